This is an optimization exercise on Yosys and OpenROAD, whose aim is small area, not a production implementation. Where RTL was checked, it was by simulation tests only, not by an equivalence proof against the original. Runs are listed by start time; runs that overlapped did not see each other's results, and the first one shown may already differ from the original design. Some runs may be left out. An edit can pass the tests and still lose a function that they never use. No functional check of the RTL was part of runs 3 to 6. In runs 10 to 15 the design's own scripts or RTL, not TritonCTS, make the clock network. The clock input has no modelled driver; a real chip could not lean on it and would need a root buffer or a full tree. Power is estimated from default activity; no workload was simulated.

===== flow/run.sh =====
#!/bin/bash
# synth_recipe.tcl (not shown) runs the flow's synth.tcl, then flattens the netlist and writes it again
# the make line also repeats each setting of config.mk as NAME=value (left out here)
make -C /OpenROAD-flow-scripts/flow DESIGN_CONFIG=/design/flow/config.mk WORK_HOME=/design/flow/orfs CLKGATE_MAP_FILE= SYNTH_SCRIPT=/design/flow/synth_recipe.tcl finish

===== flow/config.mk =====
export PLATFORM = sky130hd
export DESIGN_NAME = Game
export DESIGN_NICKNAME = Game
export VERILOG_FILES = /design/flow/design.v
export SDC_FILE = /design/flow/constraint.sdc
export NUM_CORES = 4
export LEC_CHECK = 0
export CAP_MARGIN = 20
export CORE_MARGIN = 2
export CORE_UTILIZATION = 40
export SLEW_MARGIN = 20

===== flow/constraint.sdc =====
create_clock -name core_clock -period 10.0 [get_ports {Clk100M}]
set_input_delay 2.0000 -clock core_clock [delete_from_list [all_inputs] [get_ports {Clk100M}]]
set_output_delay 2.0000 -clock core_clock [all_outputs]
set_load 0.01 [all_outputs]

===== flow/design.v =====
`timescale 1ns / 1ps
module Clock #(
    parameter integer DIV_1HZ  = 2000,
    parameter integer DIV_DISP = 10,
    parameter integer DIV_BTN  = 3
  )(
    input Clk100M,
    input rst,
    output reg ClkDisp,
    output reg Clk1Hz,
    output reg ClkBtn,
    output reg [31:0] counterBtn
    );
integer counter1Hz;
integer counterDisp;
always @(posedge Clk100M) begin
  if (rst) begin
    counter1Hz <= 0;
    counterDisp <= 0;
    counterBtn <= 0;
    Clk1Hz <= 0;
    ClkDisp <= 0;
    ClkBtn <= 0;
  end
  else begin
  if (counter1Hz == DIV_1HZ - 1) begin
    counter1Hz <= 0;
    Clk1Hz <= 1;
  end
  else begin
    Clk1Hz <= 0;
    counter1Hz <= counter1Hz + 1;
  end
  if (counterDisp == DIV_DISP - 1) begin
    counterDisp <= 0;
    ClkDisp <= 1;
  end
  else begin
    ClkDisp <= 0;
    counterDisp <= counterDisp + 1;
  end
  if (counterBtn == DIV_BTN - 1) begin
    counterBtn <= 0;
    ClkBtn <= 1;
  end
  else begin
    counterBtn <= counterBtn + 1;
    ClkBtn <= 0;
  end
  end
end
endmodule
`timescale 1ns / 1ps
module BtnInput(
   input clk,
   input rst,
   input en,    
   input btnU,  
   input btnD,  
   input btnS,  
   output reg up,
   output reg down,
   output reg start
    );
	always @(posedge clk) begin
		if (rst)
			up <= 0;
		else if (en) begin
			if (btnU)
				up <= 1;
			else
				up <= 0;
		end
	end
	always @(posedge clk) begin
		if (rst)
			down <= 0;
		else if (en) begin
			if (btnD)
				down <= 1;
			else
				down <= 0;
		end
	end
  always @(posedge clk) begin
    if (rst)
      start <= 0;
    else if (en) begin
      if (btnS)
        start <= 1;
      else
        start <= 0;
    end
  end
endmodule
`timescale 1ns / 1ps
module BtnBlip(
        input Clk100M,
        input rst,
        input D,
        output reg blip
);
reg prevVal;
always @(posedge Clk100M) begin
  if (rst) begin
    blip <= 0;
    prevVal <= 0;
  end
  else if (D == 1) begin
    if (prevVal == 1) begin
      blip <= 0;
    end
    else begin
      blip <= 1;
      prevVal <= 1;
    end
  end
  else begin  
    blip <= 0;
    prevVal <= 0;
  end
end
endmodule
`timescale 1ns / 1ps
module RandomNum(
  input clk,
  input rst,
  input [31:0] counter,
  output [12:0] randomNum
 );
wire feedback =random[12] ^ random[3] ^ random[2] ^ random[0];
reg[12:0] random;
 always @(posedge clk) begin
  if(rst) begin
    random<=13'hf;
  end
  else begin
    random<={random[11:0], feedback};
  end
 end
 assign randomNum = random;
endmodule
`timescale 1ns / 1ps
module SymGen(
        input Clk100M,
        input rst,
        input [31:0] symGenMax,  
        input [31:0] counter,
        input genSym,  
        output reg generated,  
        output reg special,  
        output reg [7:0] generatedSym
);
wire [12:0] randomNum;
RandomNum rn(
  .clk(Clk100M),
  .rst(rst),
  .counter(counter),
  .randomNum(randomNum)
);
function [7:0] newSym;
input [12:0] number;
  case(number %16)
    0: newSym=8'b11101010;
    1: newSym=8'b11110001;
    2: newSym=8'b11010110;
    3: newSym=8'b10001001;
    4: newSym=8'b10011110;
    5: newSym=8'b11100101;
    6: newSym=8'b10110110;
    7: newSym=8'b10111111;
    8: newSym=8'b11011010;
    9: newSym=8'b11010101;
    10: newSym=8'b11100110;
    11: newSym=8'b10011101;
    12: newSym=8'b11111000;
    13: newSym=8'b10110011;
    14: newSym=8'b11110100;
    15: newSym=8'b11101101;
    default: newSym=8'b11111101;
  endcase
endfunction
integer symGenCount;
always @(posedge Clk100M) begin
  if (rst) begin
    special <= 0;
    generated <= 0;
    symGenCount <= 0;
    generatedSym <= 8'b11111111;
  end
  else if (genSym && (symGenCount >= symGenMax - 1)) begin
    generated <= 1;
    symGenCount <= 0;
    generatedSym <= newSym(randomNum);
    if((~generatedSym) & (8'b00000001))
      special<=1;
    else
      special<=0;
  end
  else begin
    generated <= 0;
    special <= 0;
    symGenCount <= symGenCount + 1;
  end
end
endmodule
`timescale 1ns / 1ps
module Starter(
          input Clk100M,
          input rst,
          input Clk1Hz,
          input newLevel,
          input start,
          output reg prelimSig
);
reg started;
always @(posedge Clk100M) begin
  if (rst) begin
    started <= 0;
    prelimSig <= 0;
  end
  else if (start) begin
    started <= 1;
    prelimSig <= 1;
  end
  else if (newLevel) begin
    prelimSig <= 1;
  end
  else begin
    prelimSig <= 0;
  end
end
endmodule
`timescale 1ns / 1ps
module CountDownTimer(
              input Clk100M,
              input rst,
              input Clk1Hz,
              input start,
              input [3:0] curLevel,
              output reg doneCounting,
              output reg [7:0] seg0,
              output reg [7:0] seg1
);
function [7:0] intToSeg;
input [3:0] number;
  case(number)
    0: intToSeg=8'b11000000;
    1: intToSeg=8'b11111001;
    2: intToSeg=8'b10100100;
    3: intToSeg=8'b10110000;
    4: intToSeg=8'b10011001;
    5: intToSeg=8'b10010010;
    6: intToSeg=8'b10000010;
    7: intToSeg=8'b11011000;
    8: intToSeg=8'b10000000;
    9: intToSeg=8'b10010000;
    default: intToSeg=8'b11111111;
  endcase
endfunction
integer curCount;
reg counting;
reg finished;
always @(posedge Clk100M) begin
  if (rst) begin
    counting <= 0;
    doneCounting <= 0;
  end
  else if (start && counting == 0) begin
    counting <= 1;
  end
  else if (finished && counting == 1) begin
    counting <= 0;
    doneCounting <= 1;
  end
  else begin
    doneCounting <= 0;
  end
end
always @(posedge Clk100M) begin
  if (rst) begin
    seg0 <= 8'b11111111;
    seg1 <= 8'b11111111;
    curCount <= 6;
    finished <= 0;
  end
  else if (Clk1Hz) begin
  if (counting && curCount == 6) begin  
    seg0 <= 8'b11000111;  
    seg1 <= intToSeg(curLevel);  
    curCount <= curCount - 1;
  end
  else if (counting && curCount > 0) begin  
    seg0 <= intToSeg(curCount);
    seg1 <= 8'b11111111;
    curCount <= curCount - 1;
    finished <= 0;
  end
  else if (counting && curCount == 0) begin
    finished <= 1;
    curCount <= 6;
    seg0 <= 8'b11111111;
    seg1 <= 8'b11111111;
  end
  else begin
    finished <= 0;
  end
  end
end
endmodule
`timescale 1ns / 1ps
module PrelimPeriod(
          input Clk100M,
          input rst,
          input Clk1Hz,
          input prelimSig,
          input [3:0] curLevel,
          output reg gameSig,
          output [7:0] prelimSeg0,
          output [7:0] prelimSeg1,
          output reg [7:0] prelimSeg2,
          output reg [7:0] prelimSeg3
);
wire doneCounting;
reg startCountDown;
CountDownTimer t(.Clk100M(Clk100M),
                 .rst(rst),
                 .Clk1Hz(Clk1Hz),
                 .curLevel(curLevel),
                 .start(startCountDown),
                 .doneCounting(doneCounting),
                 .seg0(prelimSeg0),
                 .seg1(prelimSeg1));
always @(posedge Clk100M) begin
  if (rst) begin
    startCountDown <= 0;
    gameSig <= 0;
    prelimSeg2 <= 8'b11111111;
    prelimSeg3 <= 8'b11111111;
  end
  else begin
  if (prelimSig) begin
    startCountDown <= 1;
    prelimSeg2 <= 8'b11111111;
    prelimSeg3 <= 8'b11111111;
  end
  else begin
    startCountDown <= 0;
  end
  if (doneCounting) begin
    gameSig <= 1;
  end
  else begin
    gameSig <= 0;
  end
  end
end
endmodule
`timescale 1ns / 1ps
module GamePeriod(
          input Clk100M,
          input rst,
          input Clk1Hz,
          input gameSig,
          input [31:0] symGenMax,
          input [31:0] counter,
          output reg [0:0] startGen,
          output reg [0:0] stopGen,
          output reg [0:0] answerSig,
          output reg [7:0] numSpecial,
          output reg [7:0] gameSeg0,
          output reg [7:0] gameSeg1,
          output reg [7:0] gameSeg2,
          output reg [7:0] gameSeg3
);
integer gameTime;
reg runTiming;
reg periodFinished;
wire generated, special;
reg generateSymbols;
wire [7:0] generatedSym;
SymGen sg(
      .Clk100M(Clk100M),
      .rst(rst),
      .symGenMax(symGenMax),
      .counter(counter),
      .genSym(generateSymbols),
      .generated(generated),
      .special(special),
      .generatedSym(generatedSym)
);
always @(posedge Clk100M) begin
  if (rst) begin
    answerSig <= 0;
    startGen <= 0;
    stopGen <= 0;
    runTiming <= 0;
    numSpecial <= 0;
    gameSeg0 <= 8'b11111111;
    gameSeg1 <= 8'b11111111;
    gameSeg2 <= 8'b11111111;
    gameSeg3 <= 8'b11111111;
  end
  else begin
  if (gameSig) begin
    gameSeg0 <= 8'b11111111;
    gameSeg1 <= 8'b11111111;
    gameSeg2 <= 8'b11111111;
    gameSeg3 <= 8'b11111111;
    numSpecial <= 0;
    runTiming <= 1;
    startGen <= 1;
  end
  else begin
    startGen <= 0;
  end
  if (periodFinished && runTiming == 1) begin
    runTiming <= 0;
    stopGen <= 1;
    answerSig <= 1;
  end
  else begin
    stopGen <= 0;
    answerSig <= 0;
  end
  if (generated) begin
    if (special) begin
      numSpecial <= numSpecial + 1;
    end
    gameSeg3 <= gameSeg2;
    gameSeg2 <= gameSeg1;
    gameSeg1 <= gameSeg0;
    gameSeg0 <= generatedSym;
  end
  end
end
always @(posedge Clk100M) begin
  if (rst) begin
    gameTime <= 0;
    periodFinished <= 0;
    generateSymbols <= 0;
  end
  else if (Clk1Hz) begin
  if (runTiming && !periodFinished && gameTime < 14) begin
    generateSymbols <= 1;
    gameTime <= gameTime + 1;
    periodFinished <= 0;
  end
  else if (runTiming && gameTime == 14) begin
    generateSymbols <= 0;  
    gameTime <= gameTime +1;
  end
  else if (runTiming && gameTime == 15) begin
    generateSymbols <= 0;
    periodFinished <= 1;
    gameTime <= 0;
  end
  else begin
    generateSymbols <= 0;
    periodFinished <= 0;
  end
  end
end
endmodule
`timescale 1ns / 1ps
module AnswerPeriod(
          input Clk100M,
          input rst,
          input Clk1Hz,
          input answerSig,
          input [7:0] userCount,
          output reg postSig,
          output reg stopCount,
          output reg [7:0] answerSeg0,
          output reg [7:0] answerSeg1,
          output reg [7:0] answerSeg2,
          output reg [7:0] answerSeg3
);
function [7:0] intToSeg;
input [3:0] number;
  case(number)
    0: intToSeg=8'b11000000;
    1: intToSeg=8'b11111001;
    2: intToSeg=8'b10100100;
    3: intToSeg=8'b10110000;
    4: intToSeg=8'b10011001;
    5: intToSeg=8'b10010010;
    6: intToSeg=8'b10000010;
    7: intToSeg=8'b11011000;
    8: intToSeg=8'b10000000;
    9: intToSeg=8'b10010000;
    default: intToSeg=8'b11111111;
  endcase
endfunction
integer answerTime;
reg periodFinished;
reg runTiming;
always @(posedge Clk100M) begin
  if (rst) begin
    runTiming <= 0;
    postSig <= 0;
    stopCount <= 0;
    answerSeg0 <= 8'b11111111;
    answerSeg1 <= 8'b11111111;
    answerSeg2 <= 8'b11111111;
    answerSeg3 <= 8'b11111111;
  end
  else if (answerSig && runTiming == 0) begin
    answerSeg0 <= 8'b11111111;
    answerSeg1 <= 8'b11111111;
    answerSeg2 <= 8'b11111111;
    answerSeg3 <= 8'b11111111;
    runTiming <= 1;
  end
  else if (periodFinished && runTiming == 1) begin
    runTiming <= 0;
    stopCount <= 1;
    postSig <= 1;
  end
  else begin
    stopCount <= 0;
    postSig <= 0;
    answerSeg0 <= intToSeg(userCount / 10);
    answerSeg1 <= intToSeg(userCount % 10);
    answerSeg3 <= 8'b11000001;
  end
end
always @(posedge Clk100M) begin
  if (rst) begin
    answerTime <= 0;
    periodFinished <= 0;
  end
  else if (Clk1Hz) begin
  if (runTiming && !periodFinished && answerTime < 5) begin
    answerTime <= answerTime + 1;
    periodFinished <= 0;
  end
  else if (runTiming && answerTime == 5) begin
    periodFinished <= 1;
    answerTime <= 0;
  end
  else begin
    periodFinished <= 0;
  end
  end
end
endmodule
`timescale 1ns / 1ps
module PostPeriod(
          input Clk100M,
          input rst,
          input Clk1Hz,
          input postSig,
          input [7:0] magicSymbolCount,
          output reg levelComplete,
          output reg [7:0] postSeg0,
          output reg [7:0] postSeg1,
          output reg [7:0] postSeg2,
          output reg [7:0] postSeg3
);
function [7:0] intToSeg;
input [3:0] number;
  case(number)
    0: intToSeg=8'b11000000;
    1: intToSeg=8'b11111001;
    2: intToSeg=8'b10100100;
    3: intToSeg=8'b10110000;
    4: intToSeg=8'b10011001;
    5: intToSeg=8'b10010010;
    6: intToSeg=8'b10000010;
    7: intToSeg=8'b11011000;
    8: intToSeg=8'b10000000;
    9: intToSeg=8'b10010000;
    default: intToSeg=8'b11111111;
  endcase
endfunction
integer postTime;
reg periodFinished;
reg runTiming;
always @(posedge Clk100M) begin
  if (rst) begin
    runTiming <= 0;
    levelComplete <= 0;
    postSeg0 <= 8'b11111111;
    postSeg1 <= 8'b11111111;
    postSeg2 <= 8'b11111111;
    postSeg3 <= 8'b11111111;
  end
  else begin
  if (postSig && runTiming == 0) begin
    postSeg0 <= 8'b11111111;
    postSeg1 <= 8'b11111111;
    postSeg2 <= 8'b11111111;
    postSeg3 <= 8'b11111111;
    runTiming <= 1;
  end
  else if (periodFinished && runTiming == 1) begin
    runTiming <= 0;
    levelComplete <= 1;
  end
  else begin
    levelComplete <= 0;
  end
  postSeg0 <= intToSeg(magicSymbolCount / 10);
  postSeg1 <= intToSeg(magicSymbolCount % 10);
  postSeg3 <= 8'b10001000;
  end
end
always @(posedge Clk100M) begin
  if (rst) begin
    postTime <= 0;
    periodFinished <= 0;
  end
  else if (Clk1Hz) begin
  if (runTiming && !periodFinished && postTime < 5) begin
    postTime <= postTime + 1;
    periodFinished <= 0;
  end
  else if (runTiming && postTime == 5) begin
    periodFinished <= 1;
    postTime <= 0;
  end
  else begin
    periodFinished <= 0;
  end
  end
end
endmodule
`timescale 1ns / 1ps
module UserCount(
                  input Clk100M,
                  input rst,
                  input start,
                  input stop,
                  input up,
                  input down,
                  output reg [7:0] count
);
reg counting;
always @(posedge Clk100M) begin
  if (rst) begin
    count <= 0;
    counting <= 0;
  end
  else if (stop) begin
    counting <= 0;
  end
  else if (start) begin
    count <= 0;
    counting <= 1;
  end
  else if (up && counting) begin
    count <= count + 1;
  end
  else if (down && counting) begin
    count <= count - 1;
  end
  else begin
  end
end
endmodule
`timescale 1ns / 1ps
module Score(
          input Clk100M,
          input rst,
          input start,
          input stop,
          input [7:0] userCount,
          input [7:0] magicSymbolCount,
          output reg [7:0] difference
);
reg counting;
always @(posedge Clk100M) begin
  if (rst) begin
    difference <= 0;
    counting <= 0;
  end
  else begin
  if (stop) begin
    counting <= 0;
  end
  if (start) begin
    difference <= 0;
    counting <= 1;
  end
  if (counting) begin
    if(magicSymbolCount == userCount)
      difference <=0;
    else
      difference <=1;
  end
  end
end
endmodule
`timescale 1ns / 1ps
module Judge(
          input Clk100M,
          input rst,
          input levelComplete,
          input [4:0] difference,
          output reg incLevel,
          output reg lose
);
always @(posedge Clk100M) begin
  if (rst) begin
    incLevel <= 0;
    lose <= 0;
  end
  else if (levelComplete) begin
    if (difference) begin
      lose <= 1;
      incLevel <= 0;
    end
    else begin  
      incLevel <= 1;
      lose <= 0;
    end
  end
  else begin
    incLevel <= 0;
  end
end
endmodule
`timescale 1ns / 1ps
module LevelControl #(
          parameter [31:0] SYM_GEN_START = 2000,  
          parameter [31:0] SYM_GEN_STEP  = 500,   
          parameter [3:0]  MAX_LEVEL     = 3
        )(
          input Clk100M,
          input rst,
          input incLevel,
          output reg newLevel,
          output reg victory,
          output reg [3:0] curLevel,
          output reg [31:0] symGenMax  
);
always @(posedge Clk100M) begin
  if (rst) begin
    victory <= 0;
    curLevel <= 1;
    symGenMax <= SYM_GEN_START;
    newLevel <= 0;
  end
  else if (incLevel) begin
    if (curLevel == MAX_LEVEL) begin  
      victory <= 1;
    end
    else begin
      curLevel <= curLevel + 1;
      symGenMax <= symGenMax - SYM_GEN_STEP*curLevel;  
      newLevel <= 1;
    end
  end
  else begin
    newLevel <= 0;
  end
end
endmodule
`timescale 1ns / 1ps
module CurPeriod(
          input Clk100M,
          input rst,
          input prelimSig,
          input gameSig,
          input answerSig,
          input postSig,
          output reg pre,
          output reg game,
          output reg answer,
          output reg post
);
always @(posedge Clk100M) begin
  if (rst) begin
    pre <= 0;
    game <= 0;
    answer <= 0;
    post <= 0;
  end
  else if (prelimSig) begin
    pre <= 1;
    game <= 0;
    answer <= 0;
    post <= 0;
  end
  else if (gameSig) begin
    pre <= 0;
    game <= 1;
    answer <= 0;
    post <= 0;
  end
  else if (answerSig) begin
    pre <= 0;
    game <= 0;
    answer <= 1;
    post <= 0;
  end
  else if (postSig) begin
    pre <= 0;
    game <= 0;
    answer <= 0;
    post <= 1;
  end
  else begin
  end
end
endmodule
`timescale 1ns / 1ps
module DisplayCntrl(
                input Clk100M,
                input rst,
                input lose,
                input victory,
                input pre,
                input game,
                input answer,
                input post,
                input [7:0] prelimSeg0,
                input [7:0] prelimSeg1,
                input [7:0] prelimSeg2,
                input [7:0] prelimSeg3,
                input [7:0] gameSeg0,
                input [7:0] gameSeg1,
                input [7:0] gameSeg2,
                input [7:0] gameSeg3,
                input [7:0] answerSeg0,
                input [7:0] answerSeg1,
                input [7:0] answerSeg2,
                input [7:0] answerSeg3,
                input [7:0] postSeg0,
                input [7:0] postSeg1,
                input [7:0] postSeg2,
                input [7:0] postSeg3,
                output reg [7:0] segOut0,
                output reg [7:0] segOut1,
                output reg [7:0] segOut2,
                output reg [7:0] segOut3
);
function [7:0] intToSeg;
input [3:0] number;
  case(number)
    0: intToSeg=8'b11000000;
    1: intToSeg=8'b11111001;
    2: intToSeg=8'b10100100;
    3: intToSeg=8'b10110000;
    4: intToSeg=8'b10011001;
    5: intToSeg=8'b10010010;
    6: intToSeg=8'b10000010;
    7: intToSeg=8'b11011000;
    8: intToSeg=8'b10000000;
    9: intToSeg=8'b10010000;
    default: intToSeg=8'b11111111;
  endcase
endfunction
always @(posedge Clk100M) begin
  if (rst) begin
    segOut0 <= 8'b11111111;
    segOut1 <= 8'b11111111;
    segOut2 <= 8'b11111111;
    segOut3 <= 8'b11111111;
  end
  else if (lose) begin
    segOut0 <= 8'b11000111;  
    segOut1 <= 8'b11000000;  
    segOut2 <= 8'b10010010;  
    segOut3 <= 8'b10000110;  
  end
  else if (victory) begin
    segOut0 <= 8'b10010001;  
    segOut1 <= 8'b10001000;  
    segOut2 <= 8'b10010001;  
    segOut3 <= 8'b11111111; 
  end
  else if (pre) begin
    segOut0 <= prelimSeg0;
    segOut1 <= prelimSeg1;
    segOut2 <= prelimSeg2;
    segOut3 <= prelimSeg3;
  end
  else if (game) begin
    segOut0 <= gameSeg0;
    segOut1 <= gameSeg1;
    segOut2 <= gameSeg2;
    segOut3 <= gameSeg3;  
  end 
  else if (answer) begin
    segOut0 <= answerSeg0;
    segOut1 <= answerSeg1;
    segOut2 <= answerSeg2;
    segOut3 <= answerSeg3;
  end 
  else if (post) begin
    segOut0 <= postSeg0;
    segOut1 <= postSeg1;
    segOut2 <= postSeg2;
    segOut3 <= postSeg3;
  end
  else begin
    segOut0 <= 8'b10001001;
    segOut1 <= 8'b11111001;
    segOut2 <= 8'b11111111;
    segOut3 <= 8'b11111111;
  end
end
endmodule
`timescale 1ns / 1ps
module GamePlay(
                input Clk100M,
                input rst,
                input Clk1Hz,
                input ClkDisp,
                input userUp,
                input userDown,
                input start,
                input [31:0] counter,
                output [7:0] seg0,
                output [7:0] seg1,
                output [7:0] seg2,
                output [7:0] seg3
);
wire prelimSig;  
wire newLevel;
Starter st(
          .Clk100M(Clk100M),
          .rst(rst),
          .Clk1Hz(Clk1Hz),
          .start(start),
          .newLevel(newLevel),
          .prelimSig(prelimSig));
wire [7:0] prelimSeg0;
wire [7:0] prelimSeg1;
wire [7:0] prelimSeg2;
wire [7:0] prelimSeg3;
wire gameSig;
wire [3:0] curLevel;
PrelimPeriod prelim(
          .Clk100M(Clk100M),
          .rst(rst),
          .Clk1Hz(Clk1Hz),
          .prelimSig(prelimSig),
          .curLevel(curLevel),
          .gameSig(gameSig),
          .prelimSeg0(prelimSeg0),
          .prelimSeg1(prelimSeg1),
          .prelimSeg2(prelimSeg2),
          .prelimSeg3(prelimSeg3));
wire [7:0] gameSeg0;
wire [7:0] gameSeg1;
wire [7:0] gameSeg2;
wire [7:0] gameSeg3;
wire [7:0] numSpecial;
wire startGen, stopGen, answerSig;
wire [31:0] symGenMax;
GamePeriod gp(
          .Clk100M(Clk100M),
          .rst(rst),
          .Clk1Hz(Clk1Hz),
          .symGenMax(symGenMax),
          .gameSig(gameSig),
          .startGen(startGen),
          .stopGen(stopGen),
          .counter(counter),
          .answerSig(answerSig),
          .numSpecial(numSpecial),
          .gameSeg0(gameSeg0),
          .gameSeg1(gameSeg1),
          .gameSeg2(gameSeg2),
          .gameSeg3(gameSeg3));
wire [7:0] answerSeg0;
wire [7:0] answerSeg1;
wire [7:0] answerSeg2;
wire [7:0] answerSeg3;
wire postSig, stopCount;
wire [7:0] userCount; 
AnswerPeriod ap(
          .Clk100M(Clk100M),
          .rst(rst),
          .Clk1Hz(Clk1Hz),
          .answerSig(answerSig),
          .userCount(userCount),
          .postSig(postSig),
          .stopCount(stopCount),
          .answerSeg0(answerSeg0),
          .answerSeg1(answerSeg1),
          .answerSeg2(answerSeg2),
          .answerSeg3(answerSeg3));
wire [7:0] postSeg0;
wire [7:0] postSeg1;
wire [7:0] postSeg2;
wire [7:0] postSeg3;
wire levelComplete;
PostPeriod pp(
          .Clk100M(Clk100M),
          .rst(rst),
          .Clk1Hz(Clk1Hz),
          .postSig(postSig),
          .magicSymbolCount(numSpecial),
          .levelComplete(levelComplete),
          .postSeg0(postSeg0),
          .postSeg1(postSeg1),
          .postSeg2(postSeg2),
          .postSeg3(postSeg3));
UserCount uc(
           .Clk100M(Clk100M),
           .rst(rst),
           .start(startGen),
           .stop(stopCount),
           .up(userUp),  
           .down(userDown),
           .count(userCount));
wire [7:0] difference;
Score s(
          .Clk100M(Clk100M),
          .rst(rst),
          .start(startGen),
          .stop(stopCount),
          .userCount(userCount),
          .magicSymbolCount(numSpecial),
          .difference(difference));
wire incLevel, lose;
Judge j(
          .Clk100M(Clk100M),
          .rst(rst),
          .levelComplete(levelComplete),
          .difference(difference),
          .incLevel(incLevel),
          .lose(lose));
wire victory;
LevelControl lc(
          .Clk100M(Clk100M),
          .rst(rst),
          .incLevel(incLevel),
          .newLevel(newLevel),
          .victory(victory),
          .curLevel(curLevel),
          .symGenMax(symGenMax));
wire pre, game, answer, post;
CurPeriod cp(
          .Clk100M(Clk100M),
          .rst(rst),
          .prelimSig(prelimSig),
          .gameSig(gameSig),
          .answerSig(answerSig),
          .postSig(postSig),
          .pre(pre),
          .game(game),
          .answer(answer),
          .post(post));
DisplayCntrl dc(
                .Clk100M(Clk100M),
                .rst(rst),
                .lose(lose),
                .victory(victory),
                .pre(pre),
                .game(game),
                .answer(answer),
                .post(post),
                .prelimSeg0(prelimSeg0),
                .prelimSeg1(prelimSeg1),
                .prelimSeg2(prelimSeg2),
                .prelimSeg3(prelimSeg3),
                .gameSeg0(gameSeg0),
                .gameSeg1(gameSeg1),
                .gameSeg2(gameSeg2),
                .gameSeg3(gameSeg3),
                .answerSeg0(answerSeg0),
                .answerSeg1(answerSeg1),
                .answerSeg2(answerSeg2),
                .answerSeg3(answerSeg3),
                .postSeg0(postSeg0),
                .postSeg1(postSeg1),
                .postSeg2(postSeg2),
                .postSeg3(postSeg3),
                .segOut0(seg0),
                .segOut1(seg1),
                .segOut2(seg2),
                .segOut3(seg3));
endmodule
`timescale 1ns / 1ps
module Display(
        input Clk100M,
        input rst,
        input ClkDisp,
        input wire [7:0] seg0,
        input wire [7:0] seg1,
        input wire [7:0] seg2,
        input wire [7:0] seg3,
        input start,
        output reg [7:0] segOut,
        output reg [7:0] anOut
);
reg [1:0] count;
always @(posedge Clk100M) begin
  if (rst) begin
    segOut <= 8'b11111111;
    anOut <= 4'b1111;
    count <= 2'b00;
  end
  else if (ClkDisp) begin
  if (count == 0) begin
    anOut <= 4'b0111;
    segOut <= seg0;
    count <= count + 1;
  end
  else if (count == 1) begin
    anOut <= 4'b1011;
    segOut <= seg1;
    count <= count + 1;
  end
  else if (count == 2) begin
    anOut <= 4'b1101;
    segOut <= seg2;
    count <= count + 1;
  end
  else if (count == 3) begin
    anOut <= 4'b1110;
    segOut <= seg3;
    count <= 2'b00;
  end
  else begin
  end
  end
end
endmodule
`timescale 1ns / 1ps
module Game(
  input Clk100M,
  input rst,   
  input btnS,  
  input btnU,  
  input btnD,  
  output wire [7:0] seg,
  output wire [3:0] an
 );
wire Clk1Hz, ClkDisp, ClkBtn;
wire [31:0] counterBtn;
Clock c(.Clk100M(Clk100M),
            .rst(rst),
            .Clk1Hz(Clk1Hz),
            .ClkDisp(ClkDisp),
            .ClkBtn(ClkBtn),
            .counterBtn(counterBtn));
wire up, down, start;
BtnInput b(.clk(Clk100M),
                .rst(rst),
                .en(ClkBtn),
                .btnU(btnU),
                .btnD(btnD),
                .btnS(btnS),
                .up(up),
                .down(down),
                .start(start));
wire upB, downB, startB;
BtnBlip bup(.Clk100M(Clk100M),.rst(rst),.D(up),.blip(upB));
BtnBlip bdown(.Clk100M(Clk100M),.rst(rst),.D(down),.blip(downB));
BtnBlip bstart(.Clk100M(Clk100M),.rst(rst),.D(start),.blip(startB));
wire [7:0] seg0;
wire [7:0] seg1;
wire [7:0] seg2;
wire [7:0] seg3;
GamePlay gp( .Clk100M(Clk100M),
                      .rst(rst),
                      .Clk1Hz(Clk1Hz),
                      .ClkDisp(ClkDisp),
                      .userUp(upB),
                      .userDown(downB),
                      .start(startB),
                      .counter(counterBtn),
                      .seg0(seg0),
                      .seg1(seg1),
                      .seg2(seg2),
                      .seg3(seg3));
wire [7:0] anFull;
Display disp(
       .Clk100M(Clk100M),
       .rst(rst),
       .ClkDisp(ClkDisp),
       .start(startB),
        .seg0(seg0),
        .seg1(seg1),
        .seg2(seg2),
        .seg3(seg3),
        .segOut(seg),
        .anOut(anFull)
);
assign an = anFull[3:0];
endmodule

==> results of run 1 <==
-- metrics by stage --
step                std cells  total power [mW]  setup WS, ns  cell area, um^2
global route             3897              4.22          3.36            27900
finish                   3897              4.07          3.82            27900
detailed placement       3799              2.12          3.93            26100
global placement         3799              2.12          4.00            26100
floorplan                3059              2.09          4.77            25300
CTS                      3896              4.13          3.86            27900
-- state kept, by name, indices dropped and copies added, names as in the netlist, 13 cells and up, named ones only --
| register | flops |
|---|---|
| gp.gp.sg.rn.random | 13 |
| gp.gp.gameTime | 32 |
| gp.pp.postTime | 32 |
| c.counterDisp | 32 |
| gp.gp.sg.symGenCount | 32 |
| gp.prelim.t.curCount | 32 |
| gp.lc.symGenMax | 30 |
| c.counter1Hz | 32 |
| c.counterBtn | 32 |
| gp.ap.answerTime | 32 |
-- critical path, cell delays in order (launching register included) --
cell	delay, ns
dfxtp_1	0.72
inv_1	0.11
ha_1	0.24
or2_2	0.28
ha_1	0.36
nor3b_2	0.35
o221ai_1	0.20
a22oi_1	0.56
nor3b_1	0.26
a211oi_1	0.08
a311o_1	0.35
a221o_1	0.53
nand2b_1	0.32
xnor2_1	0.30
inv_1	0.13
ha_1	0.23
nand2_1	0.11
nor2_1	0.07
a21oi_2	0.12
nor2_1	0.04
or4b_1	0.55
a21boi_1	0.15
-- kinds of logic after synthesis --
kind of cell,share of synthesized area
AND/OR/NAND/NOR,0.250
AO/OA/AOI/OAI,0.140
flip-flops,0.392
XOR/XNOR,0.0953
buffers and inverters,0.0372
adder cells (fa/ha/maj),0.0709
multiplexers,0.0137
other,0.000148
-- layer usage --
| layer | vias to the layer above | wire length, um |
|---|---|---|
| met5 | - | 0 |
| met4 | 0 | 1060 |
| met3 | 77 | 2000 |
| met2 | 290 | 26100 |
| met1 | 9649 | 27000 |
| li1 | 10560 | - |
-- path summary, 6_finish.rpt --
| check | start | endpoint | slack, ns | depth (start not counted) |
|---|---|---|---|---|
| max reg2reg | gp.gp.numSpecial[6] | gp.pp.postSeg1[3] | 3.82 | 21 |
| max | gp.gp.numSpecial[6] | gp.pp.postSeg1[3] | 3.82 | 21 |
| min | bup.prevVal | bup.blip | 0.39 | 1 |
| min reg2reg | bup.prevVal | bup.blip | 0.39 | 1 |
-- layout by cell type, fill, tap and decap left out, types with 24 or more instances in the layout --
master     instances
nand3_1          113
o21ai_0          163
o211ai_1          31
ha_1             128
inv_1            103
nand4_1           49
nor2b_1           75
xnor2_1          119
mux2i_1           30
clkbuf_16         55
nand2b_1          26
xor2_1           154
and3_1            42
a21o_1            24
nor3_1            99
a21oi_1          152
nor2_1           446
nand2_1          258
or3_1             52
dfxtp_1          495
nor4_1            62
-- cell type report --
| class | instances | area share |
|---|---|---|
| clock buffer | 81 | 0.0565 |
| tap | 846 | 0.0380 |
| timing repair buffer | 26 | 0.00853 |
| sequential | 495 | 0.355 |
| inverter | 109 | 0.0147 |
| multi-input combinational | 2324 | 0.519 |
| clock inverter | 16 | 0.00754 |
-- report_power, final --
| group | internal [mW] | switching [mW] | leakage, nW | total (mW) |
|---|---|---|---|---|
| Combinational | 0.0203 | 0.0525 | 5.66 | 0.0728 |
| Clock | 1.17 | 0.824 | 0.862 | 1.99 |
| Sequential | 1.99 | 0.0141 | 4.01 | 2.00 |
| Total | 3.18 | 0.891 | 10.5 | 4.07 |
==> out/results.txt, run 1 <==
Status - finished clean
Clk root buf - clkbuf_16
H-tree Lvls - 2
EDFF count, synth - 0
Clock sink count - 495
Average via count per standard cell - 5.28
Clk buf depth - 3
Row count - 92
YS warnings - 19
Multi-input gate area in the final layout - 14,500 um^2
Syn Std Cell Area - 25,300 um^2
Net count, final - 3,153
Synth top area share - 0.392
Async S/R FF share, synth - 0
RSZ-0062 raised after global routing - no
Drc violations - 0
Max-Cap Viols - 0
Met3 Use GR - 0.0223
Tightest Pin Transition - 1.03 ns
Grt met2 use - 0.283
Final setup vio count - 0
Fillers - 6,177
Post-route setup TNS - 0 ns
Leading post-synthesis cells by cell area - dfxtp_1 (39%), nor2_1 (6.6%), ha_1 (6.3%)
Overall routed net length - 56,100 um
GRT Overall Usage - 0.168
Storage element area - 9910 um^2
Initial DRC Count - 1,132
Worst Path Arrival - 6.66 ns
CTS clk-pin slew, worst paths - 0.06 ns
Rel. slew slack - 0.309
PD cells - 146 nW/um^2
Largest net degree at the start of global routing - 90
Initial Utilization - 0.403
Vias - 20,576
# IOs - 17
Post-DP HPWL - 39,300 um
GPL Wtd Cong - 0.870
Fmax - 162 MHz
Vias in the first global route - 19,696
Grt met1 use - 0.226
Post-cts repair resize count - 0
Layout Skew - 0.0272 ns
Final period util - 0.618
WHS - 0.392 ns
CTS tree - done
# hold bufs at CTS - 0
Post-synthesis register bit count - 495
CP Class - flop to flop
WP data required - 10.48 ns
Sequential area share after synthesis - 0.392
PortBufs - 15
DIE WIDTH - 255 um
Layout cells sized above 1 - 0.0423
Critical Path Fanout Max - 20
Crit path time final - 6.18 ns
Distinct cells, synth - 93
Leakage - 10.5 nW
Syn avg cell area - 8.26 um^2
Drt wl/cell - 14.4 um
DRT antenna net count - 0
Antenna violations before repair - 0
Most common cell in the netlist - dfxtp_1
Hold Fails Final Rpt - 0
Min-delay worst type - flop to flop
Pins Over Slew Limit - 0
Peak supply drop - 0.000119 V
Dominant cell type by area after synthesis - dfxtp_1
Worst Setup Start Kind - flop
Synth-to-Final Area Change - 10.3%
Router iterations before antenna repair - 5
Synthesized instance count - 3,059
Post-synth top cells - dfxtp_1 (495), nor2_1 (446), nand2_1 (258), o21ai_0 (164), xor2_1 (154)
Skew-Pair Late Insertion Delay - 0.62 ns
Core area - 62,700 um^2
Num CTS Buffers - 55
Main synth FF type - dfxtp_1
Chip height - 255 um
First-pass GRT wire length - 95,000 um
GR peak layer - met2
Post-CTS Setup Inserts - 0
Remaining Overflow, GRT - 0
Die area - 65,200 um^2
CP Capture Type - flop
ANT cells - 0
Synthesized Nets - 3,201
Util after Layout - 0.444
==> run 2, diff against run 1 <==
==> flow/design.v (replaced) <==
`timescale 1ns / 1ps
module Game(
  input Clk100M,
  input rst,   
  input btnS,  
  input btnU,  
  input btnD,  
  output wire [7:0] seg,
  output wire [3:0] an
 );
localparam [4:0] C_FF = 5'd10, C_L = 5'd11, C_E = 5'd12, C_Y = 5'd13,
                 C_A = 5'd14, C_U = 5'd15, C_H = 5'd19;
reg [1:0] bcnt;    
reg [3:0] dcnt;    
reg [7:0] m;       
wire tickBtn  = (bcnt == 2'd0);
wire tickDisp = (dcnt == 4'd0);
wire tick1Hz  = tickDisp & (m == 8'd198);
always @(posedge Clk100M) begin
  if (rst) begin
    bcnt <= 2'd3;
    dcnt <= 4'd10;
    m <= 8'd255;
  end
  else begin
    bcnt <= tickBtn ? 2'd2 : bcnt - 2'd1;
    dcnt <= tickDisp ? 4'd9 : dcnt - 4'd1;
    if (tickDisp) m <= (m == 8'd199) ? 8'd0 : m + 8'd1;
  end
end
reg uL, dL, sL;    
reg uR, dR, sR;    
always @(posedge Clk100M) begin
  if (rst) begin
    uL <= 0; dL <= 0; sL <= 0;
    uR <= 0; dR <= 0; sR <= 0;
  end
  else if (tickBtn) begin
    uL <= btnU; dL <= btnD; sL <= btnS;
    uR <= btnU & ~uL; dR <= btnD & ~dL; sR <= btnS & ~sL;
  end
end
wire blipPhase = (bcnt == 2'd1);
wire upB = uR & blipPhase;
wire downB = dR & blipPhase;
wire startB = sR & blipPhase;
reg [12:0] rnd;
reg [10:0] sgc;
reg generated, special, genBit0;
reg prelimSig, startCountDown, counting, doneCounting, finished, gameSig;
reg [2:0] curCount;
reg [1:0] lvl;
reg answerSig, startGen, gpRun, gpPF, genSym;
reg [7:0] numSpecial;
reg [3:0] gameTime;
reg [4:0] gs0, gs1, gs2, gs3;    
reg apRun, postSig, aFlag, apPF;
reg [2:0] aTime;
reg ppRun, levelComplete, ppPF;
reg [2:0] pTime;
reg [7:0] userCount;
reg ucCounting;
reg difference, sCounting;
reg incLevel, lose;
reg victory, newLevel;
reg [1:0] curLevel;
reg pre, game, answer, post;
always @(posedge Clk100M) begin
  if (rst) rnd <= 13'hf;
  else rnd <= {rnd[11:0], rnd[12] ^ rnd[3] ^ rnd[2] ^ rnd[0]};
end
wire [10:0] th = curLevel[1] ? (curLevel[0] ? 11'd499 : 11'd1499) : 11'd1999;
wire genNow = genSym & (sgc >= th);
always @(posedge Clk100M) begin
  if (rst) begin
    sgc <= 0; generated <= 0; special <= 0; genBit0 <= 1;
  end
  else if (genNow) begin
    generated <= 1; sgc <= 0; genBit0 <= rnd[0]; special <= ~genBit0;
  end
  else begin
    generated <= 0; special <= 0;
    if (~&sgc) sgc <= sgc + 11'd1;
  end
end
wire lose_n = levelComplete ? difference : lose;
wire victory_n = (incLevel && curLevel == 2'd3) ? 1'b1 : victory;
wire pre_n    = prelimSig ? 1'b1 : (gameSig | answerSig | postSig) ? 1'b0 : pre;
wire game_n   = prelimSig ? 1'b0 : gameSig ? 1'b1 : (answerSig | postSig) ? 1'b0 : game;
wire answer_n = (prelimSig | gameSig) ? 1'b0 : answerSig ? 1'b1 : postSig ? 1'b0 : answer;
wire post_n   = (prelimSig | gameSig | answerSig) ? 1'b0 : postSig ? 1'b1 : post;
reg [2:0] cc_n;
reg [1:0] lvl_n;
reg fin_n;
always @* begin
  cc_n = curCount; lvl_n = lvl; fin_n = finished;
  if (tick1Hz) begin
    if (counting && curCount == 3'd6) begin
      lvl_n = curLevel; cc_n = 3'd5;
    end
    else if (counting && curCount != 3'd0) begin
      cc_n = curCount - 3'd1; fin_n = 0;
    end
    else if (counting) begin
      fin_n = 1; cc_n = 3'd6;
    end
    else fin_n = 0;
  end
end
wire [4:0] newSym = {1'b1, rnd[4:1]};
wire [4:0] gs0_n = generated ? newSym : gameSig ? {1'b0, gs0[3:0]} : gs0;
wire [4:0] gs1_n = generated ? gs0 : gameSig ? {1'b0, gs1[3:0]} : gs1;
wire [4:0] gs2_n = generated ? gs1 : gameSig ? {1'b0, gs2[3:0]} : gs2;
wire [4:0] gs3_n = generated ? gs2 : gameSig ? {1'b0, gs3[3:0]} : gs3;
wire aFlag_n = (answerSig && !apRun) ? 1'b0 : (apPF && apRun) ? aFlag : 1'b1;
always @(posedge Clk100M) begin
  if (rst) begin
    prelimSig <= 0; startCountDown <= 0; counting <= 0; doneCounting <= 0;
    finished <= 0; gameSig <= 0; curCount <= 3'd6; lvl <= 2'd0;
    answerSig <= 0; startGen <= 0; gpRun <= 0; gpPF <= 0; genSym <= 0;
    numSpecial <= 0; gameTime <= 0;
    gs0 <= 0; gs1 <= 0; gs2 <= 0; gs3 <= 0;
    apRun <= 0; postSig <= 0; aFlag <= 0; apPF <= 0; aTime <= 0;
    ppRun <= 0; levelComplete <= 0; ppPF <= 0; pTime <= 0;
    userCount <= 0; ucCounting <= 0; difference <= 0; sCounting <= 0;
    incLevel <= 0; lose <= 0; victory <= 0; newLevel <= 0; curLevel <= 2'd1;
    pre <= 0; game <= 0; answer <= 0; post <= 0;
  end
  else begin
    prelimSig <= startB | newLevel;
    startCountDown <= prelimSig;
    gameSig <= doneCounting;
    if (startCountDown && !counting) counting <= 1;
    else if (finished && counting) begin
      counting <= 0; doneCounting <= 1;
    end
    else doneCounting <= 0;
    curCount <= cc_n; lvl <= lvl_n; finished <= fin_n;
    startGen <= gameSig;
    if (gameSig) begin
      numSpecial <= 0; gpRun <= 1;
    end
    if (gpPF && gpRun) begin
      gpRun <= 0; answerSig <= 1;
    end
    else answerSig <= 0;
    if (generated && special) numSpecial <= numSpecial + 8'd1;
    gs0 <= gs0_n; gs1 <= gs1_n; gs2 <= gs2_n; gs3 <= gs3_n;
    if (tick1Hz) begin
      if (gpRun && !gpPF && gameTime < 4'd14) begin
        genSym <= 1; gameTime <= gameTime + 4'd1; gpPF <= 0;
      end
      else if (gpRun && gameTime == 4'd14) begin
        genSym <= 0; gameTime <= 4'd15;
      end
      else if (gpRun && gameTime == 4'd15) begin
        genSym <= 0; gpPF <= 1; gameTime <= 0;
      end
      else begin
        genSym <= 0; gpPF <= 0;
      end
    end
    if (answerSig && !apRun) apRun <= 1;
    else if (apPF && apRun) begin
      apRun <= 0; postSig <= 1;
    end
    else postSig <= 0;
    aFlag <= aFlag_n;
    if (tick1Hz) begin
      if (apRun && !apPF && aTime < 3'd5) begin
        aTime <= aTime + 3'd1; apPF <= 0;
      end
      else if (apRun && aTime == 3'd5) begin
        apPF <= 1; aTime <= 0;
      end
      else apPF <= 0;
    end
    if (postSig && !ppRun) ppRun <= 1;
    else if (ppPF && ppRun) begin
      ppRun <= 0; levelComplete <= 1;
    end
    else levelComplete <= 0;
    if (tick1Hz) begin
      if (ppRun && !ppPF && pTime < 3'd5) begin
        pTime <= pTime + 3'd1; ppPF <= 0;
      end
      else if (ppRun && pTime == 3'd5) begin
        ppPF <= 1; pTime <= 0;
      end
      else ppPF <= 0;
    end
    if (postSig) ucCounting <= 0;
    else if (startGen) begin
      userCount <= 0; ucCounting <= 1;
    end
    else if (upB && ucCounting) userCount <= userCount + 8'd1;
    else if (downB && ucCounting) userCount <= userCount - 8'd1;
    if (postSig) sCounting <= 0;
    if (startGen) begin
      difference <= 0; sCounting <= 1;
    end
    if (sCounting) difference <= (numSpecial != userCount);
    lose <= lose_n;
    incLevel <= levelComplete & ~difference;
    if (incLevel) begin
      if (curLevel == 2'd3) victory <= 1;
      else begin
        curLevel <= curLevel + 2'd1; newLevel <= 1;
      end
    end
    else newLevel <= 0;
    pre <= pre_n; game <= game_n; answer <= answer_n; post <= post_n;
  end
end
wire [7:0] num = answer_n ? userCount : numSpecial;
wire [7:0] q = num / 8'd10;
wire [7:0] r = num % 8'd10;
wire [4:0] tensC = (q[3:0] > 4'd9) ? C_FF : {1'b0, q[3:0]};
wire [4:0] onesC = {1'b0, r[3:0]};
wire [1:0] k = m[1:0] + 2'd1;    
reg [4:0] nxt;
always @* begin
  if (lose_n) begin
    case (k)
      2'd0: nxt = C_L;
      2'd1: nxt = 5'd0;
      2'd2: nxt = 5'd5;
      default: nxt = C_E;
    endcase
  end
  else if (victory_n) begin
    case (k)
      2'd0: nxt = C_Y;
      2'd1: nxt = C_A;
      2'd2: nxt = C_Y;
      default: nxt = C_FF;
    endcase
  end
  else if (pre_n) begin
    case (k)
      2'd0: nxt = (cc_n == 3'd6) ? C_FF : (cc_n == 3'd5) ? C_L : {2'b00, cc_n} + 5'd1;
      2'd1: nxt = (cc_n == 3'd5) ? {3'b000, lvl_n} : C_FF;
      default: nxt = C_FF;
    endcase
  end
  else if (game_n) begin
    case (k)
      2'd0: nxt = gs0_n[4] ? gs0_n : C_FF;
      2'd1: nxt = gs1_n[4] ? gs1_n : C_FF;
      2'd2: nxt = gs2_n[4] ? gs2_n : C_FF;
      default: nxt = gs3_n[4] ? gs3_n : C_FF;
    endcase
  end
  else if (answer_n) begin
    case (k)
      2'd0: nxt = aFlag_n ? tensC : C_FF;
      2'd1: nxt = aFlag_n ? onesC : C_FF;
      2'd2: nxt = C_FF;
      default: nxt = aFlag_n ? C_U : C_FF;
    endcase
  end
  else if (post_n) begin
    case (k)
      2'd0: nxt = tensC;
      2'd1: nxt = onesC;
      2'd2: nxt = C_FF;
      default: nxt = C_A;
    endcase
  end
  else begin
    case (k)
      2'd0: nxt = C_H;
      2'd1: nxt = 5'd1;
      default: nxt = C_FF;
    endcase
  end
end
reg [4:0] pend;    
reg [4:0] code;    
always @(posedge Clk100M) begin
  if (dcnt == 4'd2) pend <= nxt;
end
always @(posedge Clk100M) begin
  if (rst) code <= C_FF;
  else if (tickDisp) code <= pend;
end
reg [7:0] segR;
always @* begin
  case (code)
    5'd0:  segR = 8'b11000000;
    5'd1:  segR = 8'b11111001;
    5'd2:  segR = 8'b10100100;
    5'd3:  segR = 8'b10110000;
    5'd4:  segR = 8'b10011001;
    5'd5:  segR = 8'b10010010;
    5'd6:  segR = 8'b10000010;
    5'd7:  segR = 8'b11011000;
    5'd8:  segR = 8'b10000000;
    5'd9:  segR = 8'b10010000;
    5'd10: segR = 8'b11111111;
    5'd11: segR = 8'b11000111;
    5'd12: segR = 8'b10000110;
    5'd13: segR = 8'b10010001;
    5'd14: segR = 8'b10001000;
    5'd15: segR = 8'b11000001;
    5'd16: segR = 8'b11101010;
    5'd17: segR = 8'b11110001;
    5'd18: segR = 8'b11010110;
    5'd19: segR = 8'b10001001;
    5'd20: segR = 8'b10011110;
    5'd21: segR = 8'b11100101;
    5'd22: segR = 8'b10110110;
    5'd23: segR = 8'b10111111;
    5'd24: segR = 8'b11011010;
    5'd25: segR = 8'b11010101;
    5'd26: segR = 8'b11100110;
    5'd27: segR = 8'b10011101;
    5'd28: segR = 8'b11111000;
    5'd29: segR = 8'b10110011;
    5'd30: segR = 8'b11110100;
    default: segR = 8'b11101101;
  endcase
end
assign seg = segR;
assign an = (&m[7:3]) ? 4'b1111 : ~(4'b1000 >> m[1:0]);
endmodule
==> run 2 against run 1 <==
  * Sequential share of layout area fell by 3.1 points
  * Highest routed layer unchanged
  * First-iteration DRC count fell by 66%
  * Final cell count fell by 67%
  * Count of clock-buffer cells in the layout fell by 60
  * Largest cell class unchanged
==> out/results.txt, run 2 <==
Status - finished clean (unchanged)
Inst Count DP - 1,238 (was 3,799)
Layout Skew - 0.0127 ns (was 0.0272 ns)
Worst Path Arrival - 2.20 ns (was 6.66 ns)
Most frequent cells in the layout - nor2_1 (148), dfxtp_1 (141), nand2_1 (79), a21oi_1 (77), ha_1 (48) (was dfxtp_1 (495), nor2_1 (446), nand2_1 (258), o21ai_0 (163), xor2_1 (154))
Critical Path, Cell by Cell - ha_1, nand2_1, clkdlybuf4s50_1 (was inv_1, ha_1, or2_2, ha_1, nor3b_2, o221ai_1, a22oi_1, nor3b_1, a211oi_1, a311o_1, a221o_1, nand2b_1, xnor2_1, inv_1, ha_1, nand2_1, nor2_1, a21oi_2, nor2_1, or4b_1, a21boi_1)
Net count, final - 1,041 (was 3,153)
Initial Utilization - 0.406 (was 0.403)
Layout cells sized above 1 - 0.0720 (was 0.0423)
Crit-path max cell delay - 0.71 ns (was 0.72 ns)
Total power draw - 1.36 mW (was 4.07 mW)
Area after DPL - 8490 um^2 (was 26,100 um^2)
Synth top area share - 0.345 (was 0.392)
Layout Cells excl Fill - 1,270 (was 3,897)
Peak supply drop - 0.0000973 V (was 0.000119 V)
Most common cell in the netlist - nor2_1 (was dfxtp_1)
Largest net degree at the start of global routing - 67 (was 90)
Worst Setup Start Kind - flop (unchanged)
Family with the most delay on the worst path - adder cells (was compound AO/OA/AOI/OAI gates)
Setup crit start - m[0] (was gp.gp.numSpecial[6])
Synthesized Nets - 1,052 (was 3,201)
Sequential area share after synthesis - 0.363 (was 0.392)
Post-route setup TNS - 0 ns (unchanged)
Dominant cell type by area after synthesis - dfxtp_1 (unchanged)
GRT Overall Usage - 0.170 (was 0.168)
Post-CTS Setup Inserts - 0 (unchanged)
DRT antenna net count - 0 (unchanged)
Average via count per standard cell - 5.35 (was 5.28)
ANT cells - 0 (unchanged)
Final setup vio count - 0 (unchanged)
Crit path time final - 4.20 ns (was 6.18 ns)
Clk root buf - clkbuf_16 (unchanged)
Critical Path Fanout Max - 18 (was 20)
GPL Wtd Cong - 0.887 (was 0.870)
Max-Cap Viols - 0 (unchanged)
Vias - 6,793 (was 20,576)
Antenna violations before repair - 0 (unchanged)
PortBufs - 15 (unchanged)
Most common cell after layout, fill and taps aside - nor2_1 (was dfxtp_1)
WP buf/inv - 1 (was 2)
Syn Std Cell Area - 8180 um^2 (was 25,300 um^2)
Leading post-synthesis cells by cell area - dfxtp_1 (34%), ha_1 (7.3%), nor2_1 (6.8%) (was dfxtp_1 (39%), nor2_1 (6.6%), ha_1 (6.3%))
Main synth FF type - dfxtp_1 (unchanged)
Synthesized instance count - 998 (was 3,059)
WP data required - 8.00 ns (was 10.48 ns)
WHS - 0.425 ns (was 0.392 ns)
First-pass GRT wire length - 30,400 um (was 95,000 um)
Post-DP HPWL - 12,300 um (was 39,300 um)
RSZ-0062 raised after global routing - no (unchanged)
Synth-to-Final Area Change - 11.8% (was 10.3%)
Skew-Pair Late Insertion Delay - 0.42 ns (was 0.62 ns)
DIE WIDTH - 147 um (was 255 um)
# IOs - 17 (unchanged)
CTS clk-pin slew, worst paths - 0.06 ns (about the same)
Final period util - 0.420 (was 0.618)
Syn avg cell area - 8.20 um^2 (was 8.26 um^2)
CP Class - flop to primary output (was flop to flop)
CP Capture Type - primary output (was flop)
Clk buf depth - 2 (was 3)
Overall routed net length - 17,900 um (was 56,100 um)
Largest Register - rnd
EDFF count, synth - 5 (was 0)
Max FFs per register - 13
Hold Fails Final Rpt - 0 (unchanged)
Post-synth top cells - nor2_1 (148), dfxtp_1 (141), nand2_1 (79), a21oi_1 (77), ha_1 (48) (was dfxtp_1 (495), nor2_1 (446), nand2_1 (258), o21ai_0 (164), xor2_1 (154))
Crit-path slowest cell - ha_1 (was dfxtp_1)
Hold Startpoint - genBit0 (was bup.prevVal)
Pins Over Slew Limit - 0 (unchanged)
Distinct cells, synth - 80 (was 93)
FF-to-FF Start - postSig (was gp.gp.numSpecial[6])
Remaining Overflow, GRT - 0 (unchanged)
Top flop regs - rnd: 13 flops, sgc: 11 flops
Rel. slew slack - 0.377 (was 0.309)
CTS tree - done (unchanged)
Final Cell Area - 9150 um^2 (was 27,900 um^2)
Fillers - 1,956 (was 6,177)
Post-cts repair resize count - 0 (unchanged)
Router iterations before antenna repair - 5 (unchanged)
Drt wl/cell - 14.1 um (was 14.4 um)
YS warnings - 1 (was 19)
Fmax - 238 MHz (was 162 MHz)
Row count - 52 (was 92)
Die area - 21,600 um^2 (was 65,200 um^2)
Vias in the first global route - 6,265 (was 19,696)
Clock sink count - 146 (was 495)
PD cells - 149 nW/um^2 (was 146 nW/um^2)
Tightest Pin Transition - 0.932 ns (was 1.03 ns)
Num CTS Buffers - 17 (was 55)
Initial DRC Count - 385 (was 1,132)
# hold bufs at CTS - 0 (unchanged)
Chip height - 147 um (was 255 um)
Leakage - 3.51 nW (was 10.5 nW)
Min-delay worst type - flop to flop (unchanged)
Drc violations - 0 (unchanged)
Async S/R FF share, synth - 0 (unchanged)
Post-synthesis register bit count - 146 (was 495)
H-tree Lvls - 4 (was 2)
Core area - 20,200 um^2 (was 62,700 um^2)
-- run 2: changes by cell type in the layout (fill, tap and decap cells not counted), sizes merged, moves of 60 or more --
cell    change
a21oi      -77
inv        -71
xor2      -139
nor2      -297
xnor2      -99
nor3       -69
nand3      -81
nand2     -179
o21ai     -130
dfxtp     -354
ha         -80
clkbuf     -60
-- run 2: kinds of logic after synthesis --
group	synth area share
adders and majority gates	0.0758
and+or+nand+nor	0.242
xor gates and xnor gates	0.0408
DFF	0.363
AOI/OAI and AO/OA	0.177
other	0.000458
muxes	0.0555
buffers and inverters	0.0446
-- run 2: final timing paths --
check,endpoint,slack [ns],depth (start not counted)
worst min-delay path,special,0.42,1
worst max-delay path,an[0],5.80,3
worst min register to register,special,0.42,1
worst max register to register,pend[1],6.22,13
-- run 2: metal layers --
metal,track usage,share of wire,up-vias
li1,-,-,3499
met2,0.266,0.44,132
met3,0.0394,0.044,16
met4,0.0543,0.014,0
met1,0.234,0.50,3146
met5,0,0,-
-- run 2: cell type report --
class | count | area [um^2] | share of cell area
Inverter | 37 | 139 | 0.0152
Timing Repair Buffer | 21 | 193 | 0.0211
Multi-Input combinational cell | 764 | 4850 | 0.530
Tap cell | 270 | 338 | 0.0369
Clock buffer | 21 | 480 | 0.0525
Clock inverter | 11 | 176 | 0.0193
Sequential cell | 146 | 2970 | 0.325
-- run 2: through the flow --
step | setup slack (ns) | util
3_3_place_gp | 6.06 | 0.421
4_1_cts | 5.80 | 0.454
5_1_grt | 5.71 | 0.454
6_report | 5.80 | 0.454
2_1_floorplan | 6.39 | -
3_5_place_dp | 6.05 | 0.421
-- run 2: power by group --
part	internal, mW	switching [mW]
registers	0.597	0.00837
clock network	0.445	0.249
logic	0.0271	0.0373
total	1.07	0.294
==> run 3, diff against run 2 <==
--- a/flow/design.v
+++ b/flow/design.v
@@ -50,14 +50,17 @@
 reg prelimSig, startCountDown, counting, doneCounting, finished, gameSig;
 reg [2:0] curCount;
 reg [1:0] lvl;
-reg answerSig, startGen, gpRun, gpPF, genSym;
-reg [7:0] numSpecial;
+reg answerSig, startGen, gpRun, gpPF;
+reg [5:0] numSpecial;    
 reg [3:0] gameTime;
+wire genSym = (gameTime != 4'd0) && (gameTime != 4'd15);   
 reg [4:0] gs0, gs1, gs2, gs3;    
-reg apRun, postSig, aFlag, apPF;
-reg [2:0] aTime;
-reg ppRun, levelComplete, ppPF;
-reg [2:0] pTime;
+reg apRun, postSig, aFlag;
+reg [2:0] aTime;    
+wire apPF = aTime[2] & aTime[1];
+reg ppRun, levelComplete;
+reg [2:0] pTime;    
+wire ppPF = pTime[2] & pTime[1];
 reg [7:0] userCount;
 reg ucCounting;
 reg difference, sCounting;
@@ -72,16 +75,14 @@
 wire [10:0] th = curLevel[1] ? (curLevel[0] ? 11'd499 : 11'd1499) : 11'd1999;
 wire genNow = genSym & (sgc >= th);
 always @(posedge Clk100M) begin
-  if (rst) begin
-    sgc <= 0; generated <= 0; special <= 0; genBit0 <= 1;
-  end
-  else if (genNow) begin
-    generated <= 1; sgc <= 0; genBit0 <= rnd[0]; special <= ~genBit0;
-  end
-  else begin
-    generated <= 0; special <= 0;
-    if (~&sgc) sgc <= sgc + 11'd1;
-  end
+  generated <= genNow;
+  special <= genNow & ~genBit0;
+  if (genNow) sgc <= 0;
+  else if (~&sgc) sgc <= sgc + 11'd1;
+end
+always @(posedge Clk100M) begin
+  if (rst) genBit0 <= 1;
+  else if (genNow) genBit0 <= rnd[0];
 end
 wire lose_n = levelComplete ? difference : lose;
 wire victory_n = (incLevel && curLevel == 2'd3) ? 1'b1 : victory;
@@ -116,13 +117,12 @@
 always @(posedge Clk100M) begin
   if (rst) begin
     prelimSig <= 0; startCountDown <= 0; counting <= 0; doneCounting <= 0;
-    finished <= 0; gameSig <= 0; curCount <= 3'd6; lvl <= 2'd0;
-    answerSig <= 0; startGen <= 0; gpRun <= 0; gpPF <= 0; genSym <= 0;
-    numSpecial <= 0; gameTime <= 0;
-    gs0 <= 0; gs1 <= 0; gs2 <= 0; gs3 <= 0;
-    apRun <= 0; postSig <= 0; aFlag <= 0; apPF <= 0; aTime <= 0;
-    ppRun <= 0; levelComplete <= 0; ppPF <= 0; pTime <= 0;
-    userCount <= 0; ucCounting <= 0; difference <= 0; sCounting <= 0;
+    finished <= 0; gameSig <= 0; curCount <= 3'd6;
+    answerSig <= 0; startGen <= 0; gpRun <= 0; gpPF <= 0;
+    gameTime <= 0;
+    apRun <= 0; postSig <= 0; aFlag <= 0; aTime <= 0;
+    ppRun <= 0; levelComplete <= 0; pTime <= 0;
+    ucCounting <= 0; sCounting <= 0;
     incLevel <= 0; lose <= 0; victory <= 0; newLevel <= 0; curLevel <= 2'd1;
     pre <= 0; game <= 0; answer <= 0; post <= 0;
   end
@@ -135,30 +135,22 @@
       counting <= 0; doneCounting <= 1;
     end
     else doneCounting <= 0;
-    curCount <= cc_n; lvl <= lvl_n; finished <= fin_n;
+    curCount <= cc_n; finished <= fin_n;
     startGen <= gameSig;
-    if (gameSig) begin
-      numSpecial <= 0; gpRun <= 1;
-    end
+    if (gameSig) gpRun <= 1;
     if (gpPF && gpRun) begin
       gpRun <= 0; answerSig <= 1;
     end
     else answerSig <= 0;
-    if (generated && special) numSpecial <= numSpecial + 8'd1;
-    gs0 <= gs0_n; gs1 <= gs1_n; gs2 <= gs2_n; gs3 <= gs3_n;
     if (tick1Hz) begin
       if (gpRun && !gpPF && gameTime < 4'd14) begin
-        genSym <= 1; gameTime <= gameTime + 4'd1; gpPF <= 0;
-      end
-      else if (gpRun && gameTime == 4'd14) begin
-        genSym <= 0; gameTime <= 4'd15;
+        gameTime <= gameTime + 4'd1; gpPF <= 0;
       end
+      else if (gpRun && gameTime == 4'd14) gameTime <= 4'd15;
       else if (gpRun && gameTime == 4'd15) begin
-        genSym <= 0; gpPF <= 1; gameTime <= 0;
-      end
-      else begin
-        genSym <= 0; gpPF <= 0;
+        gpPF <= 1; gameTime <= 0;
       end
+      else gpPF <= 0;
     end
     if (answerSig && !apRun) apRun <= 1;
     else if (apPF && apRun) begin
@@ -167,13 +159,9 @@
     else postSig <= 0;
     aFlag <= aFlag_n;
     if (tick1Hz) begin
-      if (apRun && !apPF && aTime < 3'd5) begin
-        aTime <= aTime + 3'd1; apPF <= 0;
-      end
-      else if (apRun && aTime == 3'd5) begin
-        apPF <= 1; aTime <= 0;
-      end
-      else apPF <= 0;
+      if (apRun && aTime < 3'd5) aTime <= aTime + 3'd1;
+      else if (apRun && aTime == 3'd5) aTime <= 3'd6;
+      else if (apPF) aTime <= 3'd0;
     end
     if (postSig && !ppRun) ppRun <= 1;
     else if (ppPF && ppRun) begin
@@ -181,25 +169,14 @@
     end
     else levelComplete <= 0;
     if (tick1Hz) begin
-      if (ppRun && !ppPF && pTime < 3'd5) begin
-        pTime <= pTime + 3'd1; ppPF <= 0;
-      end
-      else if (ppRun && pTime == 3'd5) begin
-        ppPF <= 1; pTime <= 0;
-      end
-      else ppPF <= 0;
+      if (ppRun && pTime < 3'd5) pTime <= pTime + 3'd1;
+      else if (ppRun && pTime == 3'd5) pTime <= 3'd6;
+      else if (ppPF) pTime <= 3'd0;
     end
     if (postSig) ucCounting <= 0;
-    else if (startGen) begin
-      userCount <= 0; ucCounting <= 1;
-    end
-    else if (upB && ucCounting) userCount <= userCount + 8'd1;
-    else if (downB && ucCounting) userCount <= userCount - 8'd1;
+    else if (startGen) ucCounting <= 1;
     if (postSig) sCounting <= 0;
-    if (startGen) begin
-      difference <= 0; sCounting <= 1;
-    end
-    if (sCounting) difference <= (numSpecial != userCount);
+    if (startGen) sCounting <= 1;
     lose <= lose_n;
     incLevel <= levelComplete & ~difference;
     if (incLevel) begin
@@ -212,7 +189,19 @@
     pre <= pre_n; game <= game_n; answer <= answer_n; post <= post_n;
   end
 end
-wire [7:0] num = answer_n ? userCount : numSpecial;
+always @(posedge Clk100M) begin
+  lvl <= lvl_n;
+  gs0 <= gs0_n; gs1 <= gs1_n; gs2 <= gs2_n; gs3 <= gs3_n;
+  if (gameSig) numSpecial <= 0;
+  if (generated && special) numSpecial <= numSpecial + 6'd1;
+  if (postSig) ;
+  else if (startGen) userCount <= 0;
+  else if (upB && ucCounting) userCount <= userCount + 8'd1;
+  else if (downB && ucCounting) userCount <= userCount - 8'd1;
+  if (startGen) difference <= 0;
+  if (sCounting) difference <= ({2'b00, numSpecial} != userCount);
+end
+wire [7:0] num = answer_n ? userCount : {2'b00, numSpecial};
 wire [7:0] q = num / 8'd10;
 wire [7:0] r = num % 8'd10;
 wire [4:0] tensC = (q[3:0] > 4'd9) ? C_FF : {1'b0, q[3:0]};
--- a/flow/config.mk
+++ b/flow/config.mk
@@ -5,6 +5,7 @@
 export SDC_FILE = /design/flow/constraint.sdc
 export NUM_CORES = 4
 export LEC_CHECK = 0
+export ABC_AREA = 1
 export CAP_MARGIN = 20
 export CORE_MARGIN = 2
 export CORE_UTILIZATION = 40
==> run 3 against run 2 <==
  * Total power rose by 3.6%
  * Synthesized cell count rose by 0.10%
  * Via count decreased by 8.0%
  * Clock power shrank 9.9%
  * Non-clock buffer count shrank 4
  * Largest cell class unchanged
==> out/results.txt, run 3 <==
Clock sink count - 141 (was 146)
H-tree Lvls - 4 (unchanged)
Final period util - 0.405 (was 0.420)
Most common cell after layout, fill and taps aside - nand2_1 (was nor2_1)
Clk buf depth - 2 (unchanged)
Initial DRC Count - 350 (was 385)
Final setup vio count - 0 (unchanged)
CP Class - flop to flop (was flop to primary output)
Leakage - 3.89 nW (was 3.51 nW)
Vias in the first global route - 5,630 (was 6,265)
Distinct cells, synth - 51 (was 80)
Crit path time final - 4.05 ns (was 4.20 ns)
Pins Over Slew Limit - 0 (unchanged)
Critical Path Fanout Max - 17 (was 18)
DIE WIDTH - 141 um (was 147 um)
Total power draw - 1.41 mW (was 1.36 mW)
WHS - 0.403 ns (was 0.425 ns)
Crit-path max cell delay - 0.43 ns (was 0.71 ns)
Max-Cap Viols - 0 (unchanged)
PnR worst setup slack - 5.95 ns (was 5.80 ns)
# hold bufs at CTS - 0 (unchanged)
Num CTS Buffers - 17 (unchanged)
RSZ-0062 raised after global routing - no (unchanged)
Pre-CTS setup slack - 5.54 ns (was 6.05 ns)
Post-CTS Setup Inserts - 0 (unchanged)
Tightest Pin Transition - 0.910 ns (was 0.932 ns)
Syn avg cell area - 7.56 um^2 (was 8.20 um^2)
Leading post-synthesis cells by cell area - dfxtp_1 (32%), nand2_1 (8.9%), edfxtp_1 (7.9%) (was dfxtp_1 (34%), ha_1 (7.3%), nor2_1 (6.8%))
Main synth FF type - dfxtp_1 (unchanged)
Average via count per standard cell - 4.95 (was 5.35)
Fmax - 247 MHz (was 238 MHz)
Die area - 20,000 um^2 (was 21,600 um^2)
DRT antenna net count - 0 (unchanged)
Peak supply drop - 0.000126 V (was 0.0000973 V)
Drc violations - 0 (unchanged)
Synthesized Nets - 1,052 (unchanged)
Min-delay worst type - flop to flop (unchanged)
Async S/R FF share, synth - 0 (unchanged)
Hold Fails Final Rpt - 0 (unchanged)
Worst Path Arrival - 4.32 ns (was 2.20 ns)
Antenna violations before repair - 0 (unchanged)
Sequential area share after synthesis - 0.400 (was 0.363)
Remaining Overflow, GRT - 0 (unchanged)
YS warnings - 1 (unchanged)
Router iterations before antenna repair - 5 (unchanged)
Clk root buf - clkbuf_16 (unchanged)
EDFF count, synth - 20 (was 5)
First-pass GRT wire length - 26,400 um (was 30,400 um)
Top flop regs - rnd: 13 flops, sgc: 11 flops (unchanged)
Largest Register - rnd (unchanged)
Crit-path slowest cell - dfxtp_1 (was ha_1)
Drt wl/cell - 12.4 um (was 14.1 um)
Layout Skew - 0.0102 ns (was 0.0127 ns)
Status - finished clean (unchanged)
Synthesized instance count - 999 (was 998)
Syn Std Cell Area - 7560 um^2 (was 8180 um^2)
Worst Setup Start Kind - flop (unchanged)
ANT cells - 0 (unchanged)
Most frequent cells in the layout - nand2_1 (180), inv_1 (152), dfxtp_1 (121), nor2_1 (98), o21ai_0 (79) (was nor2_1 (148), dfxtp_1 (141), nand2_1 (79), a21oi_1 (77), ha_1 (48))
Synth top area share - 0.321 (was 0.345)
# IOs - 17 (unchanged)
Initial Utilization - 0.405 (was 0.406)
Cell mode on critical path - nand2_1
PortBufs - 15 (unchanged)
CP Capture Type - flop (was primary output)
Row count - 50 (was 52)
Max FFs per register - 13 (unchanged)
Util after Layout - 0.457 (was 0.454)
Post-synthesis register bit count - 141 (was 146)
GRT Overall Usage - 0.163 (was 0.170)
CTS clk-pin slew, worst paths - 0.06 ns (about the same)
Post-DP HPWL - 11,400 um (was 12,300 um)
Most common cell in the netlist - nand2_1 (was nor2_1)
Dominant cell type by area after synthesis - dfxtp_1 (unchanged)
Post-route setup TNS - 0 ns (unchanged)
Chip height - 141 um (was 147 um)
GPL Wtd Cong - 0.841 (was 0.887)
Overall routed net length - 15,700 um (was 17,900 um)
WP data required - 10.26 ns (was 8.00 ns)
Rel. slew slack - 0.391 (was 0.377)
Vias - 6,252 (was 6,793)
Largest net degree at the start of global routing - 49 (was 67)
PD cells - 166 nW/um^2 (was 149 nW/um^2)
Skew-Pair Late Insertion Delay - 0.43 ns (was 0.42 ns)
CTS tree - done (unchanged)
Post-cts repair resize count - 0 (unchanged)
Net count, final - 1,069 (was 1,041)
Post-synth top cells - nand2_1 (180), inv_1 (152), dfxtp_1 (121), nor2_1 (98), o21ai_0 (79) (was nor2_1 (148), dfxtp_1 (141), nand2_1 (79), a21oi_1 (77), ha_1 (48))
Synth-to-Final Area Change - 12.7% (was 11.8%)
Core area - 18,600 um^2 (was 20,200 um^2)
Layout cells sized above 1 - 0.0758 (was 0.0720)
run 3: cell types whose count changed in the layout (fill, tap and decap cells not counted), moves of 12 or more:
cell      change
and3_1       -12
mux2i_1      -36
nor2_1       -50
xnor2_1      -16
nand2_1     +101
dfxtp_1      -20
a21oi_1      -21
inv_1       +116
nor2b_1      -23
edfxtp_1     +15
nand2b_1     -22
o21ai_0      +40
nor3_1       -13
run 3: final cells by class:
| class | instances | area (um^2) |
|---|---|---|
| Tap cell | 234 | 293 |
| Sequential cell | 141 | 3020 |
| Fill cell | 1852 | 10100 |
| Inverter | 162 | 608 |
| Clock inverter | 11 | 105 |
| Clock buffer | 21 | 482 |
| Timing Repair Buffer | 17 | 160 |
| Multi-Input combinational cell | 677 | 3840 |
run 3: through the flow:
step / area [um^2] / cells
floorplan: 7560 / 999
global placement: 7930 / 1231
detailed placement: 7930 / 1231
CTS: 8520 / 1263
global route: 8520 / 1263
finish: 8520 / 1263
run 3: final timing paths:
kind              slack (ns)      end  startpoint  cells after the start
setup reg to reg        5.95  pend[2]     postSig                     34
setup / recovery        5.95  pend[2]     postSig                     34
hold reg to reg         0.40  rnd[12]     rnd[11]                      2
hold / removal          0.40  rnd[12]     rnd[11]                      2
run 3: logic make-up after synthesis:
group                      share of synthesized area
AOI/OAI and AO/OA                              0.169
xor gates and xnor gates                      0.0209
adders and majority gates                     0.0805
buffers and inverters                         0.0911
DFF                                            0.400
other                                       0.000496
and+or+nand+nor                                0.238
run 3: critical path, delay by kind of cell (launching register included):
| family | cells | cell delay [ns] |
|---|---|---|
| adder cells (fa/ha/maj) | 2 | 0.43 |
| AND/OR/NAND/NOR | 28 | 2.59 |
| flip-flops | 1 | 0.43 |
| buffers and inverters | 2 | 0.19 |
| AO/OA/AOI/OAI | 2 | 0.25 |
run 3: power breakdown:
group          leakage (nW)  internal, mW  switching [mW]
logic                  2.43        0.0613          0.0784
registers              1.18         0.617          0.0304
clock network         0.286         0.372           0.253
run 3: metal layers:
metal	GRT usage	part of all wire	vias up
li1	-	-	3336
met3	0.0391	0.032	27
met1	0.219	0.51	2791
met2	0.254	0.44	98
met4	0.0632	0.021	0
met5	0	0	-
==> run 4, diff against run 3 <==
--- a/flow/design.v
+++ b/flow/design.v
@@ -8,7 +8,7 @@
   output wire [7:0] seg,
   output wire [3:0] an
  );
-localparam [4:0] C_FF = 5'd10, C_L = 5'd11, C_E = 5'd12, C_Y = 5'd13,
+localparam [4:0] C_FF = 5'd0, C_0 = 5'd10, C_L = 5'd11, C_E = 5'd12, C_Y = 5'd13,
                  C_A = 5'd14, C_U = 5'd15, C_H = 5'd19;
 reg [1:0] bcnt;    
 reg [3:0] dcnt;    
@@ -48,7 +48,7 @@
 reg [10:0] sgc;
 reg generated, special, genBit0;
 reg prelimSig, startCountDown, counting, doneCounting, finished, gameSig;
-reg [2:0] curCount;
+reg [2:0] cdn;    
 reg [1:0] lvl;
 reg answerSig, startGen, gpRun, gpPF;
 reg [5:0] numSpecial;    
@@ -94,16 +94,16 @@
 reg [1:0] lvl_n;
 reg fin_n;
 always @* begin
-  cc_n = curCount; lvl_n = lvl; fin_n = finished;
+  cc_n = cdn; lvl_n = lvl; fin_n = finished;
   if (tick1Hz) begin
-    if (counting && curCount == 3'd6) begin
-      lvl_n = curLevel; cc_n = 3'd5;
-    end
-    else if (counting && curCount != 3'd0) begin
-      cc_n = curCount - 3'd1; fin_n = 0;
+    if (counting && cdn == 3'd7) begin
+      lvl_n = curLevel; cc_n = 3'd6;
+    end
+    else if (counting && cdn != 3'd1) begin
+      cc_n = cdn - 3'd1; fin_n = 0;
     end
     else if (counting) begin
-      fin_n = 1; cc_n = 3'd6;
+      fin_n = 1; cc_n = 3'd7;
     end
     else fin_n = 0;
   end
@@ -117,7 +117,7 @@
 always @(posedge Clk100M) begin
   if (rst) begin
     prelimSig <= 0; startCountDown <= 0; counting <= 0; doneCounting <= 0;
-    finished <= 0; gameSig <= 0; curCount <= 3'd6;
+    finished <= 0; gameSig <= 0; cdn <= 3'd7;
     answerSig <= 0; startGen <= 0; gpRun <= 0; gpPF <= 0;
     gameTime <= 0;
     apRun <= 0; postSig <= 0; aFlag <= 0; aTime <= 0;
@@ -135,7 +135,7 @@
       counting <= 0; doneCounting <= 1;
     end
     else doneCounting <= 0;
-    curCount <= cc_n; finished <= fin_n;
+    cdn <= cc_n; finished <= fin_n;
     startGen <= gameSig;
     if (gameSig) gpRun <= 1;
     if (gpPF && gpRun) begin
@@ -204,66 +204,47 @@
 wire [7:0] num = answer_n ? userCount : {2'b00, numSpecial};
 wire [7:0] q = num / 8'd10;
 wire [7:0] r = num % 8'd10;
-wire [4:0] tensC = (q[3:0] > 4'd9) ? C_FF : {1'b0, q[3:0]};
-wire [4:0] onesC = {1'b0, r[3:0]};
+wire [4:0] tensC = (q[3:0] == 4'd0) ? C_0 : (q[3:0] > 4'd9) ? C_FF : {1'b0, q[3:0]};
+wire [4:0] onesC = (r[3:0] == 4'd0) ? C_0 : {1'b0, r[3:0]};
 wire [1:0] k = m[1:0] + 2'd1;    
-reg [4:0] nxt;
+wire showNum = (answer_n & aFlag_n) | post_n;
+wire idle_n = ~(pre_n | game_n | answer_n | post_n);
+reg [4:0] gsSel, numSel, preSel, idleSel, fixSel;
 always @* begin
-  if (lose_n) begin
+  case (k)
+    2'd0: gsSel = gs0_n;
+    2'd1: gsSel = gs1_n;
+    2'd2: gsSel = gs2_n;
+    default: gsSel = gs3_n;
+  endcase
+  case (k)
+    2'd0: numSel = tensC;
+    2'd1: numSel = onesC;
+    2'd2: numSel = C_FF;
+    default: numSel = answer_n ? C_U : C_A;
+  endcase
+  preSel = (k == 2'd0) ? ((cc_n == 3'd7) ? C_FF : (cc_n == 3'd6) ? C_L : {2'b00, cc_n}) :
+           (k == 2'd1 && cc_n == 3'd6) ? {3'b000, lvl_n} : C_FF;
+  idleSel = (k == 2'd0) ? C_H : (k == 2'd1) ? 5'd1 : C_FF;
+  if (lose_n)
     case (k)
-      2'd0: nxt = C_L;
-      2'd1: nxt = 5'd0;
-      2'd2: nxt = 5'd5;
-      default: nxt = C_E;
+      2'd0: fixSel = C_L;
+      2'd1: fixSel = C_0;
+      2'd2: fixSel = 5'd5;
+      default: fixSel = C_E;
     endcase
-  end
-  else if (victory_n) begin
+  else
     case (k)
-      2'd0: nxt = C_Y;
-      2'd1: nxt = C_A;
-      2'd2: nxt = C_Y;
-      default: nxt = C_FF;
+      2'd0: fixSel = C_Y;
+      2'd1: fixSel = C_A;
+      2'd2: fixSel = C_Y;
+      default: fixSel = C_FF;
     endcase
-  end
-  else if (pre_n) begin
-    case (k)
-      2'd0: nxt = (cc_n == 3'd6) ? C_FF : (cc_n == 3'd5) ? C_L : {2'b00, cc_n} + 5'd1;
-      2'd1: nxt = (cc_n == 3'd5) ? {3'b000, lvl_n} : C_FF;
-      default: nxt = C_FF;
-    endcase
-  end
-  else if (game_n) begin
-    case (k)
-      2'd0: nxt = gs0_n[4] ? gs0_n : C_FF;
-      2'd1: nxt = gs1_n[4] ? gs1_n : C_FF;
-      2'd2: nxt = gs2_n[4] ? gs2_n : C_FF;
-      default: nxt = gs3_n[4] ? gs3_n : C_FF;
-    endcase
-  end
-  else if (answer_n) begin
-    case (k)
-      2'd0: nxt = aFlag_n ? tensC : C_FF;
-      2'd1: nxt = aFlag_n ? onesC : C_FF;
-      2'd2: nxt = C_FF;
-      default: nxt = aFlag_n ? C_U : C_FF;
-    endcase
-  end
-  else if (post_n) begin
-    case (k)
-      2'd0: nxt = tensC;
-      2'd1: nxt = onesC;
-      2'd2: nxt = C_FF;
-      default: nxt = C_A;
-    endcase
-  end
-  else begin
-    case (k)
-      2'd0: nxt = C_H;
-      2'd1: nxt = 5'd1;
-      default: nxt = C_FF;
-    endcase
-  end
-end
+end
+wire [4:0] gsCode = {gsSel[4], gsSel[3:0] & {4{gsSel[4]}}};
+wire [4:0] nxt = (lose_n | victory_n) ? fixSel :
+                 ({5{pre_n}} & preSel) | ({5{game_n}} & gsCode) |
+                 ({5{showNum}} & numSel) | ({5{idle_n}} & idleSel);
 reg [4:0] pend;    
 reg [4:0] code;    
 always @(posedge Clk100M) begin
@@ -273,43 +254,14 @@
   if (rst) code <= C_FF;
   else if (tickDisp) code <= pend;
 end
-reg [7:0] segR;
-always @* begin
-  case (code)
-    5'd0:  segR = 8'b11000000;
-    5'd1:  segR = 8'b11111001;
-    5'd2:  segR = 8'b10100100;
-    5'd3:  segR = 8'b10110000;
-    5'd4:  segR = 8'b10011001;
-    5'd5:  segR = 8'b10010010;
-    5'd6:  segR = 8'b10000010;
-    5'd7:  segR = 8'b11011000;
-    5'd8:  segR = 8'b10000000;
-    5'd9:  segR = 8'b10010000;
-    5'd10: segR = 8'b11111111;
-    5'd11: segR = 8'b11000111;
-    5'd12: segR = 8'b10000110;
-    5'd13: segR = 8'b10010001;
-    5'd14: segR = 8'b10001000;
-    5'd15: segR = 8'b11000001;
-    5'd16: segR = 8'b11101010;
-    5'd17: segR = 8'b11110001;
-    5'd18: segR = 8'b11010110;
-    5'd19: segR = 8'b10001001;
-    5'd20: segR = 8'b10011110;
-    5'd21: segR = 8'b11100101;
-    5'd22: segR = 8'b10110110;
-    5'd23: segR = 8'b10111111;
-    5'd24: segR = 8'b11011010;
-    5'd25: segR = 8'b11010101;
-    5'd26: segR = 8'b11100110;
-    5'd27: segR = 8'b10011101;
-    5'd28: segR = 8'b11111000;
-    5'd29: segR = 8'b10110011;
-    5'd30: segR = 8'b11110100;
-    default: segR = 8'b11101101;
-  endcase
-end
-assign seg = segR;
+localparam [31:0] SEG0 = 32'haaaaa813;
+localparam [31:0] SEG1 = 32'h25d51861;
+localparam [31:0] SEG2 = 32'hcef41805;
+localparam [31:0] SEG3 = 32'h99994093;
+localparam [31:0] SEG4 = 32'h7bd622bb;
+localparam [31:0] SEG5 = 32'hf4e3000f;
+localparam [31:0] SEG6 = 32'hd7278c83;
+localparam [31:0] SEG7 = 32'hffffffff;
+assign seg = {SEG7[code], SEG6[code], SEG5[code], SEG4[code], SEG3[code], SEG2[code], SEG1[code], SEG0[code]};
 assign an = (&m[7:3]) ? 4'b1111 : ~(4'b1000 >> m[1:0]);
 endmodule
==> flow/flow/run.sh (new file) <==
#!/bin/bash
# Standard ORFS layout; only the clock tree synthesis arguments differ:
# no dummy loads and smaller clock buffers.
set -euo pipefail
export CTS_ARGS="-sink_clustering_enable -repair_clock_nets -dont_use_dummy_load -buf_list sky130_fd_sc_hd__clkbuf_8"
bash standard.sh > standard_make.log 2>&1
==> flow/standard.sh (new file) <==
#!/bin/bash
# synth_recipe.tcl (not shown) runs the flow's synth.tcl, then flattens the netlist and writes it again
# the make line also repeats each setting of config.mk as NAME=value (left out here)
make -C /OpenROAD-flow-scripts/flow DESIGN_CONFIG=/design/flow/config.mk WORK_HOME=/design/flow/orfs CLKGATE_MAP_FILE= SYNTH_SCRIPT=/design/flow/synth_recipe.tcl "${@:-finish}"
removed: flow/run.sh
==> run 4 against run 3 <==
  * Count of clock-buffer cells in the layout down 4
  * Utilization fell by 1.4 points
  * Cell area fell by 9.8%
  * Wire length shrank 5.2%
  * Synthesized area down 6.0%
  * Fmax down 10%
  * Via count decreased by 4.8%
  * Global-route usage grew 0.56 points
  * Die area fell by 5.8%
  * Clock skew increased by 0.014 ns
==> out/results.txt, run 4 <==
Status - finished clean (unchanged)
# IOs - 17 (unchanged)
Average via count per standard cell - 5.01 (was 4.95)
Layout cells sized above 1 - 0.0674 (was 0.0758)
YS warnings - 1 (unchanged)
Final setup vio count - 0 (unchanged)
Max FFs per register - 13 (unchanged)
Distinct cells, synth - 51 (unchanged)
Layout Skew - 0.0243 ns (was 0.0102 ns)
Sequential area share after synthesis - 0.406 (was 0.400)
Family with the most delay on the worst path - buffers and inverters (was simple AND/OR/NAND/NOR gates)
Post-cts repair resize count - 0 (unchanged)
Antenna violations before repair - 0 (unchanged)
Crit path time final - 4.51 ns (was 4.05 ns)
Critical Path, Cell by Cell - clkinv_1, or2_2, nand3_1, o211ai_1, o221ai_1, clkdlybuf4s50_1
Post-CTS Setup Inserts - 0 (unchanged)
Most common cell after layout, fill and taps aside - nand2_1 (unchanged)
Drt wl/cell - 12.5 um (was 12.4 um)
EDFF count, synth - 20 (unchanged)
# hold bufs at CTS - 0 (unchanged)
Remaining Overflow, GRT - 0 (unchanged)
Post-synth top cells - nand2_1 (200), inv_1 (126), dfxtp_1 (114), nor2_1 (112), o21ai_0 (69) (was nand2_1 (180), inv_1 (152), dfxtp_1 (121), nor2_1 (98), o21ai_0 (79))
Vias - 5,955 (was 6,252)
Syn Std Cell Area - 7100 um^2 (was 7560 um^2)
CP Class - flop to primary output (was flop to flop)
Synth top area share - 0.321 (about the same)
Rel. slew slack - 0.398 (was 0.391)
Synthesized instance count - 952 (was 999)
Top flop regs - rnd: 13 flops, sgc: 11 flops (unchanged)
Peak supply drop - 0.0000790 V (was 0.000126 V)
PortBufs - 15 (unchanged)
GPL Wtd Cong - 0.834 (was 0.841)
Vias in the first global route - 5,364 (was 5,630)
CTS tree - done (unchanged)
Clk root buf - clkbuf_8 (was clkbuf_16)
Post-DP HPWL - 10,700 um (was 11,400 um)
Post-synthesis register bit count - 134 (was 141)
Worst Setup Start Kind - flop (unchanged)
GRT Overall Usage - 0.169 (was 0.163)
ANT cells - 0 (unchanged)
DRT antenna net count - 0 (unchanged)
CP Capture Type - primary output (was flop)
Util after Layout - 0.443 (was 0.457)
Clock sink count - 134 (was 141)
DIE WIDTH - 137 um (was 141 um)
Async S/R FF share, synth - 0 (unchanged)
H-tree Lvls - 4 (unchanged)
Leading post-synthesis cells by cell area - dfxtp_1 (32%), nand2_1 (11%), edfxtp_1 (8.5%) (was dfxtp_1 (32%), nand2_1 (8.9%), edfxtp_1 (7.9%))
Post-route setup TNS - 0 ns (unchanged)
Skew-Pair Late Insertion Delay - 0.44 ns (was 0.43 ns)
Most frequent cells in the layout - nand2_1 (200), inv_1 (126), dfxtp_1 (114), nor2_1 (112), o21ai_0 (69) (was nand2_1 (180), inv_1 (152), dfxtp_1 (121), nor2_1 (98), o21ai_0 (79))
Max-Cap Viols - 0 (unchanged)
Overall routed net length - 14,900 um (was 15,700 um)
Initial DRC Count - 418 (was 350)
Synth-to-Final Area Change - 8.19% (was 12.7%)
Router iterations before antenna repair - 5 (unchanged)
Final period util - 0.451 (was 0.405)
Crit-path max cell delay - 0.60 ns (was 0.43 ns)
Row count - 48 (was 50)
Inst Count DP - 1,172 (was 1,231)
Fmax - 222 MHz (was 247 MHz)
PD cells - 122 nW/um^2 (was 166 nW/um^2)
First-pass GRT wire length - 25,500 um (was 26,400 um)
Worst Path Arrival - 2.51 ns (was 4.32 ns)
Worst Reg2Reg Path Length in Cells - 28 (was 34)
Leakage - 3.59 nW (was 3.89 nW)
CTS clk-pin slew, worst paths - 0.08 ns (was 0.06 ns)
Dominant cell type by area after synthesis - dfxtp_1 (unchanged)
Synthesized Nets - 1,001 (was 1,052)
Drc violations - 0 (unchanged)
Min-Delay Path Depth - 2 (unchanged)
WP buf/inv - 2 (unchanged)
Layout Cells excl Fill - 1,189 (was 1,263)
Hold Fails Final Rpt - 0 (unchanged)
RSZ-0062 raised after global routing - no (unchanged)
Die area - 18,800 um^2 (was 20,000 um^2)
Largest net degree at the start of global routing - 45 (was 49)
Num CTS Buffers - 17 (unchanged)
Critical Path Fanout Max - 14 (was 17)
Clk buf depth - 2 (unchanged)
Pre-CTS setup slack - 5.98 ns (was 5.54 ns)
Main synth FF type - dfxtp_1 (unchanged)
Tightest Pin Transition - 0.897 ns (was 0.910 ns)
WP data required - 8.00 ns (was 10.26 ns)
PnR worst setup slack - 5.49 ns (was 5.95 ns)
Worst path depth - 6 (was 34)
Net count, final - 1,015 (was 1,069)
Chip height - 137 um (was 141 um)
Syn avg cell area - 7.46 um^2 (was 7.56 um^2)
Pins Over Slew Limit - 0 (unchanged)
Flop2flop setup slack - 6.89 ns (was 5.95 ns)
Largest Register - rnd (unchanged)
Core area - 17,400 um^2 (was 18,600 um^2)
Most common cell in the netlist - nand2_1 (unchanged)
Min-delay worst type - flop to flop (unchanged)
WHS - 0.402 ns (was 0.403 ns)
Initial Utilization - 0.409 (was 0.405)
Crit-path slowest cell - dfxtp_1 (unchanged)
[run 4: cell count changes after synthesis, moves of 5 or more]
cell and delta:
a22oi_1 -5, dfxtp_1 -7, inv_1 -26, nand2_1 +20, nand2_2 +5, nor2_1 +14
nor3_1 -7, o211ai_1 -6, o21ai_0 -10, o21ai_1 -6
[run 4: through the flow]
step	instance area [um^2]	power (mW)
after floorplan	7100	0.604
after global placement	7450	0.621
after global routing	7680	0.974
after CTS	7680	0.947
final	7680	0.937
after detailed placement	7450	0.621
[run 4: cell type report]
| class | count | area (um^2) |
|---|---|---|
| well taps | 225 | 282 |
| inverters | 136 | 510 |
| clock buffers | 17 | 234 |
| fillers | 1770 | 9670 |
| flip-flops and latches | 134 | 2880 |
| multi-input cells | 661 | 3620 |
| repair buffers | 16 | 153 |
[run 4: cells by family (layout without fill, tap and decap cells)]
logic type	count (synthesis)	in the layout	synth area share
AND/OR/NAND/NOR	411	411	0.255
AO/OA/AOI/OAI	190	190	0.157
buffers and inverters	157	169	0.0840
flip-flops	134	134	0.406
adder cells (fa/ha/maj)	44	44	0.0786
XOR/XNOR	15	15	0.0185
other	1	1	0.000528
[run 4: path summary, 6_finish.rpt]
check / startpoint / end
max: code[2] / seg[4]
min: rnd[6] / rnd[7]
max reg2reg: postSig / pend[2]
min reg2reg: rnd[6] / rnd[7]
[run 4: layer usage]
metal	global-route usage	wire length [um]	part of all wire	up-vias
li1	-	-	-	3143
met1	0.239	7690	0.52	2675
met2	0.259	6350	0.43	117
met3	0.0313	617	0.041	20
met4	0.0550	214	0.014	0
met5	0	0	0	-
[run 4: where the power goes]
group          total [mW]  internal [mW]  switching (mW)
Sequential          0.559          0.554         0.00523
Combinational      0.0497         0.0192          0.0305
Clock               0.328          0.150           0.178
[run 4: worst register-to-register path, delay by kind of cell, from the launching register on]
kind | cells | cell delay (ns)
DFF | 1 | 0.36
buffers and inverters | 2 | 0.20
and+or+nand+nor | 25 | 2.07
AOI/OAI and AO/OA | 1 | 0.26
==> run 5, diff against run 4 <==
==> flow/run.sh (new file) <==
#!/bin/bash
# synth_recipe.tcl (not shown) runs the flow's synth.tcl, then flattens the netlist and writes it again
# the make line also repeats each setting of config.mk as NAME=value (left out here)
make -C /OpenROAD-flow-scripts/flow DESIGN_CONFIG=/design/flow/config.mk WORK_HOME=/design/flow/orfs CLKGATE_MAP_FILE= SYNTH_SCRIPT=/design/flow/synth_recipe.tcl finish
removed: flow/flow/run.sh
removed: flow/standard.sh
==> run 5 against run 4 <==
  * Sequential share of layout area is 1.9 points lower
  * First-iteration DRC count down 7.9%
  * Sequential cell count did not move
  * Combinational power about the same
  * Synthesized area stayed put
  * Setup slack better by 0.017 ns
  * Utilization is 2.4 points higher
  * Total power grew 39%
  * Sequential power about the same
  * Highest routed layer unchanged
  * Register-to-register slack worse by 0.03 ns
==> out/results.txt, run 5 <==
Core area - 17,400 um^2 (unchanged)
Drc violations - 0 (unchanged)
Layout Skew - 0.00718 ns (was 0.0243 ns)
GPL Wtd Cong - 0.834 (unchanged)
Post-route setup TNS - 0 ns (unchanged)
Post-synthesis register bit count - 134 (unchanged)
Most frequent cells in the layout - nand2_1 (200), inv_1 (126), dfxtp_1 (114), nor2_1 (112), o21ai_0 (69) (unchanged)
Worst Path Arrival - 2.50 ns (was 2.51 ns)
Overall routed net length - 15,100 um (was 14,900 um)
Dominant cell type by area after synthesis - dfxtp_1 (unchanged)
RSZ-0062 raised after global routing - no (unchanged)
Skew-Pair Late Insertion Delay - 0.43 ns (was 0.44 ns)
Crit path time final - 4.50 ns (was 4.51 ns)
First-pass GRT wire length - 25,900 um (was 25,500 um)
Post-cts repair resize count - 0 (unchanged)
Sequential area share after synthesis - 0.406 (unchanged)
Initial DRC Count - 385 (was 418)
Post-CTS Setup Inserts - 0 (unchanged)
Crit-path slowest cell - dfxtp_1 (unchanged)
Synth-to-Final Area Change - 14.1% (was 8.19%)
Router iterations before antenna repair - 5 (unchanged)
Leakage - 3.78 nW (was 3.59 nW)
Remaining Overflow, GRT - 0 (unchanged)
Fmax - 222 MHz (about the same)
Syn Std Cell Area - 7100 um^2 (unchanged)
Antenna violations before repair - 0 (unchanged)
DIE WIDTH - 137 um (unchanged)
Worst Reg2Reg Path Length in Cells - 28 (unchanged)
Worst Setup Start Kind - flop (unchanged)
WP data required - 8.00 ns (about the same)
DRT antenna net count - 0 (unchanged)
Synthesized instance count - 952 (unchanged)
FF-to-FF Start - postSig (unchanged)
Fillers - 1,711 (was 1,770)
Distinct cells, synth - 51 (unchanged)
WHS - 0.401 ns (was 0.402 ns)
Min-Delay Path Depth - 2 (unchanged)
Final setup vio count - 0 (unchanged)
Util after Layout - 0.467 (was 0.443)
# IOs - 17 (unchanged)
Max FFs per register - 13 (unchanged)
PortBufs - 15 (unchanged)
Async S/R FF share, synth - 0 (unchanged)
ANT cells - 0 (unchanged)
EDFF count, synth - 20 (unchanged)
# hold bufs at CTS - 0 (unchanged)
Rel. slew slack - 0.383 (was 0.398)
Peak supply drop - 0.000122 V (was 0.0000790 V)
Drt wl/cell - 12.5 um (about the same)
CP Class - flop to primary output (unchanged)
Most common cell in the netlist - nand2_1 (unchanged)
Layout cells sized above 1 - 0.0787 (was 0.0674)
Min-delay worst type - flop to flop (unchanged)
Die area - 18,800 um^2 (unchanged)
PD cells - 161 nW/um^2 (was 122 nW/um^2)
PnR worst setup slack - 5.50 ns (was 5.49 ns)
Clk root buf - clkbuf_16 (was clkbuf_8)
CTS clk-pin slew, worst paths - 0.06 ns (was 0.08 ns)
Storage element area - 2880 um^2 (unchanged)
Multi-input gate area in the final layout - 3620 um^2 (unchanged)
Chip height - 137 um (unchanged)
Top flop regs - rnd: 13 flops, sgc: 11 flops (unchanged)
RR Endpoint - pend[2] (unchanged)
Hold Startpoint - rnd[6] (unchanged)
Tightest Pin Transition - 0.920 ns (was 0.897 ns)
Synth top area share - 0.321 (unchanged)
Num CTS Buffers - 17 (unchanged)
Vias - 5,995 (was 5,955)
CTS tree - done (unchanged)
Leading post-synthesis cells by cell area - dfxtp_1 (32%), nand2_1 (11%), edfxtp_1 (8.5%) (unchanged)
Largest net degree at the start of global routing - 45 (unchanged)
Main synth FF type - dfxtp_1 (unchanged)
Final period util - 0.450 (was 0.451)
Crit-path max cell delay - 0.58 ns (was 0.60 ns)
Pins Over Slew Limit - 0 (unchanged)
Row count - 48 (unchanged)
Pre-CTS setup slack - 5.98 ns (unchanged)
GRT Overall Usage - 0.172 (was 0.169)
YS warnings - 1 (unchanged)
Post-DP HPWL - 10,700 um (unchanged)
Vias in the first global route - 5,462 (was 5,364)
Clock sink count - 134 (unchanged)
Post-synth top cells - nand2_1 (200), inv_1 (126), dfxtp_1 (114), nor2_1 (112), o21ai_0 (69) (unchanged)
Clk buf depth - 2 (unchanged)
Max-Cap Viols - 0 (unchanged)
Critical Path Fanout Max - 14 (unchanged)
Most common cell after layout, fill and taps aside - nand2_1 (unchanged)
Net count, final - 1,015 (unchanged)
Hold Fails Final Rpt - 0 (unchanged)
Synthesized Nets - 1,001 (unchanged)
Critical Path, Cell by Cell - clkinv_1, or2_2, nand3_1, o211ai_1, o221ai_1, clkdlybuf4s50_1 (unchanged)
CP Capture Type - primary output (unchanged)
Hold Path End - rnd[7] (unchanged)
Largest Register - rnd (unchanged)
Flop2flop setup slack - 6.86 ns (was 6.89 ns)
H-tree Lvls - 4 (unchanged)
Average via count per standard cell - 4.98 (was 5.01)
Status - finished clean (unchanged)
Syn avg cell area - 7.46 um^2 (unchanged)
Initial Utilization - 0.409 (unchanged)
==> run 5: worst max path at each step <==
| stage | start | endpoint | slack, ns | depth (start not counted) |
|---|---|---|---|---|
| global placement | code[2] | seg[4] | 5.99 | 6 |
| global route | code[2] | seg[4] | 5.33 | 6 |
| floorplan | code[1] | seg[1] | 6.61 | 6 |
| detailed placement | code[2] | seg[4] | 5.98 | 6 |
| finish | code[2] | seg[4] | 5.50 | 6 |
| CTS | code[2] | seg[4] | 5.51 | 6 |
==> run 5: cell type report <==
| cell class | instances | share of cell area |
|---|---|---|
| Inverter | 136 | 0.0630 |
| Multi-Input combinational cell | 661 | 0.447 |
| Timing Repair Buffer | 16 | 0.0188 |
| Tap cell | 225 | 0.0347 |
| Sequential cell | 134 | 0.356 |
| Clock inverter | 13 | 0.0247 |
| Clock buffer | 19 | 0.0560 |
==> run 5: worst max-delay path: cells and delay by family (launching register included) <==
kind | cells | cell delay, ns
flops | 1 | 0.58
simple gates | 2 | 0.45
compound gates | 2 | 0.15
buf+inv | 2 | 0.89
==> run 5: cell families (layout without fill, tap and decap cells) <==
family / count (synthesis) / in the layout / share of synthesized area
buffers and inverters: 157 / 184 / 0.0840
AO/OA/AOI/OAI: 190 / 190 / 0.157
XOR/XNOR: 15 / 15 / 0.0185
flip-flops: 134 / 134 / 0.406
adder cells (fa/ha/maj): 44 / 44 / 0.0786
AND/OR/NAND/NOR: 411 / 411 / 0.255
other: 1 / 1 / 0.000528
==> run 5: power breakdown <==
group	internal, mW	switching (mW)
logic	0.0192	0.0306
clock network	0.455	0.238
registers	0.554	0.00525
total	1.03	0.274
==> run 5: metal layers <==
layer | GRT usage | part of all wire
met1 | 0.239 | 0.52
met2 | 0.266 | 0.43
met3 | 0.0379 | 0.038
met4 | 0.0515 | 0.011
met5 | 0 | 0
==> run 5: metrics by stage <==
| stage | cell area, um^2 | total power [mW] | cells |
|---|---|---|---|
| 2_1_floorplan | 7100 | 0.604 | 952 |
| 3_5_place_dp | 7450 | 0.621 | 1172 |
| 3_3_place_gp | 7450 | 0.621 | 1172 |
| 5_1_grt | 8110 | 1.34 | 1204 |
| 6_report | 8110 | 1.30 | 1204 |
| 4_1_cts | 8110 | 1.31 | 1204 |
==> run 6, diff against run 5 <==
==> flow/flow/run.sh (new file) <==
#!/bin/bash
# Own layout flow: the standard ORFS flow (standard.sh) with two changes.
#  1. Synthesis maps the combinational logic with a stronger ABC area script
#     (flow/abc_area.script, used through ABC_AREA=1). Everything else in the
#     synthesis, including how registers are mapped and named, is unchanged.
#  2. Clock tree synthesis without dummy loads and with smaller clock buffers.
# Each step's full output goes to a log file of its own in this folder.
set -euo pipefail
W=$PWD
rm -rf "$W/scripts_abc"
cp -r "$FLOW_HOME/scripts" "$W/scripts_abc"
cp "$W/flow/abc_area.script" "$W/scripts_abc/abc_area.script"
SCRIPTS_DIR="$W/scripts_abc" bash standard.sh synth > synth.log 2>&1
export CTS_ARGS="-sink_clustering_enable -repair_clock_nets -dont_use_dummy_load -buf_list sky130_fd_sc_hd__clkbuf_8"
bash standard.sh > layout.log 2>&1
==> flow/flow/abc_area.script (new file) <==
strash
&get -n
&st
&deepsyn -T 30
&put
dch -f
amap
topo
==> flow/standard.sh (new file) <==
#!/bin/bash
# synth_recipe.tcl (not shown) runs the flow's synth.tcl, then flattens the netlist and writes it again
# the make line also repeats each setting of config.mk as NAME=value (left out here)
make -C /OpenROAD-flow-scripts/flow DESIGN_CONFIG=/design/flow/config.mk WORK_HOME=/design/flow/orfs CLKGATE_MAP_FILE= SYNTH_SCRIPT=/design/flow/synth_recipe.tcl "${@:-finish}"
removed: flow/run.sh
==> run 6 against run 5 <==
  * Utilization shrank 1.6 points
  * Critical endpoint is now pend[3]
  * Highest routed layer unchanged
  * Final cell count shrank 15%
  * Register-to-register slack lost 1.5 ns
  * Synthesized cell count shrank 19%
  * Sequential power grew 11%
==> out/results.txt, run 6 <==
Setup crit start - gameSig (was code[2])
Synth-to-Final Area Change - 10.2% (was 14.1%)
Remaining Overflow, GRT - 0 (unchanged)
Min-delay worst type - flop to flop (unchanged)
Syn Std Cell Area - 6510 um^2 (was 7100 um^2)
Worst Setup Start Kind - flop (unchanged)
Crit path time final - 4.69 ns (was 4.50 ns)
CP Class - flop to flop (was flop to primary output)
Status - finished clean (unchanged)
Vias - 5,564 (was 5,995)
Most common cell after layout, fill and taps aside - nor2_1 (was nand2_1)
Top flop regs - rnd: 13 flops, sgc: 11 flops (unchanged)
Critical Path, Cell by Cell - clkinv_1, nand2_1, nor2_1, clkinv_1, nor4_1, nor2_1, a222oi_1, o31ai_1, or2_0, nor2_1, a21oi_1, nor2_1, clkinv_1, o21a_1, and3_1, a2111oi_0, a311oi_1 (was clkinv_1, or2_2, nand3_1, o211ai_1, o221ai_1, clkdlybuf4s50_1)
Antenna violations before repair - 0 (unchanged)
Util after Layout - 0.451 (was 0.467)
Post-route setup TNS - 0 ns (unchanged)
Critical Path Fanout Max - 11 (was 14)
Most common cell in the netlist - nor2_1 (was nand2_1)
Fillers - 1,596 (was 1,711)
GPL Wtd Cong - 0.911 (was 0.834)
Tightest Pin Transition - 0.824 ns (was 0.920 ns)
Post-synthesis register bit count - 134 (unchanged)
Chip height - 132 um (was 137 um)
Die area - 17,300 um^2 (was 18,800 um^2)
PortBufs - 15 (unchanged)
Worst Reg2Reg Path Length in Cells - 17 (was 28)
Clk buf depth - 2 (unchanged)
Crit-path slowest cell - nor2_1 (was dfxtp_1)
DRT antenna net count - 0 (unchanged)
Total power draw - 1.07 mW (was 1.30 mW)
Worst Setup EP - pend[3] (was seg[4])
Clock sink count - 134 (unchanged)
Flop2flop setup slack - 5.31 ns (was 6.86 ns)
First-pass GRT wire length - 25,300 um (was 25,900 um)
WHS - 0.429 ns (was 0.401 ns)
Average via count per standard cell - 5.46 (was 4.98)
YS warnings - 1 (unchanged)
CTS clk-pin slew, worst paths - 0.06 ns (about the same)
Num CTS Buffers - 17 (unchanged)
GRT Overall Usage - 0.179 (was 0.172)
EDFF count, synth - 20 (unchanged)
Largest net degree at the start of global routing - 46 (was 45)
Post-DP HPWL - 11,200 um (was 10,700 um)
Syn avg cell area - 8.45 um^2 (was 7.46 um^2)
Max-Cap Viols - 0 (unchanged)
Layout cells sized above 1 - 0.0237 (was 0.0787)
Skew-Pair Late Insertion Delay - 0.44 ns (was 0.43 ns)
PD cells - 149 nW/um^2 (was 161 nW/um^2)
Fmax - 213 MHz (was 222 MHz)
Synthesized Nets - 819 (was 1,001)
ANT cells - 0 (unchanged)
Cell mode on critical path - nor2_1
Post-cts repair resize count - 0 (unchanged)
Largest Register - rnd (unchanged)
Leakage - 2.64 nW (was 3.78 nW)
Post-synth top cells - nor2_1 (127), dfxtp_1 (114), clkinv_1 (106), nand2_1 (61), ha_1 (43) (was nand2_1 (200), inv_1 (126), dfxtp_1 (114), nor2_1 (112), o21ai_0 (69))
Synth top area share - 0.351 (was 0.321)
Drt wl/cell - 14.7 um (was 12.5 um)
Post-CTS Setup Inserts - 0 (unchanged)
Layout Skew - 0.0262 ns (was 0.00718 ns)
Main synth FF type - dfxtp_1 (unchanged)
Core area - 15,900 um^2 (was 17,400 um^2)
Worst Path Arrival - 4.84 ns (was 2.50 ns)
Clk root buf - clkbuf_8 (was clkbuf_16)
RSZ-0062 raised after global routing - no (unchanged)
Leading post-synthesis cells by cell area - dfxtp_1 (35%), edfxtp_1 (9.2%), ha_1 (8.3%) (was dfxtp_1 (32%), nand2_1 (11%), edfxtp_1 (8.5%))
Final period util - 0.469 (was 0.450)
Dominant cell type by area after synthesis - dfxtp_1 (unchanged)
FF-to-FF Start - gameSig (was postSig)
Rel. slew slack - 0.450 (was 0.383)
Initial DRC Count - 351 (was 385)
Sequential area share after synthesis - 0.443 (was 0.406)
Row count - 46 (was 48)
Max FFs per register - 13 (unchanged)
Vias in the first global route - 5,295 (was 5,462)
Synthesized instance count - 770 (was 952)
Overall routed net length - 15,000 um (was 15,100 um)
CP Capture Type - flop (was primary output)
CTS tree - done (unchanged)
Most frequent cells in the layout - nor2_1 (127), dfxtp_1 (114), clkinv_1 (106), nand2_1 (61), ha_1 (43) (was nand2_1 (200), inv_1 (126), dfxtp_1 (114), nor2_1 (112), o21ai_0 (69))
Crit-path max cell delay - 0.52 ns (was 0.58 ns)
H-tree Lvls - 4 (unchanged)
# IOs - 17 (unchanged)
Initial Utilization - 0.410 (was 0.409)
# hold bufs at CTS - 0 (unchanged)
Distinct cells, synth - 53 (was 51)
Net count, final - 854 (was 1,015)
Async S/R FF share, synth - 0 (unchanged)
Hold Fails Final Rpt - 0 (unchanged)
WP data required - 10.15 ns (was 8.00 ns)
Peak supply drop - 0.0000892 V (was 0.000122 V)
Drc violations - 0 (unchanged)
RR Endpoint - pend[3] (was pend[2])
DIE WIDTH - 132 um (was 137 um)
Pins Over Slew Limit - 0 (unchanged)
Router iterations before antenna repair - 5 (unchanged)
Final setup vio count - 0 (unchanged)
## run 6: cell types whose count changed after synthesis, sizes merged, moves of 10 or more
cell	change
o21ai	-35
a21oi	-21
nor2b	+11
nand2	-156
inv	-134
nor2	+14
o21a	+10
clkbuf	-19
clkinv	+104
xor2	-10
nand3	-30
o22ai	+22
## run 6: area by class of cell
| class | instances | area (um^2) | area share |
|---|---|---|---|
| Tap cell | 216 | 270 | 0.0377 |
| Timing Repair Buffer | 17 | 165 | 0.0230 |
| Inverter | 106 | 398 | 0.0555 |
| Clock buffer | 17 | 234 | 0.0326 |
| Multi-Input combinational cell | 529 | 3220 | 0.449 |
| Sequential cell | 134 | 2880 | 0.402 |
## run 6: logic make-up after synthesis
group                      synth area share
AOI/OAI and AO/OA                     0.215
buffers and inverters                0.0623
DFF                                   0.443
other                              0.000576
and+or+nand+nor                       0.193
adders and majority gates            0.0858
## run 6: metal layers
metal	up-vias	global-route usage	routed length (um)
met1	2616	0.222	6860
met5	-	0	0
li1	2804	-	-
met4	0	0.0676	256
met3	19	0.0390	613
met2	125	0.305	7280
## run 6: how the worst min path moves through the flow
stage / start / end / slack (ns) / depth (start not counted)
2_1_floorplan: genBit0 / special / 0.39 / 1
6_report: doneCounting / gameSig / 0.43 / 2
3_5_place_dp: doneCounting / gameSig / 0.42 / 2
4_1_cts: doneCounting / gameSig / 0.43 / 2
3_3_place_gp: doneCounting / gameSig / 0.42 / 2
5_1_grt: doneCounting / gameSig / 0.46 / 2
## run 6: report_power, final
group | switching [mW] | internal [mW] | total [mW]
registers | 0.0350 | 0.587 | 0.622
logic | 0.0673 | 0.0584 | 0.126
clock network | 0.174 | 0.149 | 0.324
total | 0.277 | 0.795 | 1.07
## run 6: through the flow
step / instance area [um^2] / std cells / setup WS (ns)
global route: 7170 / 1019 / 4.70
CTS: 7170 / 1019 / 5.29
global placement: 6940 / 1002 / 5.45
finish: 7170 / 1019 / 5.31
detailed placement: 6940 / 1002 / 5.34
floorplan: 6510 / 770 / 6.29
## run 6: worst max-delay path: cells and delay by family (launching register included)
kind | cells | cell delay [ns]
buffers and inverters | 3 | 0.78
flip-flops | 1 | 0.31
AO/OA/AOI/OAI | 6 | 1.35
AND/OR/NAND/NOR | 8 | 1.97
==> run 7, diff against run 6 <==
--- a/flow/design.v
+++ b/flow/design.v
@@ -46,7 +46,7 @@
 wire startB = sR & blipPhase;
 reg [12:0] rnd;
 reg [10:0] sgc;
-reg generated, special, genBit0;
+reg special, genBit0;
 reg prelimSig, startCountDown, counting, doneCounting, finished, gameSig;
 reg [2:0] cdn;    
 reg [1:0] lvl;
@@ -74,8 +74,8 @@
 end
 wire [10:0] th = curLevel[1] ? (curLevel[0] ? 11'd499 : 11'd1499) : 11'd1999;
 wire genNow = genSym & (sgc >= th);
-always @(posedge Clk100M) begin
-  generated <= genNow;
+wire generated = (sgc == 11'd0);
+always @(posedge Clk100M) begin
   special <= genNow & ~genBit0;
   if (genNow) sgc <= 0;
   else if (~&sgc) sgc <= sgc + 11'd1;
@@ -223,8 +223,8 @@
     2'd2: numSel = C_FF;
     default: numSel = answer_n ? C_U : C_A;
   endcase
-  preSel = (k == 2'd0) ? ((cc_n == 3'd7) ? C_FF : (cc_n == 3'd6) ? C_L : {2'b00, cc_n}) :
-           (k == 2'd1 && cc_n == 3'd6) ? {3'b000, lvl_n} : C_FF;
+  preSel = (k == 2'd0) ? ((cdn == 3'd7) ? C_FF : (cdn == 3'd6) ? C_L : {2'b00, cdn}) :
+           (k == 2'd1 && cdn == 3'd6) ? {3'b000, lvl} : C_FF;
   idleSel = (k == 2'd0) ? C_H : (k == 2'd1) ? 5'd1 : C_FF;
   if (lose_n)
     case (k)
==> flow/flow/run.sh (replaced) <==
#!/bin/bash
# Own layout flow: the standard ORFS flow (standard.sh) with two changes.
#  1. Synthesis maps the combinational logic with a stronger ABC area script
#     (flow/abc_area.script, used through ABC_AREA=1), and adders are left to
#     ABC as plain logic instead of being mapped to half/full adder cells
#     first (ADDER_MAP_FILE empty). Everything else in the synthesis,
#     including how registers are mapped and named, is unchanged.
#  2. Clock tree synthesis without dummy loads and with smaller clock buffers.
# Each step's full output goes to a log file of its own in this folder.
set -euo pipefail
W=$PWD
rm -rf "$W/scripts_abc"
cp -r "$FLOW_HOME/scripts" "$W/scripts_abc"
cp "$W/flow/abc_area.script" "$W/scripts_abc/abc_area.script"
SCRIPTS_DIR="$W/scripts_abc" ADDER_MAP_FILE= bash standard.sh synth > synth.log 2>&1
export CTS_ARGS="-sink_clustering_enable -repair_clock_nets -dont_use_dummy_load -buf_list sky130_fd_sc_hd__clkbuf_8"
bash standard.sh > layout.log 2>&1
==> run 7 against run 6 <==
  * Clock power is essentially flat
  * Synthesized area down 11%
  * Sequential power is 2% lower
  * Clock skew barely moved
==> out/results.txt, run 7 <==
Status - finished clean (unchanged)
Tightest Pin Transition - 1.05 ns (was 0.824 ns)
RSZ-0062 raised after global routing - no (unchanged)
Clk root buf - clkbuf_8 (unchanged)
Synth top area share - 0.385 (was 0.351)
Overall routed net length - 13,100 um (was 15,000 um)
Post-DP HPWL - 9620 um (was 11,200 um)
Most frequent cells in the layout - nor2_1 (134), dfxtp_1 (111), clkinv_1 (96), nand2_1 (49), o21ai_0 (46) (was nor2_1 (127), dfxtp_1 (114), clkinv_1 (106), nand2_1 (61), ha_1 (43))
Final period util - 0.460 (was 0.469)
CP Class - flop to primary output (was flop to flop)
CP Capture Type - primary output (was flop)
Pins Over Slew Limit - 0 (unchanged)
Synth-to-Final Area Change - 11.1% (was 10.2%)
H-tree Lvls - 4 (unchanged)
Mux contribution to synthesized area - 0 (unchanged)
Worst Path Arrival - 2.60 ns (was 4.84 ns)
Clk buf depth - 2 (unchanged)
Drc violations - 0 (unchanged)
Final Cell Area - 6410 um^2 (was 7170 um^2)
Syn Std Cell Area - 5770 um^2 (was 6510 um^2)
Clock sink count - 133 (was 134)
GRT Overall Usage - 0.187 (was 0.179)
Main synth FF type - dfxtp_1 (unchanged)
Fmax - 217 MHz (was 213 MHz)
Largest net degree at the start of global routing - 46 (unchanged)
Max-Cap Viols - 0 (unchanged)
Post-synthesis adder-cell area fraction - 0 (was 0.0858)
Final setup vio count - 0 (unchanged)
# IOs - 17 (unchanged)
Syn avg cell area - 8.20 um^2 (was 8.45 um^2)
Post-synthesis register bit count - 133 (was 134)
DIE WIDTH - 124 um (was 132 um)
YS warnings - 1 (unchanged)
Antenna violations before repair - 0 (unchanged)
DRT antenna net count - 0 (unchanged)
Post-cts repair resize count - 0 (unchanged)
Sequential area share after synthesis - 0.499 (was 0.443)
Peak supply drop - 0.0000813 V (was 0.0000892 V)
Row count - 43 (was 46)
Inst Count DP - 902 (was 1,002)
Synth Area in XOR/XNOR - 0 (unchanged)
Layout Skew - 0.0260 ns (was 0.0262 ns)
Switching part of the total - 0.254 (was 0.258)
ANT cells - 0 (unchanged)
Synthesized instance count - 704 (was 770)
CTS clk-pin slew, worst paths - 0.06 ns (about the same)
Average via count per standard cell - 5.59 (was 5.46)
Critical Path, Cell by Cell - clkinv_1, nor2_1, clkinv_1, a22oi_1, and3_1, nor2_1, o22a_1, o21ai_0, clkdlybuf4s50_1 (was clkinv_1, nand2_1, nor2_1, clkinv_1, nor4_1, nor2_1, a222oi_1, o31ai_1, or2_0, nor2_1, a21oi_1, nor2_1, clkinv_1, o21a_1, and3_1, a2111oi_0, a311oi_1)
PD cells - 163 nW/um^2 (was 149 nW/um^2)
Distinct cells, synth - 45 (was 53)
Num CTS Buffers - 17 (unchanged)
Min-delay worst type - flop to flop (unchanged)
Initial DRC Count - 367 (was 351)
Leading post-synthesis cells by cell area - dfxtp_1 (38%), edfxtp_1 (11%), nor2_1 (8.7%) (was dfxtp_1 (35%), edfxtp_1 (9.2%), ha_1 (8.3%))
First-pass GRT wire length - 22,600 um (was 25,300 um)
Crit-path slowest cell - clkdlybuf4s50_1 (was nor2_1)
Area after DPL - 6180 um^2 (was 6940 um^2)
Async S/R FF share, synth - 0 (unchanged)
Max FFs per register - 13 (unchanged)
Drt wl/cell - 14.3 um (was 14.7 um)
Largest family of logic cells by synthesized area - compound AO/OA/AOI/OAI gates (unchanged)
Post-synth top cells - nor2_1 (134), dfxtp_1 (111), clkinv_1 (96), nand2_1 (49), o21ai_0 (46) (was nor2_1 (127), dfxtp_1 (114), clkinv_1 (106), nand2_1 (61), ha_1 (43))
Leakage - 2.26 nW (was 2.64 nW)
WP data required - 8.00 ns (was 10.15 ns)
# hold bufs at CTS - 0 (unchanged)
PortBufs - 15 (unchanged)
Rel. slew slack - 0.296 (was 0.450)
CTS tree - done (unchanged)
Crit path time final - 4.60 ns (was 4.69 ns)
Router iterations before antenna repair - 5 (unchanged)
Die area - 15,400 um^2 (was 17,300 um^2)
Dominant cell type by area after synthesis - dfxtp_1 (unchanged)
Seq pwr share - 0.584 (was 0.581)
Most common cell in the netlist - nor2_1 (unchanged)
Core area - 14,000 um^2 (was 15,900 um^2)
Largest Register - rnd (unchanged)
Vias in the first global route - 4,819 (was 5,295)
Post-synthesis simple-gate area fraction - 0.218 (was 0.193)
Critical Path Fanout Max - 6 (was 11)
Internal Power - 0.782 mW (was 0.795 mW)
Hold Fails Final Rpt - 0 (unchanged)
Layout cells sized above 1 - 0.0298 (was 0.0237)
Top flop regs - rnd: 13 flops, sgc: 11 flops (unchanged)
EDFF count, synth - 22 (was 20)
Synthesized Nets - 709 (was 819)
Vias - 5,135 (was 5,564)
Remaining Overflow, GRT - 0 (unchanged)
Post-route setup TNS - 0 ns (unchanged)
Combinational share of power - 0.109 (was 0.117)
Net count, final - 746 (was 854)
Most common cell after layout, fill and taps aside - nor2_1 (unchanged)
Chip height - 124 um (was 132 um)
Synth Area in Compound Gates - 0.218 (was 0.215)
Crit-path max cell delay - 0.55 ns (was 0.52 ns)
Skew-Pair Late Insertion Delay - 0.44 ns (about the same)
Post-CTS Setup Inserts - 0 (unchanged)
Layout Cells excl Fill - 919 (was 1,019)
Switch Pwr - 0.267 mW (was 0.277 mW)
GPL Wtd Cong - 0.967 (was 0.911)
Initial Utilization - 0.413 (was 0.410)
Worst Setup Start Kind - flop (unchanged)
Part of the power in the clock network - 0.307 (was 0.302)
run 7: changes by cell type after synthesis, moves of 8 or more:
| cell | previous run | this run |
|---|---|---|
| ha_1 | 43 | 0 |
| nor3_1 | 16 | 30 |
| nand2_1 | 61 | 49 |
| or2_0 | 13 | 2 |
| clkinv_1 | 106 | 96 |
| o21ai_0 | 36 | 46 |
| o22a_1 | 2 | 12 |
| o21a_1 | 14 | 5 |
| a22o_1 | 10 | 2 |
run 7: metrics by stage:
stage	setup slack, ns	hold slack, ns	total power [mW]	utilization
final	5.40	0.416	1.05	0.458
after global routing	4.88	0.432	1.10	0.458
after CTS	5.36	0.421	1.06	0.458
after detailed placement	5.64	0.404	0.739	0.442
after global placement	5.86	0.409	0.734	0.441
after floorplan	5.08	0.394	0.702	-
run 7: worst max-delay path, delay by kind of cell (launching register included):
kind / cells / cell delay [ns]
flops: 1 / 0.39
buf+inv: 3 / 0.86
simple gates: 3 / 0.47
compound gates: 3 / 0.44
run 7: logic make-up after synthesis:
logic type,count (synthesis)
AND/OR/NAND/NOR,283
AO/OA/AOI/OAI,190
flip-flops,133
buffers and inverters,97
other,1
run 7: final cells by class:
type	count	area (um^2)
well taps	180	225
clock buffers	17	234
repair buffers	19	183
fillers	1410	7570
multi-input cells	474	2530
inverters	96	360
flip-flops and latches	133	2880
run 7: routing by layer:
layer / vias up / part of all wire / global-route usage
met5: - / 0 / 0
met4: 0 / 0.017 / 0.0618
li1: 2594 / - / -
met3: 20 / 0.049 / 0.0508
met1: 2385 / 0.48 / 0.246
met2: 136 / 0.45 / 0.295
run 7: power groups by stage:
stage / clock network [mW] / registers (mW) / logic [mW]
2_1_floorplan: 0 / 0.614 / 0.0882
5_1_grt: 0.356 / 0.618 / 0.131
3_5_place_dp: 0 / 0.624 / 0.115
6_report: 0.322 / 0.612 / 0.114
4_1_cts: 0.332 / 0.612 / 0.116
3_3_place_gp: 0 / 0.623 / 0.111
run 7: path summary, 6_finish.rpt:
path	startpoint	end	slack (ns)	depth (start not counted)
hold reg to reg	genBit0	special	0.42	1
setup reg to reg	gameSig	pend[1]	5.50	21
hold / removal	genBit0	special	0.42	1
setup / recovery	code[2]	seg[1]	5.40	9
==> run 8, diff against run 7 <==
--- a/flow/design.v
+++ b/flow/design.v
@@ -46,7 +46,7 @@
 wire startB = sR & blipPhase;
 reg [12:0] rnd;
 reg [10:0] sgc;
-reg special, genBit0;
+reg special;
 reg prelimSig, startCountDown, counting, doneCounting, finished, gameSig;
 reg [2:0] cdn;    
 reg [1:0] lvl;
@@ -54,8 +54,8 @@
 reg [5:0] numSpecial;    
 reg [3:0] gameTime;
 wire genSym = (gameTime != 4'd0) && (gameTime != 4'd15);   
-reg [4:0] gs0, gs1, gs2, gs3;    
-reg apRun, postSig, aFlag;
+reg [4:0] gs0, gs1, gs2, gs3;
+reg apRun, postSig;
 reg [2:0] aTime;    
 wire apPF = aTime[2] & aTime[1];
 reg ppRun, levelComplete;
@@ -74,15 +74,10 @@
 end
 wire [10:0] th = curLevel[1] ? (curLevel[0] ? 11'd499 : 11'd1499) : 11'd1999;
 wire genNow = genSym & (sgc >= th);
-wire generated = (sgc == 11'd0);
-always @(posedge Clk100M) begin
-  special <= genNow & ~genBit0;
+always @(posedge Clk100M) begin
+  special <= genNow & ~gs0[0];
   if (genNow) sgc <= 0;
   else if (~&sgc) sgc <= sgc + 11'd1;
-end
-always @(posedge Clk100M) begin
-  if (rst) genBit0 <= 1;
-  else if (genNow) genBit0 <= rnd[0];
 end
 wire lose_n = levelComplete ? difference : lose;
 wire victory_n = (incLevel && curLevel == 2'd3) ? 1'b1 : victory;
@@ -108,19 +103,19 @@
     else fin_n = 0;
   end
 end
-wire [4:0] newSym = {1'b1, rnd[4:1]};
-wire [4:0] gs0_n = generated ? newSym : gameSig ? {1'b0, gs0[3:0]} : gs0;
-wire [4:0] gs1_n = generated ? gs0 : gameSig ? {1'b0, gs1[3:0]} : gs1;
-wire [4:0] gs2_n = generated ? gs1 : gameSig ? {1'b0, gs2[3:0]} : gs2;
-wire [4:0] gs3_n = generated ? gs2 : gameSig ? {1'b0, gs3[3:0]} : gs3;
-wire aFlag_n = (answerSig && !apRun) ? 1'b0 : (apPF && apRun) ? aFlag : 1'b1;
+wire [4:0] newSym = {1'b1, rnd[3:0]};
+wire [4:0] gs0_n = genNow ? newSym : doneCounting ? {1'b0, gs0[3:0]} : gs0;
+wire [4:0] gs1_n = genNow ? gs0 : doneCounting ? {1'b0, gs1[3:0]} : gs1;
+wire [4:0] gs2_n = genNow ? gs1 : doneCounting ? {1'b0, gs2[3:0]} : gs2;
+wire [4:0] gs3_n = genNow ? gs2 : doneCounting ? {1'b0, gs3[3:0]} : gs3;
+wire aFlag_n = ~((answerSig & ~apRun) | (apPF & apRun));
 always @(posedge Clk100M) begin
   if (rst) begin
     prelimSig <= 0; startCountDown <= 0; counting <= 0; doneCounting <= 0;
     finished <= 0; gameSig <= 0; cdn <= 3'd7;
     answerSig <= 0; startGen <= 0; gpRun <= 0; gpPF <= 0;
     gameTime <= 0;
-    apRun <= 0; postSig <= 0; aFlag <= 0; aTime <= 0;
+    apRun <= 0; postSig <= 0; aTime <= 0;
     ppRun <= 0; levelComplete <= 0; pTime <= 0;
     ucCounting <= 0; sCounting <= 0;
     incLevel <= 0; lose <= 0; victory <= 0; newLevel <= 0; curLevel <= 2'd1;
@@ -157,7 +152,6 @@
       apRun <= 0; postSig <= 1;
     end
     else postSig <= 0;
-    aFlag <= aFlag_n;
     if (tick1Hz) begin
       if (apRun && aTime < 3'd5) aTime <= aTime + 3'd1;
       else if (apRun && aTime == 3'd5) aTime <= 3'd6;
@@ -191,15 +185,19 @@
 end
 always @(posedge Clk100M) begin
   lvl <= lvl_n;
-  gs0 <= gs0_n; gs1 <= gs1_n; gs2 <= gs2_n; gs3 <= gs3_n;
+  gs0[4:1] <= gs0_n[4:1]; gs1 <= gs1_n; gs2 <= gs2_n; gs3 <= gs3_n;
   if (gameSig) numSpecial <= 0;
-  if (generated && special) numSpecial <= numSpecial + 6'd1;
+  if (special) numSpecial <= numSpecial + 6'd1;
   if (postSig) ;
   else if (startGen) userCount <= 0;
   else if (upB && ucCounting) userCount <= userCount + 8'd1;
   else if (downB && ucCounting) userCount <= userCount - 8'd1;
   if (startGen) difference <= 0;
   if (sCounting) difference <= ({2'b00, numSpecial} != userCount);
+end
+always @(posedge Clk100M) begin
+  if (rst) gs0[0] <= 1'b1;
+  else gs0[0] <= gs0_n[0];
 end
 wire [7:0] num = answer_n ? userCount : {2'b00, numSpecial};
 wire [7:0] q = num / 8'd10;
@@ -212,10 +210,10 @@
 reg [4:0] gsSel, numSel, preSel, idleSel, fixSel;
 always @* begin
   case (k)
-    2'd0: gsSel = gs0_n;
-    2'd1: gsSel = gs1_n;
-    2'd2: gsSel = gs2_n;
-    default: gsSel = gs3_n;
+    2'd0: gsSel = gs0;
+    2'd1: gsSel = gs1;
+    2'd2: gsSel = gs2;
+    default: gsSel = gs3;
   endcase
   case (k)
     2'd0: numSel = tensC;
==> run 8 against run 7 <==
  * Fmax is 0.45% higher
  * Global-route usage down 0.43 points
  * Worst hold slack better by 0.011 ns
  * Via count shrank 4.2%
  * Sequential share of layout area increased by 2.3 points
  * Die area is 0.10% lower
  * Synthesized area fell by 0.11%
  * First-iteration DRC count grew 6.0%
  * Register-to-register slack better by 0.09 ns
  * Critical path type unchanged
  * Clock skew fell by 0.0040 ns
  * Synthesized cell count decreased by 3.8%
  * Critical path depth shrank 2
==> out/results.txt, run 8 <==
H-tree Lvls - 4 (unchanged)
Sequential area share after synthesis - 0.524 (was 0.499)
Most common cell in the netlist - nor2_1 (unchanged)
Synth top area share - 0.316 (was 0.385)
GPL Wtd Cong - 0.903 (was 0.967)
Core area - 14,000 um^2 (unchanged)
First-pass GRT wire length - 21,900 um (was 22,600 um)
Die area - 15,400 um^2 (about the same)
PD cells - 158 nW/um^2 (was 163 nW/um^2)
Router iterations before antenna repair - 5 (unchanged)
Crit-path slowest cell - clkdlybuf4s50_1 (unchanged)
Synthesized instance count - 677 (was 704)
Pins Over Slew Limit - 0 (unchanged)
Main synth FF type - dfxtp_1 (unchanged)
Critical Path, Cell by Cell - clkinv_1, nor2_1, clkinv_1, o32ai_1, nor3_1, a211o_1, clkdlybuf4s50_1 (was clkinv_1, nor2_1, clkinv_1, a22oi_1, and3_1, nor2_1, o22a_1, o21ai_0, clkdlybuf4s50_1)
Skew-Pair Late Insertion Delay - 0.44 ns (about the same)
CP Class - flop to primary output (unchanged)
YS warnings - 1 (unchanged)
Antenna violations before repair - 0 (unchanged)
Post-synthesis register bit count - 131 (was 133)
Distinct cells, synth - 47 (was 45)
Tightest Pin Transition - 0.860 ns (was 1.05 ns)
Worst Setup Start Kind - flop (unchanged)
Rel. slew slack - 0.423 (was 0.296)
Critical Path Fanout Max - 7 (was 6)
Clk root buf - clkbuf_8 (unchanged)
Most frequent cells in the layout - nor2_1 (127), dfxtp_1 (91), clkinv_1 (90), o21ai_0 (41), edfxtp_1 (40) (was nor2_1 (134), dfxtp_1 (111), clkinv_1 (96), nand2_1 (49), o21ai_0 (46))
Crit path time final - 4.58 ns (was 4.60 ns)
Largest net degree at the start of global routing - 46 (unchanged)
Top flop regs - rnd: 13 flops, sgc: 11 flops (unchanged)
Cell mode on critical path - clkinv_1
WP buf/inv - 3 (unchanged)
Net count, final - 718 (was 746)
Synthesized Nets - 682 (was 709)
Synth-to-Final Area Change - 10.9% (was 11.1%)
Leading post-synthesis cells by cell area - dfxtp_1 (32%), edfxtp_1 (21%), nor2_1 (8.3%) (was dfxtp_1 (38%), edfxtp_1 (11%), nor2_1 (8.7%))
Max-Cap Viols - 0 (unchanged)
CTS clk-pin slew, worst paths - 0.08 ns (was 0.06 ns)
Max FFs per register - 13 (unchanged)
DRT antenna net count - 0 (unchanged)
Dominant cell type by area after synthesis - dfxtp_1 (unchanged)
Vias - 4,917 (was 5,135)
Initial DRC Count - 389 (was 367)
Fillers - 1,346 (was 1,410)
Clk buf depth - 2 (unchanged)
Overall routed net length - 12,800 um (was 13,100 um)
Syn avg cell area - 8.52 um^2 (was 8.20 um^2)
Drc violations - 0 (unchanged)
Average via count per standard cell - 5.52 (was 5.59)
GRT Overall Usage - 0.182 (was 0.187)
Final period util - 0.458 (was 0.460)
Worst Reg2Reg Path Length in Cells - 18 (was 21)
Clock sink count - 131 (was 133)
Vias in the first global route - 4,704 (was 4,819)
Hold Fails Final Rpt - 0 (unchanged)
Fmax - 218 MHz (was 217 MHz)
Min-delay worst type - flop to flop (unchanged)
Async S/R FF share, synth - 0 (unchanged)
Family with the most delay on the worst path - buffers and inverters (unchanged)
Syn Std Cell Area - 5770 um^2 (about the same)
Peak supply drop - 0.000150 V (was 0.0000813 V)
# IOs - 17 (unchanged)
Multi-input gate area in the final layout - 2400 um^2 (was 2530 um^2)
PortBufs - 15 (unchanged)
ANT cells - 0 (unchanged)
Crit-path max cell delay - 0.48 ns (was 0.55 ns)
Post-synth top cells - nor2_1 (127), dfxtp_1 (91), clkinv_1 (90), o21ai_0 (41), edfxtp_1 (40) (was nor2_1 (134), dfxtp_1 (111), clkinv_1 (96), nand2_1 (49), o21ai_0 (46))
DIE WIDTH - 124 um (about the same)
Min-Delay Path Depth - 0 (was 1)
Row count - 43 (unchanged)
Chip height - 124 um (about the same)
Leakage - 2.13 nW (was 2.26 nW)
RSZ-0062 raised after global routing - no (unchanged)
Post-route setup TNS - 0 ns (unchanged)
Post-cts repair resize count - 0 (unchanged)
Storage element area - 3020 um^2 (was 2880 um^2)
Post-DP HPWL - 9230 um (was 9620 um)
WP data required - 8.00 ns (about the same)
Layout cells sized above 1 - 0.0295 (was 0.0298)
EDFF count, synth - 40 (was 22)
Status - finished clean (unchanged)
Layout Skew - 0.0220 ns (was 0.0260 ns)
Drt wl/cell - 14.4 um (was 14.3 um)
Initial Utilization - 0.412 (was 0.413)
Worst Path Arrival - 2.58 ns (was 2.60 ns)
CTS tree - done (unchanged)
Worst path depth - 7 (was 9)
Remaining Overflow, GRT - 0 (unchanged)
Total power draw - 1.01 mW (was 1.05 mW)
Largest Register - rnd (unchanged)
# hold bufs at CTS - 0 (unchanged)
Post-CTS Setup Inserts - 0 (unchanged)
Num CTS Buffers - 17 (unchanged)
CP Capture Type - primary output (unchanged)
Most common cell after layout, fill and taps aside - nor2_1 (unchanged)
Final setup vio count - 0 (unchanged)
==> run 8: cell families after synthesis <==
group	count (synthesis)	share of synthesized area
AND/OR/NAND/NOR	283	0.225
AO/OA/AOI/OAI	171	0.190
flip-flops	131	0.524
buffers and inverters	91	0.0599
other	1	0.000650
==> run 8: power by group <==
group	leakage (nW)	switching, mW	internal [mW]
registers	1.11	0.0212	0.576
logic	0.899	0.0559	0.0402
clock network	0.122	0.168	0.149
==> run 8: final cells by class <==
type,count,area share
clock buffer,17,0.0366
inverter,90,0.0528
multi-input combinational,455,0.376
sequential,131,0.473
tap,180,0.0352
timing repair buffer,18,0.0270
==> run 8: routing by layer <==
metal	up-vias	track usage	part of all wire
li1	2480	-	-
met1	2294	0.232	0.47
met2	123	0.298	0.47
met3	20	0.0531	0.048
met4	0	0.0569	0.014
met5	-	0	0
==> run 8: final timing paths <==
kind / startpoint / end / slack (ns)
worst min-delay path: rnd[2] / gs0[2] / 0.43
worst max-delay path: code[0] / seg[1] / 5.42
worst max register to register: postSig / pend[3] / 5.59
worst min register to register: rnd[2] / gs0[2] / 0.43
==> run 8: per-stage QoR <==
step / hold slack [ns] / area, um^2 / worst slack, ns / util / std cells
after floorplan: 0.401 / 5770 / 4.54 / - / 677
after detailed placement: 0.413 / 6160 / 5.35 / 0.441 / 874
final: 0.427 / 6400 / 5.42 / 0.457 / 891
after global routing: 0.457 / 6400 / 5.17 / 0.457 / 891
after global placement: 0.410 / 6160 / 5.48 / 0.441 / 874
after CTS: 0.433 / 6400 / 5.42 / 0.457 / 891
==> run 9, diff against run 8 <==
--- a/flow/flow/run.sh
+++ b/flow/flow/run.sh
@@ -13,5 +13,6 @@
 cp -r "$FLOW_HOME/scripts" "$W/scripts_abc"
 cp "$W/flow/abc_area.script" "$W/scripts_abc/abc_area.script"
 SCRIPTS_DIR="$W/scripts_abc" ADDER_MAP_FILE= bash standard.sh synth > synth.log 2>&1
-export CTS_ARGS="-sink_clustering_enable -repair_clock_nets -dont_use_dummy_load -buf_list sky130_fd_sc_hd__clkbuf_8"
+export CTS_ARGS="-sink_clustering_enable -repair_clock_nets -dont_use_dummy_load -buf_list sky130_fd_sc_hd__clkbuf_4"
+export BUFFER_PORTS_ARGS="-inputs -outputs -buffer_cell sky130_fd_sc_hd__buf_1"
 bash standard.sh > layout.log 2>&1
--- a/flow/config.mk
+++ b/flow/config.mk
@@ -8,5 +8,5 @@
 export ABC_AREA = 1
 export CAP_MARGIN = 20
 export CORE_MARGIN = 2
-export CORE_UTILIZATION = 40
+export CORE_UTILIZATION = 70
 export SLEW_MARGIN = 20
==> run 9 against run 8 <==
  * Utilization up 30 points
  * Global-route usage up 10 points
  * Clock power down 27%
  * Via count up 0.89%
  * Setup slack better by 0.11 ns
  * Cell area down 4.6%
  * Wire length down 5.9%
  * Non-clock buffer count unchanged
  * Synthesized cell count unchanged
  * Worst hold slack worse by 0.0054 ns
  * Register-to-register slack worse by 0.06 ns
  * Combinational power down 6.1%
  * Critical path type is now flop to flop
==> out/results.txt, run 9 <==
Leakage - 2.04 nW (was 2.13 nW)
H-tree Lvls - 4 (unchanged)
Post-DP HPWL - 8650 um (was 9230 um)
Drc violations - 0 (unchanged)
Synth-to-Final Area Change - 5.86% (was 10.9%)
Most common cell in the netlist - nor2_1 (unchanged)
Post-cts repair resize count - 0 (unchanged)
Crit path time final - 4.47 ns (was 4.58 ns)
Area after DPL - 5980 um^2 (was 6160 um^2)
Status - finished clean (unchanged)
Pre-CTS setup slack - 5.73 ns (was 5.35 ns)
Min-delay worst type - flop to flop (unchanged)
Cell mode on critical path - clkinv_1 (unchanged)
# IOs - 17 (unchanged)
ANT cells - 0 (unchanged)
Final setup vio count - 0 (unchanged)
CP Class - flop to flop (was flop to primary output)
Skew-Pair Late Insertion Delay - 0.50 ns (was 0.44 ns)
Post-CTS Setup Inserts - 0 (unchanged)
Average via count per standard cell - 6.08 (was 5.52)
Post-route setup TNS - 0 ns (unchanged)
Post-synthesis register bit count - 131 (unchanged)
Combinational share of power - 0.098 (was 0.095)
DRT antenna net count - 0 (unchanged)
Overall routed net length - 12,000 um (was 12,800 um)
DIE WIDTH - 94.8 um (was 124 um)
Num CTS Buffers - 17 (unchanged)
Layout Cells excl Fill - 816 (was 891)
Critical Path, Cell by Cell - clkinv_1, a21oi_1, nor2_1, clkinv_1, nor4_1, a31oi_1, o21ai_0, nor2_1, o211ai_1, a21boi_0, o21ai_0, clkinv_1, nor2_1, o31ai_1, clkinv_1, o22ai_1, o2111ai_1, nor3b_1 (was clkinv_1, nor2_1, clkinv_1, o32ai_1, nor3_1, a211o_1, clkdlybuf4s50_1)
Sequential area share after synthesis - 0.524 (unchanged)
GRT Overall Usage - 0.283 (was 0.182)
Layout Skew - 0.0517 ns (was 0.0220 ns)
Layout cells sized above 1 - 0.0309 (was 0.0295)
Tightest Pin Transition - 0.872 ns (was 0.860 ns)
Worst Setup Start Kind - flop (unchanged)
Fillers - 615 (was 1,346)
Switching part of the total - 0.248 (was 0.243)
Initial Utilization - 0.713 (was 0.412)
Die area - 8980 um^2 (was 15,400 um^2)
Distinct cells, synth - 47 (unchanged)
CTS tree - done (unchanged)
Fmax - 224 MHz (was 218 MHz)
Chip height - 94.8 um (was 124 um)
Internal Power - 0.689 mW (was 0.765 mW)
WP buf/inv - 4 (was 3)
Syn avg cell area - 8.52 um^2 (unchanged)
Vias - 4,961 (was 4,917)
Post-synth top cells - nor2_1 (127), dfxtp_1 (91), clkinv_1 (90), o21ai_0 (41), edfxtp_1 (40) (unchanged)
Total power draw - 0.916 mW (was 1.01 mW)
Peak supply drop - 0.000142 V (was 0.000150 V)
Clk root buf - clkbuf_4 (was clkbuf_8)
Crit-path slowest cell - nor2_1 (was clkdlybuf4s50_1)
Family with the most delay on the worst path - compound AO/OA/AOI/OAI gates (was buffers and inverters)
YS warnings - 1 (unchanged)
Rel. slew slack - 0.415 (was 0.423)
EDFF count, synth - 40 (unchanged)
Main synth FF type - dfxtp_1 (unchanged)
Dominant cell type by area after synthesis - dfxtp_1 (unchanged)
Final Cell Area - 6100 um^2 (was 6400 um^2)
Core area - 8090 um^2 (was 14,000 um^2)
Largest net degree at the start of global routing - 46 (unchanged)
Critical Path Fanout Max - 10 (was 7)
Final period util - 0.447 (was 0.458)
Net count, final - 718 (unchanged)
Antenna violations before repair - 0 (unchanged)
CP Capture Type - flop (was primary output)
PD cells - 150 nW/um^2 (was 158 nW/um^2)
Row count - 33 (was 43)
Vias in the first global route - 4,613 (was 4,704)
First-pass GRT wire length - 20,100 um (was 21,900 um)
Syn Std Cell Area - 5770 um^2 (unchanged)
Hold Fails Final Rpt - 0 (unchanged)
Inst Count DP - 799 (was 874)
Router iterations before antenna repair - 5 (unchanged)
Synthesized instance count - 677 (unchanged)
Max FFs per register - 13 (unchanged)
Most common cell after layout, fill and taps aside - nor2_1 (unchanged)
Synth top area share - 0.316 (unchanged)
Storage element area - 3020 um^2 (unchanged)
Multi-input gate area in the final layout - 2400 um^2 (unchanged)
PortBufs - 15 (unchanged)
Seq pwr share - 0.650 (was 0.591)
Most frequent cells in the layout - nor2_1 (127), dfxtp_1 (91), clkinv_1 (90), o21ai_0 (41), edfxtp_1 (40) (unchanged)
Part of the power in the clock network - 0.252 (was 0.314)
Largest Register - rnd (unchanged)
Pins Over Slew Limit - 0 (unchanged)
Switch Pwr - 0.227 mW (was 0.246 mW)
PnR worst setup slack - 5.53 ns (was 5.42 ns)
Clock sink count - 131 (unchanged)
Synthesized Nets - 682 (unchanged)
Initial DRC Count - 303 (was 389)
CTS clk-pin slew, worst paths - 0.10 ns (was 0.08 ns)
# hold bufs at CTS - 0 (unchanged)
Leading post-synthesis cells by cell area - dfxtp_1 (32%), edfxtp_1 (21%), nor2_1 (8.3%) (unchanged)
Async S/R FF share, synth - 0 (unchanged)
RSZ-0062 raised after global routing - no (unchanged)
Max-Cap Viols - 0 (unchanged)
Crit-path max cell delay - 0.53 ns (was 0.48 ns)
Top flop regs - rnd: 13 flops, sgc: 11 flops (unchanged)
Remaining Overflow, GRT - 0 (unchanged)
Worst Path Arrival - 4.70 ns (was 2.58 ns)
Drt wl/cell - 14.8 um (was 14.4 um)
Clk buf depth - 2 (unchanged)
GPL Wtd Cong - 0.967 (was 0.903)
WP data required - 10.22 ns (was 8.00 ns)
[run 9: layout make-up]
type | count | share of cell area
multi-input cells | 455 | 0.394
well taps | 105 | 0.0215
inverters | 90 | 0.0553
repair buffers | 18 | 0.0131
flip-flops and latches | 131 | 0.495
clock buffers | 17 | 0.0209
[run 9: path summary, 6_finish.rpt]
check                             start       to  slack [ns]  cells past startpoint
worst max-delay path            postSig  pend[3]        5.53                     18
worst min-delay path             rnd[1]   gs0[1]        0.42                      0
worst min register to register   rnd[1]   gs0[1]        0.42                      0
worst max register to register  postSig  pend[3]        5.53                     18
[run 9: per-layer routing]
layer	global-route usage	vias up	part of all wire
li1	-	2490	-
met1	0.356	2322	0.46
met2	0.491	134	0.49
met3	0.0559	15	0.042
met4	0.0882	0	0.012
met5	0	-	0
[run 9: through the flow]
stage                     hold WS, ns  utilization
after floorplan                 0.401            -
after global placement          0.407        0.739
after detailed placement        0.414        0.739
after CTS                       0.415        0.754
after global routing            0.428        0.754
final                           0.422        0.754
[run 9: kinds of logic after synthesis]
logic type	synth area share
other	0.000650
buffers and inverters	0.0599
and+or+nand+nor	0.225
AOI/OAI and AO/OA	0.190
DFF	0.524
[run 9: power groups by stage]
stage	clock network, mW	logic [mW]	registers [mW]
after global placement	0	0.0861	0.606
after detailed placement	0	0.0904	0.607
after global routing	0.254	0.104	0.599
after CTS	0.232	0.0908	0.595
after floorplan	0	0.0706	0.603
final	0.231	0.0902	0.595
==> run 10, diff against run 9 <==
--- a/flow/design.v
+++ b/flow/design.v
@@ -113,11 +113,10 @@
   if (rst) begin
     prelimSig <= 0; startCountDown <= 0; counting <= 0; doneCounting <= 0;
     finished <= 0; gameSig <= 0; cdn <= 3'd7;
-    answerSig <= 0; startGen <= 0; gpRun <= 0; gpPF <= 0;
+    answerSig <= 0; gpRun <= 0;
     gameTime <= 0;
     apRun <= 0; postSig <= 0; aTime <= 0;
     ppRun <= 0; levelComplete <= 0; pTime <= 0;
-    ucCounting <= 0; sCounting <= 0;
     incLevel <= 0; lose <= 0; victory <= 0; newLevel <= 0; curLevel <= 2'd1;
     pre <= 0; game <= 0; answer <= 0; post <= 0;
   end
@@ -131,21 +130,15 @@
     end
     else doneCounting <= 0;
     cdn <= cc_n; finished <= fin_n;
-    startGen <= gameSig;
     if (gameSig) gpRun <= 1;
     if (gpPF && gpRun) begin
       gpRun <= 0; answerSig <= 1;
     end
     else answerSig <= 0;
     if (tick1Hz) begin
-      if (gpRun && !gpPF && gameTime < 4'd14) begin
-        gameTime <= gameTime + 4'd1; gpPF <= 0;
-      end
+      if (gpRun && !gpPF && gameTime < 4'd14) gameTime <= gameTime + 4'd1;
       else if (gpRun && gameTime == 4'd14) gameTime <= 4'd15;
-      else if (gpRun && gameTime == 4'd15) begin
-        gpPF <= 1; gameTime <= 0;
-      end
-      else gpPF <= 0;
+      else if (gpRun && gameTime == 4'd15) gameTime <= 0;
     end
     if (answerSig && !apRun) apRun <= 1;
     else if (apPF && apRun) begin
@@ -167,10 +160,6 @@
       else if (ppRun && pTime == 3'd5) pTime <= 3'd6;
       else if (ppPF) pTime <= 3'd0;
     end
-    if (postSig) ucCounting <= 0;
-    else if (startGen) ucCounting <= 1;
-    if (postSig) sCounting <= 0;
-    if (startGen) sCounting <= 1;
     lose <= lose_n;
     incLevel <= levelComplete & ~difference;
     if (incLevel) begin
@@ -194,6 +183,14 @@
   else if (downB && ucCounting) userCount <= userCount - 8'd1;
   if (startGen) difference <= 0;
   if (sCounting) difference <= ({2'b00, numSpecial} != userCount);
+end
+always @(posedge Clk100M) begin
+  if (tick1Hz) gpPF <= gpRun && gameTime == 4'd15 && !(!gpPF && gameTime < 4'd14);
+  startGen <= gameSig;
+  if (postSig) ucCounting <= 0;
+  else if (startGen) ucCounting <= 1;
+  if (postSig) sCounting <= 0;
+  if (startGen) sCounting <= 1;
 end
 always @(posedge Clk100M) begin
   if (rst) gs0[0] <= 1'b1;
==> flow/flow/run.sh (replaced) <==
#!/bin/bash
# Own layout flow: the standard ORFS flow (standard.sh) with two changes.
#  1. Synthesis maps the combinational logic with a stronger ABC area script
#     (flow/abc_area.script, used through ABC_AREA=1), and adders are left to
#     ABC as plain logic instead of being mapped to half/full adder cells
#     first (ADDER_MAP_FILE empty). Everything else in the synthesis,
#     including how registers are mapped and named, is unchanged.
#  2. The clock tree is built by flow/mycts.tcl (run in place of TritonCTS
#     through the PRE_CTS_TCL hook): the clock port drives one root buffer,
#     which drives 16 clock buffers, each at the centre of its own group of
#     flip-flops. Ports are buffered with the smallest buffer.
# Each step's full output goes to a log file of its own in this folder.
set -euo pipefail
W=$PWD
rm -rf "$W/scripts_abc"
cp -r "$FLOW_HOME/scripts" "$W/scripts_abc"
cp "$W/flow/abc_area.script" "$W/scripts_abc/abc_area.script"
SCRIPTS_DIR="$W/scripts_abc" ADDER_MAP_FILE= bash standard.sh synth > synth.log 2>&1
export PRE_CTS_TCL="$W/flow/mycts.tcl"
export MYCTS_GROUPS=16 MYCTS_BUF=sky130_fd_sc_hd__clkbuf_4 MYCTS_ROOT=sky130_fd_sc_hd__clkbuf_8
export BUFFER_PORTS_ARGS="-inputs -outputs -buffer_cell sky130_fd_sc_hd__buf_1"
bash standard.sh > layout.log 2>&1
==> flow/flow/mycts.tcl (new file) <==
rename clock_tree_synthesis orfs_clock_tree_synthesis
proc mycts_split {items axis} {
  set s [lsort -real -index $axis $items]
  set h [expr {[llength $s] / 2}]
  return [list [lrange $s 0 [expr {$h - 1}]] [lrange $s $h end]]
}
proc clock_tree_synthesis {args} {
  set block [ord::get_db_block]
  set ngroups [expr {[info exists ::env(MYCTS_GROUPS)] ? $::env(MYCTS_GROUPS) : 4}]
  set bufname [expr {[info exists ::env(MYCTS_BUF)] ? $::env(MYCTS_BUF) : "sky130_fd_sc_hd__clkbuf_4"}]
  set master [[ord::get_db] findMaster $bufname]
  set clkport [lindex [get_property [lindex [all_clocks] 0] sources] 0]
  set net [$block findNet [get_full_name $clkport]]
  $net setSigType CLOCK
  set items {}
  foreach it [$net getITerms] {
    set inst [$it getInst]
    set bb [$inst getBBox]
    lappend items [list [expr {([$bb xMin] + [$bb xMax]) / 2}] [expr {([$bb yMin] + [$bb yMax]) / 2}] $it]
  }
  set groups [list $items]
  set axis 0
  while {[llength $groups] < $ngroups} {
    set ng {}
    foreach g $groups { foreach h [mycts_split $g $axis] { lappend ng $h } }
    set groups $ng
    set axis [expr {1 - $axis}]
  }
  # root buffer between the port and the group buffers when there are more than 4
  set rootnet $net
  if {[llength $groups] > 4} {
    set rootbuf [expr {[info exists ::env(MYCTS_ROOT)] ? $::env(MYCTS_ROOT) : "sky130_fd_sc_hd__clkbuf_8"}]
    set rinst [odb::dbInst_create $block [[ord::get_db] findMaster $rootbuf] "clkbuf_root"]
    set rootnet [odb::dbNet_create $block "clknet_root"]
    $rootnet setSigType CLOCK
    [$rinst findITerm A] connect $net
    [$rinst findITerm X] connect $rootnet
    set sx 0; set sy 0
    foreach e $items { set sx [expr {$sx + [lindex $e 0]}]; set sy [expr {$sy + [lindex $e 1]}] }
    $rinst setLocation [expr {$sx / [llength $items]}] [expr {$sy / [llength $items]}]
    $rinst setPlacementStatus PLACED
  }
  set i 0
  foreach g $groups {
    set sx 0; set sy 0
    foreach e $g { set sx [expr {$sx + [lindex $e 0]}]; set sy [expr {$sy + [lindex $e 1]}] }
    set cx [expr {$sx / [llength $g]}]; set cy [expr {$sy / [llength $g]}]
    set inst [odb::dbInst_create $block $master "clkbuf_grp_$i"]
    set n [odb::dbNet_create $block "clknet_grp_$i"]
    $n setSigType CLOCK
    foreach e $g {
      set it [lindex $e 2]
      $it disconnect
      $it connect $n
    }
    [$inst findITerm A] connect $rootnet
    [$inst findITerm X] connect $n
    $inst setLocation $cx $cy
    $inst setPlacementStatus PLACED
    incr i
  }
  puts "mycts: $i clock buffers ($bufname) for [llength $items] sinks"
  set_propagated_clock [all_clocks]
}
==> run 10 against run 9 <==
  * First-iteration DRC count grew 28%
  * Wire length is 0.62% higher
  * Synthesized cell count shrank 0.74%
  * Die area shrank 0.32%
  * Critical path depth grew 1
  * Synthesized area down 0.33%
  * Clock skew fell by 0.035 ns
  * Global-route usage fell by 0.87 points
==> out/results.txt, run 10 <==
Router iterations before antenna repair - 5 (unchanged)
RSZ-0062 raised after global routing - no (unchanged)
GRT Overall Usage - 0.274 (was 0.283)
Distinct cells, synth - 43 (was 47)
Die area - 8950 um^2 (was 8980 um^2)
Pins Over Slew Limit - 0 (unchanged)
GPL Wtd Cong - 0.966 (was 0.967)
DRT antenna net count - 0 (unchanged)
Post-synthesis simple-gate area fraction - 0.198 (was 0.225)
CTS clk-pin slew, worst paths - 0.10 ns (about the same)
Hold Fails Final Rpt - 0 (unchanged)
Vias - 4,882 (was 4,961)
Initial DRC Count - 388 (was 303)
Syn Std Cell Area - 5750 um^2 (was 5770 um^2)
Overall routed net length - 12,100 um (was 12,000 um)
Layout cells sized above 1 - 0.0298 (was 0.0309)
Post-synthesis register bit count - 131 (unchanged)
WHS - 0.387 ns (was 0.422 ns)
YS warnings - 1 (unchanged)
Largest Register - rnd (unchanged)
Critical Path Fanout Max - 11 (was 10)
Drc violations - 0 (unchanged)
Layout Skew - 0.0170 ns (was 0.0517 ns)
PortBufs - 15 (unchanged)
Crit-path slowest cell - nor2_1 (unchanged)
Chip height - 94.6 um (was 94.8 um)
Max-Cap Viols - 0 (unchanged)
Dominant cell type by area after synthesis - dfxtp_1 (unchanged)
CP Class - flop to flop (unchanged)
Post-CTS Setup Inserts - 0 (unchanged)
# hold bufs at CTS - 0 (unchanged)
Peak supply drop - 0.000130 V (was 0.000142 V)
Tightest Pin Transition - 1.17 ns (was 0.872 ns)
Status - finished clean (unchanged)
Post-cts repair resize count - 0 (unchanged)
ANT cells - 0 (unchanged)
Top flop regs - rnd: 13 flops, sgc: 11 flops (unchanged)
Most common cell after layout, fill and taps aside - nor2_1 (unchanged)
Synthesized instance count - 672 (was 677)
Synth Area in Compound Gates - 0.205 (was 0.190)
Vias in the first global route - 4,504 (was 4,613)
Leakage - 2.05 nW (was 2.04 nW)
Post-route setup TNS - 0 ns (unchanged)
WP data required - 10.17 ns (was 10.22 ns)
Net count, final - 712 (was 718)
Remaining Overflow, GRT - 0 (unchanged)
Worst Setup Start Kind - flop (unchanged)
Post-synth top cells - nor2_1 (131), clkinv_1 (104), dfxtp_1 (90), o21ai_0 (45), nand2_1 (43) (was nor2_1 (127), dfxtp_1 (91), clkinv_1 (90), o21ai_0 (41), edfxtp_1 (40))
Antenna violations before repair - 0 (unchanged)
Worst Path Arrival - 4.67 ns (was 4.70 ns)
Synth Area in XOR/XNOR - 0 (unchanged)
Max FFs per register - 13 (unchanged)
Core area - 8090 um^2 (unchanged)
Post-DP HPWL - 8660 um (was 8650 um)
Largest net degree at the start of global routing - 45 (was 46)
Most common cell in the netlist - nor2_1 (unchanged)
Row count - 33 (unchanged)
Crit path time final - 4.49 ns (was 4.47 ns)
Skew-Pair Late Insertion Delay - 0.42 ns (was 0.50 ns)
EDFF count, synth - 41 (was 40)
First-pass GRT wire length - 20,200 um (was 20,100 um)
CP Capture Type - flop (unchanged)
Final setup vio count - 0 (unchanged)
Main synth FF type - dfxtp_1 (unchanged)
Syn avg cell area - 8.55 um^2 (was 8.52 um^2)
Critical Path, Cell by Cell - clkinv_1, a21oi_1, nor2_1, clkinv_1, nor2_1, o21ai_0, a21oi_1, a21oi_1, o31ai_1, or2_0, nand2_1, clkinv_1, o21ai_0, a22oi_1, o21ai_0, o21a_1, or4_1, a31oi_1, nor3_1 (was clkinv_1, a21oi_1, nor2_1, clkinv_1, nor4_1, a31oi_1, o21ai_0, nor2_1, o211ai_1, a21boi_0, o21ai_0, clkinv_1, nor2_1, o31ai_1, clkinv_1, o22ai_1, o2111ai_1, nor3b_1)
Fillers - 610 (was 615)
Fmax - 223 MHz (was 224 MHz)
Post-synthesis adder-cell area fraction - 0 (unchanged)
Leading post-synthesis cells by cell area - dfxtp_1 (31%), edfxtp_1 (21%), nor2_1 (8.6%) (was dfxtp_1 (32%), edfxtp_1 (21%), nor2_1 (8.3%))
Mux contribution to synthesized area - 0 (unchanged)
Crit-path max cell delay - 0.58 ns (was 0.53 ns)
Drt wl/cell - 15.0 um (was 14.8 um)
Most frequent cells in the layout - nor2_1 (131), clkinv_1 (104), dfxtp_1 (90), o21ai_0 (45), nand2_1 (43) (was nor2_1 (127), dfxtp_1 (91), clkinv_1 (90), o21ai_0 (41), edfxtp_1 (40))
Average via count per standard cell - 6.03 (was 6.08)
Largest family of logic cells by synthesized area - compound AO/OA/AOI/OAI gates (was simple AND/OR/NAND/NOR gates)
DIE WIDTH - 94.6 um (was 94.8 um)
Synth-to-Final Area Change - 5.83% (was 5.86%)
Final period util - 0.449 (was 0.447)
# IOs - 17 (unchanged)
Synthesized Nets - 677 (was 682)
Initial Utilization - 0.710 (was 0.713)
Min-delay worst type - flop to flop (unchanged)
Rel. slew slack - 0.215 (was 0.415)
PD cells - 152 nW/um^2 (was 150 nW/um^2)
Sequential area share after synthesis - 0.528 (was 0.524)
Async S/R FF share, synth - 0 (unchanged)
Synth top area share - 0.313 (was 0.316)
-- run 10: worst max-delay path: cells and delay by family, from the launching register on --
family                 cells  cell delay [ns]
and+or+nand+nor            6             1.69
AOI/OAI and AO/OA         10             1.51
buffers and inverters      3             0.66
DFF                        1             0.39
-- run 10: cell type report --
| class | count | area (um^2) | area share |
|---|---|---|---|
| buffer | 17 | 134 | 0.0220 |
| tap | 105 | 131 | 0.0216 |
| timing repair buffer | 17 | 72.6 | 0.0119 |
| sequential | 131 | 3030 | 0.499 |
| inverter | 104 | 390 | 0.0642 |
| multi-input combinational | 436 | 2320 | 0.382 |
-- run 10: stage by stage --
step / worst slack, ns / util / cells / cell area [um^2] / power (mW)
2_1_floorplan: 5.62 / - / 672 / 5750 / 0.674
3_3_place_gp: 5.89 / 0.735 / 793 / 5950 / 0.693
3_5_place_dp: 5.71 / 0.735 / 793 / 5950 / 0.698
4_1_cts: 5.67 / 0.752 / 810 / 6080 / 0.931
5_1_grt: 4.92 / 0.752 / 810 / 6080 / 0.968
6_report: 5.51 / 0.752 / 810 / 6080 / 0.925
-- run 10: report_power, final --
group | leakage [nW] | internal, mW | switching, mW
sequential | 1.10 | 0.576 | 0.0206
clock | 0.0808 | 0.0831 | 0.156
combinational | 0.873 | 0.0346 | 0.0553
-- run 10: final timing paths --
| path | cells past startpoint | slack, ns | start | endpoint |
|---|---|---|---|---|
| max | 19 | 5.51 | postSig | pend[3] |
| min | 0 | 0.39 | gameSig | startGen |
| max reg2reg | 19 | 5.51 | postSig | pend[3] |
| min reg2reg | 0 | 0.39 | gameSig | startGen |
-- run 10: cell families (layout without fill, tap and decap cells) --
family                 after synthesis  in the layout
flip-flops                         131            131
AO/OA/AOI/OAI                      178            178
buffers and inverters              105            138
AND/OR/NAND/NOR                    257            257
other                                1              1
-- run 10: layer usage --
metal  up-vias  global-route usage  wire (um)
met5         -                   0          0
met4         0              0.0652        196
met3        18              0.0343        743
met2       167               0.477       5860
met1      2227               0.366       5320
li1       2470                   -          -
==> run 11, diff against run 10 <==
--- a/flow/design.v
+++ b/flow/design.v
@@ -12,20 +12,28 @@
                  C_A = 5'd14, C_U = 5'd15, C_H = 5'd19;
 reg [1:0] bcnt;    
 reg [3:0] dcnt;    
-reg [7:0] m;       
+reg [1:0] dg;
+reg [5:0] u;
+localparam [5:0] U_START = 6'd25, U_END = 6'd36, U_IDLE = 6'd44;
+wire uEnd = (u == U_END);
+wire [5:0] uNext = {u[4:0], u[5] ^ u[4]} ^ ({6{uEnd}} & 6'd16);   
 wire tickBtn  = (bcnt == 2'd0);
 wire tickDisp = (dcnt == 4'd0);
-wire tick1Hz  = tickDisp & (m == 8'd198);
+wire tick1Hz  = tickDisp & (dg == 2'd2) & uEnd;    
 always @(posedge Clk100M) begin
   if (rst) begin
     bcnt <= 2'd3;
     dcnt <= 4'd10;
-    m <= 8'd255;
+    dg <= 2'd3;
+    u <= U_IDLE;
   end
   else begin
     bcnt <= tickBtn ? 2'd2 : bcnt - 2'd1;
     dcnt <= tickDisp ? 4'd9 : dcnt - 4'd1;
-    if (tickDisp) m <= (m == 8'd199) ? 8'd0 : m + 8'd1;
+    if (tickDisp) begin
+      dg <= dg + 2'd1;
+      if (dg == 2'd3) u <= uNext;
+    end
   end
 end
 reg uL, dL, sL;    
@@ -103,11 +111,6 @@
     else fin_n = 0;
   end
 end
-wire [4:0] newSym = {1'b1, rnd[3:0]};
-wire [4:0] gs0_n = genNow ? newSym : doneCounting ? {1'b0, gs0[3:0]} : gs0;
-wire [4:0] gs1_n = genNow ? gs0 : doneCounting ? {1'b0, gs1[3:0]} : gs1;
-wire [4:0] gs2_n = genNow ? gs1 : doneCounting ? {1'b0, gs2[3:0]} : gs2;
-wire [4:0] gs3_n = genNow ? gs2 : doneCounting ? {1'b0, gs3[3:0]} : gs3;
 wire aFlag_n = ~((answerSig & ~apRun) | (apPF & apRun));
 always @(posedge Clk100M) begin
   if (rst) begin
@@ -174,7 +177,16 @@
 end
 always @(posedge Clk100M) begin
   lvl <= lvl_n;
-  gs0[4:1] <= gs0_n[4:1]; gs1 <= gs1_n; gs2 <= gs2_n; gs3 <= gs3_n;
+  if (genNow) begin
+    gs0[3:1] <= rnd[3:1];
+    gs1[3:0] <= gs0[3:0]; gs2[3:0] <= gs1[3:0]; gs3[3:0] <= gs2[3:0];
+  end
+  if (genNow) begin
+    gs0[4] <= 1'b1; gs1[4] <= gs0[4]; gs2[4] <= gs1[4]; gs3[4] <= gs2[4];
+  end
+  else if (doneCounting) begin
+    gs0[4] <= 1'b0; gs1[4] <= 1'b0; gs2[4] <= 1'b0; gs3[4] <= 1'b0;
+  end
   if (gameSig) numSpecial <= 0;
   if (special) numSpecial <= numSpecial + 6'd1;
   if (postSig) ;
@@ -194,14 +206,14 @@
 end
 always @(posedge Clk100M) begin
   if (rst) gs0[0] <= 1'b1;
-  else gs0[0] <= gs0_n[0];
+  else if (genNow) gs0[0] <= rnd[0];
 end
 wire [7:0] num = answer_n ? userCount : {2'b00, numSpecial};
 wire [7:0] q = num / 8'd10;
 wire [7:0] r = num % 8'd10;
 wire [4:0] tensC = (q[3:0] == 4'd0) ? C_0 : (q[3:0] > 4'd9) ? C_FF : {1'b0, q[3:0]};
 wire [4:0] onesC = (r[3:0] == 4'd0) ? C_0 : {1'b0, r[3:0]};
-wire [1:0] k = m[1:0] + 2'd1;    
+wire [1:0] k = dg + 2'd1;    
 wire showNum = (answer_n & aFlag_n) | post_n;
 wire idle_n = ~(pre_n | game_n | answer_n | post_n);
 reg [4:0] gsSel, numSel, preSel, idleSel, fixSel;
@@ -258,5 +270,5 @@
 localparam [31:0] SEG6 = 32'hd7278c83;
 localparam [31:0] SEG7 = 32'hffffffff;
 assign seg = {SEG7[code], SEG6[code], SEG5[code], SEG4[code], SEG3[code], SEG2[code], SEG1[code], SEG0[code]};
-assign an = (&m[7:3]) ? 4'b1111 : ~(4'b1000 >> m[1:0]);
+assign an = (u == U_IDLE) ? 4'b1111 : ~(4'b1000 >> dg);
 endmodule
==> run 11 against run 10 <==
  * Sequential cell count did not move
  * Via count down 2.3%
  * Still clean on timing, DRC and antenna
  * Cell area fell by 2.1%
==> out/results.txt, run 11 <==
Status - finished clean (unchanged)
Die area - 8760 um^2 (was 8950 um^2)
Internal Power - 0.701 mW (was 0.694 mW)
Switching part of the total - 0.257 (was 0.250)
Sequential area share after synthesis - 0.540 (was 0.528)
# IOs - 17 (unchanged)
Overall routed net length - 11,700 um (was 12,100 um)
Fmax - 225 MHz (was 223 MHz)
Peak supply drop - 0.000138 V (was 0.000130 V)
Main synth FF type - dfxtp_1 (unchanged)
Core area - 7770 um^2 (was 8090 um^2)
GRT Overall Usage - 0.270 (was 0.274)
Layout Skew - 0.0202 ns (was 0.0170 ns)
Post-route setup TNS - 0 ns (unchanged)
Min-delay worst type - flop to flop (unchanged)
Layout cells sized above 1 - 0.0303 (was 0.0298)
Synthesized Nets - 664 (was 677)
Initial DRC Count - 274 (was 388)
Max FFs per register - 13 (unchanged)
Rel. slew slack - 0.531 (was 0.215)
Final period util - 0.444 (was 0.449)
Max-Cap Viols - 0 (unchanged)
CP Class - flop to primary output (was flop to flop)
YS warnings - 1 (unchanged)
WP data required - 8.00 ns (was 10.17 ns)
Drc violations - 0 (unchanged)
Synth-to-Final Area Change - 6.03% (was 5.83%)
Drt wl/cell - 14.7 um (was 15.0 um)
Final setup vio count - 0 (unchanged)
Vias in the first global route - 4,489 (was 4,504)
GPL Wtd Cong - 0.875 (was 0.966)
ANT cells - 0 (unchanged)
Net count, final - 700 (was 712)
RSZ-0062 raised after global routing - no (unchanged)
Dominant cell type by area after synthesis - dfxtp_1 (unchanged)
Post-cts repair resize count - 0 (unchanged)
CP Capture Type - primary output (was flop)
CTS clk-pin slew, worst paths - 0.09 ns (was 0.10 ns)
Tightest Pin Transition - 0.699 ns (was 1.17 ns)
Synth top area share - 0.321 (was 0.313)
Post-CTS Setup Inserts - 0 (unchanged)
Syn Std Cell Area - 5620 um^2 (was 5750 um^2)
Initial Utilization - 0.723 (was 0.710)
Combinational share of power - 0.112 (was 0.097)
Crit path time final - 4.44 ns (was 4.49 ns)
Remaining Overflow, GRT - 0 (unchanged)
Vias - 4,770 (was 4,882)
Antenna violations before repair - 0 (unchanged)
Leakage - 2.07 nW (was 2.05 nW)
PD cells - 158 nW/um^2 (was 152 nW/um^2)
Pins Over Slew Limit - 0 (unchanged)
Router iterations before antenna repair - 5 (unchanged)
Most common cell after layout, fill and taps aside - nor2_1 (unchanged)
Syn avg cell area - 8.53 um^2 (was 8.55 um^2)
EDFF count, synth - 41 (unchanged)
Synthesized instance count - 659 (was 672)
Most frequent cells in the layout - nor2_1 (142), dfxtp_1 (90), clkinv_1 (82), nand2_1 (58), edfxtp_1 (41) (was nor2_1 (131), clkinv_1 (104), dfxtp_1 (90), o21ai_0 (45), nand2_1 (43))
Part of the power in the clock network - 0.252 (was 0.258)
DIE WIDTH - 93.6 um (was 94.6 um)
Top flop regs - rnd: 13 flops, sgc: 11 flops, userCount: 8 flops (was rnd: 13 flops, sgc: 11 flops)
Final Cell Area - 5960 um^2 (was 6080 um^2)
Chip height - 93.6 um (was 94.6 um)
PortBufs - 15 (unchanged)
Distinct cells, synth - 38 (was 43)
Seq pwr share - 0.636 (was 0.645)
Row count - 32 (was 33)
Largest net degree at the start of global routing - 41 (was 45)
Async S/R FF share, synth - 0 (unchanged)
First-pass GRT wire length - 19,600 um (was 20,200 um)
Critical Path Fanout Max - 5 (was 11)
Largest Register - rnd (unchanged)
Switch Pwr - 0.243 mW (was 0.232 mW)
Average via count per standard cell - 6.00 (was 6.03)
Leading post-synthesis cells by cell area - dfxtp_1 (32%), edfxtp_1 (22%), nor2_1 (9.5%) (was dfxtp_1 (31%), edfxtp_1 (21%), nor2_1 (8.6%))
Hold Fails Final Rpt - 0 (unchanged)
# hold bufs at CTS - 0 (unchanged)
Skew-Pair Late Insertion Delay - 0.43 ns (was 0.42 ns)
Worst Path Arrival - 2.44 ns (was 4.67 ns)
Post-DP HPWL - 8390 um (was 8660 um)
Worst Setup Start Kind - flop (unchanged)
Area after DPL - 5820 um^2 (was 5950 um^2)
Most common cell in the netlist - nor2_1 (unchanged)
Post-synthesis register bit count - 131 (unchanged)
DRT antenna net count - 0 (unchanged)
Post-synth top cells - nor2_1 (142), dfxtp_1 (90), clkinv_1 (82), nand2_1 (58), edfxtp_1 (41) (was nor2_1 (131), clkinv_1 (104), dfxtp_1 (90), o21ai_0 (45), nand2_1 (43))
## run 11: final cells by class
class / instances / area [um^2]
Multi-Input combinational cell: 445 / 2280
Buffer: 17 / 134
Tap cell: 102 / 128
Timing Repair Buffer: 18 / 78.8
Fill cell: 555 / 1810
Inverter: 82 / 308
Sequential cell: 131 / 3030
## run 11: worst max-delay path, stage by stage, from the launching register on
cell	delay (ns)
dfxtp_1	0.42
clkinv_1	0.18
nor2_1	0.28
clkinv_1	0.15
nand2_1	0.11
o21ai_0	0.12
nor2b_1	0.19
nor2_1	0.15
a21oi_1	0.10
a31oi_1	0.15
buf_1	0.17
## run 11: logic make-up (layout without fill, tap and decap cells)
kind of cell / Yosys count / count (layout) / share of synthesized area
and+or+nand+nor: 284 / 284 / 0.219
AOI/OAI and AO/OA: 160 / 160 / 0.185
DFF: 131 / 131 / 0.540
buffers and inverters: 83 / 117 / 0.0561
other: 1 / 1 / 0.000667
## run 11: stage by stage
step                      hold slack (ns)   util  setup slack, ns  instances  total power [mW]
after global placement              0.376  0.750             5.93        778             0.710
after floorplan                     0.365      -             5.25        659             0.689
after global routing                0.407  0.767             5.22        795             0.986
final                               0.400  0.767             5.56        795             0.944
after detailed placement            0.377  0.750             5.81        778             0.717
after CTS                           0.395  0.767             5.61        795             0.947
## run 11: power groups by stage
| stage | Clock, mW | Sequential [mW] | Combinational [mW] |
|---|---|---|---|
| 6_report | 0.238 | 0.601 | 0.106 |
| 5_1_grt | 0.261 | 0.604 | 0.121 |
| 4_1_cts | 0.242 | 0.600 | 0.106 |
| 3_5_place_dp | 0 | 0.612 | 0.105 |
| 3_3_place_gp | 0 | 0.610 | 0.0996 |
| 2_1_floorplan | 0 | 0.606 | 0.0830 |
## run 11: path summary, 6_finish.rpt
path | to | start | depth (start not counted) | slack (ns)
hold / removal | startGen | gameSig | 0 | 0.40
setup / recovery | seg[2] | code[3] | 10 | 5.56
setup reg to reg | pend[2] | postSig | 22 | 5.74
hold reg to reg | startGen | gameSig | 0 | 0.40
## run 11: layer usage
layer  share of wire  global-route usage  wire, um
met5               0                   0         0
met4           0.026              0.0713       305
met3           0.049              0.0242       577
met2            0.49               0.483      5700
met1            0.44               0.353      5100
==> run 12, diff against run 11 <==
--- a/flow/design.v
+++ b/flow/design.v
@@ -8,8 +8,8 @@
   output wire [7:0] seg,
   output wire [3:0] an
  );
-localparam [4:0] C_FF = 5'd0, C_0 = 5'd10, C_L = 5'd11, C_E = 5'd12, C_Y = 5'd13,
-                 C_A = 5'd14, C_U = 5'd15, C_H = 5'd19;
+localparam [4:0] C_FF = 5'd0, C_0 = 5'd10, C_A = 5'd11, C_Y = 5'd12, C_E = 5'd13,
+                 C_L = 5'd14, C_U = 5'd15, C_H = 5'd19;
 reg [1:0] bcnt;    
 reg [3:0] dcnt;    
 reg [1:0] dg;
@@ -191,8 +191,7 @@
   if (special) numSpecial <= numSpecial + 6'd1;
   if (postSig) ;
   else if (startGen) userCount <= 0;
-  else if (upB && ucCounting) userCount <= userCount + 8'd1;
-  else if (downB && ucCounting) userCount <= userCount - 8'd1;
+  else if ((upB | downB) && ucCounting) userCount <= userCount + {{7{~upB}}, 1'b1};   
   if (startGen) difference <= 0;
   if (sCounting) difference <= ({2'b00, numSpecial} != userCount);
 end
@@ -261,13 +260,13 @@
   if (rst) code <= C_FF;
   else if (tickDisp) code <= pend;
 end
-localparam [31:0] SEG0 = 32'haaaaa813;
-localparam [31:0] SEG1 = 32'h25d51861;
-localparam [31:0] SEG2 = 32'hcef41805;
-localparam [31:0] SEG3 = 32'h99994093;
-localparam [31:0] SEG4 = 32'h7bd622bb;
+localparam [31:0] SEG0 = 32'haaaad013;
+localparam [31:0] SEG1 = 32'h25d56061;
+localparam [31:0] SEG2 = 32'hcef46005;
+localparam [31:0] SEG3 = 32'h99990893;
+localparam [31:0] SEG4 = 32'h7bd612bb;
 localparam [31:0] SEG5 = 32'hf4e3000f;
-localparam [31:0] SEG6 = 32'hd7278c83;
+localparam [31:0] SEG6 = 32'hd727c483;
 localparam [31:0] SEG7 = 32'hffffffff;
 assign seg = {SEG7[code], SEG6[code], SEG5[code], SEG4[code], SEG3[code], SEG2[code], SEG1[code], SEG0[code]};
 assign an = (u == U_IDLE) ? 4'b1111 : ~(4'b1000 >> dg);
==> run 12 against run 11 <==
  * Still clean on timing, DRC and antenna
  * Clock skew increased by 0.00065 ns
  * Worst hold slack worse by 0.0029 ns
  * Total power down 4.4%
  * Die area rose by 0.49%
  * Critical path depth increased by 9
  * Fmax down 13%
  * Global-route usage is essentially flat
  * Synthesized area is 0.51% higher
  * Wire length grew 0.40%
  * Sequential power down 2%
  * First-iteration DRC count up 17%
  * Setup slack worse by 0.66 ns
  * Critical path type is now flop to flop
  * Critical endpoint is now pend[0]
  * Largest power group unchanged
  * Highest routed layer unchanged
==> out/results.txt, run 12 <==
Largest Register - rnd (unchanged)
WP data required - 10.25 ns (was 8.00 ns)
Post-cts repair resize count - 0 (unchanged)
GRT Overall Usage - 0.270 (about the same)
Net count, final - 687 (was 700)
Top flop regs - rnd: 13 flops, sgc: 11 flops, userCount: 8 flops (unchanged)
# IOs - 17 (unchanged)
Core area - 7770 um^2 (unchanged)
Syn Std Cell Area - 5650 um^2 (was 5620 um^2)
Row count - 32 (unchanged)
Peak supply drop - 0.000155 V (was 0.000138 V)
Skew-Pair Late Insertion Delay - 0.41 ns (was 0.43 ns)
Fillers - 546 (was 555)
Drc violations - 0 (unchanged)
Antenna violations before repair - 0 (unchanged)
Initial DRC Count - 320 (was 274)
Final Cell Area - 5990 um^2 (was 5960 um^2)
Critical Path, Cell by Cell - clkinv_1, a21oi_1, nor3_1, clkinv_1, o32ai_1, nand2_1, o22ai_1, o21ai_0, o21ai_0, clkinv_1, nor2_1, nor3_1, a21oi_1, nand2_1, o21a_1, nor4_1, o21a_1, nor4_1, o21ai_0 (was clkinv_1, nor2_1, clkinv_1, nand2_1, o21ai_0, nor2b_1, nor2_1, a21oi_1, a31oi_1, buf_1)
Critical Path Fanout Max - 8 (was 5)
Post-synthesis register bit count - 131 (unchanged)
Post-route setup TNS - 0 ns (unchanged)
Crit-path slowest cell - nor3_1 (was dfxtp_1)
GPL Wtd Cong - 0.919 (was 0.875)
CP Capture Type - flop (was primary output)
Remaining Overflow, GRT - 0 (unchanged)
Pins Over Slew Limit - 0 (unchanged)
Combinational share of power - 0.083 (was 0.112)
Router iterations before antenna repair - 5 (unchanged)
Dominant cell type by area after synthesis - dfxtp_1 (unchanged)
Most frequent cells in the layout - nor2_1 (123), clkinv_1 (92), dfxtp_1 (90), edfxtp_1 (41), o21ai_0 (40) (was nor2_1 (142), dfxtp_1 (90), clkinv_1 (82), nand2_1 (58), edfxtp_1 (41))
First-pass GRT wire length - 19,800 um (was 19,600 um)
Main synth FF type - dfxtp_1 (unchanged)
EDFF count, synth - 41 (unchanged)
Post-synth top cells - nor2_1 (123), clkinv_1 (92), dfxtp_1 (90), edfxtp_1 (41), o21ai_0 (40) (was nor2_1 (142), dfxtp_1 (90), clkinv_1 (82), nand2_1 (58), edfxtp_1 (41))
DIE WIDTH - 93.8 um (was 93.6 um)
Chip height - 93.8 um (was 93.6 um)
ANT cells - 0 (unchanged)
Synth-to-Final Area Change - 6.14% (was 6.03%)
CTS clk-pin slew, worst paths - 0.09 ns (about the same)
Hold Fails Final Rpt - 0 (unchanged)
Switching part of the total - 0.243 (was 0.257)
PD cells - 150 nW/um^2 (was 158 nW/um^2)
Crit path time final - 5.10 ns (was 4.44 ns)
Largest net degree at the start of global routing - 42 (was 41)
Most common cell after layout, fill and taps aside - nor2_1 (unchanged)
Final setup vio count - 0 (unchanged)
Overall routed net length - 11,700 um (about the same)
Synthesized Nets - 650 (was 664)
Most common cell in the netlist - nor2_1 (unchanged)
Post-DP HPWL - 8620 um (was 8390 um)
Leakage - 2.02 nW (was 2.07 nW)
Tightest Pin Transition - 0.926 ns (was 0.699 ns)
YS warnings - 1 (unchanged)
Rel. slew slack - 0.374 (was 0.531)
Layout Skew - 0.0209 ns (was 0.0202 ns)
Distinct cells, synth - 47 (was 38)
PortBufs - 15 (unchanged)
RSZ-0062 raised after global routing - no (unchanged)
# hold bufs at CTS - 0 (unchanged)
Fmax - 196 MHz (was 225 MHz)
Final period util - 0.510 (was 0.444)
Vias - 4,795 (was 4,770)
Max FFs per register - 13 (unchanged)
Family with the most delay on the worst path - compound AO/OA/AOI/OAI gates (was simple AND/OR/NAND/NOR gates)
CP Class - flop to flop (was flop to primary output)
Synth top area share - 0.319 (was 0.321)
Status - finished clean (unchanged)
Part of the power in the clock network - 0.261 (was 0.252)
Switch Pwr - 0.219 mW (was 0.243 mW)
Post-CTS Setup Inserts - 0 (unchanged)
Min-delay worst type - flop to flop (unchanged)
Average via count per standard cell - 6.13 (was 6.00)
DRT antenna net count - 0 (unchanged)
WP buf/inv - 3 (unchanged)
Worst Path Arrival - 5.35 ns (was 2.44 ns)
Syn avg cell area - 8.76 um^2 (was 8.53 um^2)
Internal Power - 0.683 mW (was 0.701 mW)
Initial Utilization - 0.727 (was 0.723)
Seq pwr share - 0.656 (was 0.636)
Drt wl/cell - 15.0 um (was 14.7 um)
Max-Cap Viols - 0 (unchanged)
Async S/R FF share, synth - 0 (unchanged)
Vias in the first global route - 4,523 (was 4,489)
Worst Setup Start Kind - flop (unchanged)
Leading post-synthesis cells by cell area - dfxtp_1 (32%), edfxtp_1 (22%), nor2_1 (8.2%) (was dfxtp_1 (32%), edfxtp_1 (22%), nor2_1 (9.5%))
Area after DPL - 5860 um^2 (was 5820 um^2)
Synthesized instance count - 645 (was 659)
Die area - 8800 um^2 (was 8760 um^2)
Sequential area share after synthesis - 0.537 (was 0.540)
Crit-path max cell delay - 0.67 ns (was 0.42 ns)
Layout cells sized above 1 - 0.0324 (was 0.0303)
-- run 12: cell count changes after synthesis, moves of 4 or more --
| cell | previous run | this run |
|---|---|---|
| nor2_1 | 142 | 123 |
| clkinv_1 | 82 | 92 |
| nor3_1 | 25 | 33 |
| a211oi_1 | 13 | 17 |
| a32o_1 | 0 | 7 |
| a21oi_1 | 30 | 25 |
| nand2_1 | 58 | 37 |
-- run 12: layout make-up --
type	count	area, um^2	area share
inverter	92	345	0.0576
buffer	17	134	0.0223
sequential	131	3030	0.506
tap	102	128	0.0213
timing repair buffer	19	86.3	0.0144
multi-input combinational	421	2270	0.378
-- run 12: power by group through the flow --
| stage | logic (mW) | clock network (mW) | registers, mW |
|---|---|---|---|
| floorplan | 0.0572 | 0 | 0.597 |
| global placement | 0.0702 | 0 | 0.601 |
| detailed placement | 0.0739 | 0 | 0.602 |
| CTS | 0.0745 | 0.240 | 0.591 |
| global route | 0.0848 | 0.264 | 0.595 |
| finish | 0.0749 | 0.236 | 0.591 |
-- run 12: per-stage QoR --
stage           util  hold slack, ns  setup WS, ns  power [mW]  cells
3_5_place_dp   0.755           0.382          5.15       0.676    765
3_3_place_gp   0.755           0.372          5.63       0.671    765
2_1_floorplan      -           0.368          2.78       0.655    645
4_1_cts        0.772           0.394          5.11       0.905    782
5_1_grt        0.772           0.402          4.34       0.943    782
6_report       0.772           0.397          4.90       0.902    782
-- run 12: logic make-up (layout without fill, tap and decap cells) --
family	count (synthesis)	in the layout	synth area share
buf+inv	93	128	0.0625
other cells	1	1	0.000664
flops	131	131	0.537
simple gates	248	248	0.195
compound gates	172	172	0.205
-- run 12: worst paths after layout --
path / startpoint / endpoint / slack [ns] / depth (start not counted)
hold / removal: gameSig / startGen / 0.40 / 0
setup / recovery: postSig / pend[0] / 4.90 / 19
setup reg to reg: postSig / pend[0] / 4.90 / 19
hold reg to reg: gameSig / startGen / 0.40 / 0
-- run 12: routing by layer --
layer	share of wire	GRT usage	vias up
met5	0	0	-
met4	0.014	0.0519	0
met3	0.052	0.0241	20
met2	0.49	0.485	152
met1	0.44	0.360	2236
li1	-	-	2387
==> run 13, diff against run 12 <==
--- a/flow/design.v
+++ b/flow/design.v
@@ -191,7 +191,8 @@
   if (special) numSpecial <= numSpecial + 6'd1;
   if (postSig) ;
   else if (startGen) userCount <= 0;
-  else if ((upB | downB) && ucCounting) userCount <= userCount + {{7{~upB}}, 1'b1};   
+  else if (upB && ucCounting) userCount <= userCount + 8'd1;
+  else if (downB && ucCounting) userCount <= userCount - 8'd1;
   if (startGen) difference <= 0;
   if (sCounting) difference <= ({2'b00, numSpecial} != userCount);
 end
==> flow/flow/abc_area.script (replaced) <==
strash
&get -n
&st
&deepsyn -T 30 -S 1
&put
dch -f
amap
topo
==> run 13 against run 12 <==
  * Cell area decreased by 1.5%
  * Global-route usage decreased by 0.98 points
  * Still clean on timing, DRC and antenna
  * Setup slack got worse by 0.53 ns
  * Register-to-register slack got worse by 0.53 ns
  * Sequential cell count unchanged
  * Synthesized cell count decreased by 1.2%
  * Clock skew increased by 0.0012 ns
  * Combinational power increased by 36%
  * Via count decreased by 2.2%
==> out/results.txt, run 13 <==
Vias - 4,688 (was 4,795)
Most frequent cells in the layout - nor2_1 (118), dfxtp_1 (90), clkinv_1 (85), nand2_1 (45), o21ai_0 (43) (was nor2_1 (123), clkinv_1 (92), dfxtp_1 (90), edfxtp_1 (41), o21ai_0 (40))
Internal Power - 0.699 mW (was 0.683 mW)
Largest Register - rnd (unchanged)
GPL Wtd Cong - 0.979 (was 0.919)
Leakage - 2.02 nW (about the same)
Max-Cap Viols - 0 (unchanged)
# IOs - 17 (unchanged)
Switch Pwr - 0.237 mW (was 0.219 mW)
Post-route setup TNS - 0 ns (unchanged)
Combinational share of power - 0.109 (was 0.083)
Most common cell after layout, fill and taps aside - nor2_1 (unchanged)
First-pass GRT wire length - 19,000 um (was 19,800 um)
Final period util - 0.563 (was 0.510)
Layout cells sized above 1 - 0.0328 (was 0.0324)
Worst Setup Start Kind - flop (unchanged)
Row count - 32 (unchanged)
DIE WIDTH - 93.1 um (was 93.8 um)
Initial Utilization - 0.720 (was 0.727)
Crit-path slowest cell - nor3_1 (unchanged)
Area after DPL - 5770 um^2 (was 5860 um^2)
# hold bufs at CTS - 0 (unchanged)
Drc violations - 0 (unchanged)
Distinct cells, synth - 42 (was 47)
DRT antenna net count - 0 (unchanged)
Main synth FF type - dfxtp_1 (unchanged)
Synth-to-Final Area Change - 6.19% (was 6.14%)
Vias in the first global route - 4,295 (was 4,523)
Post-cts repair resize count - 0 (unchanged)
Overall routed net length - 11,200 um (was 11,700 um)
Remaining Overflow, GRT - 0 (unchanged)
Layout Skew - 0.0221 ns (was 0.0209 ns)
Largest net degree at the start of global routing - 40 (was 42)
Leading post-synthesis cells by cell area - dfxtp_1 (32%), edfxtp_1 (22%), nor2_1 (8.0%) (was dfxtp_1 (32%), edfxtp_1 (22%), nor2_1 (8.2%))
Crit path time final - 5.63 ns (was 5.10 ns)
Final Cell Area - 5910 um^2 (was 5990 um^2)
Antenna violations before repair - 0 (unchanged)
Max FFs per register - 13 (unchanged)
Die area - 8670 um^2 (was 8800 um^2)
Rel. slew slack - 0.377 (was 0.374)
Initial DRC Count - 298 (was 320)
Seq pwr share - 0.637 (was 0.656)
Multi-input gate area in the final layout - 2210 um^2 (was 2270 um^2)
Dominant cell type by area after synthesis - dfxtp_1 (unchanged)
Post-synth top cells - nor2_1 (118), dfxtp_1 (90), clkinv_1 (85), nand2_1 (45), o21ai_0 (43) (was nor2_1 (123), clkinv_1 (92), dfxtp_1 (90), edfxtp_1 (41), o21ai_0 (40))
Top flop regs - rnd: 13 flops, sgc: 11 flops, userCount: 8 flops (unchanged)
Router iterations before antenna repair - 5 (unchanged)
EDFF count, synth - 41 (unchanged)
PortBufs - 15 (unchanged)
Min-delay worst type - flop to flop (unchanged)
PD cells - 158 nW/um^2 (was 150 nW/um^2)
Hold Fails Final Rpt - 0 (unchanged)
YS warnings - 1 (unchanged)
Syn avg cell area - 8.73 um^2 (was 8.76 um^2)
GRT Overall Usage - 0.260 (was 0.270)
CP Class - flop to flop (unchanged)
Critical Path, Cell by Cell - clkinv_1, a21oi_1, nor3_1, o21ai_0, o21ai_0, nor2_1, a21oi_1, o21ai_0, o31a_1, o22ai_1, a22oi_1, o21ai_0, clkinv_1, o22ai_1, or2_0, o211ai_1, o21a_1, a21oi_1, a31oi_1, a21oi_1, nor2_1, nor4_1, nor3_1 (was clkinv_1, a21oi_1, nor3_1, clkinv_1, o32ai_1, nand2_1, o22ai_1, o21ai_0, o21ai_0, clkinv_1, nor2_1, nor3_1, a21oi_1, nand2_1, o21a_1, nor4_1, o21a_1, nor4_1, o21ai_0)
Critical Path Fanout Max - 10 (was 8)
Tightest Pin Transition - 0.927 ns (was 0.926 ns)
Most common cell in the netlist - nor2_1 (unchanged)
Fmax - 178 MHz (was 196 MHz)
Post-CTS Setup Inserts - 0 (unchanged)
Net count, final - 678 (was 687)
Synth top area share - 0.324 (was 0.319)
Part of the power in the clock network - 0.254 (was 0.261)
Synthesized Nets - 642 (was 650)
Fillers - 544 (was 546)
ANT cells - 0 (unchanged)
Min-Delay Path Depth - 0 (unchanged)
CP Capture Type - flop (unchanged)
Inst Count DP - 756 (was 765)
Syn Std Cell Area - 5560 um^2 (was 5650 um^2)
Status - finished clean (unchanged)
Sequential area share after synthesis - 0.545 (was 0.537)
Layout Cells excl Fill - 773 (was 782)
CTS clk-pin slew, worst paths - 0.10 ns (was 0.09 ns)
Synthesized instance count - 637 (was 645)
Peak supply drop - 0.000130 V (was 0.000155 V)
Skew-Pair Late Insertion Delay - 0.42 ns (was 0.41 ns)
Post-DP HPWL - 8140 um (was 8620 um)
Chip height - 93.1 um (was 93.8 um)
WP data required - 10.16 ns (was 10.25 ns)
Storage element area - 3030 um^2 (unchanged)
Switching part of the total - 0.253 (was 0.243)
Post-synthesis register bit count - 131 (unchanged)
RSZ-0062 raised after global routing - no (unchanged)
Worst Path Arrival - 5.79 ns (was 5.35 ns)
Pins Over Slew Limit - 0 (unchanged)
Util after Layout - 0.764 (was 0.772)
Average via count per standard cell - 6.06 (was 6.13)
Core area - 7730 um^2 (was 7770 um^2)
Crit-path max cell delay - 0.71 ns (was 0.67 ns)
Drt wl/cell - 14.6 um (was 15.0 um)
Final setup vio count - 0 (unchanged)
Worst Reg2Reg Path Length in Cells - 23 (was 19)
Async S/R FF share, synth - 0 (unchanged)
## run 13: cell count changes after synthesis, sizes merged, moves of 3 or more
cell,before,now
nand2,37,45
a31oi,16,6
clkinv,92,85
nand3,11,5
nor2,123,118
a211oi,17,13
o22ai,16,30
o21a,7,2
o21ai,40,43
a21oi,25,38
## run 13: cell families after synthesis
logic type,share of synthesized area
and+or+nand+nor,0.193
AOI/OAI and AO/OA,0.202
DFF,0.545
buffers and inverters,0.0587
other,0.000674
## run 13: power by group through the flow
stage          Combinational [mW]  Sequential, mW  Clock (mW)
2_1_floorplan              0.0798           0.603           0
3_3_place_gp               0.0966           0.605           0
3_5_place_dp                0.101           0.607           0
4_1_cts                     0.102           0.595       0.243
5_1_grt                     0.119           0.598       0.263
6_report                    0.102           0.595       0.238
## run 13: final timing paths
check,startpoint,endpoint,slack (ns)
setup / recovery,postSig,pend[1],4.37
hold / removal,gameSig,startGen,0.41
setup reg to reg,postSig,pend[1],4.37
hold reg to reg,gameSig,startGen,0.41
## run 13: metrics by stage
stage / setup slack (ns) / power [mW] / hold WS, ns
detailed placement: 4.57 / 0.708 / 0.382
CTS: 4.53 / 0.940 / 0.400
global placement: 5.09 / 0.702 / 0.372
global route: 3.74 / 0.980 / 0.403
floorplan: 2.77 / 0.683 / 0.368
finish: 4.37 / 0.935 / 0.408
## run 13: final cells by class
cell class / count / area share
multi-input combinational: 420 / 0.375
tap: 102 / 0.0216
inverter: 85 / 0.0540
buffer: 17 / 0.0227
timing repair buffer: 18 / 0.0133
sequential: 131 / 0.514
## run 13: layer usage
| layer | part of all wire | routed length, um | GRT usage | vias to the layer above |
|---|---|---|---|---|
| met3 | 0.064 | 719 | 0.0282 | 30 |
| met5 | 0 | 0 | 0 | - |
| met1 | 0.45 | 5090 | 0.361 | 2130 |
| li1 | - | - | - | 2346 |
| met4 | 0.020 | 224 | 0.0674 | 0 |
| met2 | 0.46 | 5220 | 0.441 | 182 |
## run 13: critical path: cells and delay by family (launching register included)
| kind | cells | cell delay [ns] |
|---|---|---|
| flip-flops | 1 | 0.39 |
| AO/OA/AOI/OAI | 15 | 3.41 |
| buffers and inverters | 2 | 0.26 |
| AND/OR/NAND/NOR | 6 | 1.33 |
==> run 14, diff against run 13 <==
--- a/flow/flow/run.sh
+++ b/flow/flow/run.sh
@@ -7,7 +7,7 @@
 #     including how registers are mapped and named, is unchanged.
 #  2. The clock tree is built by flow/mycts.tcl (run in place of TritonCTS
 #     through the PRE_CTS_TCL hook): the clock port drives one root buffer,
-#     which drives 16 clock buffers, each at the centre of its own group of
+#     which drives 12 clock buffers, each at the centre of its own group of
 #     flip-flops. Ports are buffered with the smallest buffer.
 # Each step's full output goes to a log file of its own in this folder.
 set -euo pipefail
@@ -17,6 +17,6 @@
 cp "$W/flow/abc_area.script" "$W/scripts_abc/abc_area.script"
 SCRIPTS_DIR="$W/scripts_abc" ADDER_MAP_FILE= bash standard.sh synth > synth.log 2>&1
 export PRE_CTS_TCL="$W/flow/mycts.tcl"
-export MYCTS_GROUPS=16 MYCTS_BUF=sky130_fd_sc_hd__clkbuf_4 MYCTS_ROOT=sky130_fd_sc_hd__clkbuf_8
+export MYCTS_GROUPS=12 MYCTS_BUF=sky130_fd_sc_hd__clkbuf_4 MYCTS_ROOT=sky130_fd_sc_hd__clkbuf_8
 export BUFFER_PORTS_ARGS="-inputs -outputs -buffer_cell sky130_fd_sc_hd__buf_1"
 bash standard.sh > layout.log 2>&1
--- a/flow/flow/mycts.tcl
+++ b/flow/flow/mycts.tcl
@@ -3,6 +3,17 @@
   set s [lsort -real -index $axis $items]
   set h [expr {[llength $s] / 2}]
   return [list [lrange $s 0 [expr {$h - 1}]] [lrange $s $h end]]
+}
+# split items into n groups of near equal size by recursive median cuts,
+# alternating between x and y
+proc mycts_groups {items n axis} {
+  if {$n <= 1} { return [list $items] }
+  set n1 [expr {$n / 2}]
+  set s [lsort -real -index $axis $items]
+  set cut [expr {([llength $s] * $n1) / $n}]
+  set a [lrange $s 0 [expr {$cut - 1}]]
+  set b [lrange $s $cut end]
+  return [concat [mycts_groups $a $n1 [expr {1 - $axis}]] [mycts_groups $b [expr {$n - $n1}] [expr {1 - $axis}]]]
 }
 proc clock_tree_synthesis {args} {
   set block [ord::get_db_block]
@@ -18,14 +29,7 @@
     set bb [$inst getBBox]
     lappend items [list [expr {([$bb xMin] + [$bb xMax]) / 2}] [expr {([$bb yMin] + [$bb yMax]) / 2}] $it]
   }
-  set groups [list $items]
-  set axis 0
-  while {[llength $groups] < $ngroups} {
-    set ng {}
-    foreach g $groups { foreach h [mycts_split $g $axis] { lappend ng $h } }
-    set groups $ng
-    set axis [expr {1 - $axis}]
-  }
+  set groups [mycts_groups $items $ngroups 0]
   # root buffer between the port and the group buffers when there are more than 4
   set rootnet $net
   if {[llength $groups] > 4} {
--- a/flow/config.mk
+++ b/flow/config.mk
@@ -8,5 +8,5 @@
 export ABC_AREA = 1
 export CAP_MARGIN = 20
 export CORE_MARGIN = 2
-export CORE_UTILIZATION = 70
+export CORE_UTILIZATION = 85
 export SLEW_MARGIN = 20
==> run 14 against run 13 <==
  * Still clean
  * Setup slack got worse by 0.27 ns
  * Sequential share of layout area is 0.52 points higher
  * Critical path depth is the same
  * Via count rose by 8.6%
  * Die area fell by 17%
  * Wire length is 21% higher
  * Largest cell class unchanged
==> out/results.txt, run 14 <==
Post-synth top cells - nor2_1 (118), dfxtp_1 (90), clkinv_1 (85), nand2_1 (45), o21ai_0 (43) (unchanged)
Worst Setup Start Kind - flop (unchanged)
Critical Path, Cell by Cell - clkinv_1, a21oi_1, nor3_1, o21ai_0, o21ai_0, nor2_1, a21oi_1, o21ai_0, o31a_1, o22ai_1, a22oi_1, o21ai_0, clkinv_1, o22ai_1, or2_0, o211ai_1, o21a_1, a21oi_1, a31oi_1, a21oi_1, nor2_1, nor4_1, nor3_1 (unchanged)
Layout Skew - 0.0251 ns (was 0.0221 ns)
GPL Wtd Cong - 0.927 (was 0.979)
Skew-Pair Late Insertion Delay - 0.42 ns (about the same)
Vias - 5,092 (was 4,688)
RSZ-0062 raised after global routing - no (unchanged)
Synthesized Nets - 642 (unchanged)
Status - finished clean (unchanged)
Core area - 6350 um^2 (was 7730 um^2)
Crit path time final - 5.89 ns (was 5.63 ns)
YS warnings - 1 (unchanged)
# IOs - 17 (unchanged)
Mux contribution to synthesized area - 0 (unchanged)
Pre-CTS setup slack - 4.47 ns (was 4.57 ns)
Remaining Overflow, GRT - 0 (unchanged)
Leakage - 2.01 nW (was 2.02 nW)
Min-delay worst type - flop to flop (unchanged)
Rel. slew slack - 0.248 (was 0.377)
Dominant cell type by area after synthesis - dfxtp_1 (unchanged)
# hold bufs at CTS - 0 (unchanged)
Main synth FF type - dfxtp_1 (unchanged)
Largest Register - rnd (unchanged)
CTS clk-pin slew, worst paths - 0.11 ns (was 0.10 ns)
CP Class - flop to flop (unchanged)
Chip height - 84.9 um (was 93.1 um)
Worst Path Arrival - 6.07 ns (was 5.79 ns)
Tightest Pin Transition - 1.12 ns (was 0.927 ns)
Distinct cells, synth - 42 (unchanged)
Async S/R FF share, synth - 0 (unchanged)
WP buf/inv - 2 (unchanged)
Flop2flop setup slack - 4.11 ns (was 4.37 ns)
Antenna violations before repair - 0 (unchanged)
Net count, final - 675 (was 678)
Max-Cap Viols - 0 (unchanged)
Max FFs per register - 13 (unchanged)
First-pass GRT wire length - 22,500 um (was 19,000 um)
Top flop regs - rnd: 13 flops, sgc: 11 flops, userCount: 8 flops (unchanged)
WP data required - 10.17 ns (was 10.16 ns)
Most common cell in the netlist - nor2_1 (unchanged)
Largest net degree at the start of global routing - 40 (unchanged)
CP Capture Type - flop (unchanged)
Final Cell Area - 5850 um^2 (was 5910 um^2)
Peak supply drop - 0.000187 V (was 0.000130 V)
Pins Over Slew Limit - 0 (unchanged)
Final period util - 0.589 (was 0.563)
Family with the most delay on the worst path - compound AO/OA/AOI/OAI gates (unchanged)
Critical Path Fanout Max - 10 (unchanged)
Syn avg cell area - 8.73 um^2 (unchanged)
EDFF count, synth - 41 (unchanged)
Initial DRC Count - 720 (was 298)
Fmax - 170 MHz (was 178 MHz)
Synth-to-Final Area Change - 5.13% (was 6.19%)
Hold Fails Final Rpt - 0 (unchanged)
Die area - 7210 um^2 (was 8670 um^2)
Router iterations before antenna repair - 6 (was 5)
GRT Overall Usage - 0.381 (was 0.260)
Post-DP HPWL - 9620 um (was 8140 um)
ANT cells - 0 (unchanged)
Most common cell after layout, fill and taps aside - nor2_1 (unchanged)
Area after DPL - 5740 um^2 (was 5770 um^2)
Sequential area share after synthesis - 0.545 (unchanged)
Post-route setup TNS - 0 ns (unchanged)
Crit-path slowest cell - nor3_1 (unchanged)
PortBufs - 15 (unchanged)
Syn Std Cell Area - 5560 um^2 (unchanged)
DRT antenna net count - 0 (unchanged)
Vias in the first global route - 4,792 (was 4,295)
Post-synthesis simple-gate area fraction - 0.193 (unchanged)
Post-CTS Setup Inserts - 0 (unchanged)
Average via count per standard cell - 6.83 (was 6.06)
Post-synthesis adder-cell area fraction - 0 (unchanged)
Leading post-synthesis cells by cell area - dfxtp_1 (32%), edfxtp_1 (22%), nor2_1 (8.0%) (unchanged)
Util after Layout - 0.921 (was 0.764)
DIE WIDTH - 84.9 um (was 93.1 um)
Synth Area in XOR/XNOR - 0 (unchanged)
Largest family of logic cells by synthesized area - compound AO/OA/AOI/OAI gates (unchanged)
Post-cts repair resize count - 0 (unchanged)
Synth top area share - 0.324 (unchanged)
Most frequent cells in the layout - nor2_1 (118), dfxtp_1 (90), clkinv_1 (85), nand2_1 (45), o21ai_0 (43) (unchanged)
PD cells - 159 nW/um^2 (was 158 nW/um^2)
Overall routed net length - 13,600 um (was 11,200 um)
Row count - 29 (was 32)
Post-synthesis register bit count - 131 (unchanged)
Drc violations - 0 (unchanged)
PnR worst setup slack - 4.11 ns (was 4.37 ns)
Synth Area in Compound Gates - 0.202 (unchanged)
Total power draw - 0.928 mW (was 0.935 mW)
Crit-path max cell delay - 0.86 ns (was 0.71 ns)
Initial Utilization - 0.876 (was 0.720)
Drt wl/cell - 18.2 um (was 14.6 um)
Synthesized instance count - 637 (unchanged)
Layout cells sized above 1 - 0.0269 (was 0.0328)
Final setup vio count - 0 (unchanged)
==> run 14: final cells by class <==
type	count	area, um^2
timing repair buffer	19	86.3
tap	77	96.3
sequential	131	3030
buffer	13	104
inverter	85	319
fill	260	503
multi-input combinational	420	2210
==> run 14: metal layers <==
metal / vias up / wire length [um] / share of wire / global-route usage
met5: - / 0 / 0 / 0
met1: 2323 / 5060 / 0.37 / 0.482
met3: 97 / 1150 / 0.085 / 0.0438
li1: 2333 / - / - / -
met2: 339 / 6690 / 0.49 / 0.668
met4: 0 / 673 / 0.050 / 0.162
==> run 14: path summary, 6_finish.rpt <==
kind / startpoint / end / cells past startpoint
hold / removal: gameSig / startGen / 0
setup / recovery: postSig / pend[1] / 23
setup reg to reg: postSig / pend[1] / 23
hold reg to reg: gameSig / startGen / 0
==> run 14: cells by family after synthesis <==
kind of cell    after synthesis
flops                       131
other cells                   1
buf+inv                      86
simple gates                244
compound gates              175
==> run 14: worst reg2reg max path: stages, from the launching register on <==
cell and delay, ns:
dfxtp_1 0.41, clkinv_1 0.10, a21oi_1 0.07, nor3_1 0.86, o21ai_0 0.31, o21ai_0 0.52
nor2_1 0.10, a21oi_1 0.34, o21ai_0 0.17, o31a_1 0.14, o22ai_1 0.36, a22oi_1 0.12
o21ai_0 0.36, clkinv_1 0.16, o22ai_1 0.29, or2_0 0.20, o211ai_1 0.12, o21a_1 0.17
a21oi_1 0.25, a31oi_1 0.12, a21oi_1 0.14, nor2_1 0.06, nor4_1 0.23, nor3_1 0.08
==> run 14: report_power, final <==
part           internal, mW  switching (mW)
clock                0.0653           0.153
combinational        0.0391          0.0727
sequential            0.577          0.0216
total                 0.681           0.247
==> run 14: metrics by stage <==
step	hold WS, ns	cells
detailed placement	0.380	732
global placement	0.369	732
CTS	0.395	745
global route	0.401	745
floorplan	0.368	637
finish	0.397	745
==> run 15, diff against run 14 <==
--- a/flow/design.v
+++ b/flow/design.v
@@ -189,7 +189,7 @@
   end
   if (gameSig) numSpecial <= 0;
   if (special) numSpecial <= numSpecial + 6'd1;
-  if (postSig) ;
+  if (postSig) ;    
   else if (startGen) userCount <= 0;
   else if (upB && ucCounting) userCount <= userCount + 8'd1;
   else if (downB && ucCounting) userCount <= userCount - 8'd1;
--- a/flow/flow/run.sh
+++ b/flow/flow/run.sh
@@ -7,7 +7,7 @@
 #     including how registers are mapped and named, is unchanged.
 #  2. The clock tree is built by flow/mycts.tcl (run in place of TritonCTS
 #     through the PRE_CTS_TCL hook): the clock port drives one root buffer,
-#     which drives 12 clock buffers, each at the centre of its own group of
+#     which drives 16 clock buffers, each at the centre of its own group of
 #     flip-flops. Ports are buffered with the smallest buffer.
 # Each step's full output goes to a log file of its own in this folder.
 set -euo pipefail
@@ -17,6 +17,6 @@
 cp "$W/flow/abc_area.script" "$W/scripts_abc/abc_area.script"
 SCRIPTS_DIR="$W/scripts_abc" ADDER_MAP_FILE= bash standard.sh synth > synth.log 2>&1
 export PRE_CTS_TCL="$W/flow/mycts.tcl"
-export MYCTS_GROUPS=12 MYCTS_BUF=sky130_fd_sc_hd__clkbuf_4 MYCTS_ROOT=sky130_fd_sc_hd__clkbuf_8
+export MYCTS_GROUPS=16 MYCTS_BUF=sky130_fd_sc_hd__clkbuf_4 MYCTS_ROOT=sky130_fd_sc_hd__clkbuf_8
 export BUFFER_PORTS_ARGS="-inputs -outputs -buffer_cell sky130_fd_sc_hd__buf_1"
 bash standard.sh > layout.log 2>&1
--- a/flow/flow/mycts.tcl
+++ b/flow/flow/mycts.tcl
@@ -3,17 +3,6 @@
   set s [lsort -real -index $axis $items]
   set h [expr {[llength $s] / 2}]
   return [list [lrange $s 0 [expr {$h - 1}]] [lrange $s $h end]]
-}
-# split items into n groups of near equal size by recursive median cuts,
-# alternating between x and y
-proc mycts_groups {items n axis} {
-  if {$n <= 1} { return [list $items] }
-  set n1 [expr {$n / 2}]
-  set s [lsort -real -index $axis $items]
-  set cut [expr {([llength $s] * $n1) / $n}]
-  set a [lrange $s 0 [expr {$cut - 1}]]
-  set b [lrange $s $cut end]
-  return [concat [mycts_groups $a $n1 [expr {1 - $axis}]] [mycts_groups $b [expr {$n - $n1}] [expr {1 - $axis}]]]
 }
 proc clock_tree_synthesis {args} {
   set block [ord::get_db_block]
@@ -29,7 +18,14 @@
     set bb [$inst getBBox]
     lappend items [list [expr {([$bb xMin] + [$bb xMax]) / 2}] [expr {([$bb yMin] + [$bb yMax]) / 2}] $it]
   }
-  set groups [mycts_groups $items $ngroups 0]
+  set groups [list $items]
+  set axis 0
+  while {[llength $groups] < $ngroups} {
+    set ng {}
+    foreach g $groups { foreach h [mycts_split $g $axis] { lappend ng $h } }
+    set groups $ng
+    set axis [expr {1 - $axis}]
+  }
   # root buffer between the port and the group buffers when there are more than 4
   set rootnet $net
   if {[llength $groups] > 4} {
--- a/flow/config.mk
+++ b/flow/config.mk
@@ -8,5 +8,5 @@
 export ABC_AREA = 1
 export CAP_MARGIN = 20
 export CORE_MARGIN = 2
-export CORE_UTILIZATION = 85
+export CORE_UTILIZATION = 70
 export SLEW_MARGIN = 20
==> run 15 against run 14 <==
  * Fmax is 4.7% higher
  * Sequential cell count stayed put
  * Final cell count is 3.8% higher
  * Sequential power hardly changed
  * Sequential share of layout area is 0.52 points lower
  * First-iteration DRC count is 59% lower
  * Total power is 0.74% higher
==> out/results.txt, run 15 <==
Status - finished clean (unchanged)
Layout Skew - 0.0221 ns (was 0.0251 ns)
Post-route setup TNS - 0 ns (unchanged)
Average via count per standard cell - 6.06 (was 6.83)
Die area - 8670 um^2 (was 7210 um^2)
Syn avg cell area - 8.73 um^2 (unchanged)
Top Metal Used - met4 (unchanged)
PD cells - 158 nW/um^2 (was 159 nW/um^2)
Skew-Pair Late Insertion Delay - 0.42 ns (about the same)
Flop2flop setup slack - 4.37 ns (was 4.11 ns)
ANT cells - 0 (unchanged)
Final period util - 0.563 (was 0.589)
Worst Path Arrival - 5.79 ns (was 6.07 ns)
Metal2 WL - 5220 um (was 6690 um)
First-pass GRT wire length - 19,000 um (was 22,500 um)
EDFF count, synth - 41 (unchanged)
Hold Fails Final Rpt - 0 (unchanged)
DR WL met3 - 719 um (was 1150 um)
Pins Over Slew Limit - 0 (unchanged)
Leakage - 2.02 nW (was 2.01 nW)
Post-cts repair resize count - 0 (unchanged)
CTS clk-pin slew, worst paths - 0.10 ns (was 0.11 ns)
DIE WIDTH - 93.1 um (was 84.9 um)
Synth-to-Final Area Change - 6.19% (was 5.13%)
Initial Utilization - 0.720 (was 0.876)
Largest net degree at the start of global routing - 40 (unchanged)
Async S/R FF share, synth - 0 (unchanged)
Overall routed net length - 11,200 um (was 13,600 um)
Post-synthesis register bit count - 131 (unchanged)
RSZ-0062 raised after global routing - no (unchanged)
Synth top area share - 0.324 (unchanged)
Most common cell in the netlist - nor2_1 (unchanged)
Router iterations before antenna repair - 5 (was 6)
Leading post-synthesis cells by cell area - dfxtp_1 (32%), edfxtp_1 (22%), nor2_1 (8.0%) (unchanged)
Drc violations - 0 (unchanged)
Net count, final - 678 (was 675)
Vias - 4,688 (was 5,092)
GRT Overall Usage - 0.260 (was 0.381)
M1 WL - 5090 um (was 5060 um)
Most common cell after layout, fill and taps aside - nor2_1 (unchanged)
Drt wl/cell - 14.6 um (was 18.2 um)
Distinct cells, synth - 42 (unchanged)
CP Class - flop to flop (unchanged)
Dominant cell type by area after synthesis - dfxtp_1 (unchanged)
Peak supply drop - 0.000130 V (was 0.000187 V)
Most frequent cells in the layout - nor2_1 (118), dfxtp_1 (90), clkinv_1 (85), nand2_1 (45), o21ai_0 (43) (unchanged)
DRT antenna net count - 0 (unchanged)
Final setup vio count - 0 (unchanged)
Rel. slew slack - 0.377 (was 0.248)
Synthesized instance count - 637 (unchanged)
Critical Path Fanout Max - 10 (unchanged)
Syn Std Cell Area - 5560 um^2 (unchanged)
Min-delay worst type - flop to flop (unchanged)
Post-CTS Setup Inserts - 0 (unchanged)
Layout cells sized above 1 - 0.0328 (was 0.0269)
CP Capture Type - flop (unchanged)
Row count - 32 (was 29)
Fillers - 544 (was 260)
Largest Register - rnd (unchanged)
Synthesized Nets - 642 (unchanged)
Main synth FF type - dfxtp_1 (unchanged)
Crit path time final - 5.63 ns (was 5.89 ns)
# hold bufs at CTS - 0 (unchanged)
PnR worst setup slack - 4.37 ns (was 4.11 ns)
Post-synth top cells - nor2_1 (118), dfxtp_1 (90), clkinv_1 (85), nand2_1 (45), o21ai_0 (43) (unchanged)
WP data required - 10.16 ns (was 10.17 ns)
Post-DP HPWL - 8140 um (was 9620 um)
YS warnings - 1 (unchanged)
Initial DRC Count - 298 (was 720)
Pre-CTS setup slack - 4.57 ns (was 4.47 ns)
Total power draw - 0.935 mW (was 0.928 mW)
Tightest Pin Transition - 0.927 ns (was 1.12 ns)
Max FFs per register - 13 (unchanged)
PortBufs - 15 (unchanged)
Antenna violations before repair - 0 (unchanged)
Remaining Overflow, GRT - 0 (unchanged)
# IOs - 17 (unchanged)
Top flop regs - rnd: 13 flops, sgc: 11 flops, userCount: 8 flops (unchanged)
Fmax - 178 MHz (was 170 MHz)
Worst Setup Start Kind - flop (unchanged)
Chip height - 93.1 um (was 84.9 um)
Max-Cap Viols - 0 (unchanged)
Vias in the first global route - 4,295 (was 4,792)
Core area - 7730 um^2 (was 6350 um^2)
Sequential area share after synthesis - 0.545 (unchanged)
GPL Wtd Cong - 0.979 (was 0.927)
## run 15: cell types whose count changed in the layout (fill, tap and decap cells not counted), sizes merged
cell and change:
clkbuf +4, buf -1
## run 15: kinds of logic (layout without fill, tap and decap cells)
kind of cell,Yosys count,after routing,synth area share
flip-flops,131,131,0.545
buffers and inverters,86,120,0.0587
AO/OA/AOI/OAI,175,175,0.202
other,1,1,0.000674
AND/OR/NAND/NOR,244,244,0.193
## run 15: path summary, 6_finish.rpt
path	startpoint	end	depth (start not counted)
hold / removal	gameSig	startGen	0
hold reg to reg	gameSig	startGen	0
setup reg to reg	postSig	pend[1]	23
setup / recovery	postSig	pend[1]	23
## run 15: through the flow
step / hold WS, ns / cell area [um^2] / util / cells
2_1_floorplan: 0.368 / 5560 / - / 637
3_3_place_gp: 0.372 / 5770 / 0.746 / 756
3_5_place_dp: 0.382 / 5770 / 0.746 / 756
4_1_cts: 0.400 / 5900 / 0.764 / 773
5_1_grt: 0.403 / 5910 / 0.764 / 773
6_report: 0.408 / 5910 / 0.764 / 773
## run 15: per-layer routing
| metal | vias up | track usage |
|---|---|---|
| li1 | 2346 | - |
| met1 | 2130 | 0.361 |
| met2 | 182 | 0.441 |
| met3 | 30 | 0.0282 |
| met4 | 0 | 0.0674 |
| met5 | - | 0 |
## run 15: critical path, stage by stage, from the launching register on
cell	delay (ns)
dfxtp_1	0.39
clkinv_1	0.10
a21oi_1	0.06
nor3_1	0.71
o21ai_0	0.32
o21ai_0	0.55
nor2_1	0.10
a21oi_1	0.31
o21ai_0	0.18
o31a_1	0.15
o22ai_1	0.35
a22oi_1	0.12
o21ai_0	0.32
clkinv_1	0.16
o22ai_1	0.29
or2_0	0.19
o211ai_1	0.12
o21a_1	0.17
a21oi_1	0.20
a31oi_1	0.13
a21oi_1	0.14
nor2_1	0.07
nor4_1	0.19
nor3_1	0.07
## run 15: final cells by class
| type | instances | area [um^2] | share of cell area |
|---|---|---|---|
| flip-flops and latches | 131 | 3030 | 0.514 |
| multi-input cells | 420 | 2210 | 0.375 |
| inverters | 85 | 319 | 0.0540 |
| plain buffers | 17 | 134 | 0.0227 |
| well taps | 102 | 128 | 0.0216 |
| repair buffers | 18 | 78.8 | 0.0133 |
## run 15: report_power, final
group	leakage [nW]	switching [mW]	internal, mW	total (mW)
combinational	0.836	0.0628	0.0391	0.102
sequential	1.10	0.0191	0.576	0.595
clock	0.0808	0.155	0.0832	0.238
total	2.02	0.237	0.699	0.935

-- port drivers added, routing unchanged --
The flow's constraints put no driver on any port. The routed layouts listed below were extracted and timed again, unchanged, in two steps.
Step 1 sets driving cells, clkbuf_16 on the clock port and buf_2 on the other inputs (assumed; they add their load-dependent delay and slew).
Step 2 also shifts input and output timing later by t, the mid clock arrival at the registers, as if the neighbouring blocks saw the same clock.
Slacks: ideal / step 1 / step 2; pairs: ideal / step 1.
| run | shift t [ns] | slack for setup (ns) | worst register clock-pin slew, ns |
|---|---|---|---|
| run 1 | 0.671 | 3.825 / 3.825 / 3.825 | 0.06 / 0.06 |
| run 2 | 0.462 | 5.802 / 5.755 / 6.020 | 0.06 / 0.06 |
| run 3 | 0.468 | 5.948 / 5.937 / 5.551 | 0.06 / 0.06 |
| run 4 | 0.465 | 5.486 / 5.449 / 5.913 | 0.08 / 0.08 |
| run 5 | 0.463 | 5.503 / 5.462 / 5.925 | 0.06 / 0.06 |
| run 6 | 0.465 | 5.313 / 5.288 / 5.313 | 0.08 / 0.08 |
| run 7 | 0.466 | 5.396 / 5.360 / 5.501 | 0.08 / 0.08 |
| run 8 | 0.463 | 5.417 / 5.382 / 5.360 | 0.08 / 0.08 |
| run 9 | 0.505 | 5.527 / 5.527 / 5.527 | 0.12 / 0.12 |
| run 10 | 0.441 | 5.509 / 5.509 / 5.509 | 0.10 / 0.10 |
| run 11 | 0.450 | 5.562 / 5.529 / 5.738 | 0.10 / 0.10 |
| run 12 | 0.433 | 4.905 / 4.905 / 4.905 | 0.11 / 0.11 |
| run 13 | 0.443 | 4.373 / 4.373 / 4.373 | 0.11 / 0.11 |
| run 14 | 0.440 | 4.106 / 4.106 / 4.106 | 0.12 / 0.12 |
| run 15 | 0.443 | 4.373 / 4.373 / 4.373 | 0.11 / 0.11 |
After both steps setup and hold are still met in every run listed. For run 3, which loses most, drivers alone change the setup slack by -0.011 ns; drivers and shift together by -0.397 ns.
